From an optimization exercise on the open Yosys and OpenROAD flow, aimed at small area; shortcuts taken in it are not production practice. Where RTL was checked, it was by simulation tests only, not by an equivalence proof against the original. Runs are listed by start time; runs that overlapped did not see each other's results, and the first one shown may already differ from the original design. Not every run is shown, and edits may drop behaviour that the tests do not exercise. For run 3, only the layout was checked, not whether the RTL still works. The clock cells of runs 10 to 29 come from the design's own scripts or RTL, not from TritonCTS. The flow treats the clock pin as an ideal source. Dropping or thinning the clock tree relies on that and would not hold on a real chip.

==> constraint.sdc <==
create_clock -name core_clock -period 5.0 [get_ports {CLOCK}]
set_input_delay 1.0000 -clock core_clock [delete_from_list [all_inputs] [get_ports {CLOCK}]]
set_output_delay 1.0000 -clock core_clock [all_outputs]
set_load 0.01 [all_outputs]
==> config.mk <==
export PLATFORM = sky130hd
export DESIGN_NAME = cpu
export DESIGN_NICKNAME = cpu
export VERILOG_FILES = /design/flow/design.v
export SDC_FILE = /design/flow/constraint.sdc
export NUM_CORES = 4
export LEC_CHECK = 0
export CAP_MARGIN = 20
export CORE_MARGIN = 2
export CORE_UTILIZATION = 40
export SLEW_MARGIN = 20
==> run.sh <==
#!/bin/bash
# synth_recipe.tcl (not shown) runs the flow's synth.tcl, then flattens the netlist and writes it again
# the make line also repeats each setting of config.mk as NAME=value (left out here)
make -C /OpenROAD-flow-scripts/flow DESIGN_CONFIG=/design/flow/config.mk WORK_HOME=/design/flow/orfs CLKGATE_MAP_FILE= SYNTH_SCRIPT=/design/flow/synth_recipe.tcl finish
==> design.v <==
typedef logic [8-1:0] DEFAULT_TYPE;
typedef logic [9-1:0] EXTEND_DEFAULT_TYPE;
typedef struct packed{
  DEFAULT_TYPE a;
  DEFAULT_TYPE sp;
  DEFAULT_TYPE flag;
} REGISTER_PACK_TYPE;
typedef enum logic [2:0] {
  RESET_STAGE
  , FETCH_OPERATION
  , DECODE
  , FETCH_IMMEDIATE
  , EXECUTE
  , WRITE_REGISTER
  , WRITE_MEMORY
} STAGE_TYPE;
typedef enum logic [1:0] {
  IDL_FETCH_OPERATION
  , BGN_FETCH_OPERATION
  , END_FETCH_OPERATION
} STAGE_FETCH_OPERATION_TYPE;
typedef enum logic [3:0] {
  IDL_FETCH_IMMEDIATE
  , BGN_FETCH_IMMEDIATE
  , END_FETCH_IMMEDIATE
  , WAIT_IMMEDIATE
  , LOAD_IMMEDIATE
  , WAIT_SRC_ADDR
  , LOAD_SRC_ADDR
  , WAIT_SRC
  , LOAD_SRC
  , WAIT_DST_ADDR
  , LOAD_DST_ADDR
  , WAIT_DST
  , LOAD_DST
} STAGE_FETCH_IMMEDIATE_TYPE;
typedef enum logic [4:0] {ADD, CMP, MOV, HLT, JMP, NOP, PUSH, POP, JO, JNO, JC, JNC, JZ, JNZ, JBE, JA, JS, JNS, JP, JNP, JL, JGE, JLE, JG} OPECODE_TYPE;
typedef enum logic [3:0] {
  REG_A
  , REG_SP
  , ADDRESS_REG_A
  , ADDRESS_REG_SP_PUSH
  , ADDRESS_REG_SP_POP
  , ADDRESS_REG_SP
  , ADDRESS_IMM
  , IMM
  , UNUSED
} OPERAND_TYPE;
typedef enum logic [3:0] {MEMORY_STAY, MEMORY_READ, MEMORY_WRITE} MEMORY_FLAG_TYPE;
typedef enum logic [1:0] {
  IDL_WRITE_MEMORY
  , BGN_WRITE_MEMORY
  , END_WRITE_MEMORY
} STAGE_WRITE_MEMORY_TYPE;
typedef struct packed{
  OPECODE_TYPE ope;
  OPERAND_TYPE src;
  OPERAND_TYPE dst;
} INSTRUCTION_PACK_TYPE;
module cpu( 
  input logic CLOCK
  , input logic RESET
  , input  logic [8-1:0] read_bus
  , output logic [3:0]          ctrl_bus
  , output logic [8-1:0] addr_bus
  , output logic [8-1:0] write_bus
  , output logic [8-1:0] OUT
);
  STAGE_TYPE stage;
  STAGE_FETCH_OPERATION_TYPE stage_fetch_operation;
  STAGE_FETCH_IMMEDIATE_TYPE stage_fetch_immediate;
  STAGE_WRITE_MEMORY_TYPE    stage_write_memory;
  DEFAULT_TYPE ip;
  DEFAULT_TYPE ope;
  INSTRUCTION_PACK_TYPE instruction;
  decoder decoder0(.*);
  REGISTER_PACK_TYPE register;
  DEFAULT_TYPE imm;
  DEFAULT_TYPE mem_src, imm_src_addr;
  DEFAULT_TYPE mem_dst, imm_dst_addr;
  DEFAULT_TYPE addr_immediate;
  DEFAULT_TYPE next_ip_immediate;
  DEFAULT_TYPE src;
  decoder_src decoder_src0(.*);
  DEFAULT_TYPE original_dst;
  update_original_dst update_original_dst0(.*);
  DEFAULT_TYPE dst, dst_register_flag;;
  alu alu0(.*);
  update_register_value update_register_value0(.*);
  DEFAULT_TYPE jmp;
  jmp_addr_bus jmp_addr_bus0(.*);
  DEFAULT_TYPE addr_write;
  MEMORY_FLAG_TYPE ctrl_bus_write;
  update_memory_write update_memory_write0(.*,
    .addr(addr_write),
    .ctrl_bus(ctrl_bus_write)
  );
  update_memory_addr_bus update_memory_addr_bus0(.*);
  update_memory_flag update_memory_flag0(.*);
  update_stage update_stage0(.*);
  DEFAULT_TYPE next_ip_operation;
  update_stage_fetch_operation update_stage_fetch_operation0(.*, .next_ip(next_ip_operation));
  update_ip  update_ip0(.*);
  update_stage_fetch_immediate update_stage_fetch_immediate0(.*,
    .next_ip(next_ip_immediate),
    .addr(addr_immediate)
  );
  assign OUT = register.a;
  logic flag_carry, flag_zero, flag_sign, flag_overflow, flag_underflow;
  assign flag_carry     = register.flag[0];
  assign flag_zero      = register.flag[1];
  assign flag_sign      = register.flag[2];
  assign flag_overflow  = register.flag[3];
  assign flag_underflow = register.flag[4];
endmodule 
module decoder( 
  input    logic        CLOCK
  , input  logic        RESET
  , input  STAGE_TYPE   stage
  , input  DEFAULT_TYPE ope
  , output INSTRUCTION_PACK_TYPE instruction
);
  INSTRUCTION_PACK_TYPE next_instruction;
  always_comb begin
    case (stage)
      DECODE: casez (ope)
        8'b00_???_???: next_instruction.ope = MOV;
        8'b01_???_???: next_instruction.ope = ADD;
        8'b10_???_???: next_instruction.ope = CMP;
        8'b11_000_???: next_instruction.ope = PUSH;
        8'b11_001_???: next_instruction.ope = POP;
        8'b11_010_000: next_instruction.ope = JMP;
        8'b11_100_000: next_instruction.ope = JO;
        8'b11_100_001: next_instruction.ope = JNO;
        8'b11_100_010: next_instruction.ope = JC;
        8'b11_100_011: next_instruction.ope = JNC;
        8'b11_100_100: next_instruction.ope = JZ;
        8'b11_100_101: next_instruction.ope = JNZ;
        8'b11_100_110: next_instruction.ope = JBE;
        8'b11_100_111: next_instruction.ope = JA;
        8'b11_101_000: next_instruction.ope = JS;
        8'b11_101_001: next_instruction.ope = JNS;
        8'b11_101_010: next_instruction.ope = JP;
        8'b11_101_011: next_instruction.ope = JNP;
        8'b11_101_100: next_instruction.ope = JL;
        8'b11_101_101: next_instruction.ope = JGE;
        8'b11_101_110: next_instruction.ope = JLE;
        8'b11_101_111: next_instruction.ope = JG;
        8'b11_111_110: next_instruction.ope = NOP;
        8'b11_111_111: next_instruction.ope = HLT;
        default:              next_instruction.ope = HLT;
      endcase
      default:                next_instruction.ope = instruction.ope;
    endcase
  end
  always_comb begin
    case (stage)
      DECODE: casez (ope)
        8'b0?_000_???: next_instruction.dst = REG_A;
        8'b0?_001_???: next_instruction.dst = ADDRESS_REG_A;
        8'b0?_010_???: next_instruction.dst = ADDRESS_IMM;
        8'b0?_011_???: next_instruction.dst = IMM;
        8'b0?_100_???: next_instruction.dst = REG_SP;
        8'b0?_101_???: next_instruction.dst = ADDRESS_REG_SP;
        8'b0?_110_???: next_instruction.dst = ADDRESS_IMM;
        8'b0?_111_???: next_instruction.dst = IMM;
        8'b10_000_???: next_instruction.dst = REG_A;
        8'b10_001_???: next_instruction.dst = ADDRESS_REG_A;
        8'b10_010_???: next_instruction.dst = ADDRESS_IMM;
        8'b10_011_???: next_instruction.dst = IMM;
        8'b10_100_???: next_instruction.dst = REG_SP;
        8'b10_101_???: next_instruction.dst = ADDRESS_REG_SP;
        8'b10_110_???: next_instruction.dst = ADDRESS_IMM;
        8'b10_111_???: next_instruction.dst = IMM;
        8'b11_000_???: next_instruction.dst = ADDRESS_REG_SP;
        8'b11_001_000: next_instruction.dst = REG_A;
        8'b11_001_001: next_instruction.dst = ADDRESS_REG_A;
        8'b11_001_010: next_instruction.dst = ADDRESS_IMM;
        8'b11_001_011: next_instruction.dst = IMM;
        8'b11_001_100: next_instruction.dst = REG_SP;
        8'b11_001_101: next_instruction.dst = ADDRESS_REG_SP;
        8'b11_001_110: next_instruction.dst = ADDRESS_IMM;
        8'b11_001_111: next_instruction.dst = IMM;
        default:              next_instruction.dst = UNUSED;
        endcase
      default:                next_instruction.dst = instruction.dst;
    endcase
  end
  always_comb begin
    case (stage)
      DECODE: casez (ope)
        8'b0?_???_000: next_instruction.src = REG_A;
        8'b0?_???_001: next_instruction.src = ADDRESS_REG_A;
        8'b0?_???_010: next_instruction.src = ADDRESS_IMM;
        8'b0?_???_011: next_instruction.src = IMM;  
        8'b0?_???_100: next_instruction.src = REG_SP;
        8'b0?_???_101: next_instruction.src = ADDRESS_REG_SP;
        8'b0?_???_110: next_instruction.src = ADDRESS_IMM;
        8'b0?_???_111: next_instruction.src = IMM;
        8'b10_???_000: next_instruction.src = REG_A;
        8'b10_???_001: next_instruction.src = ADDRESS_REG_A;
        8'b10_???_010: next_instruction.src = ADDRESS_IMM;
        8'b10_???_011: next_instruction.src = IMM;  
        8'b10_???_100: next_instruction.src = REG_SP;
        8'b10_???_101: next_instruction.src = ADDRESS_REG_SP;
        8'b10_???_110: next_instruction.src = ADDRESS_IMM;
        8'b10_???_111: next_instruction.src = IMM;
        8'b11_000_000: next_instruction.src = REG_A;
        8'b11_000_001: next_instruction.src = ADDRESS_REG_A;
        8'b11_000_010: next_instruction.src = ADDRESS_IMM;
        8'b11_000_011: next_instruction.src = IMM;
        8'b11_000_100: next_instruction.src = REG_SP;
        8'b11_000_101: next_instruction.src = ADDRESS_REG_SP;
        8'b11_000_110: next_instruction.src = ADDRESS_IMM;
        8'b11_000_111: next_instruction.src = IMM;
        8'b11_001_???: next_instruction.src = ADDRESS_REG_SP;
        8'b11_01?_???: next_instruction.src = IMM;
        8'b11_10?_???: next_instruction.src = IMM;
        default:              next_instruction.src = UNUSED;
        endcase
      default:                next_instruction.src = instruction.src;
    endcase
  end
  always_ff @(posedge CLOCK) begin
    if (RESET) begin
      instruction.ope <= NOP;
      instruction.src <= UNUSED;
      instruction.dst <= UNUSED;
    end else begin
      instruction.ope <= next_instruction.ope;
      instruction.src <= next_instruction.src;
      instruction.dst <= next_instruction.dst;
    end
  end
endmodule 
module decoder_src( 
  input INSTRUCTION_PACK_TYPE instruction
  , input REGISTER_PACK_TYPE register
  , input DEFAULT_TYPE imm
  , input DEFAULT_TYPE mem_src
  , output DEFAULT_TYPE src
);
  always_comb begin
    case (instruction.src)
      REG_A:               src = register.a;
      REG_SP:              src = register.sp;
      ADDRESS_REG_A:       src = mem_src;
      ADDRESS_REG_SP:      src = mem_src;
      ADDRESS_IMM:         src = mem_src;
      IMM:                 src = imm;
      default:             src = 8'd0;
    endcase
  end
endmodule 
module update_original_dst( 
  input    logic        CLOCK
  , input  logic        RESET
  , input INSTRUCTION_PACK_TYPE instruction
  , input  REGISTER_PACK_TYPE register
  , input  DEFAULT_TYPE imm
  , input  DEFAULT_TYPE mem_dst
  , output DEFAULT_TYPE original_dst
);
  DEFAULT_TYPE next_original_dst;
  always_comb begin
    case (instruction.dst)
      REG_A:               next_original_dst = register.a;
      REG_SP:              next_original_dst = register.sp;
      ADDRESS_REG_A:       next_original_dst = mem_dst;
      ADDRESS_REG_SP:      next_original_dst = mem_dst;
      ADDRESS_IMM:         next_original_dst = mem_dst;
      default:             next_original_dst = 8'd0;
    endcase
  end
  always_ff @(posedge CLOCK) begin
    if (RESET) original_dst <= 8'b0;
    else original_dst <= next_original_dst;
  end
endmodule 
module alu( 
  input    logic        CLOCK
  , input  logic        RESET
  , input  STAGE_TYPE   stage
  , input  INSTRUCTION_PACK_TYPE instruction
  , input  DEFAULT_TYPE src
  , input  DEFAULT_TYPE original_dst
  , output DEFAULT_TYPE dst
  , output DEFAULT_TYPE dst_register_flag
);
  EXTEND_DEFAULT_TYPE u_ex_src1, u_ex_src2, u_ex_inv2;
  EXTEND_DEFAULT_TYPE s_ex_src1, s_ex_src2, s_ex_inv2;
  assign u_ex_src1 = {1'b0, original_dst};
  assign u_ex_src2 = {1'b0, src};
  assign u_ex_inv2 = {1'b0, 8'(~(src) + 8'b1)};
  assign s_ex_src1 = {original_dst[8-1], original_dst};
  assign s_ex_src2 = {src[8-1], src};
  assign s_ex_inv2 = ~(s_ex_src2) + 9'b1;
  EXTEND_DEFAULT_TYPE u_ex_dst;
  always_comb begin
    case (instruction.ope)
      ADD:     u_ex_dst = u_ex_src1 + u_ex_src2;
      CMP:     u_ex_dst = u_ex_src1 + u_ex_inv2;
      MOV:     u_ex_dst = u_ex_src2;
      PUSH:    u_ex_dst = u_ex_src2;
      POP:     u_ex_dst = u_ex_src2;
      HLT:     u_ex_dst = u_ex_src1;
      default: u_ex_dst = u_ex_src1;
    endcase
  end
  EXTEND_DEFAULT_TYPE s_ex_dst;
  always_comb begin
    case (instruction.ope)
      ADD:     s_ex_dst = s_ex_src1 + s_ex_src2;
      CMP:     s_ex_dst = s_ex_src1 + s_ex_inv2;
      MOV:     s_ex_dst = s_ex_src2;
      PUSH:    s_ex_dst = s_ex_src2;
      POP:     s_ex_dst = s_ex_src2;
      HLT:     s_ex_dst = s_ex_src1;
      default: s_ex_dst = s_ex_src1;
    endcase
  end
  logic carry, zero, sign, overflow, underflow;
  assign carry     = u_ex_dst[9-1];
  assign zero      = ~(|(u_ex_dst[8-1:0]));
  assign sign      = u_ex_dst[8-1];
  assign overflow  = ((s_ex_dst[9-1] == 1'b0) & (s_ex_dst[8-1] == 1'b1)) ? 1'b1 : 1'b0;
  assign underflow = ((s_ex_dst[9-1] == 1'b1) & (s_ex_dst[8-1] == 1'b0)) ? 1'b1 : 1'b0;
  DEFAULT_TYPE flag;
  assign flag = {1'b0, 1'b0, 1'b0, underflow, overflow, sign, zero, carry};
  DEFAULT_TYPE next_dst;
  always_comb begin
    case (stage)
      EXECUTE: case (instruction.ope)
        CMP:     next_dst = dst;
        default: next_dst = u_ex_dst[8-1:0];
      endcase
      default:   next_dst = dst;
    endcase
  end
  DEFAULT_TYPE next_flag;
  always_comb begin
    case (stage)
      EXECUTE: case (instruction.ope)
        ADD:     next_flag = flag;
        CMP:     next_flag = flag;
        default: next_flag = dst_register_flag;
      endcase
      default:   next_flag = dst_register_flag;
    endcase
  end
  always_ff @(posedge CLOCK) begin
    if (RESET) dst <= 8'd0;
    else dst <= next_dst;
    if (RESET) dst_register_flag <= 8'd0;
    else dst_register_flag <= next_flag;
  end
endmodule 
module jmp_addr_bus( 
  input INSTRUCTION_PACK_TYPE instruction
  , input DEFAULT_TYPE imm
  , input REGISTER_PACK_TYPE register
  , output DEFAULT_TYPE jmp
);
  logic cf, zf, sf, of;
  assign cf = register.flag[0];
  assign zf = register.flag[1];
  assign sf = register.flag[2];
  assign of = register.flag[3];
  always_comb begin
    case (instruction.ope)
      JMP:     jmp = imm;
      JO:      jmp = (of == 1'b1)                   ? imm : 8'd0;
      JNO:     jmp = (of == 1'b0)                   ? imm : 8'd0;
      JC:      jmp = (cf == 1'b1)                   ? imm : 8'd0;
      JNC:     jmp = (cf == 1'b0)                   ? imm : 8'd0;
      JZ:      jmp = (zf == 1'b1)                   ? imm : 8'd0;
      JNZ:     jmp = (zf == 1'b0)                   ? imm : 8'd0;
      JBE:     jmp = ((cf == 1'b1) | (zf == 1'b1))  ? imm : 8'd0;
      JA:      jmp = ((cf == 1'b0) & (zf == 1'b0))  ? imm : 8'd0;
      JS:      jmp = (sf == 1'b1)                   ? imm : 8'd0;
      JNS:     jmp = (sf == 1'b0)                   ? imm : 8'd0;
      JP:      jmp = imm;  
      JNP:     jmp = imm;  
      JL:      jmp = (sf != of)                     ? imm : 8'd0;
      JGE:     jmp = (sf == of)                     ? imm : 8'd0;
      JLE:     jmp = ((zf == 1'b1) | (sf != of))    ? imm : 8'd0;
      JG:      jmp = ((zf != 1'b1) & (sf == of))    ? imm : 8'd0;
      default: jmp = 8'd0;
    endcase
  end
endmodule 
module update_stage( 
  input    logic CLOCK
  , input  logic RESET
  , input STAGE_FETCH_OPERATION_TYPE stage_fetch_operation
  , input STAGE_FETCH_IMMEDIATE_TYPE stage_fetch_immediate
  , input STAGE_WRITE_MEMORY_TYPE    stage_write_memory
  , input INSTRUCTION_PACK_TYPE instruction
  , output STAGE_TYPE stage
);
  STAGE_TYPE next_stage;
  always_comb begin
    case (stage)
      RESET_STAGE: next_stage = FETCH_OPERATION;
      FETCH_OPERATION: case (stage_fetch_operation)
        END_FETCH_OPERATION: next_stage = DECODE;
        default:             next_stage = FETCH_OPERATION;
      endcase
      DECODE: next_stage = FETCH_IMMEDIATE;
      FETCH_IMMEDIATE: case (stage_fetch_immediate)
        END_FETCH_IMMEDIATE: next_stage = EXECUTE;
        default:             next_stage = FETCH_IMMEDIATE;
      endcase
      EXECUTE: next_stage = WRITE_REGISTER;
      WRITE_REGISTER: case (instruction.dst)
        ADDRESS_IMM:         next_stage = WRITE_MEMORY;
        ADDRESS_REG_SP:      next_stage = WRITE_MEMORY;
        default:             next_stage = FETCH_OPERATION;
      endcase
      WRITE_MEMORY: case (stage_write_memory)
        END_WRITE_MEMORY:    next_stage = FETCH_OPERATION;
        default:             next_stage = WRITE_MEMORY;
      endcase
      default: next_stage = FETCH_OPERATION;
    endcase
  end
  always_ff @(posedge CLOCK) begin
    if (RESET) stage <= RESET_STAGE;
    else stage <= next_stage;
  end
endmodule 
module update_register_value( 
  input    logic        CLOCK
  , input  logic        RESET
  , input  STAGE_TYPE   stage
  , input  INSTRUCTION_PACK_TYPE instruction
  , input  DEFAULT_TYPE dst
  , output REGISTER_PACK_TYPE register
  , input  DEFAULT_TYPE dst_register_flag
);
  REGISTER_PACK_TYPE next_register;
  always_comb begin
    if ((stage == WRITE_REGISTER) & (instruction.dst == REG_A )) next_register.a  = dst;
    else next_register.a = register.a;
  end
  always_comb begin
    if (stage == WRITE_REGISTER) begin
      if (instruction.dst == REG_SP)    next_register.sp = dst;
      else if (instruction.ope == PUSH) next_register.sp = register.sp-8'd1;
      else if (instruction.ope == POP)  next_register.sp = register.sp+8'd1;
      else next_register.sp = register.sp;
    end else next_register.sp = register.sp;
  end
  always_comb begin
    if (stage == WRITE_REGISTER) next_register.flag = dst_register_flag;
    else next_register.flag = register.flag;
  end
  always_ff @(posedge CLOCK) begin
    if (RESET) register.a <= 8'd0;
    else              register.a <= next_register.a;
    if (RESET) register.sp <= 8'd128;
    else              register.sp <= next_register.sp;
    if (RESET) register.flag <= 8'd128;
    else              register.flag <= next_register.flag;
  end
endmodule 
module update_ip( 
  input    logic        CLOCK
  , input  logic        RESET
  , input  STAGE_TYPE   stage
  , input INSTRUCTION_PACK_TYPE instruction
  , input  DEFAULT_TYPE next_ip_operation
  , input  DEFAULT_TYPE next_ip_immediate
  , input  DEFAULT_TYPE jmp
  , output DEFAULT_TYPE ip
);
  DEFAULT_TYPE next_ip;
  always_comb begin
    if (instruction.ope == HLT) next_ip = ip;
    else case (stage)
      FETCH_OPERATION: next_ip = next_ip_operation;
      FETCH_IMMEDIATE: next_ip = next_ip_immediate;
      EXECUTE:         next_ip = ip + jmp;
      default:         next_ip = ip;
    endcase
  end
  always_ff @(posedge CLOCK) begin
    if (RESET) ip <= 8'b0;
    else ip <= next_ip;
  end
endmodule 
module update_memory_addr_bus( 
  input    STAGE_TYPE   stage
  , input  DEFAULT_TYPE ip
  , input  DEFAULT_TYPE addr_immediate
  , input  DEFAULT_TYPE addr_write
  , output DEFAULT_TYPE addr_bus
);
  always_comb begin
    case (stage)
      FETCH_OPERATION: addr_bus = ip;
      FETCH_IMMEDIATE: addr_bus = addr_immediate;
      WRITE_MEMORY:    addr_bus = addr_write;
      default:         addr_bus = 8'd0;
    endcase
  end
endmodule 
module update_memory_write( 
  input    logic        CLOCK
  , input  logic        RESET
  , input  REGISTER_PACK_TYPE register
  , input  DEFAULT_TYPE imm_dst_addr
  , output DEFAULT_TYPE addr
  , input  STAGE_TYPE   stage
  , input INSTRUCTION_PACK_TYPE instruction
  , input  DEFAULT_TYPE dst
  , output DEFAULT_TYPE write_bus
  , output STAGE_WRITE_MEMORY_TYPE stage_write_memory
  , output MEMORY_FLAG_TYPE ctrl_bus
);
  STAGE_WRITE_MEMORY_TYPE next_stage_write_memory;
  always_comb begin
    case (stage)
      WRITE_MEMORY: begin
        case (stage_write_memory)
          BGN_WRITE_MEMORY: next_stage_write_memory = END_WRITE_MEMORY;
          END_WRITE_MEMORY: next_stage_write_memory = IDL_WRITE_MEMORY;
          IDL_WRITE_MEMORY: next_stage_write_memory = BGN_WRITE_MEMORY;
          default:          next_stage_write_memory = IDL_WRITE_MEMORY;
        endcase
      end
      default: next_stage_write_memory = IDL_WRITE_MEMORY;
    endcase
  end
  always_comb begin
    case (stage)
      WRITE_MEMORY: case(stage_write_memory)
        BGN_WRITE_MEMORY: ctrl_bus = MEMORY_WRITE;
        END_WRITE_MEMORY: ctrl_bus = MEMORY_WRITE;
        IDL_WRITE_MEMORY: ctrl_bus = MEMORY_STAY;
        default:          ctrl_bus = MEMORY_STAY;
      endcase
      default:            ctrl_bus = MEMORY_STAY;
    endcase
  end
  always_comb begin
    case (stage)
      WRITE_MEMORY: case (instruction.dst)
        ADDRESS_REG_A:  addr = register.a;
        ADDRESS_REG_SP: addr = register.sp;
        ADDRESS_IMM:    addr = imm_dst_addr;
        default:        addr = 8'd0;
      endcase
      default:          addr = 8'd0;
    endcase
  end
  DEFAULT_TYPE next_write_bus;
  always_comb begin
    case (stage)
      WRITE_MEMORY: case (instruction.dst)
        REG_A:          next_write_bus = write_bus;
        REG_SP:         next_write_bus = write_bus;
        ADDRESS_REG_A:  next_write_bus = dst;
        ADDRESS_REG_SP: next_write_bus = dst;
        ADDRESS_IMM:    next_write_bus = dst;
        default:        next_write_bus = write_bus;
      endcase
      default:         next_write_bus = write_bus;
    endcase
  end
  always_ff @(posedge CLOCK) begin
    if (RESET) begin
      stage_write_memory <= IDL_WRITE_MEMORY;
      write_bus <= 8'b0;
    end else begin
      stage_write_memory <= next_stage_write_memory;
      write_bus <= next_write_bus;
    end
  end
endmodule 
module update_memory_flag( 
  input    STAGE_TYPE       stage
  , input  MEMORY_FLAG_TYPE ctrl_bus_write
  , output MEMORY_FLAG_TYPE ctrl_bus
);
  always_comb begin
    case (stage)
      FETCH_OPERATION: ctrl_bus = MEMORY_READ;
      FETCH_IMMEDIATE: ctrl_bus = MEMORY_READ;
      WRITE_MEMORY:    ctrl_bus = ctrl_bus_write;
      default:         ctrl_bus = MEMORY_STAY;
    endcase
  end
endmodule 
module update_stage_fetch_operation( 
  input logic CLOCK
  , input logic RESET
  , input STAGE_TYPE stage
  , input  DEFAULT_TYPE read_bus
  , input  DEFAULT_TYPE ip
  , output STAGE_FETCH_OPERATION_TYPE stage_fetch_operation
  , output DEFAULT_TYPE next_ip
  , output DEFAULT_TYPE ope
);
  STAGE_FETCH_OPERATION_TYPE next_stage_fetch_operation;
  always_comb begin
    case (stage)
      FETCH_OPERATION: begin
        case (stage_fetch_operation)
          BGN_FETCH_OPERATION: next_stage_fetch_operation = END_FETCH_OPERATION;
          END_FETCH_OPERATION: next_stage_fetch_operation = IDL_FETCH_OPERATION;
          IDL_FETCH_OPERATION: next_stage_fetch_operation = BGN_FETCH_OPERATION;
          default:             next_stage_fetch_operation = IDL_FETCH_OPERATION;
        endcase
      end
      default: next_stage_fetch_operation = IDL_FETCH_OPERATION;
    endcase
  end
  DEFAULT_TYPE next_ope;
  always_comb begin
    case (stage)
      FETCH_OPERATION: begin
        case (stage_fetch_operation)
          BGN_FETCH_OPERATION: begin
            next_ope = read_bus;
            next_ip  = ip;
          end
          END_FETCH_OPERATION: begin
            next_ope = ope;
            next_ip  = ip + 8'd1;
          end
          default: begin
            next_ope = ope;
            next_ip  = ip;
          end
        endcase
      end
      default: begin
        next_ope = ope;
        next_ip  = ip;
      end
    endcase
  end
  always_ff @(posedge CLOCK) begin
    if (RESET) begin
      stage_fetch_operation <= IDL_FETCH_OPERATION;
      ope <= 8'b11111110;
    end else begin
      stage_fetch_operation <= next_stage_fetch_operation;
      ope <= next_ope;
    end
  end
endmodule 
module update_stage_fetch_immediate( 
  input logic CLOCK
  , input logic RESET
  , input STAGE_TYPE stage
  , input  DEFAULT_TYPE read_bus
  , input  DEFAULT_TYPE ip
  , input  REGISTER_PACK_TYPE register
  , input  INSTRUCTION_PACK_TYPE instruction
  , output STAGE_FETCH_IMMEDIATE_TYPE stage_fetch_immediate
  , output DEFAULT_TYPE next_ip
  , output DEFAULT_TYPE imm
  , output DEFAULT_TYPE mem_src
  , output DEFAULT_TYPE imm_src_addr
  , output DEFAULT_TYPE mem_dst
  , output DEFAULT_TYPE imm_dst_addr
  , output DEFAULT_TYPE addr
);
  STAGE_FETCH_IMMEDIATE_TYPE next_stage_fetch_immediate;
  always_comb begin
    case (stage)
      FETCH_IMMEDIATE: case (stage_fetch_immediate)
        BGN_FETCH_IMMEDIATE: begin
          if (instruction.src == IMM)            next_stage_fetch_immediate = WAIT_IMMEDIATE;
          else if     (instruction.src == ADDRESS_IMM)    next_stage_fetch_immediate = WAIT_SRC_ADDR;
          else if     (instruction.src == ADDRESS_REG_A)  next_stage_fetch_immediate = WAIT_SRC;
          else if     (instruction.src == ADDRESS_REG_SP) next_stage_fetch_immediate = WAIT_SRC;
          else if     (instruction.dst == ADDRESS_IMM)    next_stage_fetch_immediate = WAIT_DST_ADDR;
          else if     (instruction.dst == ADDRESS_REG_A)  next_stage_fetch_immediate = WAIT_DST;
          else if     (instruction.dst == ADDRESS_REG_SP) next_stage_fetch_immediate = WAIT_DST;
          else                                            next_stage_fetch_immediate = END_FETCH_IMMEDIATE;
        end
        LOAD_IMMEDIATE: begin
          if (instruction.dst == ADDRESS_IMM)    next_stage_fetch_immediate = WAIT_DST_ADDR;
          else if     (instruction.dst == ADDRESS_REG_A)  next_stage_fetch_immediate = WAIT_DST;
          else if     (instruction.dst == ADDRESS_REG_SP) next_stage_fetch_immediate = WAIT_DST;
          else                                            next_stage_fetch_immediate = END_FETCH_IMMEDIATE;
        end
        LOAD_SRC_ADDR: next_stage_fetch_immediate = WAIT_SRC;
        LOAD_SRC: begin
          if (instruction.dst == ADDRESS_IMM)    next_stage_fetch_immediate = WAIT_DST_ADDR;
          else if     (instruction.dst == ADDRESS_REG_A)  next_stage_fetch_immediate = WAIT_DST;
          else if     (instruction.dst == ADDRESS_REG_SP) next_stage_fetch_immediate = WAIT_DST;
          else                                            next_stage_fetch_immediate = END_FETCH_IMMEDIATE;
        end
        LOAD_DST_ADDR: next_stage_fetch_immediate = WAIT_DST;
        LOAD_DST: next_stage_fetch_immediate = END_FETCH_IMMEDIATE;
        WAIT_IMMEDIATE: next_stage_fetch_immediate = LOAD_IMMEDIATE;
        WAIT_SRC_ADDR:  next_stage_fetch_immediate = LOAD_SRC_ADDR;
        WAIT_SRC:       next_stage_fetch_immediate = LOAD_SRC;
        WAIT_DST_ADDR:  next_stage_fetch_immediate = LOAD_DST_ADDR;
        WAIT_DST:       next_stage_fetch_immediate = LOAD_DST;
        END_FETCH_IMMEDIATE: next_stage_fetch_immediate = IDL_FETCH_IMMEDIATE;
        IDL_FETCH_IMMEDIATE: next_stage_fetch_immediate = BGN_FETCH_IMMEDIATE;
        default:             next_stage_fetch_immediate = IDL_FETCH_IMMEDIATE;
      endcase
      default: next_stage_fetch_immediate = IDL_FETCH_IMMEDIATE;
    endcase
  end
  DEFAULT_TYPE next_imm;
  DEFAULT_TYPE next_mem_src;
  DEFAULT_TYPE next_mem_dst;
  DEFAULT_TYPE next_imm_src_addr;
  DEFAULT_TYPE next_imm_dst_addr;
  always_comb begin
    case (stage)
      FETCH_IMMEDIATE: case (stage_fetch_immediate)
        LOAD_IMMEDIATE: begin
          next_ip           = ip + 8'd1;
          next_imm          = read_bus;
          next_imm_src_addr = imm_src_addr;
          next_mem_src      = mem_src;
          next_imm_dst_addr = imm_dst_addr;
          next_mem_dst      = mem_dst;
        end
        LOAD_SRC_ADDR: begin
          next_ip           = ip + 8'd1;
          next_imm          = imm;
          next_imm_src_addr = read_bus;
          next_mem_src      = mem_src;
          next_imm_dst_addr = imm_dst_addr;
          next_mem_dst      = mem_dst;
        end
        LOAD_SRC: begin
          next_ip           = ip;
          next_imm          = imm;
          next_imm_src_addr = imm_src_addr;
          next_mem_src      = read_bus;
          next_imm_dst_addr = imm_dst_addr;
          next_mem_dst      = mem_dst;
        end
        LOAD_DST_ADDR: begin
          next_ip           = ip + 8'd1;
          next_imm          = imm;
          next_imm_src_addr = imm_src_addr;
          next_mem_src      = mem_src;
          next_imm_dst_addr = read_bus;
          next_mem_dst      = mem_dst;
        end
        LOAD_DST: begin
          next_ip           = ip;
          next_imm          = imm;
          next_imm_src_addr = imm_src_addr;
          next_mem_src      = mem_src;
          next_imm_dst_addr = imm_dst_addr;
          next_mem_dst      = read_bus;
        end
        default: begin
          next_ip           = ip;
          next_imm          = imm;
          next_imm_src_addr = imm_src_addr;
          next_mem_src      = mem_src;
          next_imm_dst_addr = imm_dst_addr;
          next_mem_dst      = mem_dst;
        end
      endcase
      default: begin
        next_ip           = ip;
        next_imm          = imm;
        next_imm_src_addr = imm_src_addr;
        next_mem_src      = mem_src;
        next_imm_dst_addr = imm_dst_addr;
        next_mem_dst      = mem_dst;
      end
    endcase
  end
  always_comb begin
    case (stage)
      FETCH_IMMEDIATE: begin
        case (stage_fetch_immediate)
          WAIT_IMMEDIATE, LOAD_IMMEDIATE:  addr = ip;
          WAIT_SRC_ADDR,  LOAD_SRC_ADDR:   addr = ip;
          WAIT_DST_ADDR,  LOAD_DST_ADDR:   addr = ip;
          WAIT_SRC, LOAD_SRC: case (instruction.src)
            ADDRESS_REG_A:       addr = register.a;
            ADDRESS_REG_SP:      addr = register.sp;
            ADDRESS_IMM:         addr = imm_src_addr;
            default:             addr = 8'd0;
          endcase
          WAIT_DST, LOAD_DST: case (instruction.dst)
            ADDRESS_REG_A:  addr = register.a;
            ADDRESS_REG_SP: addr = register.sp;
            ADDRESS_IMM:    addr = imm_dst_addr;
            default:        addr = 8'd0;
          endcase
          default:          addr = 8'd0;
        endcase
      end
      default:              addr = 8'd0;
    endcase
  end
  always_ff @(posedge CLOCK) begin
    if (RESET) begin
      stage_fetch_immediate <= IDL_FETCH_IMMEDIATE;
      imm          <= 8'd0;
      imm_src_addr <= 8'd0;
      mem_src      <= 8'd0;
      imm_dst_addr <= 8'd0;
      mem_dst      <= 8'd0;
    end else begin
      stage_fetch_immediate <= next_stage_fetch_immediate;
      imm          <= next_imm;
      imm_src_addr <= next_imm_src_addr;
      mem_src      <= next_mem_src;
      imm_dst_addr <= next_imm_dst_addr;
      mem_dst      <= next_mem_dst;
    end
  end
endmodule 
==> impl_metrics.toml, run 1 <==
[die]
core-area_um2 = 19500
io-pin-count = 38
dieWidth_um = 146
row_count = 51
die-area_um2 = 21200
start_util_pct = 41.0
die_h_um = 146

[worst_hold_path]
hp-start = "alu0.dst_register_flag[3]$_SDFFE_PP0P_"
hold_path_class = "reg2reg"
min_to = "update_register_value0.register[3]$_SDFFE_PP0P_"
hold_depth = 2

[grt]
gr-usage-all-layers_pct = 22.9
overflow = 0
grt_first_pass_wirelength_mm = 38.1
grt_antenna_before_repair = 0
grt_pass1_vias = 6679
grt_max_degree = 78

[clocking]
clockBufferDepth = 2
clock_latency_ns = 0.43
cts-root-buf = "clkbuf_16"
clk_pin_slew_worst_paths_ns = 0.06
htreeDepth = 4
post-cts-setup-buffers = 0
cts_buffers = 17
cts_sinks = 128
cts-resized-gates = 0
cts_tree = "yes"
cts_hold_buffers = 0

[sta]
whs_ns = 0.456
rsz0062_at_grt = "no"
maxSlewHeadroom_pct = 27.4
fin_crit_sh_pct = 81.1
worstMarginPinSlew_ns = 1.08
slew_violations = 0
fmax_ghz = 0.247
setup_violations = 0
period_needed_ns = 4.05
setup_tns_ns = 0
finalHoldViolations = 0
clock_skew_ns = 0.00475

[setup_path]
worstPathMaxFanout = 18
reg2regPathDepth = 14
critPathKind = "reg2out"
crit_family = "buffers and inverters"
reg2reg_slack_ns = 1.00
crit_path_end_kind = "output pin"
timing.rr.end = "update_ip0.ip[7]$_SDFFE_PP0P_"
arrival_ns = 3.05
max_stage_delay_ns = 0.68
cp_num_cells = 7
r2r-start = "decoder0.instruction[8]$_SDFFE_PP1P_"
cp-startpoint = "decoder0.instruction[4]$_SDFFE_PP0P_"
cp.required_ns = 4.00
cp_num_buf_inv = 2
startpoint_type = "flip-flop"
crit_slowest_cell = "dfxtp_1"
crit_chain = "nand3b_1 > a21oi_1 > buf_4 > and3_1 > a22oi_1 > o22ai_1 > clkdlybuf4s50_1"

[synth]
syn_area_um2 = 8010
synthCells = 1010
ys_types = 66
ys_seq_area_share_pct = 32.0
ys_seq_elements = 128
ys_top_cells_by_count = "nor2_1, dfxtp_1, nand2_1, a21oi_1, mux2i_1"
synth_area_leaders = "dfxtp_1, mux2i_1, nor2_1"
synth_warnings = 13
synth_edf_count = 0
ys.flop_type = "dfxtp_1"
postSynthAreaPerCell_um2 = 7.93
yosys.area.top_type = "dfxtp_1"
synth.most_common_cell = "nor2_1"
synth_top_area_share_pct = 32.0
async_reset_ff_share_pct = 0

[place]
io_buffers = 35
dpl.hpwl_mm = 17.7
globalplace.congestion = 0.949
placed_cells = 1254

[routing]
vias = 7334
viasPerCell = 5.70
totalWireLength_mm = 24.2
firstDrtPassIters = 8
ant_nets = 0
drc = 0
dr.first_iter.drc_count = 559
post_drt_wl_per_cell_um = 18.8

[cells_and_area]
area_growth_pct = 13.3
layout.cells.non_filler = 1286
fin_nets = 1062
final_util_pct = 46.5
drive_above_1_share_pct = 6.76
num_antenna_cells = 0

[outcome]
outcome = "finished clean"

[job]
drv_cap = 0
-- through the flow --
step | area [um^2] | setup WS, ns
5_1_grt | 9070 | 0.650
3_5_place_dp | 8470 | 1.07
4_1_cts | 9070 | 0.964
6_report | 9070 | 0.946
3_3_place_gp | 8470 | 1.13
2_1_floorplan | 8010 | 1.62
-- per-layer routing --
metal  global-route usage (%)  wire length (um)  vias to the layer above
li1                         -                 -                     3583
met1                     31.1             11300                     3500
met2                     37.0             11100                      216
met3                     3.86              1240                       35
met4                     7.45               529                        0
met5                        0                 0                        -
-- logic make-up (layout without fill, tap and decap cells) --
kind of cell	after synthesis	in the layout	share of synthesized area, %
simple gates	369	369	21.7
xor+xnor	20	20	2.19
fa+ha+maj	44	44	7.16
buf+inv	113	123	6.03
mux	81	81	10.3
flops	128	128	32.0
other cells	1	2	0.0468
compound gates	254	254	20.5
-- worst reg2reg max path: stages, from the launching register on --
cell,delay [ns]
dfxtp_1,0.56
inv_1,0.20
a2111oi_0,0.40
a31oi_1,0.11
a311o_1,0.44
a21oi_1,0.33
and2_1,0.23
ha_1,0.29
a21oi_1,0.16
nor2b_1,0.08
nor4_1,0.38
nor2_1,0.11
a41oi_1,0.21
o21ai_1,0.09
mux2_1,0.30
-- area by class of cell --
type	instances	area, um^2
Clock buffer	19	443
Clock inverter	13	163
Fill cell	2026	10500
Inverter	43	161
Multi-Input combinational cell	770	4970
Sequential cell	128	2560
Tap cell	265	332
Timing Repair Buffer	48	445
-- flip-flops by register name, summed over array words and instances (netlist names) --
signal and cells:
update_register_value0.register 20, decoder0.instruction 13, alu0.dst 8, update_ip0.ip 8, update_memory_write0.write_bus 8, update_original_dst0.original_dst 8
update_stage_fetch_immediate0.imm 8, update_stage_fetch_immediate0.imm_dst_addr 8, update_stage_fetch_immediate0.imm_src_addr 8, update_stage_fetch_immediate0.mem_dst 8, update_stage_fetch_immediate0.mem_src 8, update_stage_fetch_operation0.ope 8
alu0.dst_register_flag 4, update_stage_fetch_immediate0.stage_fetch_immediate 4, update_stage0.stage 3, update_memory_write0.stage_write_memory 2, update_stage_fetch_operation0.stage_fetch_operation 2
-- layout by cell type (no fill, tap or decap), types with 4 or more instances in the layout --
| master | count |
|---|---|
| clkdlybuf4s50_1 | 34 |
| dfxtp_1 | 128 |
| or3_1 | 5 |
| a2111oi_0 | 6 |
| and3_1 | 9 |
| a22oi_1 | 24 |
| clkbuf_16 | 17 |
| a22o_1 | 6 |
| nand2_1 | 82 |
| nand3_1 | 26 |
| nor3b_1 | 8 |
| a21boi_0 | 4 |
| nor4_1 | 7 |
| o22ai_1 | 11 |
| o21a_1 | 7 |
| and2_1 | 6 |
| xor2_1 | 5 |
| nor3_1 | 17 |
| nor2b_1 | 16 |
| inv_1 | 42 |
| buf_4 | 14 |
| mux2_2 | 11 |
| a31oi_1 | 12 |
| nand2b_1 | 16 |
| nor2_1 | 146 |
| a211oi_1 | 16 |
| a21oi_1 | 71 |
| a221o_1 | 6 |
| ha_1 | 41 |
| mux2i_1 | 69 |
| o21ai_0 | 49 |
| a21o_1 | 5 |
| a311oi_1 | 6 |
| o211ai_1 | 9 |
| xnor2_1 | 15 |
| nand4_1 | 5 |
| nand3b_1 | 7 |
-- worst max-delay path by stage --
stage	to
5_1_grt	update_ip0.ip[6]$_SDFFE_PP0P_
2_1_floorplan	alu0.dst_register_flag[1]$_SDFFE_PP0P_
3_3_place_gp	alu0.dst_register_flag[1]$_SDFFE_PP0P_
4_1_cts	addr_bus[7]
3_5_place_dp	update_ip0.ip[7]$_SDFFE_PP0P_
6_report	addr_bus[7]
Power of run 1 is not shown: the default activity estimate is doubtful for this run.
==> inputs of run 2 (changes only) <==
==> design.v (replaced) <==
module cpu (
  input  logic       CLOCK,
  input  logic       RESET,
  input  logic [7:0] read_bus,
  output logic [3:0] ctrl_bus,
  output logic [7:0] addr_bus,
  output logic [7:0] write_bus,
  output logic [7:0] OUT
);
  localparam logic [3:0] F0     = 4'd0;   
  localparam logic [3:0] F1     = 4'd1;   
  localparam logic [3:0] DEC    = 4'd2;   
  localparam logic [3:0] J1     = 4'd3;   
  localparam logic [3:0] S_I    = 4'd4;   
  localparam logic [3:0] S_D    = 4'd5;   
  localparam logic [3:0] INC    = 4'd6;   
  localparam logic [3:0] DST0   = 4'd7;   
  localparam logic [3:0] X_I    = 4'd8;   
  localparam logic [3:0] X_D    = 4'd9;   
  localparam logic [3:0] WB0    = 4'd10;  
  localparam logic [3:0] WB1    = 4'd11;  
  localparam logic [3:0] WB_I   = 4'd12;  
  localparam logic [3:0] WB_INC = 4'd13;  
  logic [3:0] st, st_n;
  logic [7:0] opc, t, l, a, sp, ip;
  logic       fc, fz, fs, fo;
  logic is_add, is_cmp, is_arith, is_push, is_pop, is_stk, is_jmp, is_jcc, is_hlt;
  assign is_add   = (opc[7:6] == 2'b01);
  assign is_cmp   = (opc[7:6] == 2'b10);
  assign is_arith = is_add | is_cmp;
  assign is_push  = (opc[7:3] == 5'b11000);
  assign is_pop   = (opc[7:3] == 5'b11001);
  assign is_stk   = is_push | is_pop;
  assign is_jmp   = (opc == 8'b11010000);
  assign is_jcc   = (opc[7:4] == 4'b1110);
  assign is_hlt   = (opc[7:6] == 2'b11) & ~is_stk & ~is_jmp & ~is_jcc & (opc != 8'b11111110);
  logic [2:0] sm, dm;
  assign sm = is_pop ? 3'b101 : (is_jmp | is_jcc) ? 3'b011 : opc[2:0];
  assign dm = is_push ? 3'b101 : is_pop ? opc[2:0] : opc[5:3];
  logic cb, taken;
  always_comb begin
    case (opc[3:1])
      3'b000:  cb = fo;
      3'b001:  cb = fc;
      3'b010:  cb = fz;
      3'b011:  cb = fc | fz;
      3'b100:  cb = fs;
      3'b101:  cb = ~opc[0];
      3'b110:  cb = fs ^ fo;
      default: cb = fz | (fs ^ fo);
    endcase
    taken = is_jmp | (cb ^ opc[0]);
  end
  logic xa, xsp, xip, xd, yt, yd, inv, cin;
  logic [7:0] x, y, r;
  logic [8:0] c;
  assign x = ({8{xa}} & a) | ({8{xsp}} & sp) | ({8{xip}} & ip) | ({8{xd}} & read_bus);
  assign y = (({8{yt}} & t) | ({8{yd}} & read_bus)) ^ {8{inv}};
  always_comb begin
    c[0] = cin;
    for (int i = 0; i < 8; i++) begin
      r[i]   = x[i] ^ y[i] ^ c[i];
      c[i+1] = (x[i] & y[i]) | (x[i] & c[i]) | (y[i] & c[i]);
    end
  end
  logic ld_opc, ld_ip, ld_t, ld_l, clr_l, ld_f, ld_a, ld_sp_r, ld_sp_l, we;
  always_comb begin
    xa = 1'b0; xsp = 1'b0; xip = 1'b0; xd = 1'b0;
    yt = 1'b0; yd = 1'b0; inv = 1'b0; cin = 1'b0;
    ld_opc = 1'b0; ld_ip = 1'b0; ld_t = 1'b0; ld_l = 1'b0; clr_l = 1'b0;
    ld_f = 1'b0; ld_a = 1'b0; ld_sp_r = 1'b0; ld_sp_l = 1'b0; we = 1'b0;
    st_n = F0;
    case (st)
      F0: begin
        xip = 1'b1;
        st_n = F1;
      end
      F1: begin
        xip = 1'b1; cin = ~is_hlt; ld_ip = 1'b1; ld_opc = 1'b1;
        st_n = DEC;
      end
      DEC: begin
        if (is_jmp | is_jcc) begin
          clr_l = 1'b1; xip = 1'b1;
          st_n = J1;
        end else if (~is_arith & (opc[7:6] != 2'b00) & ~is_stk) begin
          clr_l = 1'b1;   
          st_n = F0;
        end else begin
          case (sm[1:0])
            2'b00: begin
              xa = ~sm[2]; xsp = sm[2]; ld_t = 1'b1; ld_l = ~is_arith;
              st_n = is_arith ? DST0 : is_stk ? WB0 : WB1;
            end
            2'b01: begin
              xa = ~sm[2]; xsp = sm[2];
              st_n = S_D;
            end
            2'b10: begin
              xip = 1'b1;
              st_n = S_I;
            end
            default: begin
              xip = 1'b1;
              st_n = S_D;
            end
          endcase
        end
      end
      J1: begin
        xip = 1'b1; yd = taken; cin = 1'b1; ld_ip = 1'b1;
        st_n = F0;
      end
      S_I: begin
        xd = 1'b1;
        st_n = S_D;
      end
      S_D: begin
        xd = 1'b1; ld_t = 1'b1; ld_l = ~is_arith;
        st_n = sm[1] ? INC : is_arith ? DST0 : is_stk ? WB0 : WB1;
      end
      INC: begin
        xip = 1'b1; cin = 1'b1; ld_ip = 1'b1;
        st_n = is_arith ? DST0 : is_stk ? WB0 : WB1;
      end
      DST0: begin
        case (dm[1:0])
          2'b00: begin
            xa = ~dm[2]; xsp = dm[2]; yt = 1'b1; inv = is_cmp; cin = is_cmp;
            ld_f = 1'b1; ld_l = ~is_cmp;
            st_n = WB1;
          end
          2'b01: begin
            xa = ~dm[2]; xsp = dm[2];
            st_n = X_D;
          end
          2'b10: begin
            xip = 1'b1;
            st_n = X_I;
          end
          default: begin
            yt = 1'b1; inv = is_cmp; cin = is_cmp;
            ld_f = 1'b1; ld_l = ~is_cmp;
            st_n = F0;
          end
        endcase
      end
      X_I: begin
        xd = 1'b1;
        st_n = X_D;
      end
      X_D: begin
        xd = 1'b1; yt = 1'b1; inv = is_cmp; cin = is_cmp;
        ld_f = 1'b1; ld_l = ~is_cmp;
        st_n = WB1;
      end
      WB0: begin
        xsp = 1'b1; inv = is_push; cin = is_pop; ld_sp_r = 1'b1;
        st_n = WB1;
      end
      WB1: begin
        case (dm[1:0])
          2'b00: begin
            ld_a = ~dm[2]; ld_sp_l = dm[2];
            st_n = F0;
          end
          2'b01: begin
            xsp = 1'b1; we = dm[2];
            st_n = F0;
          end
          2'b10: begin
            xip = 1'b1;
            st_n = WB_I;
          end
          default: st_n = F0;
        endcase
      end
      WB_I: begin
        xd = 1'b1; we = 1'b1;
        st_n = WB_INC;
      end
      WB_INC: begin
        xip = 1'b1; cin = 1'b1; ld_ip = 1'b1;
        st_n = F0;
      end
      default: st_n = F0;
    endcase
  end
  logic nc, nz, ns, no;
  assign nc = c[8] & (is_add | (|t));
  assign nz = ~|r;
  assign ns = r[7];
  assign no = ~x[7] & ~y[7] & r[7];
  always_ff @(posedge CLOCK) begin
    if (RESET) begin
      st <= F0;
      ip <= 8'd0;
      a  <= 8'd0;
      sp <= 8'h80;
      l  <= 8'd0;
      fc <= 1'b0; fz <= 1'b0; fs <= 1'b0; fo <= 1'b0;
      opc[7] <= 1'b0;
    end else begin
      st <= st_n;
      if (ld_ip) ip <= r;
      if (ld_a) a <= l;
      if (ld_sp_r) sp <= r;
      else if (ld_sp_l) sp <= l;
      if (clr_l) l <= 8'd0;
      else if (ld_l) l <= r;
      if (ld_f) begin
        fc <= nc; fz <= nz; fs <= ns; fo <= no;
      end
      if (ld_opc) opc[7] <= read_bus[7];
    end
  end
  always_ff @(posedge CLOCK) begin
    if (ld_opc) opc[6:0] <= read_bus[6:0];
    if (ld_t) t <= r;
  end
  assign addr_bus  = r;
  assign write_bus = l;
  assign ctrl_bus  = {2'b00, we, 1'b0};
  assign OUT       = a;
endmodule
==> run 2 against run 1 <==
- the layout now fails its checks (negative setup slack)
- first-iteration DRC count down 59%
- cell count fell by 50%
- sequential cell count decreased by 72
- non-clock buffer count rose by 84
==> impl_metrics.toml, run 2 <==
[sta]
fmax_ghz = 0.152
layout_setup_ws_ns = -1.56
fin_crit_sh_pct = 131
finalHoldViolations = 0
slew_violations = 0
maxSlewHeadroom_pct = 58.6
setup_violations = 18
worstMarginPinSlew_ns = 0.614
clock_skew_ns = 0.0102
period_needed_ns = 6.56
rsz0062_at_grt = "yes"

[setup_path]
cp.required_ns = 4.00
crit_slowest_cell = "fa_2"
startpoint_type = "flip-flop"
critPathKind = "reg2out"
worst_path_most_repeated_cell = "fa_2"
crit_path_end_kind = "output pin"
arrival_ns = 5.56
max_stage_delay_ns = 0.60
crit_chain = "and4bb_4 > nor2_1 > or2_4 > ha_4 > and4bb_2 > nor2_4 > nor2_4 > a22o_1 > a221oi_2 > a211o_1 > fa_2 > fa_2 > inv_2 > fa_2 > fa_2 > fa_2 > fa_2 > fa_2 > fa_2 > buf_6"
worstPathMaxFanout = 6

[routing]
ant_nets = 0
totalWireLength_mm = 11.2
vias = 3559
viasPerCell = 5.53
post_drt_wl_per_cell_um = 17.4
drc = 0
dr.first_iter.drc_count = 230
firstDrtPassIters = 5

[grt]
grt_max_degree = 31
grt_first_pass_wirelength_mm = 18.0
grt_pass1_vias = 3453
overflow = 0
gr-usage-all-layers_pct = 22.9
grt_antenna_before_repair = 0

[cells_and_area]
area.sequential_um2 = 1270
fillCellCount = 850
num_antenna_cells = 0
layout_commonest_cell = "buf_4"
fin_nets = 559
area_growth_pct = 35.6
multi_input_area_um2 = 2310
final_cell_mix = "buf_4, nor2_1, dfxtp_1"
drive_above_1_share_pct = 30.8

[synth]
synth_top_area_share_pct = 22.2
synth.most_common_cell = "nor2_1"
ys_seq_area_share_pct = 34.4
ys_top_cells_by_count = "nor2_1, dfxtp_1, nand2_1, mux2i_1, inv_1"
postSynthAreaPerCell_um2 = 8.78
ys_seq_elements = 56
syn_area_um2 = 3690
synthCells = 421
yosys.area.top_type = "dfxtp_1"
synth_area_leaders = "dfxtp_1, edfxtp_1, mux2i_1"
ys_types = 69
async_reset_ff_share_pct = 0
ys.flop_type = "dfxtp_1"
synth_warnings = 1
synth_edf_count = 15

[die]
die-area_um2 = 10000
io-pin-count = 38
row_count = 35
dieWidth_um = 100
start_util_pct = 40.6
core-area_um2 = 9110
die_h_um = 100

[clocking]
cts_hold_buffers = 0
cts_buffers = 5
cts_tree = "yes"
htreeDepth = 2
clk_pin_slew_worst_paths_ns = 0.10
cts-root-buf = "clkbuf_8"
clockBufferDepth = 2
clock_latency_ns = 0.31
cts_sinks = 56

[place]
globalplace.congestion = 0.914
dpl.hpwl_mm = 8.69
place_ws_ns = -1.64
io_buffers = 34

[outcome]
outcome = "complete, but fails checks"
so_faults = "negative setup slack"

[worst_hold_path]
hold_path_class = "reg2reg"

[job]
drv_cap = 0
[run 2: logic make-up after synthesis]
| kind of cell | after synthesis | share of synthesized area [%] |
|---|---|---|
| muxes | 28 | 7.62 |
| and+or+nand+nor | 145 | 19.9 |
| DFF | 56 | 34.4 |
| adders and majority gates | 17 | 7.38 |
| xor gates and xnor gates | 1 | 0.237 |
| other | 1 | 0.101 |
| AOI/OAI and AO/OA | 118 | 23.4 |
| buffers and inverters | 55 | 6.94 |
[run 2: layout make-up]
cell class / count / area share, %
Multi-Input combinational cell: 312 / 46.2
Sequential cell: 56 / 25.4
Timing Repair Buffer: 132 / 22.1
Tap cell: 111 / 2.77
Inverter: 25 / 1.87
Clock buffer: 6 / 1.45
Clock inverter: 2 / 0.275
[run 2: critical path: cells and delay by family, from the launching register on]
kind                     cells  cell delay [ns]
buffers and inverters        2             0.16
AO/OA/AOI/OAI                3             0.59
flip-flops                   1             0.41
AND/OR/NAND/NOR              6             1.11
adder cells (fa/ha/maj)      9             2.98
[run 2: final timing paths]
check	start	endpoint	slack (ns)	depth (start not counted)
max	opc[4]$_DFFE_PP_	addr_bus[7]	-1.56	20
min	fc$_SDFFE_PP0P_	fc$_SDFFE_PP0P_	0.48	2
max reg2reg	opc[4]$_DFFE_PP_	sp[7]$_SDFFE_PP1P_	-1.02	24
min reg2reg	fc$_SDFFE_PP0P_	fc$_SDFFE_PP0P_	0.48	2
[run 2: metrics by stage]
stage               util, %  instance area (um^2)  hold slack [ns]  instances  TNS [ns]
floorplan                 -                  3770            0.436        423     -6.17
global placement       52.1                  4740            0.457        628     -9.59
detailed placement     52.1                  4740            0.456        628    -10.41
CTS                    53.3                  4860            0.474        638    -11.36
global route           55.0                  5010            0.500        644    -14.20
finish                 55.0                  5010            0.484        644    -10.58
[run 2: per-layer routing]
| metal | vias up | wire length [um] | GRT usage [%] |
|---|---|---|---|
| li1 | 1748 | - | - |
| met2 | 121 | 5070 | 36.0 |
| met5 | - | 0 | 0 |
| met4 | 0 | 156 | 4.00 |
| met1 | 1671 | 5340 | 33.5 |
| met3 | 19 | 608 | 4.25 |
[run 2: timing repair]
action | 4_1_cts | 5_1_grt
pin swaps | 7 | 5
setup buffers | 2 | 6
resized for setup | 18 | 46
endpoints found under the setup margin | 20 | 27
Power of run 2 is not shown: the default activity estimate is doubtful for this run.
==> inputs of run 3 (changes only) <==
--- a/design.v
+++ b/design.v
@@ -12,4 +12,5 @@
   localparam logic [3:0] DEC    = 4'd2;   
   localparam logic [3:0] J1     = 4'd3;   
+  localparam logic [3:0] J2     = 4'd14;  
   localparam logic [3:0] S_I    = 4'd4;   
   localparam logic [3:0] S_D    = 4'd5;   
@@ -52,9 +53,9 @@
     taken = is_jmp | (cb ^ opc[0]);
   end
-  logic xa, xsp, xip, xd, yt, yd, inv, cin;
+  logic xa, xsp, xip, xd, yt, inv, cin;
   logic [7:0] x, y, r;
   logic [8:0] c;
   assign x = ({8{xa}} & a) | ({8{xsp}} & sp) | ({8{xip}} & ip) | ({8{xd}} & read_bus);
-  assign y = (({8{yt}} & t) | ({8{yd}} & read_bus)) ^ {8{inv}};
+  assign y = ({8{yt}} & t) ^ {8{inv}};
   always_comb begin
     c[0] = cin;
@@ -67,5 +68,5 @@
   always_comb begin
     xa = 1'b0; xsp = 1'b0; xip = 1'b0; xd = 1'b0;
-    yt = 1'b0; yd = 1'b0; inv = 1'b0; cin = 1'b0;
+    yt = 1'b0; inv = 1'b0; cin = 1'b0;
     ld_opc = 1'b0; ld_ip = 1'b0; ld_t = 1'b0; ld_l = 1'b0; clr_l = 1'b0;
     ld_f = 1'b0; ld_a = 1'b0; ld_sp_r = 1'b0; ld_sp_l = 1'b0; we = 1'b0;
@@ -109,5 +110,9 @@
       end
       J1: begin
-        xip = 1'b1; yd = taken; cin = 1'b1; ld_ip = 1'b1;
+        xd = 1'b1; ld_t = 1'b1;
+        st_n = J2;
+      end
+      J2: begin
+        xip = 1'b1; yt = taken; cin = 1'b1; ld_ip = 1'b1;
         st_n = F0;
       end
@@ -219,5 +224,5 @@
     if (ld_t) t <= r;
   end
-  assign addr_bus  = r;
+  assign addr_bus  = x;
   assign write_bus = l;
   assign ctrl_bus  = {2'b00, we, 1'b0};
--- a/config.mk
+++ b/config.mk
@@ -6,4 +6,5 @@
 export NUM_CORES = 4
 export LEC_CHECK = 0
+export ABC_AREA = 1
 export CAP_MARGIN = 20
 export CORE_MARGIN = 2
==> run 3 against run 2 <==
- still fails the layout checks on negative setup slack
- via count shrank 0.22%
- sequential share of layout area grew 1.4 points
- clock-buffer cell count shrank 1
- register-to-register slack gained 0.55 ns
- core utilization shrank 0.99 points
- die area shrank 0.85%
- design area shrank 5.1%
- clock skew is essentially flat
- area after synthesis shrank 0.88%
==> impl_metrics.toml, run 3 <==
[clocking]
clock_latency_ns = 0.31
clk_pin_slew_worst_paths_ns = 0.10
cts_tree = "yes"
cts-root-buf = "clkbuf_8"
clockBufferDepth = 2
cts_buffers = 5
htreeDepth = 2
cts_sinks = 56

[synth]
postSynthAreaPerCell_um2 = 7.38
synth_top_area_share_pct = 22.4
synthCells = 496
async_reset_ff_share_pct = 0
ys_top_cells_by_count = "nand2_1, inv_1, nor2_1, dfxtp_1, nand3_1"
ys_seq_area_share_pct = 34.7
synth.most_common_cell = "nand2_1"
synth_warnings = 1
synth_edf_count = 15
yosys.area.top_type = "dfxtp_1"
synth_area_leaders = "dfxtp_1, nand2_1, edfxtp_1"
ys_types = 44
ys_seq_elements = 56
syn_area_um2 = 3660
ys.flop_type = "dfxtp_1"

[sta]
finalHoldViolations = 0
setup_violations = 10
slew_violations = 0
setup_tns_ns = -2.73
maxSlewHeadroom_pct = 47.6
fmax_ghz = 0.183
rsz0062_at_grt = "yes"
clock_skew_ns = 0.0101
layout_setup_ws_ns = -0.466
worstMarginPinSlew_ns = 0.783
period_needed_ns = 5.47
fin_crit_sh_pct = 109
whs_ns = 0.482

[die]
core-area_um2 = 8810
row_count = 34
io-pin-count = 38
die-area_um2 = 9940
dieWidth_um = 99.7
die_h_um = 99.7
start_util_pct = 41.6

[setup_path]
worstPathMaxFanout = 4
critPathKind = "reg2reg"
startpoint_type = "flip-flop"
crit_slowest_cell = "fa_2"
arrival_ns = 5.64
crit_path_end_kind = "flip-flop"
worst_path_most_repeated_cell = "fa_2"
max_stage_delay_ns = 0.45
cp.required_ns = 5.18

[cells_and_area]
final_cell_area_um2 = 4760
area.sequential_um2 = 1270
drive_above_1_share_pct = 23.5
layout.cells.non_filler = 703
area_growth_pct = 29.9
num_antenna_cells = 0
layout_commonest_cell = "nand2_1"
fillCellCount = 863
multi_input_area_um2 = 2140
final_cell_mix = "nand2_1, buf_4, inv_1"
fin_nets = 621

[place]
dpl.hpwl_mm = 8.60
io_buffers = 34
placed_cells = 686
globalplace.congestion = 0.879
place_area_um2 = 4560

[outcome]
outcome = "complete, but fails checks"
so_faults = "negative setup slack"

[routing]
ant_nets = 0
totalWireLength_mm = 10.7
firstDrtPassIters = 4
vias = 3551
dr.first_iter.drc_count = 232
viasPerCell = 5.05
post_drt_wl_per_cell_um = 15.2
drc = 0

[grt]
grt_pass1_vias = 3410
gr-usage-all-layers_pct = 22.4
overflow = 0
grt_antenna_before_repair = 0
grt_first_pass_wirelength_mm = 17.4
grt_max_degree = 20

[job]
drv_cap = 0

[worst_hold_path]
hold_path_class = "reg2reg"
run 3: cell types whose count changed after synthesis, moves of 8 or more:
cell	delta
nand4_1	+11
a221oi_1	-10
nand3_1	+32
nand3b_1	+8
nor2_1	-9
nand2_1	+89
inv_2	+9
inv_1	+25
a21oi_1	+13
mux2i_1	-27
run 3: path summary, 6_finish.rpt:
| path | start | to | slack (ns) | cells after the start |
|---|---|---|---|---|
| max | opc[4]$_DFFE_PP_ | sp[7]$_SDFFE_PP1P_ | -0.47 | 25 |
| min | ip[7]$_SDFFE_PP0P_ | ip[7]$_SDFFE_PP0P_ | 0.48 | 2 |
| max reg2reg | opc[4]$_DFFE_PP_ | sp[7]$_SDFFE_PP1P_ | -0.47 | 25 |
| min reg2reg | ip[7]$_SDFFE_PP0P_ | ip[7]$_SDFFE_PP0P_ | 0.48 | 2 |
run 3: final cells by class:
type                    count  area share [%]
well taps                 108            2.84
clock buffers               5            1.45
flip-flops and latches     56            26.7
repair buffers            105            18.4
inverters                  62            5.05
clock inverters             3           0.421
multi-input cells         364            45.1
run 3: cells by family (layout without fill, tap and decap cells):
group | Yosys count | after routing | share of synthesized area [%]
compound gates | 93 | 93 | 16.1
fa+ha+maj | 17 | 17 | 7.45
buf+inv | 78 | 175 | 9.19
flops | 56 | 56 | 34.7
other cells | 1 | 3 | 0.102
simple gates | 251 | 251 | 32.5
run 3: critical path: cells and delay by family (launching register included):
| kind | cells | cell delay [ns] |
|---|---|---|
| adders and majority gates | 9 | 3.17 |
| buffers and inverters | 7 | 0.68 |
| AOI/OAI and AO/OA | 4 | 0.55 |
| and+or+nand+nor | 5 | 0.51 |
| DFF | 1 | 0.41 |
run 3: what timing repair did:
item | 4_1_cts | 5_1_grt
setup buffers | 5 | 4
pin swaps | 7 | 5
endpoints found under the setup margin | 11 | 12
hold buffers | 0 | 0
gates cloned | 0 | 0
resized for setup | 5 | 8
run 3: per-layer routing:
| metal | vias to the layer above | wire, um | GRT usage (%) |
|---|---|---|---|
| li1 | 1837 | - | - |
| met1 | 1624 | 5270 | 32.7 |
| met2 | 76 | 4660 | 34.5 |
| met3 | 14 | 518 | 3.58 |
| met4 | 0 | 214 | 6.01 |
| met5 | - | 0 | 0 |
run 3: through the flow:
stage	setup slack [ns]	utilization (%)
after floorplan	-0.597	-
after global placement	-0.357	51.8
after detailed placement	-0.478	51.8
after CTS	-0.422	53.4
after global routing	-0.732	54.0
final	-0.466	54.0
Power of run 3 is not shown: the default activity estimate is doubtful for this run.
==> inputs of run 4 (changes only) <==
--- a/design.v
+++ b/design.v
@@ -58,9 +58,15 @@
   assign x = ({8{xa}} & a) | ({8{xsp}} & sp) | ({8{xip}} & ip) | ({8{xd}} & read_bus);
   assign y = ({8{yt}} & t) ^ {8{inv}};
+  logic [7:0] p, g;
+  assign p = x ^ y;
+  assign g = x & y;
   always_comb begin
     c[0] = cin;
     for (int i = 0; i < 8; i++) begin
-      r[i]   = x[i] ^ y[i] ^ c[i];
-      c[i+1] = (x[i] & y[i]) | (x[i] & c[i]) | (y[i] & c[i]);
+      if (i == 4)
+        c[4] = g[3] | (p[3] & g[2]) | (p[3] & p[2] & g[1]) | (p[3] & p[2] & p[1] & g[0])
+             | (p[3] & p[2] & p[1] & p[0] & cin);
+      r[i]   = p[i] ^ c[i];
+      if (i != 3) c[i+1] = g[i] | (p[i] & c[i]);
     end
   end
@@ -129,13 +135,13 @@
         st_n = is_arith ? DST0 : is_stk ? WB0 : WB1;
       end
-      DST0: begin
-        case (dm[1:0])
+      DST0: begin   
+        case (opc[4:3])
           2'b00: begin
-            xa = ~dm[2]; xsp = dm[2]; yt = 1'b1; inv = is_cmp; cin = is_cmp;
-            ld_f = 1'b1; ld_l = ~is_cmp;
+            xa = ~opc[5]; xsp = opc[5]; yt = 1'b1; inv = opc[7]; cin = opc[7];
+            ld_f = 1'b1; ld_l = ~opc[7];
             st_n = WB1;
           end
           2'b01: begin
-            xa = ~dm[2]; xsp = dm[2];
+            xa = ~opc[5]; xsp = opc[5];
             st_n = X_D;
           end
@@ -145,6 +151,6 @@
           end
           default: begin
-            yt = 1'b1; inv = is_cmp; cin = is_cmp;
-            ld_f = 1'b1; ld_l = ~is_cmp;
+            yt = 1'b1; inv = opc[7]; cin = opc[7];
+            ld_f = 1'b1; ld_l = ~opc[7];
             st_n = F0;
           end
@@ -156,10 +162,10 @@
       end
       X_D: begin
-        xd = 1'b1; yt = 1'b1; inv = is_cmp; cin = is_cmp;
-        ld_f = 1'b1; ld_l = ~is_cmp;
+        xd = 1'b1; yt = 1'b1; inv = opc[7]; cin = opc[7];
+        ld_f = 1'b1; ld_l = ~opc[7];
         st_n = WB1;
       end
       WB0: begin
-        xsp = 1'b1; inv = is_push; cin = is_pop; ld_sp_r = 1'b1;
+        xsp = 1'b1; inv = ~opc[3]; cin = opc[3]; ld_sp_r = 1'b1;   
         st_n = WB1;
       end
@@ -193,5 +199,5 @@
   end
   logic nc, nz, ns, no;
-  assign nc = c[8] & (is_add | (|t));
+  assign nc = c[8] & (~opc[7] | (|t));
   assign nz = ~|r;
   assign ns = r[7];
==> run 4 against run 3 <==
- now clean on timing, DRC and antenna
- non-clock buffer count shrank 14
- via count rose by 5.1%
- clock skew grew 0.0024 ns
- critical path depth increased by 2
- area after synthesis down 2.4%
- sequential cell count unchanged
- critical path type unchanged
- critical endpoint unchanged
- highest routed layer unchanged
==> impl_metrics.toml, run 4 <==
[synth]
postSynthAreaPerCell_um2 = 7.05
ys_seq_elements = 56
synth.most_common_cell = "nand2_1"
synthCells = 507
ys_top_cells_by_count = "nand2_1, inv_1, nor2_1, nand3_1, a21oi_1"
ys.flop_type = "dfxtp_1"
yosys.area.top_type = "dfxtp_1"
synth_warnings = 1
synth_area_leaders = "dfxtp_1, edfxtp_1, nand2_1"
async_reset_ff_share_pct = 0
synth_top_area_share_pct = 23.0
synth_edf_count = 15
ys_seq_area_share_pct = 35.6
ys_types = 37
syn_area_um2 = 3570

[clocking]
clock_latency_ns = 0.33
cts_buffers = 5
cts_sinks = 56
clockBufferDepth = 2
cts_tree = "yes"
htreeDepth = 2
clk_pin_slew_worst_paths_ns = 0.12
cts-root-buf = "clkbuf_8"

[routing]
post_drt_wl_per_cell_um = 16.4
ant_nets = 0
firstDrtPassIters = 5
vias = 3733
dr.first_iter.drc_count = 233
drc = 0
viasPerCell = 5.32
totalWireLength_mm = 11.5

[cells_and_area]
area_growth_pct = 33.5
drive_above_1_share_pct = 24.4
final_cell_mix = "nand2_1, buf_4, inv_1"
num_antenna_cells = 0
fin_nets = 621
layout_commonest_cell = "nand2_1"
final_util_pct = 55.0
fillCellCount = 846

[place]
io_buffers = 34
dpl.hpwl_mm = 8.67
place_ws_ns = -0.0648
globalplace.congestion = 0.926

[setup_path]
startpoint_type = "flip-flop"
critPathKind = "reg2reg"
crit_path_end_kind = "flip-flop"
cp.required_ns = 5.19
arrival_ns = 5.06
worstPathMaxFanout = 5

[sta]
worstMarginPinSlew_ns = 0.748
fin_crit_sh_pct = 97.5
setup_violations = 0
layout_setup_ws_ns = 0.125
slew_violations = 0
clock_skew_ns = 0.0125
fmax_ghz = 0.205
maxSlewHeadroom_pct = 50.0
finalHoldViolations = 0
period_needed_ns = 4.88
rsz0062_at_grt = "yes"

[grt]
gr-usage-all-layers_pct = 22.6
grt_antenna_before_repair = 0
grt_pass1_vias = 3398
grt_max_degree = 28
overflow = 0
grt_first_pass_wirelength_mm = 17.2

[die]
dieWidth_um = 98.5
die_h_um = 98.5
core-area_um2 = 8680
row_count = 34
die-area_um2 = 9710
start_util_pct = 41.2
io-pin-count = 38

[job]
drv_cap = 0

[worst_hold_path]
hold_path_class = "reg2reg"

[outcome]
outcome = "finished clean"
## run 4: cell count changes after synthesis, sizes merged, moves of 3 or more
cell,previous run,this run
nand2,129,116
nor3,3,8
nand3b,8,0
inv,60,69
a21oi,40,44
o21ai,30,43
nand3,43,46
nor2,47,59
a31oi,9,2
a21boi,8,0
## run 4: metrics by stage
stage	cells	area (um^2)	hold WS, ns	setup TNS, ns
finish	702	4770	0.491	0
global route	702	4770	0.531	-0.0956
CTS	683	4370	0.500	0
detailed placement	675	4260	0.471	-0.0957
global placement	675	4260	0.459	0
floorplan	509	3580	0.442	0
## run 4: routing by layer
metal	wire length, um	GRT usage [%]	vias up
li1	-	-	1844
met1	5110	30.2	1726
met2	5540	37.9	134
met3	535	2.62	29
met4	324	8.01	0
met5	0	0	-
## run 4: layout make-up
cell class	count	area [um^2]	share of cell area, %
clock inverters	3	28.8	0.603
well taps	108	135	2.83
multi-input cells	370	2230	46.8
flip-flops and latches	56	1270	26.6
inverters	69	259	5.43
clock buffers	5	68.8	1.44
repair buffers	91	776	16.3
## run 4: logic make-up (layout without fill, tap and decap cells)
kind of cell	count (synthesis)	count (layout)	share of synthesized area (%)
simple gates	250	251	31.8
compound gates	97	97	14.8
buf+inv	84	168	9.63
flops	56	56	35.6
fa+ha+maj	18	18	7.77
other cells	1	3	0.105
xor+xnor	1	1	0.245
## run 4: critical path, stage by stage (launching register included)
cell and delay [ns]:
edfxtp_1 0.50, inv_2 0.10, ha_1 0.18, nand2_2 0.08, a21oi_2 0.22, nor2_4 0.08, nor2_4 0.10, buf_4 0.13
nand3_2 0.10, nand2_4 0.13, a21oi_2 0.07, nand3_2 0.11, ha_4 0.20, nand2_1 0.06, inv_1 0.06, nand2_1 0.08
inv_1 0.06, a221oi_2 0.25, nand2_1 0.12, fa_2 0.38, fa_2 0.37, fa_2 0.38, fa_1 0.49, buf_4 0.17
inv_1 0.08, nand2_1 0.06, o211ai_1 0.09, nand3_1 0.09
## run 4: final timing paths
kind                            from                  to  slack (ns)  depth (start not counted)
setup reg to reg    opc[3]$_DFFE_PP_  sp[7]$_SDFFE_PP1P_        0.12                         27
hold / removal    sp[7]$_SDFFE_PP1P_  sp[7]$_SDFFE_PP1P_        0.49                          2
hold reg to reg   sp[7]$_SDFFE_PP1P_  sp[7]$_SDFFE_PP1P_        0.49                          2
setup / recovery    opc[3]$_DFFE_PP_  sp[7]$_SDFFE_PP1P_        0.12                         27
## run 4: timing repair
action                                  CTS  global route
gates cloned                              0             1
pin swaps                                 0            32
hold buffers                              0             0
endpoints found under the hold margin     0             0
setup buffers                             0            18
endpoints found under the setup margin    3             8
resized for setup                         3            58
Power of run 4 is not shown: the default activity estimate is doubtful for this run.
==> inputs of run 5 (changes only) <==
==> design.v (replaced) <==
module cpu (
  input  logic       CLOCK,
  input  logic       RESET,
  input  logic [7:0] read_bus,
  output logic [3:0] ctrl_bus,
  output logic [7:0] addr_bus,
  output logic [7:0] write_bus,
  output logic [7:0] OUT
);
  localparam logic [3:0] FA   = 4'd0;    
  localparam logic [3:0] FB   = 4'd1;    
  localparam logic [3:0] SA   = 4'd2;    
  localparam logic [3:0] SB   = 4'd3;    
  localparam logic [3:0] SC   = 4'd4;    
  localparam logic [3:0] JC   = 4'd5;    
  localparam logic [3:0] DA   = 4'd6;    
  localparam logic [3:0] DB   = 4'd7;    
  localparam logic [3:0] CM   = 4'd8;    
  localparam logic [3:0] WB   = 4'd9;    
  localparam logic [3:0] WR   = 4'd10;   
  localparam logic [3:0] PU   = 4'd11;   
  localparam logic [3:0] PO   = 4'd12;   
  localparam logic [3:0] CL   = 4'd13;   
  localparam logic [3:0] IN   = 4'd14;   
  logic [3:0] st, st_n;
  logic [2:0] ph;
  logic [7:0] a, l, ip, sp, t, opc, mar;
  logic       fc, fz, fs, fo, cy;
  logic is_mov, is_cmp, is_arith, is_push, is_pop, is_jmp, is_jcc, is_jump, is_hlt, is_nop;
  assign is_mov   = (opc[7:6] == 2'b00);
  assign is_cmp   = (opc[7:6] == 2'b10);
  assign is_arith = (opc[7:6] == 2'b01) | is_cmp;
  assign is_push  = (opc[7:3] == 5'b11000);
  assign is_pop   = (opc[7:3] == 5'b11001);
  assign is_jmp   = (opc == 8'b11010000);
  assign is_jcc   = (opc[7:4] == 4'b1110);
  assign is_jump  = is_jmp | is_jcc;
  assign is_nop   = (opc == 8'b11111110);
  assign is_hlt   = (opc[7:6] == 2'b11) & ~is_push & ~is_pop & ~is_jump & ~is_nop;
  logic [2:0] sm, dm;
  assign sm = is_pop ? 3'b101 : is_jump ? 3'b011 : opc[2:0];
  assign dm = is_push ? 3'b101 : is_pop ? opc[2:0] : opc[5:3];
  logic cb, taken;
  always_comb begin
    case (opc[3:1])
      3'b000:  cb = fo;
      3'b001:  cb = fc;
      3'b010:  cb = fz;
      3'b011:  cb = fc | fz;
      3'b100:  cb = fs;
      3'b101:  cb = ~opc[0];
      3'b110:  cb = fs ^ fo;
      default: cb = fz | (fs ^ fo);
    endcase
    taken = is_jmp | (cb ^ opc[0]);
  end
  logic a_bit, d_bit;
  assign a_bit = a[ph];
  assign d_bit = read_bus[ph];
  logic xa, xsp, xip, xd, xl, yt, yd, y1, neg, cin;
  logic ld_ip, ld_sp, ld_t, ld_l, clr_l, ld_f, ld_a, ld_opc, sh_mar, ld_mar, we;
  logic ph0, ph7, init;
  assign ph0 = (ph == 3'd0);
  assign ph7 = (ph == 3'd7);
  always_comb begin
    xa = 1'b0; xsp = 1'b0; xip = 1'b0; xd = 1'b0; xl = 1'b0;
    yt = 1'b0; yd = 1'b0; y1 = 1'b0; neg = 1'b0; cin = 1'b0;
    ld_ip = 1'b0; ld_sp = 1'b0; ld_t = 1'b0; ld_l = 1'b0; clr_l = 1'b0; ld_f = 1'b0;
    ld_a = 1'b0; ld_opc = 1'b0; sh_mar = 1'b0; ld_mar = 1'b0; we = 1'b0;
    init = 1'b0;
    st_n = FA;
    case (st)
      FA: begin
        xip = 1'b1; cin = 1'b1; ld_ip = ~is_hlt; sh_mar = 1'b1;
        st_n = FB;
      end
      FB: begin
        ld_opc = (ph == 3'd1);
        if (is_jump | is_pop) st_n = SA;
        else if (is_hlt | is_nop) st_n = CL;
        else if (opc[1:0] == 2'b00) st_n = SC;
        else st_n = SA;
      end
      SA: begin
        xip = sm[1]; xsp = ~sm[1] & sm[2]; xa = ~sm[1] & ~sm[2];
        cin = sm[1]; ld_ip = sm[1]; sh_mar = 1'b1; clr_l = is_jump;
        st_n = SB;
      end
      SB: begin
        ld_mar = (ph == 3'd1) & (sm[1:0] == 2'b10);
        st_n = is_jump ? JC : SC;
      end
      JC: begin
        xip = 1'b1; yd = taken; ld_ip = 1'b1;
        st_n = FA;
      end
      SC: begin
        if (sm[1:0] == 2'b00) begin
          xsp = sm[2]; xa = ~sm[2];
        end else xd = 1'b1;
        ld_t = 1'b1; ld_l = ~is_cmp;
        if (is_arith) st_n = (dm[1:0] == 2'b00 || dm[1:0] == 2'b11) ? CM : DA;
        else if (is_push) st_n = PU;
        else if (is_pop) st_n = PO;
        else st_n = (dm[1:0] == 2'b10) ? DA : WB;
      end
      DA: begin
        xip = dm[1]; xsp = ~dm[1] & dm[2]; xa = ~dm[1] & ~dm[2];
        cin = dm[1]; ld_ip = dm[1]; sh_mar = 1'b1;
        st_n = DB;
      end
      DB: begin
        ld_mar = (ph == 3'd1) & (dm[1:0] == 2'b10);
        st_n = is_arith ? CM : WR;
      end
      CM: begin
        case (dm[1:0])
          2'b00: begin xsp = dm[2]; xa = ~dm[2]; end
          2'b11: ;
          default: xd = 1'b1;
        endcase
        yt = 1'b1; neg = is_cmp; ld_l = ~is_cmp; ld_f = 1'b1;
        st_n = WB;
      end
      WB: begin
        case (dm[1:0])
          2'b00: begin
            ld_a = ~dm[2] & ph0;
            xl = 1'b1; ld_sp = dm[2];
            st_n = FA;
          end
          2'b01: begin
            xsp = 1'b1; sh_mar = dm[2];
            st_n = dm[2] ? WR : FA;
          end
          2'b10: st_n = WR;
          default: st_n = FA;
        endcase
      end
      WR: begin
        we = ph0;
        st_n = FA;
      end
      PU: begin
        xsp = 1'b1; y1 = 1'b1; ld_sp = 1'b1; sh_mar = 1'b1;
        st_n = WR;
      end
      PO: begin
        xsp = 1'b1; cin = 1'b1; ld_sp = 1'b1; sh_mar = 1'b1;
        st_n = (dm[1:0] == 2'b10) ? DA : WB;
      end
      CL: begin
        clr_l = 1'b1;
        st_n = FA;
      end
      IN: begin
        clr_l = 1'b1; init = 1'b1;
        st_n = FA;
      end
      default: st_n = FA;
    endcase
  end
  logic xb, yb, seen, b, ci, sum, co;
  assign xb   = (xa & a_bit) | (xsp & sp[0]) | (xip & ip[0]) | (xd & d_bit) | (xl & l[0]);
  assign yb   = (yt & t[0]) | (yd & d_bit) | y1;
  assign seen = ~ph0 & fo;
  assign b    = yb ^ (neg & seen);
  assign ci   = ph0 ? cin : cy;
  assign sum  = xb ^ b ^ ci;
  assign co   = (xb & b) | (xb & ci) | (b & ci);
  always_ff @(posedge CLOCK) begin
    if (RESET) begin
      st <= IN;
      ph <= 3'd0;
      a  <= 8'd0;
      fc <= 1'b0; fz <= 1'b0; fs <= 1'b0; fo <= 1'b0;
      opc[7] <= 1'b0;
    end else begin
      ph <= ph + 3'd1;
      if (ph7) st <= st_n;
      if (ld_a) a <= l;
      if (ld_f) begin
        fz <= (ph0 | fz) & ~sum;
        fo <= ph7 ? (~xb & ~(yb ^ neg) & sum) : (seen | yb);
        if (ph7) begin
          fs <= sum;
          fc <= co;
        end
      end
      if (ld_opc) opc[7] <= read_bus[7];
    end
  end
  always_ff @(posedge CLOCK) begin
    cy <= co;
    l  <= {clr_l ? 1'b0 : ld_l ? sum : l[0], l[7:1]};
    ip <= {init | (ld_ip ? sum : ip[0]), ip[7:1]};
    sp <= {init ? ph7 : ld_sp ? sum : sp[0], sp[7:1]};
    t  <= {ld_t ? sum : t[0], t[7:1]};
    if (ld_opc) opc[6:0] <= read_bus[6:0];
    if (ld_mar) mar <= read_bus;
    else if (sh_mar) mar <= {sum, mar[7:1]};
  end
  assign addr_bus  = mar;
  assign write_bus = l;
  assign ctrl_bus  = {2'b00, we, 1'b0};
  assign OUT       = a;
endmodule
==> run 5 against run 4 <==
- still clean
- synthesized cell count down 20%
- core utilization decreased by 5.2 points
- clock-buffer cell count rose by 7
- design area is 19% lower
- maximum frequency rose by 46%
- critical endpoint is now l[7]$_SDFF_PP0_
==> impl_metrics.toml, run 5 <==
[outcome]
outcome = "finished clean"

[synth]
ys_types = 44
ys.flop_type = "dfxtp_1"
synth_top_area_share_pct = 32.5
synth_edf_count = 15
postSynthAreaPerCell_um2 = 7.99
synth.most_common_cell = "nand2_1"
synthCells = 408
ys_seq_area_share_pct = 46.3
yosys.area.top_type = "dfxtp_1"
synth_warnings = 1
ys_seq_elements = 68
ys_top_cells_by_count = "nand2_1, nor2_1, dfxtp_1, inv_1, o21ai_0"
syn_area_um2 = 3260
async_reset_ff_share_pct = 0
synth_area_leaders = "dfxtp_1, edfxtp_1, nand2_1"

[setup_path]
timing.rr.end = "l[7]$_SDFF_PP0_"
worstPathMaxFanout = 5
cp.required_ns = 5.29
crit_path_end_kind = "flip-flop"
critPathKind = "in2reg"
r2r-start = "opc[4]$_DFFE_PP_"
arrival_ns = 3.63
reg2reg_slack_ns = 1.86
reg2regPathDepth = 17
startpoint_type = "input port"

[job]
drv_cap = 0

[cells_and_area]
area_growth_pct = 19.1
fin_nets = 468
multi_input_area_um2 = 1490
num_antenna_cells = 0
layout_commonest_cell = "nand2_1"
fillCellCount = 786
area.sequential_um2 = 1510
final_cell_mix = "nand2_1, nor2_1, dfxtp_1"
drive_above_1_share_pct = 11.9
final_cell_area_um2 = 3880

[die]
row_count = 32
dieWidth_um = 94.3
start_util_pct = 41.8
core-area_um2 = 7810
io-pin-count = 38
die_h_um = 94.3
die-area_um2 = 8890

[sta]
period_needed_ns = 3.35
fmax_ghz = 0.299
setup_violations = 0
finalHoldViolations = 0
rsz0062_at_grt = "no"
worstMarginPinSlew_ns = 0.515
clock_skew_ns = 0.00857
setup_tns_ns = 0
maxSlewHeadroom_pct = 65.6
fin_crit_sh_pct = 66.9
slew_violations = 0

[grt]
met2_usage_pct = 30.4
grtUsageMet3_pct = 5.14
gr-usage-all-layers_pct = 19.8
grt_pass1_vias = 2799
busiest_layer = "met2"
grt_first_pass_wirelength_mm = 13.5
overflow = 0
grt_antenna_before_repair = 0
grt_max_degree = 15
met1_usage_pct = 27.0

[clocking]
cts_hold_buffers = 0
cts_tree = "yes"
htreeDepth = 3
clock_latency_ns = 0.34
cts_buffers = 9
clockBufferDepth = 2
cts-root-buf = "clkbuf_8"
cts-resized-gates = 0
cts_sinks = 68
clk_pin_slew_worst_paths_ns = 0.08
post-cts-setup-buffers = 0

[routing]
totalWireLength_mm = 8.07
dr.first_iter.drc_count = 186
firstDrtPassIters = 5
drc = 0
ant_nets = 0
vias = 2787
viasPerCell = 5.02
post_drt_wl_per_cell_um = 14.5

[place]
place_area_um2 = 3690
io_buffers = 34
dpl.hpwl_mm = 6.19
globalplace.congestion = 0.892

[worst_hold_path]
hold_depth = 0
hold_path_class = "reg2reg"
min_to = "ip[2]$_DFF_P_"
hp-start = "ip[3]$_DFF_P_"
==> run 5: cell types whose count changed after synthesis, sizes merged, moves of 6 or more <==
cell and change:
fa -6, nand3 -21, inv -11, a21oi -25
nand4 -9, o21ai -9, nand2 -29, dfxtp +12
==> run 5: cells by family after synthesis <==
kind of cell / after synthesis / synth area share [%]
buf+inv: 66 / 8.32
flops: 68 / 46.3
compound gates: 70 / 12.7
fa+ha+maj: 10 / 4.07
mux: 5 / 2.07
simple gates: 188 / 26.4
other cells: 1 / 0.115
==> run 5: worst max-delay path by stage <==
stage                startpoint              end  slack, ns  cells after the start
global placement    read_bus[5]  fz$_SDFFE_PP0P_       1.45                     15
detailed placement  read_bus[1]  l[7]$_SDFF_PP0_       1.32                     16
global route        read_bus[5]  l[7]$_SDFF_PP0_       1.37                     16
floorplan           read_bus[5]  fz$_SDFFE_PP0P_       2.10                     14
finish              read_bus[1]  l[7]$_SDFF_PP0_       1.65                     16
CTS                 read_bus[1]  l[7]$_SDFF_PP0_       1.67                     16
==> run 5: per-layer routing <==
metal  part of all wire (%)  wire (um)  up-vias
li1                       -          -     1403
met1                     48       3870     1294
met2                     45       3620       75
met3                    5.3        428       15
met4                    1.7        140        0
met5                      0          0        -
==> run 5: final cells by class <==
cell class / instances / share of cell area [%]
clock inverters: 4 / 0.805
inverters: 59 / 5.70
multi-input cells: 276 / 38.3
clock buffers: 12 / 4.28
repair buffers: 34 / 8.76
well taps: 102 / 3.29
flip-flops and latches: 68 / 38.9
==> run 5: worst max-delay path, cell delays in order <==
cell             delay (ns)
clkdlybuf4s50_1        0.49
inv_1                  0.05
a21oi_1                0.10
o21ai_0                0.09
o21ai_0                0.10
nand2_1                0.09
a21oi_1                0.13
nand2_1                0.10
nand3_1                0.08
nand2_1                0.07
o21ai_0                0.16
inv_1                  0.08
fa_1                   0.59
inv_1                  0.12
o21ai_0                0.21
o311a_1                0.18
==> run 5: through the flow <==
step | util [%] | hold slack (ns) | worst slack [ns] | instances
4_1_cts | 49.8 | 0.325 | 1.67 | 555
6_report | 49.8 | 0.326 | 1.65 | 555
5_1_grt | 49.8 | 0.328 | 1.37 | 555
3_5_place_dp | 47.2 | 0.313 | 1.32 | 539
2_1_floorplan | - | 0.310 | 2.10 | 410
3_3_place_gp | 47.2 | 0.311 | 1.45 | 539
Power of run 5 is not shown: the default activity estimate is doubtful for this run.
==> inputs of run 6 (changes only) <==
--- a/config.mk
+++ b/config.mk
@@ -10,3 +10,6 @@
 export CORE_MARGIN = 2
 export CORE_UTILIZATION = 40
+export CTS_BUF_LIST = sky130_fd_sc_hd__clkbuf_16
+export CTS_CLUSTER_DIAMETER = 500
+export CTS_CLUSTER_SIZE = 70
 export SLEW_MARGIN = 20
==> run 6 against run 5 <==
- via count is 1.1% higher
- die area stayed put
- area after synthesis stayed put
- sequential share of layout area is 0.89 points lower
- maximum frequency is 0.51% lower
- first-iteration DRC count is 1.1% higher
- sequential cell count stayed put
- critical path depth stayed put
- synthesized cell count stayed put
- register-to-register slack hardly changed
- core utilization is 1.2 points higher
- critical path type unchanged
- largest cell class unchanged
==> impl_metrics.toml, run 6 <==
[clocking]
clockBufferDepth = 2
clk_pin_slew_worst_paths_ns = 0.06
cts_hold_buffers = 0
htreeDepth = 3
post-cts-setup-buffers = 0
cts_buffers = 9
cts-resized-gates = 0
cts-root-buf = "clkbuf_16"
cts_tree = "yes"
clock_latency_ns = 0.33
cts_sinks = 68

[setup_path]
r2r-start = "opc[5]$_DFFE_PP_"
crit_path_end_kind = "flip-flop"
worstPathMaxFanout = 5
critPathKind = "in2reg"
cp.required_ns = 5.27
reg2regPathDepth = 17
reg2reg_slack_ns = 1.85
startpoint_type = "input port"
arrival_ns = 3.64
timing.rr.end = "l[7]$_SDFF_PP0_"

[cells_and_area]
fin_nets = 468
drive_above_1_share_pct = 11.7
layout_commonest_cell = "nand2_1"
final_cell_mix = "nand2_1, nor2_1, dfxtp_1"
num_antenna_cells = 0
area_growth_pct = 21.9

[grt]
grt_max_degree = 15
grt_pass1_vias = 2807
gr-usage-all-layers_pct = 19.9
grt_antenna_before_repair = 0
grt_first_pass_wirelength_mm = 13.6
overflow = 0

[sta]
clock_skew_ns = 0.00725
fin_crit_sh_pct = 67.3
setup_violations = 0
finalHoldViolations = 0
rsz0062_at_grt = "no"
fmax_ghz = 0.297
setup_tns_ns = 0
maxSlewHeadroom_pct = 66.1
period_needed_ns = 3.36
worstMarginPinSlew_ns = 0.506
slew_violations = 0

[synth]
synth_top_area_share_pct = 32.5
synth_warnings = 1
async_reset_ff_share_pct = 0
ys.flop_type = "dfxtp_1"
ys_seq_area_share_pct = 46.3
postSynthAreaPerCell_um2 = 7.99
synth_area_leaders = "dfxtp_1, edfxtp_1, nand2_1"
yosys.area.top_type = "dfxtp_1"
synth_edf_count = 15
syn_area_um2 = 3260
synth.most_common_cell = "nand2_1"
ys_seq_elements = 68
ys_types = 44
synthCells = 408
ys_top_cells_by_count = "nand2_1, nor2_1, dfxtp_1, inv_1, o21ai_0"

[die]
core-area_um2 = 7810
start_util_pct = 41.8
die_h_um = 94.3
row_count = 32
io-pin-count = 38
die-area_um2 = 8890
dieWidth_um = 94.3

[routing]
vias = 2819
firstDrtPassIters = 4
drc = 0
viasPerCell = 5.08
ant_nets = 0
post_drt_wl_per_cell_um = 14.6
totalWireLength_mm = 8.08
dr.first_iter.drc_count = 188

[worst_hold_path]
min_to = "t[2]$_DFF_P_"
hold_path_class = "reg2reg"
hold_depth = 0
hp-start = "t[3]$_DFF_P_"

[place]
globalplace.congestion = 0.892
io_buffers = 34
dpl.hpwl_mm = 6.19

[outcome]
outcome = "finished clean"

[job]
drv_cap = 0
## run 6: critical path, cell delays in order
cell	delay (ns)
clkdlybuf4s50_1	0.49
inv_1	0.05
a21oi_1	0.10
o21ai_0	0.09
o21ai_0	0.10
nand2_1	0.09
a21oi_1	0.13
nand2_1	0.10
nand3_1	0.08
nand2_1	0.07
o21ai_0	0.16
inv_1	0.08
fa_1	0.59
inv_1	0.12
o21ai_0	0.21
o311a_1	0.18
## run 6: cells by family after synthesis
family,synth area share [%]
AO/OA/AOI/OAI,12.7
multiplexers,2.07
flip-flops,46.3
adder cells (fa/ha/maj),4.07
other,0.115
buffers and inverters,8.32
AND/OR/NAND/NOR,26.4
## run 6: worst max path at each step
| stage | from | to | slack (ns) |
|---|---|---|---|
| floorplan | read_bus[5] | fz$_SDFFE_PP0P_ | 2.10 |
| global placement | read_bus[5] | fz$_SDFFE_PP0P_ | 1.45 |
| detailed placement | read_bus[1] | l[7]$_SDFF_PP0_ | 1.32 |
| CTS | read_bus[1] | l[7]$_SDFF_PP0_ | 1.65 |
| global route | read_bus[5] | l[7]$_SDFF_PP0_ | 1.35 |
| finish | read_bus[1] | l[7]$_SDFF_PP0_ | 1.64 |
## run 6: final cells by class
class | count | area, um^2
multi-input cells | 276 | 1490
flip-flops and latches | 68 | 1510
clock inverters | 6 | 38.8
well taps | 102 | 128
repair buffers | 34 | 340
inverters | 59 | 221
fillers | 774 | 3830
clock buffers | 10 | 250
## run 6: metal layers
layer | GRT usage [%] | vias up | part of all wire, %
li1 | - | 1405 | -
met1 | 27.1 | 1315 | 48
met2 | 30.4 | 82 | 45
met3 | 4.65 | 17 | 5.5
met4 | 8.33 | 0 | 2.1
met5 | 0 | - | 0
## run 6: stage by stage
stage / instances / hold slack [ns] / setup WS [ns] / cell area (um^2) / utilization (%)
2_1_floorplan: 410 / 0.310 / 2.10 / 3270 / -
3_3_place_gp: 539 / 0.311 / 1.45 / 3690 / 47.2
3_5_place_dp: 539 / 0.313 / 1.32 / 3690 / 47.2
4_1_cts: 555 / 0.322 / 1.65 / 3980 / 50.9
5_1_grt: 555 / 0.325 / 1.35 / 3980 / 50.9
6_report: 555 / 0.323 / 1.64 / 3980 / 50.9
Power of run 6 is not shown: the default activity estimate is doubtful for this run.
==> inputs of run 7 (changes only) <==
--- a/config.mk
+++ b/config.mk
@@ -10,6 +10,6 @@
 export CORE_MARGIN = 2
 export CORE_UTILIZATION = 40
-export CTS_BUF_LIST = sky130_fd_sc_hd__clkbuf_16
+export CTS_BUF_LIST = sky130_fd_sc_hd__clkbuf_8
 export CTS_CLUSTER_DIAMETER = 500
-export CTS_CLUSTER_SIZE = 70
+export CTS_CLUSTER_SIZE = 40
 export SLEW_MARGIN = 20
==> run 7 against run 6 <==
- still clean
- wire length rose by 0.20%
- cell count did not move
- non-clock buffer count did not move
- synthesized cell count did not move
- die area is the same
- critical endpoint unchanged
==> impl_metrics.toml, run 7 <==
[die]
die-area_um2 = 8890
row_count = 32
start_util_pct = 41.8
dieWidth_um = 94.3
core-area_um2 = 7810
die_h_um = 94.3
io-pin-count = 38

[setup_path]
arrival_ns = 3.63
worst_path_most_repeated_cell = "o21ai_0"
reg2regPathDepth = 17
reg2reg_slack_ns = 1.85
max_stage_delay_ns = 0.59
crit_chain = "clkdlybuf4s50_1 > inv_1 > a21oi_1 > o21ai_0 > o21ai_0 > nand2_1 > a21oi_1 > nand2_1 > nand3_1 > nand2_1 > o21ai_0 > inv_1 > fa_1 > inv_1 > o21ai_0 > o311a_1"
worstPathMaxFanout = 5
cp.required_ns = 5.29
crit_slowest_cell = "fa_1"
crit_family = "compound AO/OA/AOI/OAI gates"
crit_path_end_kind = "flip-flop"
r2r-start = "opc[5]$_DFFE_PP_"
critPathKind = "in2reg"
timing.rr.end = "l[7]$_SDFF_PP0_"
cp_num_buf_inv = 4
startpoint_type = "input port"

[clocking]
clock_latency_ns = 0.34
clk_pin_slew_worst_paths_ns = 0.08
cts_tree = "yes"
htreeDepth = 3
cts_buffers = 9
cts_hold_buffers = 0
cts_sinks = 68
post-cts-setup-buffers = 0
cts-root-buf = "clkbuf_8"
cts-resized-gates = 0
clockBufferDepth = 2

[outcome]
outcome = "finished clean"

[synth]
ys.flop_type = "dfxtp_1"
ys_seq_elements = 68
synth_edf_count = 15
postSynthAreaPerCell_um2 = 7.99
ys_top_cells_by_count = "nand2_1, nor2_1, dfxtp_1, inv_1, o21ai_0"
synth_top_area_share_pct = 32.5
async_reset_ff_share_pct = 0
syn_area_um2 = 3260
synth.most_common_cell = "nand2_1"
synth_area_leaders = "dfxtp_1, edfxtp_1, nand2_1"
ys_seq_area_share_pct = 46.3
ys_types = 44
synthCells = 408
synth_warnings = 1
yosys.area.top_type = "dfxtp_1"

[cells_and_area]
num_antenna_cells = 0
final_cell_mix = "nand2_1, nor2_1, dfxtp_1"
drive_above_1_share_pct = 11.9
final_util_pct = 49.8
fin_nets = 468
area_growth_pct = 19.3
fillCellCount = 783
layout_commonest_cell = "nand2_1"

[routing]
totalWireLength_mm = 8.10
post_drt_wl_per_cell_um = 14.6
dr.first_iter.drc_count = 186
drc = 0
viasPerCell = 5.06
firstDrtPassIters = 5
ant_nets = 0
vias = 2806

[place]
io_buffers = 34
globalplace.congestion = 0.892
dpl.hpwl_mm = 6.19

[grt]
grt_pass1_vias = 2799
grt_antenna_before_repair = 0
gr-usage-all-layers_pct = 19.8
grt_first_pass_wirelength_mm = 13.5
overflow = 0
grt_max_degree = 15

[sta]
fmax_ghz = 0.299
rsz0062_at_grt = "no"
period_needed_ns = 3.34
setup_violations = 0
whs_ns = 0.326
clock_skew_ns = 0.00759
setup_tns_ns = 0
slew_violations = 0
worstMarginPinSlew_ns = 0.504
fin_crit_sh_pct = 66.9
finalHoldViolations = 0
maxSlewHeadroom_pct = 66.3

[job]
drv_cap = 0

[worst_hold_path]
hold_depth = 0
hold_path_class = "reg2reg"
min_to = "ip[2]$_DFF_P_"
hp-start = "ip[3]$_DFF_P_"
## run 7: changes by cell type in the layout (fill, tap and decap cells not counted)
cell	previous run	this run
bufinv_16	0	1
clkbuf_16	10	0
clkbuf_8	0	10
clkinv_1	2	1
## run 7: worst max path at each step
| stage | start | end | slack [ns] | cells past startpoint |
|---|---|---|---|---|
| CTS | read_bus[1] | l[7]$_SDFF_PP0_ | 1.67 | 16 |
| global route | read_bus[5] | l[7]$_SDFF_PP0_ | 1.37 | 16 |
| finish | read_bus[1] | l[7]$_SDFF_PP0_ | 1.66 | 16 |
| detailed placement | read_bus[1] | l[7]$_SDFF_PP0_ | 1.32 | 16 |
| floorplan | read_bus[5] | fz$_SDFFE_PP0P_ | 2.10 | 14 |
| global placement | read_bus[5] | fz$_SDFFE_PP0P_ | 1.45 | 15 |
## run 7: through the flow
step,setup WS [ns],cell area [um^2],instances
finish,1.66,3890,555
global route,1.37,3890,555
CTS,1.67,3890,555
detailed placement,1.32,3690,539
global placement,1.45,3690,539
floorplan,2.10,3270,410
## run 7: final cells by class
cell class	instances	area, um^2	area share [%]
Clock inverter	6	65.1	1.67
Sequential cell	68	1510	38.9
Clock buffer	10	138	3.54
Multi-Input combinational cell	276	1490	38.2
Timing Repair Buffer	34	340	8.75
Inverter	59	221	5.69
Tap cell	102	128	3.28
## run 7: layer usage
metal / wire, um / vias to the layer above / track usage (%)
li1: - / 1405 / -
met1: 3890 / 1307 / 27.0
met2: 3650 / 79 / 30.4
met3: 420 / 15 / 5.14
met4: 140 / 0 / 6.88
met5: 0 / - / 0
## run 7: cells by family after synthesis
family	count (synthesis)	share of synthesized area [%]
AO/OA/AOI/OAI	70	12.7
adder cells (fa/ha/maj)	10	4.07
AND/OR/NAND/NOR	188	26.4
buffers and inverters	66	8.32
multiplexers	5	2.07
flip-flops	68	46.3
other	1	0.115
Power of run 7 is not shown: the default activity estimate is doubtful for this run.
==> inputs of run 8 (changes only) <==
==> flow/run.sh (new file) <==
#!/bin/bash
set -e
export BUFFER_PORTS_ARGS="-buffer_cell sky130_fd_sc_hd__buf_1"
export CTS_ARGS="-buf_list sky130_fd_sc_hd__clkbuf_8 -root_buf sky130_fd_sc_hd__clkbuf_8 -dont_use_dummy_load -repair_clock_nets"
bash standard.sh > standard.log 2>&1
==> standard.sh (new file) <==
#!/bin/bash
# synth_recipe.tcl (not shown) runs the flow's synth.tcl, then flattens the netlist and writes it again
# the make line also repeats each setting of config.mk as NAME=value (left out here)
make -C /OpenROAD-flow-scripts/flow DESIGN_CONFIG=/design/flow/config.mk WORK_HOME=/design/flow/orfs CLKGATE_MAP_FILE= SYNTH_SCRIPT=/design/flow/synth_recipe.tcl "${@:-finish}"
--- a/config.mk
+++ b/config.mk
@@ -10,6 +10,3 @@
 export CORE_MARGIN = 2
 export CORE_UTILIZATION = 40
-export CTS_BUF_LIST = sky130_fd_sc_hd__clkbuf_8
-export CTS_CLUSTER_DIAMETER = 500
-export CTS_CLUSTER_SIZE = 40
 export SLEW_MARGIN = 20
removed: run.sh
==> run 8 against run 7 <==
- first-iteration DRC count is 0.54% higher
- die area unchanged
- critical path depth is 1 higher
==> impl_metrics.toml, run 8 <==
[outcome]
outcome = "finished clean"

[setup_path]
timing.rr.end = "l[7]$_SDFF_PP0_"
startpoint_type = "flip-flop"
arrival_ns = 3.48
worstPathMaxFanout = 6
critPathCapture = "l[7]$_SDFF_PP0_"
r2r-start = "opc[5]$_DFFE_PP_"
crit_path_end_kind = "flip-flop"
critPathKind = "reg2reg"
cp.required_ns = 5.26
cp-startpoint = "opc[5]$_DFFE_PP_"
reg2regPathDepth = 17
reg2reg_slack_ns = 1.78

[routing]
ant_nets = 0
drt-met1-wl_mm = 3.75
firstDrtPassIters = 5
drc = 0
wl_met3_um = 390
dr.first_iter.drc_count = 187
top_layer_used = "met4"
vias = 2762
viasPerCell = 5.04
routed-wl-met2_mm = 3.48
post_drt_wl_per_cell_um = 14.1
totalWireLength_mm = 7.75

[synth]
ys.flop_type = "dfxtp_1"
postSynthAreaPerCell_um2 = 7.99
synth_area_leaders = "dfxtp_1, edfxtp_1, nand2_1"
ys_seq_elements = 68
ys_top_cells_by_count = "nand2_1, nor2_1, dfxtp_1, inv_1, o21ai_0"
syn_area_um2 = 3260
synth_top_area_share_pct = 32.5
ys_types = 44
yosys.area.top_type = "dfxtp_1"
synthCells = 408
synth.most_common_cell = "nand2_1"
synth_warnings = 1
ys_seq_area_share_pct = 46.3
async_reset_ff_share_pct = 0
synth_edf_count = 15

[cells_and_area]
fillCellCount = 822
num_antenna_cells = 0
area_growth_pct = 10.3
fin_nets = 468
final_cell_mix = "nand2_1, nor2_1, dfxtp_1"
drive_above_1_share_pct = 10.8
layout_commonest_cell = "nand2_1"

[grt]
grt_pass1_vias = 2600
gr-usage-all-layers_pct = 18.7
grt_antenna_before_repair = 0
grt_max_degree = 15
grt_first_pass_wirelength_mm = 12.6
overflow = 0

[sta]
fin_crit_sh_pct = 64.3
worstMarginPinSlew_ns = 0.662
clock_skew_ns = 0.0170
rsz0062_at_grt = "no"
maxSlewHeadroom_pct = 55.8
fmax_ghz = 0.311
slew_violations = 0
period_needed_ns = 3.22
setup_violations = 0
setup_tns_ns = 0
finalHoldViolations = 0

[die]
die_h_um = 94.3
start_util_pct = 41.8
io-pin-count = 38
dieWidth_um = 94.3
row_count = 32
core-area_um2 = 7810
die-area_um2 = 8890

[clocking]
htreeDepth = 3
clock_latency_ns = 0.34
cts_tree = "yes"
clockBufferDepth = 2
post-cts-setup-buffers = 0
cts_buffers = 9
cts-root-buf = "clkbuf_8"
clk_pin_slew_worst_paths_ns = 0.08
cts-resized-gates = 0
cts_hold_buffers = 0
cts_sinks = 68

[place]
globalplace.congestion = 0.935
io_buffers = 34
dpl.hpwl_mm = 5.98

[job]
drv_cap = 0

[worst_hold_path]
hold_path_class = "reg2reg"
-- run 8: cell counts after synthesis --
Identical to the previous run, type by type.
-- run 8: final cells by class --
type,count,area (um^2),share of cell area [%]
clock buffers,9,124,3.44
inverters,59,221,6.15
multi-input cells,276,1490,41.3
flip-flops and latches,68,1510,42.0
well taps,102,128,3.55
repair buffers,34,128,3.55
-- run 8: worst max-delay path, cell delays in order (launching register included) --
cell	delay, ns
edfxtp_1	0.42
inv_1	0.15
nand2_1	0.08
nor2_2	0.20
nor2_1	0.07
a21oi_1	0.23
inv_1	0.08
ha_1	0.20
inv_1	0.08
o21ai_1	0.07
a21oi_1	0.13
nand2_1	0.08
nand2_1	0.10
nand3_1	0.12
fa_1	0.63
inv_1	0.12
o21ai_0	0.20
o311a_1	0.19
-- run 8: logic make-up after synthesis --
logic type,share of synthesized area [%]
compound gates,12.7
fa+ha+maj,4.07
buf+inv,8.32
flops,46.3
mux,2.07
other cells,0.115
simple gates,26.4
-- run 8: stage by stage --
step                      std cells  area [um^2]  hold WS (ns)  util, %  setup slack, ns
after floorplan                 410         3270         0.310        -             2.10
after global placement          539         3470         0.311     44.5             1.84
after detailed placement        539         3470         0.312     44.5             1.75
after CTS                       548         3600         0.313     46.1             1.80
after global routing            548         3600         0.317     46.1             1.40
final                           548         3600         0.314     46.1             1.78
-- run 8: how the worst min path moves through the flow --
| stage | startpoint | endpoint | slack [ns] | cells past startpoint |
|---|---|---|---|---|
| finish | ip[7]$_DFF_P_ | ip[6]$_DFF_P_ | 0.31 | 0 |
| global route | ip[7]$_DFF_P_ | ip[6]$_DFF_P_ | 0.32 | 0 |
| CTS | ip[7]$_DFF_P_ | ip[6]$_DFF_P_ | 0.31 | 0 |
| detailed placement | sp[4]$_DFF_P_ | sp[3]$_DFF_P_ | 0.31 | 0 |
| global placement | t[3]$_DFF_P_ | t[2]$_DFF_P_ | 0.31 | 0 |
| floorplan | ip[1]$_DFF_P_ | ip[0]$_DFF_P_ | 0.31 | 0 |
-- run 8: layer usage --
metal	up-vias	GRT usage (%)
li1	1395	-
met1	1273	25.3
met2	85	28.2
met3	9	4.90
met4	0	7.97
met5	-	0
Power of run 8 is not shown: the default activity estimate is doubtful for this run.
==> inputs of run 9 (changes only) <==
==> flow/run.sh (replaced) <==
#!/bin/bash
set -e
export BUFFER_PORTS_ARGS="-buffer_cell sky130_fd_sc_hd__buf_1"
export CTS_ARGS="-sink_clustering_enable -sink_clustering_size 80 -sink_clustering_max_diameter 1000 -buf_list sky130_fd_sc_hd__clkbuf_16 -dont_use_dummy_load -repair_clock_nets"
bash standard.sh > standard.log 2>&1
==> run 9 against run 8 <==
- still clean on timing, DRC and antenna
- sequential cell count did not move
- clock skew decreased by 0.0051 ns
- sequential share of layout area decreased by 1.2 points
- global-route usage is 0.085 points higher
- core utilization grew 1.3 points
- die area unchanged
- highest routed layer unchanged
==> impl_metrics.toml, run 9 <==
[outcome]
outcome = "finished clean"

[grt]
grt_max_degree = 15
grt_first_pass_wirelength_mm = 12.7
gr-usage-all-layers_pct = 18.8
overflow = 0
grt_pass1_vias = 2612
grt_antenna_before_repair = 0

[routing]
dr.first_iter.drc_count = 184
viasPerCell = 5.02
ant_nets = 0
drc = 0
vias = 2749
firstDrtPassIters = 4
totalWireLength_mm = 7.78
post_drt_wl_per_cell_um = 14.2

[worst_hold_path]
hold_path_class = "reg2reg"

[sta]
worstMarginPinSlew_ns = 0.631
clock_skew_ns = 0.0119
period_needed_ns = 3.21
slew_violations = 0
setup_tns_ns = 0
fmax_ghz = 0.311
setup_violations = 0
maxSlewHeadroom_pct = 58.0
fin_crit_sh_pct = 64.2
finalHoldViolations = 0
rsz0062_at_grt = "no"
layout_setup_ws_ns = 1.79

[place]
dpl.hpwl_mm = 5.98
io_buffers = 34
place_ws_ns = 1.75
globalplace.congestion = 0.935

[cells_and_area]
layout_commonest_cell = "nand2_1"
num_antenna_cells = 0
area.sequential_um2 = 1510
fin_nets = 468
final_cell_mix = "nand2_1, nor2_1, dfxtp_1"
drive_above_1_share_pct = 10.8
fillCellCount = 807
multi_input_area_um2 = 1490
area_growth_pct = 13.4

[synth]
ys_types = 44
ys_seq_area_share_pct = 46.3
yosys.area.top_type = "dfxtp_1"
ys.flop_type = "dfxtp_1"
synthCells = 408
synth.most_common_cell = "nand2_1"
synth_area_leaders = "dfxtp_1, edfxtp_1, nand2_1"
async_reset_ff_share_pct = 0
synth_warnings = 1
synth_top_area_share_pct = 32.5
ys_top_cells_by_count = "nand2_1, nor2_1, dfxtp_1, inv_1, o21ai_0"
syn_area_um2 = 3260
synth_edf_count = 15
postSynthAreaPerCell_um2 = 7.99
ys_seq_elements = 68

[setup_path]
startpoint_type = "flip-flop"
critPathKind = "reg2reg"
cp.required_ns = 5.25
arrival_ns = 3.46
worstPathMaxFanout = 6
crit_path_end_kind = "flip-flop"

[clocking]
clockBufferDepth = 2
cts_buffers = 9
clk_pin_slew_worst_paths_ns = 0.06
htreeDepth = 3
post-cts-setup-buffers = 0
cts_sinks = 68
clock_latency_ns = 0.32
cts-resized-gates = 0
cts-root-buf = "clkbuf_16"
cts_tree = "yes"
cts_hold_buffers = 0

[die]
io-pin-count = 38
row_count = 32
start_util_pct = 41.8
die-area_um2 = 8890
core-area_um2 = 7810
die_h_um = 94.3
dieWidth_um = 94.3

[job]
drv_cap = 0
[run 9: cell counts after synthesis]
Identical to the previous run, type by type.
[run 9: layout make-up]
class	count	area share, %
Clock buffer	9	6.09
Inverter	59	5.99
Multi-Input combinational cell	276	40.2
Sequential cell	68	40.9
Tap cell	102	3.45
Timing Repair Buffer	34	3.45
[run 9: per-layer routing]
layer	track usage (%)	wire length, um
met1	25.4	3700
met2	28.3	3550
met3	4.33	486
met4	8.82	53
met5	0	0
[run 9: cell families (layout without fill, tap and decap cells)]
kind of cell | count (synthesis) | count (layout) | share of synthesized area (%)
compound gates | 70 | 70 | 12.7
fa+ha+maj | 10 | 10 | 4.07
buf+inv | 66 | 102 | 8.32
flops | 68 | 68 | 46.3
mux | 5 | 5 | 2.07
other cells | 1 | 3 | 0.115
simple gates | 188 | 188 | 26.4
[run 9: worst max-delay path, stage by stage (launching register included)]
cell and delay [ns]:
edfxtp_1 0.42, inv_1 0.15, nand2_1 0.08, nor2_2 0.20, nor2_1 0.07, a21oi_1 0.23
inv_1 0.08, ha_1 0.20, inv_1 0.08, o21ai_1 0.07, a21oi_1 0.14, nand2_1 0.09
nand2_1 0.10, nand3_1 0.13, fa_1 0.63, inv_1 0.12, o21ai_0 0.19, o311a_1 0.19
[run 9: stage by stage]
step	instance area (um^2)	cells	hold slack, ns	utilization, %
floorplan	3270	410	0.310	-
global placement	3470	539	0.311	44.5
detailed placement	3470	539	0.312	44.5
CTS	3700	548	0.319	47.4
global route	3700	548	0.322	47.4
finish	3700	548	0.318	47.4
[run 9: worst paths after layout]
path                     from               to  slack (ns)  cells after the start
max          opc[5]$_DFFE_PP_  l[7]$_SDFF_PP0_        1.79                     17
min             ip[7]$_DFF_P_    ip[6]$_DFF_P_        0.32                      0
max reg2reg  opc[5]$_DFFE_PP_  l[7]$_SDFF_PP0_        1.79                     17
min reg2reg     ip[7]$_DFF_P_    ip[6]$_DFF_P_        0.32                      0
Power of run 9 is not shown: the default activity estimate is doubtful for this run.
==> inputs of run 10 (changes only) <==
==> flow/run.sh (replaced) <==
#!/bin/bash
# Standard layout, with buf_1 port buffers and four clock buffers in place of the clock tree.
set -e
export BUFFER_PORTS_ARGS="-buffer_cell sky130_fd_sc_hd__buf_1"
export PRE_CTS_TCL="$(pwd)/flow/clock_buffers.tcl"
export CTS_ONE_BUF=sky130_fd_sc_hd__clkbuf_8
export CTS_NBUF=4
bash standard.sh > standard.log 2>&1
==> flow/clock_buffers.tcl (new file) <==
# Replaces clock_tree_synthesis: the clock port drives CTS_NBUF clock buffers,
# each placed at the centre of a group of nearby flip-flops and driving their
# clock pins.
rename clock_tree_synthesis __orig_clock_tree_synthesis
proc cluster_centre { its } {
  set sx 0
  set sy 0
  foreach it $its {
    set bb [[$it getInst] getBBox]
    set sx [expr {$sx + ([$bb xMin] + [$bb xMax]) / 2}]
    set sy [expr {$sy + ([$bb yMin] + [$bb yMax]) / 2}]
  }
  set n [llength $its]
  return [list [expr {$sx / $n}] [expr {$sy / $n}]]
}
proc sort_by { its axis } {
  set keyed {}
  foreach it $its {
    set bb [[$it getInst] getBBox]
    if { $axis == "x" } {
      lappend keyed [list [expr {[$bb xMin] + [$bb xMax]}] $it]
    } else {
      lappend keyed [list [expr {[$bb yMin] + [$bb yMax]}] $it]
    }
  }
  set out {}
  foreach k [lsort -integer -index 0 $keyed] { lappend out [lindex $k 1] }
  return $out
}
proc split_half { its axis } {
  set s [sort_by $its $axis]
  set h [expr {[llength $s] / 2}]
  return [list [lrange $s 0 [expr {$h - 1}]] [lrange $s $h end]]
}
proc clock_tree_synthesis { args } {
  set db [ord::get_db]
  set block [ord::get_db_block]
  set master [$db findMaster $::env(CTS_ONE_BUF)]
  set nbuf $::env(CTS_NBUF)
  set clk [$block findNet CLOCK]
  set sinks [$clk getITerms]
  puts "manual clock buffering: [llength $sinks] clock sinks, $nbuf x $::env(CTS_ONE_BUF)"
  set groups [list $sinks]
  if { $nbuf >= 2 } { set groups [split_half $sinks x] }
  if { $nbuf >= 4 } {
    set g {}
    foreach h $groups { foreach q [split_half $h y] { lappend g $q } }
    set groups $g
  }
  set i 0
  foreach grp $groups {
    set inst [odb::dbInst_create $block $master clkbuf_leaf_$i]
    set net [odb::dbNet_create $block clknet_leaf_$i]
    $net setSigType CLOCK
    foreach it $grp {
      $it disconnect
      $it connect $net
    }
    [$inst findITerm A] connect $clk
    [$inst findITerm X] connect $net
    lassign [cluster_centre $grp] x y
    $inst setLocation $x $y
    $inst setPlacementStatus PLACED
    puts "  clkbuf_leaf_$i: [llength $grp] sinks at $x $y"
    incr i
  }
  set_propagated_clock [all_clocks]
}
==> run 10 against run 9 <==
- global-route usage decreased by 1.4 points
- sequential cell count unchanged
- design area shrank 4.6%
- synthesized cell count unchanged
- via count fell by 0.98%
- first-iteration DRC count decreased by 9.2%
- area after synthesis is the same
- die area unchanged
- wire length is 1.4% lower
- clock skew increased by 0.0092 ns
- critical endpoint unchanged
- highest routed layer unchanged
==> impl_metrics.toml, run 10 <==
[routing]
ant_nets = 0
viasPerCell = 5.01
totalWireLength_mm = 7.67
dr.first_iter.drc_count = 167
drc = 0
post_drt_wl_per_cell_um = 14.1
vias = 2722
firstDrtPassIters = 4

[synth]
ys_seq_area_share_pct = 46.3
ys_top_cells_by_count = "nand2_1, nor2_1, dfxtp_1, inv_1, o21ai_0"
ys_types = 44
ys_seq_elements = 68
yosys.area.top_type = "dfxtp_1"
synth_edf_count = 15
syn_area_um2 = 3260
synth_area_leaders = "dfxtp_1, edfxtp_1, nand2_1"
synth.most_common_cell = "nand2_1"
synth_top_area_share_pct = 32.5
ys.flop_type = "dfxtp_1"
synthCells = 408
async_reset_ff_share_pct = 0
postSynthAreaPerCell_um2 = 7.99
synth_warnings = 1

[setup_path]
worstPathMaxFanout = 6
crit_family = "adder cells"
max_stage_delay_ns = 0.62
crit_slowest_cell = "fa_1"
critPathKind = "reg2reg"
arrival_ns = 3.34
cp.required_ns = 5.10
startpoint_type = "flip-flop"
reg2regPathDepth = 17
worst_path_most_repeated_cell = "inv_1"
r2r-start = "opc[5]$_DFFE_PP_"
cp_num_buf_inv = 4
timing.rr.end = "l[7]$_SDFF_PP0_"
crit_chain = "inv_1 > nand2_1 > nor2_2 > nor2_1 > a21oi_1 > inv_1 > ha_1 > inv_1 > o21ai_1 > a21oi_1 > nand2_1 > nand2_1 > nand3_1 > fa_1 > inv_1 > o21ai_0 > o311a_1"
crit_path_end_kind = "flip-flop"
reg2reg_slack_ns = 1.76

[die]
io-pin-count = 38
dieWidth_um = 94.3
core-area_um2 = 7810
row_count = 32
die_h_um = 94.3
die-area_um2 = 8890
start_util_pct = 41.8

[sta]
worstMarginPinSlew_ns = 0.635
fin_crit_sh_pct = 64.8
finalHoldViolations = 0
rsz0062_at_grt = "no"
layout_setup_ws_ns = 1.76
setup_violations = 0
slew_violations = 0
setup_tns_ns = 0
fmax_ghz = 0.308
maxSlewHeadroom_pct = 57.7
clock_skew_ns = 0.0211
period_needed_ns = 3.24

[clocking]
cts-resized-gates = 0
post-cts-setup-buffers = 0
cts_hold_buffers = 0
clk_pin_slew_worst_paths_ns = 0.12
clock_latency_ns = 0.17

[cells_and_area]
num_antenna_cells = 0
fin_nets = 463
final_util_pct = 45.2
drive_above_1_share_pct = 9.75
layout_commonest_cell = "nand2_1"
area.sequential_um2 = 1510
layout.cells.non_filler = 543
area_growth_pct = 8.21
multi_input_area_um2 = 1490
final_cell_mix = "nand2_1, nor2_1, dfxtp_1"
fillCellCount = 825

[job]
drv_cap = 0

[grt]
gr-usage-all-layers_pct = 17.4
grt_first_pass_wirelength_mm = 12.4
grtUsageMet3_pct = 1.44
busiest_layer = "met2"
overflow = 0
grt_antenna_before_repair = 0
met2_usage_pct = 28.7
met1_usage_pct = 24.9
grt_pass1_vias = 2573
grt_max_degree = 18

[place]
place_ws_ns = 1.75
dpl.hpwl_mm = 5.98
io_buffers = 34
placed_cells = 539
globalplace.congestion = 0.935

[worst_hold_path]
min_to = "t[1]$_DFF_P_"
hold_path_class = "reg2reg"
hold_depth = 0
hp-start = "t[2]$_DFF_P_"

[outcome]
outcome = "finished clean"
-- run 10: cell counts after synthesis --
Identical to the previous run, type by type.
-- run 10: logic make-up after synthesis --
family          count (synthesis)  synth area share, %
other cells                     1                0.115
compound gates                 70                 12.7
fa+ha+maj                      10                 4.07
mux                             5                 2.07
buf+inv                        66                 8.32
simple gates                  188                 26.4
flops                          68                 46.3
-- run 10: routing by layer --
layer,part of all wire (%),vias up
met5,0,-
met2,46,69
met1,48,1260
li1,-,1383
met4,1.3,0
met3,5.0,10
-- run 10: worst max-delay path by stage --
| stage | end | cells past startpoint | slack (ns) | startpoint |
|---|---|---|---|---|
| after floorplan | fz$_SDFFE_PP0P_ | 14 | 2.10 | read_bus[5] |
| after global placement | fz$_SDFFE_PP0P_ | 15 | 1.84 | read_bus[1] |
| after detailed placement | l[7]$_SDFF_PP0_ | 16 | 1.75 | read_bus[1] |
| after CTS | l[7]$_SDFF_PP0_ | 17 | 1.78 | opc[5]$_DFFE_PP_ |
| after global routing | l[7]$_SDFF_PP0_ | 17 | 1.38 | opc[5]$_DFFE_PP_ |
| final | l[7]$_SDFF_PP0_ | 17 | 1.76 | opc[5]$_DFFE_PP_ |
-- run 10: layout make-up --
| cell class | instances | share of cell area, % |
|---|---|---|
| buffer | 4 | 1.56 |
| inverter | 59 | 6.27 |
| multi-input combinational | 276 | 42.1 |
| sequential | 68 | 42.8 |
| tap | 102 | 3.62 |
| timing repair buffer | 34 | 3.62 |
-- run 10: per-stage QoR --
stage	hold WS [ns]	instance area, um^2
finish	0.312	3530
global placement	0.311	3470
floorplan	0.310	3270
global route	0.320	3530
CTS	0.309	3530
detailed placement	0.312	3470
Power of run 10 is not shown: the default activity estimate is doubtful for this run.
==> inputs of run 11 (changes only) <==
--- a/config.mk
+++ b/config.mk
@@ -9,4 +9,4 @@
 export CAP_MARGIN = 20
 export CORE_MARGIN = 2
-export CORE_UTILIZATION = 40
+export CORE_UTILIZATION = 65
 export SLEW_MARGIN = 20
==> run 11 against run 10 <==
- die area fell by 37%
- first-iteration DRC count rose by 62%
- clock skew fell by 0.0019 ns
- area after synthesis did not move
- design area fell by 1.2%
- register-to-register slack improved by 0.09 ns
- cell count fell by 6.4%
- worst hold slack barely moved
- global-route usage rose by 10 points
- core utilization rose by 28 points
- critical path type unchanged
- largest cell class unchanged
==> impl_metrics.toml, run 11 <==
[job]
drv_cap = 0

[routing]
dr.first_iter.drc_count = 271
firstDrtPassIters = 5
post_drt_wl_per_cell_um = 14.5
ant_nets = 0
vias = 2765
viasPerCell = 5.44
totalWireLength_mm = 7.35
drc = 0

[die]
io-pin-count = 38
row_count = 25
die_h_um = 74.8
start_util_pct = 68.2
core-area_um2 = 4790
dieWidth_um = 74.8
die-area_um2 = 5600

[grt]
gr-usage-all-layers_pct = 27.8
grt_antenna_before_repair = 0
grt_max_degree = 18
grt_first_pass_wirelength_mm = 12.1
overflow = 0
grt_pass1_vias = 2619

[setup_path]
worstPathMaxFanout = 6
crit_slowest_cell = "fa_1"
startpoint_type = "flip-flop"
max_stage_delay_ns = 0.63
crit_chain = "inv_1 > nand2_1 > nor2_2 > nor2_1 > a21oi_1 > inv_1 > ha_1 > inv_1 > o21ai_1 > a21oi_1 > nand2_1 > nand2_1 > nand3_1 > fa_1 > inv_1 > o21ai_0 > o311a_1"
cp.required_ns = 5.12
crit_path_end_kind = "flip-flop"
critPathKind = "reg2reg"
crit_family = "adder cells"
arrival_ns = 3.27
cp_num_buf_inv = 4
worst_path_most_repeated_cell = "inv_1"

[synth]
ys_seq_elements = 68
synthCells = 408
synth_warnings = 1
yosys.area.top_type = "dfxtp_1"
synth_area_leaders = "dfxtp_1, edfxtp_1, nand2_1"
synth.most_common_cell = "nand2_1"
postSynthAreaPerCell_um2 = 7.99
ys_types = 44
ys.flop_type = "dfxtp_1"
ys_top_cells_by_count = "nand2_1, nor2_1, dfxtp_1, inv_1, o21ai_0"
synth_edf_count = 15
async_reset_ff_share_pct = 0
ys_seq_area_share_pct = 46.3
synth_top_area_share_pct = 32.5
syn_area_um2 = 3260

[cells_and_area]
num_antenna_cells = 0
final_cell_mix = "nand2_1, nor2_1, dfxtp_1"
drive_above_1_share_pct = 9.75
layout_commonest_cell = "nand2_1"
fin_nets = 463
fillCellCount = 399
area_growth_pct = 6.87

[clocking]
post-cts-setup-buffers = 0
clk_pin_slew_worst_paths_ns = 0.11
cts-resized-gates = 0
clock_latency_ns = 0.17
cts_hold_buffers = 0

[sta]
worstMarginPinSlew_ns = 0.542
slew_violations = 0
maxSlewHeadroom_pct = 63.9
rsz0062_at_grt = "no"
fmax_ghz = 0.318
setup_violations = 0
clock_skew_ns = 0.0192
finalHoldViolations = 0
setup_tns_ns = 0
fin_crit_sh_pct = 63.0
period_needed_ns = 3.15

[place]
dpl.hpwl_mm = 5.80
io_buffers = 34
globalplace.congestion = 0.977

[outcome]
outcome = "finished clean"

[worst_hold_path]
hold_path_class = "reg2reg"
==> run 11: cell counts in the layout (fill, tap and decap cells not counted) <==
Identical to the previous run, type by type.
==> run 11: cell type report <==
type / count / area (um^2) / share of cell area (%)
sequential: 68 / 1510 / 43.4
multi-input combinational: 276 / 1490 / 42.6
inverter: 59 / 221 / 6.35
timing repair buffer: 34 / 128 / 3.66
tap: 67 / 83.8 / 2.40
buffer: 4 / 55.1 / 1.58
==> run 11: worst paths after layout <==
path / startpoint / to / slack [ns] / cells past startpoint
worst min-delay path: sp[1]$_DFF_P_ / sp[0]$_DFF_P_ / 0.31 / 0
worst max register to register: opc[5]$_DFFE_PP_ / l[7]$_SDFF_PP0_ / 1.85 / 17
worst min register to register: sp[1]$_DFF_P_ / sp[0]$_DFF_P_ / 0.31 / 0
worst max-delay path: opc[5]$_DFFE_PP_ / l[7]$_SDFF_PP0_ / 1.85 / 17
==> run 11: metal layers <==
| layer | up-vias | GRT usage [%] | part of all wire (%) |
|---|---|---|---|
| li1 | 1392 | - | - |
| met1 | 1278 | 39.6 | 47 |
| met2 | 81 | 46.1 | 46 |
| met3 | 14 | 2.81 | 5.3 |
| met4 | 0 | 6.55 | 2.3 |
| met5 | - | 0 | 0 |
==> run 11: kinds of logic (layout without fill, tap and decap cells) <==
kind of cell,after synthesis,in the layout,share of synthesized area (%)
compound gates,70,70,12.7
fa+ha+maj,10,10,4.07
buf+inv,66,97,8.32
flops,68,68,46.3
mux,5,5,2.07
other cells,1,3,0.115
simple gates,188,188,26.4
==> run 11: metrics by stage <==
step	setup WS, ns	util [%]	hold slack (ns)	instance area (um^2)	std cells
after floorplan	2.10	-	0.310	3270	410
after global placement	1.87	71.7	0.310	3430	504
after detailed placement	1.77	71.7	0.312	3430	504
after CTS	1.90	72.8	0.308	3490	508
after global routing	1.49	72.8	0.323	3490	508
final	1.85	72.8	0.312	3490	508
Power of run 11 is not shown: the default activity estimate is doubtful for this run.
==> inputs of run 12 (changes only) <==
--- a/config.mk
+++ b/config.mk
@@ -9,4 +9,4 @@
 export CAP_MARGIN = 20
 export CORE_MARGIN = 2
-export CORE_UTILIZATION = 65
+export CORE_UTILIZATION = 80
 export SLEW_MARGIN = 20
==> run 12 against run 11 <==
- still clean
- design area down 0.61%
- global-route usage up 8.2 points
- first-iteration DRC count is 48% higher
- register-to-register slack worse by 0.10 ns
- die area shrank 18%
- worst setup slack worse by 0.19 ns
- area after synthesis is the same
- synthesized cell count unchanged
- cell count down 3.3%
- maximum frequency fell by 5.8%
==> impl_metrics.toml, run 12 <==
[sta]
period_needed_ns = 3.34
slew_violations = 0
setup_tns_ns = 0
rsz0062_at_grt = "no"
fin_crit_sh_pct = 66.8
finalHoldViolations = 0
setup_violations = 0
clock_skew_ns = 0.0153
fmax_ghz = 0.299
maxSlewHeadroom_pct = 58.4
worstMarginPinSlew_ns = 0.624

[routing]
post_drt_wl_per_cell_um = 16.7
ant_nets = 0
dr.first_iter.drc_count = 401
drc = 0
totalWireLength_mm = 8.19
vias = 3001
firstDrtPassIters = 6
viasPerCell = 6.11

[clocking]
clk_pin_slew_worst_paths_ns = 0.11
post-cts-setup-buffers = 0
cts-resized-gates = 0
clock_latency_ns = 0.16
cts_hold_buffers = 0

[setup_path]
worst_path_most_repeated_cell = "o21ai_0"
crit_slowest_cell = "fa_1"
reg2regPathDepth = 17
worstPathMaxFanout = 5
crit_path_end_kind = "flip-flop"
arrival_ns = 3.44
startpoint_type = "input port"
critPathKind = "in2reg"
crit_chain = "buf_1 > inv_1 > a21oi_1 > o21ai_0 > o21ai_0 > nand2_1 > a21oi_1 > nand2_1 > nand3_1 > nand2_1 > o21ai_0 > inv_1 > fa_1 > inv_1 > o21ai_0 > o311a_1"
max_stage_delay_ns = 0.57
cp.required_ns = 5.10

[cells_and_area]
layout.cells.non_filler = 491
fillCellCount = 216
num_antenna_cells = 0
fin_nets = 463
multi_input_area_um2 = 1490
area.sequential_um2 = 1510
area_growth_pct = 6.21
final_util_pct = 87.2
layout_commonest_cell = "nand2_1"
final_cell_mix = "nand2_1, nor2_1, dfxtp_1"
drive_above_1_share_pct = 9.75

[die]
dieWidth_um = 67.9
die-area_um2 = 4600
core-area_um2 = 3970
die_h_um = 67.9
io-pin-count = 38
start_util_pct = 82.1
row_count = 23

[synth]
ys_types = 44
ys_top_cells_by_count = "nand2_1, nor2_1, dfxtp_1, inv_1, o21ai_0"
synth_warnings = 1
yosys.area.top_type = "dfxtp_1"
synth_area_leaders = "dfxtp_1, edfxtp_1, nand2_1"
async_reset_ff_share_pct = 0
synth_top_area_share_pct = 32.5
ys_seq_area_share_pct = 46.3
ys_seq_elements = 68
ys.flop_type = "dfxtp_1"
postSynthAreaPerCell_um2 = 7.99
synthCells = 408
synth.most_common_cell = "nand2_1"
synth_edf_count = 15
syn_area_um2 = 3260

[place]
io_buffers = 34
globalplace.congestion = 0.989
placed_cells = 487
dpl.hpwl_mm = 6.25

[grt]
grt_antenna_before_repair = 0
overflow = 0
grt_max_degree = 18
gr-usage-all-layers_pct = 36.0
grt_first_pass_wirelength_mm = 12.5
grt_pass1_vias = 2731

[worst_hold_path]
hold_depth = 0
hold_path_class = "reg2reg"

[outcome]
outcome = "finished clean"

[job]
drv_cap = 0
-- run 12: cell counts after synthesis --
Identical to the previous run, type by type.
-- run 12: path summary, 6_finish.rpt --
kind | startpoint | end | slack (ns)
setup / recovery | read_bus[1] | l[7]$_SDFF_PP0_ | 1.66
hold reg to reg | ip[3]$_DFF_P_ | ip[2]$_DFF_P_ | 0.32
setup reg to reg | opc[5]$_DFFE_PP_ | l[7]$_SDFF_PP0_ | 1.75
hold / removal | ip[3]$_DFF_P_ | ip[2]$_DFF_P_ | 0.32
-- run 12: per-stage QoR --
stage | cell area [um^2] | setup slack, ns | hold slack (ns)
2_1_floorplan | 3270 | 2.10 | 0.310
3_3_place_gp | 3410 | 1.86 | 0.312
3_5_place_dp | 3410 | 1.59 | 0.313
4_1_cts | 3460 | 1.75 | 0.327
5_1_grt | 3460 | 1.49 | 0.339
6_report | 3460 | 1.66 | 0.323
-- run 12: kinds of logic after synthesis --
| family | Yosys count | synth area share (%) |
|---|---|---|
| AOI/OAI and AO/OA | 70 | 12.7 |
| adders and majority gates | 10 | 4.07 |
| buffers and inverters | 66 | 8.32 |
| DFF | 68 | 46.3 |
| muxes | 5 | 2.07 |
| other | 1 | 0.115 |
| and+or+nand+nor | 188 | 26.4 |
-- run 12: cell type report --
cell class | instances | area share [%]
tap | 50 | 1.81
buffer | 4 | 1.59
timing repair buffer | 34 | 3.68
multi-input combinational | 276 | 42.9
inverter | 59 | 6.39
sequential | 68 | 43.6
-- run 12: per-layer routing --
layer	global-route usage (%)	up-vias	routed length (um)
met5	0	-	0
met4	11.8	0	345
met3	5.26	48	763
met2	64.5	211	3890
met1	44.7	1352	3190
li1	-	1390	-
-- run 12: worst max-delay path: cells and delay by family --
kind,cells,cell delay (ns)
and+or+nand+nor,4,0.44
buffers and inverters,4,0.39
adders and majority gates,1,0.57
AOI/OAI and AO/OA,7,1.03
Power of run 12 is not shown: the default activity estimate is doubtful for this run.
==> inputs of run 13 (changes only) <==
==> flow/run.sh (replaced) <==
#!/bin/bash
# The standard layout (standard.sh) with these changes:
#  - synthesis maps logic with the ABC script flow/abc_area.script (ABC_AREA is 1);
#    everything else in synthesis is the standard one, so the registers are the same;
#  - ports are buffered with sky130_fd_sc_hd__buf_1;
#  - in place of the clock tree, the clock port drives four clkbuf_8, each placed at the
#    centre of a quarter of the flip-flops and driving their clock pins (flow/clock_buffers.tcl).
# make's output goes to standard.log; each step's log is in orfs/logs/.
set -euo pipefail
rm -rf scripts_local
cp -r "$FLOW_HOME/scripts" scripts_local
cp flow/abc_area.script scripts_local/abc_area.script
export SCRIPTS_DIR="$(pwd)/scripts_local"
export BUFFER_PORTS_ARGS="-buffer_cell sky130_fd_sc_hd__buf_1"
export PRE_CTS_TCL="$(pwd)/flow/clock_buffers.tcl"
export CTS_ONE_BUF=sky130_fd_sc_hd__clkbuf_8
export CTS_NBUF=4
bash standard.sh > standard.log 2>&1
==> flow/abc_area.script (new file) <==
strash
&get -n
&deepsyn -T 20
&st
&dch
&nf -R 1000
&put
--- a/config.mk
+++ b/config.mk
@@ -9,4 +9,4 @@
 export CAP_MARGIN = 20
 export CORE_MARGIN = 2
-export CORE_UTILIZATION = 80
+export CORE_UTILIZATION = 70
 export SLEW_MARGIN = 20
==> run 13 against run 12 <==
- sequential cell count stayed put
- highest routed layer unchanged
- clock skew down 0.0032 ns
- largest cell class unchanged
- worst hold slack improved by 0.011 ns
- sequential share of layout area up 4.9 points
- core utilization fell by 8.8 points
- synthesized cell count is 29% lower
- global-route usage decreased by 8.4 points
- worst setup slack got worse by 0.49 ns
- via count shrank 20%
- die area is 0.53% higher
- cell count down 23%
- maximum frequency down 13%
==> impl_metrics.toml, run 13 <==
[outcome]
outcome = "finished clean"

[clocking]
post-cts-setup-buffers = 0
clock_latency_ns = 0.16
clk_pin_slew_worst_paths_ns = 0.10
cts-resized-gates = 0
cts_hold_buffers = 0

[routing]
totalWireLength_mm = 6.24
post_drt_wl_per_cell_um = 16.6
vias = 2393
dr.first_iter.drc_count = 334
firstDrtPassIters = 6
viasPerCell = 6.35
drc = 0
ant_nets = 0

[sta]
worstMarginPinSlew_ns = 0.721
fin_crit_sh_pct = 76.6
setup_tns_ns = 0
period_needed_ns = 3.83
finalHoldViolations = 0
slew_violations = 0
rsz0062_at_grt = "no"
whs_ns = 0.334
layout_setup_ws_ns = 1.17
clock_skew_ns = 0.0120
fmax_ghz = 0.261
setup_violations = 0
maxSlewHeadroom_pct = 51.9

[synth]
synth_top_area_share_pct = 37.0
synth_compound_area_share_pct = 16.0
yosys.area.top_type = "dfxtp_1"
synth_warnings = 1
ys_types = 42
ys.flop_type = "dfxtp_1"
postSynthAreaPerCell_um2 = 9.97
syn_area_um2 = 2870
synth_edf_count = 15
ys_seq_area_share_pct = 52.7
synth.mux.area_fraction_pct = 4.62
ys_seq_elements = 68
yosys.area_share.simple_pct = 19.7
async_reset_ff_share_pct = 0
synth_top_family_by_area = "simple AND/OR/NAND/NOR gates"
synthCells = 288
synthXorXnorAreaFrac_pct = 0.305
synth-adder-area-share_pct = 4.62
synth_area_leaders = "dfxtp_1, edfxtp_1, ha_1"
synth.most_common_cell = "dfxtp_1"
ys_top_cells_by_count = "dfxtp_1, nand2_1, nor2_1, a21oi_1, nor3_1"

[grt]
overflow = 0
grt_pass1_vias = 2136
gr-usage-all-layers_pct = 27.6
grt_max_degree = 18
grt_antenna_before_repair = 0
grt_first_pass_wirelength_mm = 9.89

[setup_path]
worstPathMaxFanout = 7
arrival_ns = 3.93
crit_path_end_kind = "flip-flop"
critPathKind = "reg2reg"
cp.required_ns = 5.10
startpoint_type = "flip-flop"

[cells_and_area]
area_growth_pct = 8.54
fin_nets = 349
layout_commonest_cell = "dfxtp_1"
num_antenna_cells = 0
final_cell_mix = "dfxtp_1, buf_1, nand2_1"
drive_above_1_share_pct = 2.14
final_util_pct = 78.4

[die]
core-area_um2 = 3970
row_count = 23
die-area_um2 = 4630
start_util_pct = 72.3
io-pin-count = 38
die_h_um = 68.0
dieWidth_um = 68.0

[place]
io_buffers = 34
globalplace.congestion = 0.968
place_ws_ns = 1.29
dpl.hpwl_mm = 4.57

[job]
drv_cap = 0

[worst_hold_path]
hold_path_class = "reg2reg"
==> run 13: worst max-delay path: stages (launching register included) <==
cell	delay (ns)
edfxtp_1	0.46
nor3_1	0.61
and2_0	0.28
a21o_1	0.19
clkinv_1	0.09
ha_1	0.24
nand2_1	0.07
nand2_1	0.05
nand2_1	0.08
o311ai_0	0.12
a31oi_1	0.18
o211ai_1	0.17
fa_1	0.72
nand2b_1	0.13
nor3_1	0.21
nor2_1	0.07
a21oi_1	0.10
==> run 13: cell families after synthesis <==
| logic type | after synthesis |
|---|---|
| AND/OR/NAND/NOR | 115 |
| AO/OA/AOI/OAI | 70 |
| flip-flops | 68 |
| multiplexers | 12 |
| buffers and inverters | 11 |
| adder cells (fa/ha/maj) | 10 |
| other | 1 |
| XOR/XNOR | 1 |
==> run 13: per-layer routing <==
| metal | vias to the layer above | part of all wire [%] | track usage [%] |
|---|---|---|---|
| met2 | 132 | 46 | 46.4 |
| met1 | 1112 | 44 | 38.0 |
| met3 | 20 | 7.4 | 3.13 |
| met4 | 0 | 2.4 | 7.25 |
| met5 | - | 0 | 0 |
| li1 | 1129 | - | - |
==> run 13: worst paths after layout <==
check / start / to / slack (ns) / depth (start not counted)
min: t[6]$_DFF_P_ / t[5]$_DFF_P_ / 0.33 / 0
min reg2reg: t[6]$_DFF_P_ / t[5]$_DFF_P_ / 0.33 / 0
max reg2reg: opc[5]$_DFFE_PP_ / fo$_SDFFE_PP0P_ / 1.17 / 16
max: opc[5]$_DFFE_PP_ / fo$_SDFFE_PP0P_ / 1.17 / 16
==> run 13: metrics by stage <==
step | instances | cell area [um^2]
CTS | 377 | 3120
global route | 377 | 3120
detailed placement | 373 | 3060
finish | 377 | 3120
global placement | 373 | 3060
floorplan | 290 | 2880
==> run 13: cell type report <==
type | instances | area, um^2
buffer | 4 | 55.1
fill | 297 | 856
inverter | 7 | 26.3
multi-input combinational | 211 | 1310
sequential | 68 | 1510
tap | 50 | 62.6
timing repair buffer | 37 | 150
Power of run 13 is not shown: the default activity estimate is doubtful for this run.
==> inputs of run 14 (changes only) <==
==> design.v (replaced) <==
module cpu (
  input  logic       CLOCK,
  input  logic       RESET,
  input  logic [7:0] read_bus,
  output logic [3:0] ctrl_bus,
  output logic [7:0] addr_bus,
  output logic [7:0] write_bus,
  output logic [7:0] OUT
);
  localparam logic [4:0] FA = 5'b00000;   
  localparam logic [4:0] FB = 5'b00001;   
  localparam logic [4:0] SA = 5'b00011;   
  localparam logic [4:0] SB = 5'b00111;   
  localparam logic [4:0] SC = 5'b01111;   
  localparam logic [4:0] DA = 5'b11111;   
  localparam logic [4:0] DB = 5'b11110;   
  localparam logic [4:0] CM = 5'b11100;   
  localparam logic [4:0] WB = 5'b11000;   
  localparam logic [4:0] WR = 5'b10000;   
  logic [4:0] st;
  logic       init_slot;    
  logic [2:0] ph;
  logic [7:0] a, l, ip, sp, t, opc, mar;
  logic       fc, fz, fs, fo, cy;
  logic is_cmp, is_arith, is_push, is_pop, is_jmp, is_jcc, is_jump, is_data, is_nop, is_hlt;
  assign is_cmp   = (opc[7:6] == 2'b10);
  assign is_arith = (opc[7:6] == 2'b01) | is_cmp;
  assign is_push  = (opc[7:3] == 5'b11000);
  assign is_pop   = (opc[7:3] == 5'b11001);
  assign is_jmp   = (opc == 8'b11010000);
  assign is_jcc   = (opc[7:4] == 4'b1110);
  assign is_jump  = is_jmp | is_jcc;
  assign is_data  = ~(opc[7] & opc[6]) | is_push | is_pop;    
  assign is_nop   = (opc == 8'b11111110);
  assign is_hlt   = ~is_data & ~is_jump & ~is_nop;
  logic [2:0] sm, dm;
  assign sm = is_pop ? 3'b101 : is_jump ? 3'b011 : opc[2:0];
  assign dm = is_push ? 3'b101 : is_pop ? opc[2:0] : opc[5:3];
  logic s_mem, d_mem;    
  assign s_mem = (is_data | is_jump) & (sm[1:0] != 2'b00);
  assign d_mem = is_data & (dm[1:0] == 2'b01 || dm[1:0] == 2'b10);
  logic cb, taken;
  always_comb begin
    case (opc[3:1])
      3'b000:  cb = fo;
      3'b001:  cb = fc;
      3'b010:  cb = fz;
      3'b011:  cb = fc | fz;
      3'b100:  cb = fs;
      3'b101:  cb = ~opc[0];
      3'b110:  cb = fs ^ fo;
      default: cb = fz | (fs ^ fo);
    endcase
    taken = is_jmp | (cb ^ opc[0]);
  end
  logic a_bit, d_bit;
  assign a_bit = a[ph];
  assign d_bit = read_bus[ph];
  logic xa, xsp, xip, xd, xl, yt, yd, y1, neg, cin;
  logic ld_ip, ld_sp, ld_t, ld_l, clr_l, ld_f, ld_a, ld_opc, sh_mar, ld_mar, we, init;
  logic ph0, ph1, ph7;
  assign ph0 = (ph == 3'd0);
  assign ph1 = (ph == 3'd1);
  assign ph7 = (ph == 3'd7);
  logic s_fa, s_fb, s_sa, s_sb, s_sc, s_da, s_db, s_cm, s_wb, s_wr;
  assign s_fa = ~st[4] & ~st[0];
  assign s_fb =  st[0] & ~st[1];
  assign s_sa =  st[1] & ~st[2];
  assign s_sb =  st[2] & ~st[3];
  assign s_sc =  st[3] & ~st[4];
  assign s_da =  st[4] &  st[0];
  assign s_db = ~st[0] &  st[1];
  assign s_cm = ~st[1] &  st[2];
  assign s_wb = ~st[2] &  st[3];
  assign s_wr = ~st[3] &  st[4];
  assign xip    = s_fa | (s_sa & sm[1]) | (s_sc & is_jump) | (s_da & dm[1]);
  assign xa     = (s_sa & ~sm[1] & ~sm[2]) | (s_sc & (sm == 3'b000)) | (s_da & ~dm[1] & ~dm[2])
                | (s_cm & (dm == 3'b000));
  assign xsp    = s_sb | (s_sa & ~sm[1] & sm[2]) | (s_sc & (sm == 3'b100)) | (s_da & ~dm[1] & dm[2])
                | (s_cm & (dm == 3'b100));
  assign xd     = (s_sc & ~is_jump & (sm[1:0] != 2'b00)) | (s_cm & (dm[1] ^ dm[0]));
  assign xl     = s_wb;
  assign yt     = s_cm;
  assign yd     = s_sc & is_jump & taken;
  assign y1     = s_da & is_push;
  assign neg    = s_cm & is_cmp;
  assign cin    = s_fa | (s_sa & sm[1]) | s_sb | (s_da & dm[1]);
  assign ld_ip  = (s_fa & ~is_hlt) | (s_sa & sm[1] & s_mem) | (s_sc & is_jump) | (s_da & dm[1] & d_mem);
  assign ld_sp  = (s_sb & is_pop) | (s_da & is_push) | (s_wb & is_data & (dm == 3'b100));
  assign ld_t   = s_sc;
  assign ld_l   = (s_sc & is_data & ~is_cmp) | (s_cm & is_arith & ~is_cmp);
  assign clr_l  = (s_sa & ~is_data) | init_slot;
  assign init   = init_slot;
  assign ld_f   = s_cm & is_arith;
  assign ld_a   = s_wb & is_data & (dm == 3'b000) & ph0;
  assign ld_opc = s_fb & ph1;
  assign sh_mar = s_fa | s_sa | s_da;
  assign ld_mar = ph1 & ((s_sb & s_mem & (sm[1:0] == 2'b10)) | (s_db & d_mem & (dm[1:0] == 2'b10)));
  assign we     = s_wr & ~init_slot & ph0 & is_data & ((dm == 3'b101) | (dm[1:0] == 2'b10));
  logic xb, yb, seen, b, ci, sum, co;
  assign xb   = (xa & a_bit) | (xsp & sp[0]) | (xip & ip[0]) | (xd & d_bit) | (xl & l[0]);
  assign yb   = (yt & t[0]) | (yd & d_bit) | y1;
  assign seen = ~ph0 & fo;
  assign b    = yb ^ (neg & seen);
  assign ci   = ph0 ? cin : cy;
  assign sum  = xb ^ b ^ ci;
  assign co   = (xb & b) | (xb & ci) | (b & ci);
  always_ff @(posedge CLOCK) begin
    if (RESET) begin
      st <= WR;
      init_slot <= 1'b1;
      ph <= 3'd0;
      a  <= 8'd0;
      fc <= 1'b0; fz <= 1'b0; fs <= 1'b0; fo <= 1'b0;
      opc[7] <= 1'b0;
    end else begin
      ph <= ph + 3'd1;
      if (ph7) begin
        st <= {st[3:0], ~st[4]};
        init_slot <= 1'b0;
      end
      if (ld_a) a <= l;
      if (ld_f) begin
        fz <= (ph0 | fz) & ~sum;
        fo <= ph7 ? (~xb & ~(yb ^ neg) & sum) : (seen | yb);
        if (ph7) begin
          fs <= sum;
          fc <= co;
        end
      end
      if (ld_opc) opc[7] <= read_bus[7];
    end
  end
  always_ff @(posedge CLOCK) begin
    cy <= co;
    l  <= {clr_l ? 1'b0 : ld_l ? sum : l[0], l[7:1]};
    ip <= {init | (ld_ip ? sum : ip[0]), ip[7:1]};
    sp <= {init ? ph7 : ld_sp ? sum : sp[0], sp[7:1]};
    t  <= {ld_t ? sum : t[0], t[7:1]};
    if (ld_opc) opc[6:0] <= read_bus[6:0];
    if (ld_mar) mar <= read_bus;
    else if (sh_mar) mar <= {sum, mar[7:1]};
  end
  assign addr_bus  = mar;
  assign write_bus = l;
  assign ctrl_bus  = {2'b00, we, 1'b0};
  assign OUT       = a;
endmodule
==> run 14 against run 13 <==
- still clean
- core utilization up 1.8 points
- first-iteration DRC count down 16%
- wire length up 6.7%
- critical path depth down 5
- die area down 3.8%
- synthesized cell count down 5.9%
- area after synthesis down 4.1%
- via count down 6.0%
- sequential share of layout area up 3.5 points
- global-route usage up 3.4 points
- cell count down 5.6%
- sequential cell count up 2
- critical endpoint is now mar[7]$_DFFE_PP_
==> impl_metrics.toml, run 14 <==
[grt]
gr-usage-all-layers_pct = 31.0
grt_pass1_vias = 2101
overflow = 0
grt_antenna_before_repair = 0
grt_first_pass_wirelength_mm = 10.3
grt_max_degree = 19

[setup_path]
crit_slowest_cell = "nor4_1"
worst_path_most_repeated_cell = "a21oi_1"
crit_path_end_kind = "flip-flop"
reg2regPathDepth = 11
arrival_ns = 3.92
critPathKind = "reg2reg"
crit_chain = "clkinv_1 > nor4_1 > a21oi_1 > ha_1 > nand2_1 > a21oi_1 > a221oi_1 > nand3_1 > fa_1 > clkinv_1 > a21oi_1"
timing.rr.end = "mar[7]$_DFFE_PP_"
max_stage_delay_ns = 0.82
cp.required_ns = 5.00
reg2reg_slack_ns = 1.08
startpoint_type = "flip-flop"
worstPathMaxFanout = 6
r2r-start = "opc[3]$_DFFE_PP_"

[routing]
vias = 2249
ant_nets = 0
dr.first_iter.drc_count = 280
drc = 0
viasPerCell = 6.32
totalWireLength_mm = 6.66
firstDrtPassIters = 5
post_drt_wl_per_cell_um = 18.7

[place]
globalplace.congestion = 0.913
place_ws_ns = 1.22
io_buffers = 34
dpl.hpwl_mm = 5.15
place_area_um2 = 2930

[die]
start_util_pct = 74.1
die_h_um = 66.7
io-pin-count = 38
dieWidth_um = 66.7
core-area_um2 = 3720
die-area_um2 = 4450
row_count = 22

[cells_and_area]
num_antenna_cells = 0
multi_input_area_um2 = 1150
drive_above_1_share_pct = 1.62
fin_nets = 330
final_util_pct = 80.2
layout_commonest_cell = "dfxtp_1"
area_growth_pct = 8.27
fillCellCount = 221
final_cell_area_um2 = 2980
area.sequential_um2 = 1550
final_cell_mix = "dfxtp_1, buf_1, nor2_1"

[clocking]
clk_pin_slew_worst_paths_ns = 0.10
post-cts-setup-buffers = 0
clock_latency_ns = 0.16
cts_hold_buffers = 0
cts-resized-gates = 0

[synth]
synth_top_area_share_pct = 40.0
ys_top_cells_by_count = "dfxtp_1, nor2_1, a21oi_1, nand2_1"
synthCells = 271
syn_area_um2 = 2750
synth_warnings = 1
yosys.area.top_type = "dfxtp_1"
synth_edf_count = 15
synth.most_common_cell = "dfxtp_1"
postSynthAreaPerCell_um2 = 10.2
async_reset_ff_share_pct = 0
ys.flop_type = "dfxtp_1"
ys_types = 36
ys_seq_area_share_pct = 56.3
synth_area_leaders = "dfxtp_1, edfxtp_1, a21oi_1"
ys_seq_elements = 70

[sta]
rsz0062_at_grt = "no"
fmax_ghz = 0.255
setup_tns_ns = 0
maxSlewHeadroom_pct = 38.7
setup_violations = 0
clock_skew_ns = 0.00907
layout_setup_ws_ns = 1.08
worstMarginPinSlew_ns = 0.911
period_needed_ns = 3.92
fin_crit_sh_pct = 78.3
slew_violations = 0
finalHoldViolations = 0

[worst_hold_path]
min_to = "sp[4]$_DFF_P_"
hold_depth = 0
hold_path_class = "reg2reg"
hp-start = "sp[5]$_DFF_P_"

[outcome]
outcome = "finished clean"

[job]
drv_cap = 0
run 14: cell families (layout without fill, tap and decap cells):
family / count (synthesis) / in the layout / synth area share (%)
buf+inv: 13 / 48 / 2.32
other cells: 1 / 3 / 0.136
simple gates: 101 / 101 / 17.8
fa+ha+maj: 10 / 10 / 4.82
flops: 70 / 70 / 56.3
compound gates: 67 / 67 / 15.1
xor+xnor: 2 / 2 / 0.636
mux: 7 / 7 / 2.86
run 14: layout make-up:
cell class	instances	share of cell area, %
well taps	48	2.01
flip-flops and latches	70	52.0
inverters	9	1.13
multi-input cells	190	38.4
repair buffers	35	4.53
plain buffers	4	1.85
run 14: worst max-delay path, delay by kind of cell, from the launching register on:
| kind | cells | cell delay [ns] |
|---|---|---|
| flops | 1 | 0.46 |
| simple gates | 3 | 1.07 |
| buf+inv | 2 | 0.37 |
| fa+ha+maj | 2 | 1.07 |
| compound gates | 4 | 0.79 |
run 14: layer usage:
layer  part of all wire, %  global-route usage (%)
met5                     0                       0
met4                   2.2                    5.87
met3                   8.1                    3.38
met2                    52                    57.1
met1                    38                    39.4
run 14: how the worst max path moves through the flow:
stage	startpoint	end	slack, ns
2_1_floorplan	opc[3]$_DFFE_PP_	fo$_SDFFE_PP0P_	1.77
3_3_place_gp	opc[3]$_DFFE_PP_	mar[7]$_DFFE_PP_	1.49
3_5_place_dp	opc[3]$_DFFE_PP_	mar[7]$_DFFE_PP_	1.22
4_1_cts	opc[3]$_DFFE_PP_	fo$_SDFFE_PP0P_	1.22
5_1_grt	opc[3]$_DFFE_PP_	mar[7]$_DFFE_PP_	0.81
6_report	opc[3]$_DFFE_PP_	mar[7]$_DFFE_PP_	1.08
run 14: stage by stage:
stage	hold WS, ns	instances
3_5_place_dp	0.313	352
6_report	0.337	356
5_1_grt	0.343	356
3_3_place_gp	0.310	352
4_1_cts	0.338	356
2_1_floorplan	0.310	273
Power of run 14 is not shown: the default activity estimate is doubtful for this run.
==> inputs of run 15 (changes only) <==
--- a/flow/run.sh
+++ b/flow/run.sh
@@ -14,5 +14,5 @@
 export BUFFER_PORTS_ARGS="-buffer_cell sky130_fd_sc_hd__buf_1"
 export PRE_CTS_TCL="$(pwd)/flow/clock_buffers.tcl"
-export CTS_ONE_BUF=sky130_fd_sc_hd__clkbuf_8
-export CTS_NBUF=4
+export CTS_ONE_BUF=sky130_fd_sc_hd__clkbuf_16
+export CTS_NBUF=2
 bash standard.sh > standard.log 2>&1
==> run 15 against run 14 <==
- synthesized cell count unchanged
- worst setup slack got worse by 0.057 ns
- core utilization decreased by 0.13 points
- clock skew is 0.0020 ns higher
- area after synthesis unchanged
==> impl_metrics.toml, run 15 <==
[synth]
ys_top_cells_by_count = "dfxtp_1, nor2_1, a21oi_1, nand2_1"
synth_area_leaders = "dfxtp_1, edfxtp_1, a21oi_1"
ys.flop_type = "dfxtp_1"
ys_seq_area_share_pct = 56.3
async_reset_ff_share_pct = 0
ys_seq_elements = 70
postSynthAreaPerCell_um2 = 10.2
synthCells = 271
synth_edf_count = 15
synth_warnings = 1
yosys.area.top_type = "dfxtp_1"
synth.most_common_cell = "dfxtp_1"
synth_top_area_share_pct = 40.0
ys_types = 36
syn_area_um2 = 2750

[sta]
worstMarginPinSlew_ns = 0.905
period_needed_ns = 3.97
setup_tns_ns = 0
whs_ns = 0.341
slew_violations = 0
clock_skew_ns = 0.0110
fin_crit_sh_pct = 79.4
maxSlewHeadroom_pct = 39.1
setup_violations = 0
fmax_ghz = 0.252
rsz0062_at_grt = "no"
finalHoldViolations = 0

[setup_path]
crit_path_end_kind = "flip-flop"
critPathKind = "reg2reg"
reg2regPathDepth = 11
worstPathMaxFanout = 6
crit_slowest_cell = "nor4_1"
cp.required_ns = 5.02
startpoint_type = "flip-flop"
cp_num_buf_inv = 2
crit_family = "adder cells"
max_stage_delay_ns = 0.82
crit_chain = "clkinv_1 > nor4_1 > a21oi_1 > ha_1 > nand2_1 > a21oi_1 > a221oi_1 > nand3_1 > fa_1 > clkinv_1 > a21oi_1"
reg2reg_slack_ns = 1.03
arrival_ns = 3.99
r2r-start = "opc[3]$_DFFE_PP_"
worst_path_most_repeated_cell = "a21oi_1"
timing.rr.end = "mar[7]$_DFFE_PP_"

[routing]
totalWireLength_mm = 6.67
firstDrtPassIters = 5
post_drt_wl_per_cell_um = 18.8
ant_nets = 0
dr.first_iter.drc_count = 238
drc = 0
viasPerCell = 6.46
vias = 2286

[clocking]
clk_pin_slew_worst_paths_ns = 0.12
cts-resized-gates = 0
cts_hold_buffers = 0
clock_latency_ns = 0.18
post-cts-setup-buffers = 0

[cells_and_area]
final_cell_mix = "dfxtp_1, buf_1, nor2_1"
area_growth_pct = 8.09
num_antenna_cells = 0
fin_nets = 328
layout_commonest_cell = "dfxtp_1"
drive_above_1_share_pct = 0.980

[place]
globalplace.congestion = 0.913
dpl.hpwl_mm = 5.15
io_buffers = 34

[die]
core-area_um2 = 3720
die-area_um2 = 4450
die_h_um = 66.7
dieWidth_um = 66.7
io-pin-count = 38
start_util_pct = 74.1
row_count = 22

[grt]
overflow = 0
grt_pass1_vias = 2150
grt_max_degree = 36
grt_first_pass_wirelength_mm = 10.3
gr-usage-all-layers_pct = 31.0
grt_antenna_before_repair = 0

[worst_hold_path]
hold_path_class = "reg2reg"
hp-start = "ip[4]$_DFF_P_"
hold_depth = 0
min_to = "ip[3]$_DFF_P_"

[job]
drv_cap = 0

[outcome]
outcome = "finished clean"
-- run 15: cell count changes in the layout (fill, tap and decap cells not counted), sizes merged --
cell / change
clkbuf: -2
-- run 15: area by class of cell --
cell class                 instances  area (um^2)
sequential                        70         1550
timing repair buffer              35          135
multi-input combinational        190         1150
buffer                             2         50.0
inverter                           9         33.8
tap                               48         60.1
fill                             216          739
-- run 15: cells by family (layout without fill, tap and decap cells) --
kind of cell / after synthesis / in the layout / synth area share, %
simple gates: 101 / 101 / 17.8
flops: 70 / 70 / 56.3
compound gates: 67 / 67 / 15.1
buf+inv: 13 / 46 / 2.32
fa+ha+maj: 10 / 10 / 4.82
mux: 7 / 7 / 2.86
xor+xnor: 2 / 2 / 0.636
other cells: 1 / 3 / 0.136
-- run 15: worst max-delay path by stage --
stage / cells after the start / start / end
5_1_grt: 11 / opc[3]$_DFFE_PP_ / mar[7]$_DFFE_PP_
6_report: 11 / opc[3]$_DFFE_PP_ / mar[7]$_DFFE_PP_
3_3_place_gp: 11 / opc[3]$_DFFE_PP_ / mar[7]$_DFFE_PP_
3_5_place_dp: 11 / opc[3]$_DFFE_PP_ / mar[7]$_DFFE_PP_
4_1_cts: 11 / opc[3]$_DFFE_PP_ / mar[7]$_DFFE_PP_
2_1_floorplan: 13 / opc[3]$_DFFE_PP_ / fo$_SDFFE_PP0P_
-- run 15: routing by layer --
metal / vias to the layer above / GRT usage [%] / routed length [um]
li1: 1041 / - / -
met1: 1076 / 38.5 / 2550
met2: 147 / 56.4 / 3370
met3: 22 / 3.38 / 526
met4: 0 / 9.44 / 223
met5: - / 0 / 0
-- run 15: worst register-to-register path, stage by stage, from the launching register on --
cell	delay, ns
edfxtp_1	0.47
clkinv_1	0.19
nor4_1	0.82
a21oi_1	0.33
ha_1	0.39
nand2_1	0.07
a21oi_1	0.07
a221oi_1	0.24
nand3_1	0.19
fa_1	0.69
clkinv_1	0.19
a21oi_1	0.17
-- run 15: through the flow --
stage	instance area [um^2]	setup slack (ns)	std cells	utilization (%)
floorplan	2760	1.77	273	-
global placement	2930	1.49	352	78.8
detailed placement	2930	1.22	352	78.8
CTS	2980	1.19	354	80.1
global route	2980	0.821	354	80.1
finish	2980	1.03	354	80.1
Power of run 15 is not shown: the default activity estimate is doubtful for this run.
==> inputs of run 16 (changes only) <==
==> design.v (replaced) <==
module cpu (
  input  logic       CLOCK,
  input  logic       RESET,
  input  logic [7:0] read_bus,
  output logic [3:0] ctrl_bus,
  output logic [7:0] addr_bus,
  output logic [7:0] write_bus,
  output logic [7:0] OUT
);
  logic [3:0] st;
  logic       init_slot;
  logic [3:0] ph;    
  logic [7:0] a, l, ip, sp, t, opc, mar;
  logic       fc, fz, fs, fo, cy;
  logic is_cmp, is_arith, is_push, is_pop, is_jmp, is_jcc, is_jump, is_data, is_nop, is_hlt, is_nh;
  assign is_cmp   = (opc[7:6] == 2'b10);
  assign is_arith = (opc[7:6] == 2'b01) | is_cmp;
  assign is_push  = (opc[7:3] == 5'b11000);
  assign is_pop   = (opc[7:3] == 5'b11001);
  assign is_jmp   = (opc == 8'b11010000);
  assign is_jcc   = (opc[7:4] == 4'b1110);
  assign is_jump  = is_jmp | is_jcc;
  assign is_data  = ~(opc[7] & opc[6]) | is_push | is_pop;    
  assign is_nop   = (opc == 8'b11111110);
  assign is_nh    = ~is_data & ~is_jump;                       
  assign is_hlt   = is_nh & ~is_nop;
  logic [2:0] sm, dm;
  assign sm = is_pop ? 3'b101 : is_jump ? 3'b011 : opc[2:0];
  assign dm = is_push ? 3'b101 : is_pop ? opc[2:0] : opc[5:3];
  logic cb, taken;
  always_comb begin
    case (opc[3:1])
      3'b000:  cb = fo;
      3'b001:  cb = fc;
      3'b010:  cb = fz;
      3'b011:  cb = fc | fz;
      3'b100:  cb = fs;
      3'b101:  cb = ~opc[0];
      3'b110:  cb = fs ^ fo;
      default: cb = fz | (fs ^ fo);
    endcase
    taken = is_jmp | (cb ^ opc[0]);
  end
  logic a_bit, d_bit;
  logic [7:0] phs;   
  assign phs = {~ph[2] & ph[3], ~ph[1] & ph[2], ~ph[0] & ph[1], ph[3] & ph[0],
                ph[2] & ~ph[3], ph[1] & ~ph[2], ph[0] & ~ph[1], ~ph[3] & ~ph[0]};
  assign a_bit = |(a & phs);
  assign d_bit = |(read_bus & phs);
  logic xa, xsp, xip, xd, yt, yd, y1, neg, cin;
  logic ld_ip, ld_sp, ld_spl, ld_t, ld_l, clr_l, ld_f, ld_a, ld_opc, sh_mar, ld_mar, we, init;
  logic ph0, ph1, ph7;
  assign ph0 = phs[0];
  assign ph1 = phs[1];
  assign ph7 = phs[7];
  logic s_fa, s_fb, s_sa, s_sb, s_sc, s_da, s_db, s_cm;
  assign s_fa = ~st[3] & ~st[0];
  assign s_fb =  st[0] & ~st[1];
  assign s_sa =  st[1] & ~st[2];
  assign s_sb =  st[2] & ~st[3];
  assign s_sc =  st[3] &  st[0];
  assign s_da = ~st[0] &  st[1];
  assign s_db = ~st[1] &  st[2];
  assign s_cm = ~st[2] &  st[3];
  assign xip    = s_fa | (s_sa & sm[1]) | (s_sc & is_jump) | (s_da & dm[1]);
  assign xa     = (s_sa & ~sm[1] & ~sm[2]) | (s_sc & (sm == 3'b000)) | (s_da & ~dm[1] & ~dm[2])
                | (s_cm & (dm == 3'b000));
  assign xsp    = s_sb | (s_sa & ~sm[1] & sm[2]) | (s_sc & (sm == 3'b100)) | (s_da & ~dm[1] & dm[2])
                | (s_cm & (dm == 3'b100));
  assign xd     = (s_sc & ~is_jump & (sm[1:0] != 2'b00)) | (s_cm & (dm[1] ^ dm[0]));
  assign yt     = s_cm;
  assign yd     = s_sc & is_jump & taken;
  assign y1     = s_da & is_push;
  assign neg    = s_cm & is_cmp;
  assign cin    = s_fa | (s_sa & sm[1]) | s_sb | (s_da & dm[1]);
  assign ld_ip  = (s_fa & ~is_hlt) | (s_sa & sm[1] & ~is_nh) | (s_sc & is_jump)
                | (s_da & dm[1] & ~dm[0] & is_data);
  assign ld_sp  = (s_sb & is_pop) | (s_da & is_push);
  assign ld_spl = s_fa & is_data & (dm == 3'b100);
  assign ld_t   = s_sc;
  assign ld_l   = (s_sc & is_data & ~is_cmp) | (s_cm & is_arith & ~is_cmp);
  assign clr_l  = (s_sa & ~is_data) | init_slot;
  assign init   = init_slot;
  assign ld_f   = s_cm & is_arith;
  assign ld_a   = s_fa & is_data & (dm == 3'b000) & ph0;
  assign ld_opc = s_fb & ph1;
  assign sh_mar = s_fa | s_sa | s_da;
  assign ld_mar = ph1 & ((s_sb & (sm[1:0] == 2'b10)) | (s_db & (dm[1:0] == 2'b10)));
  assign we     = s_fa & ph0 & is_data & ((dm == 3'b101) | (dm[1:0] == 2'b10));
  logic xb, yb, seen, b, ci, sum, co;
  assign xb   = (xa & a_bit) | (xsp & sp[0]) | (xip & ip[0]) | (xd & d_bit);
  assign yb   = (yt & t[0]) | (yd & d_bit) | y1;
  assign seen = ~ph0 & fo;
  assign b    = yb ^ (neg & seen);
  assign ci   = ph0 ? cin : cy;
  assign sum  = xb ^ b ^ ci;
  assign co   = (xb & b) | (xb & ci) | (b & ci);
  always_ff @(posedge CLOCK) begin
    if (RESET) begin
      st <= 4'b1000;
      init_slot <= 1'b1;
      ph <= 4'd0;
      a  <= 8'd0;
      fc <= 1'b0; fz <= 1'b0; fs <= 1'b0; fo <= 1'b0;
      opc[7:6] <= 2'b00;
      opc[4:3] <= 2'b11;
    end else begin
      ph <= {ph[2:0], ~ph[3]};
      if (ph7) begin
        st <= {st[2:0], ~st[3]};
        init_slot <= 1'b0;
      end
      if (ld_a) a <= l;
      if (ld_f) begin
        fz <= (ph0 | fz) & ~sum;
        fo <= ph7 ? (~xb & ~(yb ^ neg) & sum) : (seen | yb);
        if (ph7) begin
          fs <= sum;
          fc <= co;
        end
      end
      if (ld_opc) begin
        opc[7:6] <= read_bus[7:6];
        opc[4:3] <= read_bus[4:3];
      end
    end
  end
  always_ff @(posedge CLOCK) begin
    cy <= co;
    l  <= {clr_l ? 1'b0 : ld_l ? sum : l[0], l[7:1]};
    ip <= {init | (ld_ip ? sum : ip[0]), ip[7:1]};
    sp <= {init ? ph7 : ld_sp ? sum : ld_spl ? l[0] : sp[0], sp[7:1]};
    t  <= {ld_t ? sum : t[0], t[7:1]};
    if (ld_opc) begin
      opc[5]   <= read_bus[5];
      opc[2:0] <= read_bus[2:0];
    end
    if (ld_mar) mar <= read_bus;
    else if (sh_mar) mar <= {sum, mar[7:1]};
  end
  assign addr_bus  = mar;
  assign write_bus = l;
  assign ctrl_bus  = {2'b00, we, 1'b0};
  assign OUT       = a;
endmodule
--- a/flow/run.sh
+++ b/flow/run.sh
@@ -14,5 +14,5 @@
 export BUFFER_PORTS_ARGS="-buffer_cell sky130_fd_sc_hd__buf_1"
 export PRE_CTS_TCL="$(pwd)/flow/clock_buffers.tcl"
-export CTS_ONE_BUF=sky130_fd_sc_hd__clkbuf_16
-export CTS_NBUF=2
+export CTS_ONE_BUF=sky130_fd_sc_hd__clkbuf_8
+export CTS_NBUF=4
 bash standard.sh > standard.log 2>&1
==> run 16 against run 15 <==
- global-route usage decreased by 2.0 points
- synthesized cell count decreased by 3.3%
- register-to-register slack improved by 0.30 ns
- first-iteration DRC count increased by 38%
- sequential cell count unchanged
- maximum frequency increased by 8.2%
==> impl_metrics.toml, run 16 <==
[place]
place_ws_ns = 1.28
place_area_um2 = 2860
io_buffers = 34
dpl.hpwl_mm = 4.41
globalplace.congestion = 1.01

[outcome]
outcome = "finished clean"

[job]
drv_cap = 0

[sta]
fmax_ghz = 0.272
period_needed_ns = 3.67
fin_crit_sh_pct = 73.4
worstMarginPinSlew_ns = 0.908
layout_setup_ws_ns = 1.33
setup_violations = 0
rsz0062_at_grt = "no"
maxSlewHeadroom_pct = 39.0
finalHoldViolations = 0
slew_violations = 0
setup_tns_ns = 0
clock_skew_ns = 0.00874

[cells_and_area]
final_util_pct = 79.1
area_growth_pct = 8.46
num_antenna_cells = 0
fillCellCount = 254
layout_commonest_cell = "dfxtp_1"
final_cell_area_um2 = 2920
fin_nets = 317
final_cell_mix = "dfxtp_1, buf_1, nor2_1"
area.sequential_um2 = 1520
multi_input_area_um2 = 1080
drive_above_1_share_pct = 1.67

[routing]
viasPerCell = 6.25
drc = 0
dr.first_iter.drc_count = 328
ant_nets = 0
vias = 2169
firstDrtPassIters = 5
post_drt_wl_per_cell_um = 17.3
totalWireLength_mm = 6.01

[setup_path]
startpoint_type = "flip-flop"
arrival_ns = 3.74
critPathKind = "reg2reg"
cp.required_ns = 5.07
crit_path_end_kind = "flip-flop"
worstPathMaxFanout = 9

[synth]
ys.flop_type = "dfxtp_1"
async_reset_ff_share_pct = 0
syn_area_um2 = 2690
yosys.area.top_type = "dfxtp_1"
synth_edf_count = 12
synth_warnings = 1
ys_types = 44
postSynthAreaPerCell_um2 = 10.3
synth_area_leaders = "dfxtp_1, edfxtp_1, nor2_1"
synth.most_common_cell = "dfxtp_1"
ys_seq_elements = 70
ys_top_cells_by_count = "dfxtp_1, nor2_1, nand2_1, clkinv_1, a21oi_1"
synth_top_area_share_pct = 43.1
synthCells = 262
ys_seq_area_share_pct = 56.5

[clocking]
clk_pin_slew_worst_paths_ns = 0.10
clock_latency_ns = 0.16
cts_hold_buffers = 0
cts-resized-gates = 0
post-cts-setup-buffers = 0

[die]
row_count = 22
start_util_pct = 73.0
die-area_um2 = 4360
io-pin-count = 38
core-area_um2 = 3690
dieWidth_um = 66.0
die_h_um = 66.0

[grt]
gr-usage-all-layers_pct = 29.0
grt_first_pass_wirelength_mm = 9.80
grt_antenna_before_repair = 0
overflow = 0
grt_max_degree = 19
grt_pass1_vias = 2017

[worst_hold_path]
hold_path_class = "reg2reg"
run 16: cell types whose count changed after synthesis, moves of 4 or more:
cell / before / now
ha_1: 9 / 5
clkinv_1: 9 / 17
nor2_1: 31 / 26
a21oi_1: 25 / 16
nor2b_1: 15 / 10
nand3_1: 10 / 4
nor3_1: 14 / 8
run 16: area by class of cell:
| type | count | area share [%] |
|---|---|---|
| flip-flops and latches | 70 | 52.1 |
| inverters | 17 | 2.19 |
| repair buffers | 35 | 4.63 |
| well taps | 48 | 2.06 |
| multi-input cells | 173 | 37.1 |
| plain buffers | 4 | 1.89 |
run 16: cell families (layout without fill, tap and decap cells):
logic type                 after synthesis  count (layout)  synth area share, %
AOI/OAI and AO/OA                       70              70                 18.0
muxes                                    8               8                 3.21
and+or+nand+nor                         84              84                 14.9
DFF                                     70              70                 56.5
adders and majority gates                6               6                 3.07
buffers and inverters                   21              56                 3.49
xor gates and xnor gates                 2               2                0.651
other                                    1               3                0.139
run 16: worst paths after layout:
check                      startpoint              end  slack [ns]  cells after the start
setup / recovery  opc[6]$_SDFFE_PP0P_  fo$_SDFFE_PP0P_        1.33                     13
hold / removal          sp[1]$_DFF_P_    sp[0]$_DFF_P_        0.33                      0
setup reg to reg  opc[6]$_SDFFE_PP0P_  fo$_SDFFE_PP0P_        1.33                     13
hold reg to reg         sp[1]$_DFF_P_    sp[0]$_DFF_P_        0.33                      0
run 16: critical path, stage by stage, from the launching register on:
cell and delay, ns:
dfxtp_1 0.36, clkinv_1 0.12, nor4_1 0.30, buf_4 0.20, and2_0 0.24, a21oi_1 0.18, ha_1 0.30, a2bb2oi_1 0.18
o211ai_1 0.12, a22oi_1 0.19, o221ai_1 0.23, fa_1 0.76, nand4_1 0.13, a311oi_1 0.27
run 16: per-stage QoR:
step | hold slack [ns] | std cells
detailed placement | 0.314 | 343
global route | 0.343 | 347
floorplan | 0.310 | 264
finish | 0.333 | 347
CTS | 0.335 | 347
global placement | 0.310 | 343
run 16: metal layers:
metal	vias up	wire, um	GRT usage [%]	share of wire, %
met5	-	0	0	0
li1	1021	-	-	-
met1	1019	2570	40.8	43
met4	0	124	5.10	2.1
met3	15	479	2.90	8.0
met2	114	2830	49.5	47
Power of run 16 is not shown: the default activity estimate is doubtful for this run.
==> inputs of run 17 (changes only) <==
==> flow/abc_area.script (replaced) <==
strash
&get -n
&deepsyn -T 20
&st
&dch
&nf -R 1000
&put
strash
&get -n
&deepsyn -T 20
&st
&dch
&nf -R 1000
&put
==> run 17 against run 16 <==
- still clean on timing, DRC and antenna
- design area down 0.21%
- worst setup slack worse by 0.24 ns
- maximum frequency down 6.0%
- cell count up 2.0%
- synthesized cell count up 2.7%
- core utilization up 0.42 points
- sequential share of layout area up 0.11 points
- largest cell class unchanged
- die area down 0.21%
==> impl_metrics.toml, run 17 <==
[synth]
ys_types = 43
synth_area_leaders = "dfxtp_1, edfxtp_1, nor2_1"
async_reset_ff_share_pct = 0
postSynthAreaPerCell_um2 = 9.98
synth.most_common_cell = "dfxtp_1"
ys_top_cells_by_count = "dfxtp_1, nor2_1, nand2_1, clkinv_1, a21oi_1"
yosys.area.top_type = "dfxtp_1"
synth_warnings = 1
synthCells = 269
synth_edf_count = 12
ys_seq_elements = 70
synth_top_area_share_pct = 43.2
ys_seq_area_share_pct = 56.7
syn_area_um2 = 2690
ys.flop_type = "dfxtp_1"

[sta]
setup_tns_ns = 0
maxSlewHeadroom_pct = 41.1
worstMarginPinSlew_ns = 0.883
period_needed_ns = 3.91
setup_violations = 0
slew_violations = 0
fin_crit_sh_pct = 78.1
clock_skew_ns = 0.0118
finalHoldViolations = 0
fmax_ghz = 0.256
rsz0062_at_grt = "no"

[routing]
viasPerCell = 6.13
dr.first_iter.drc_count = 173
totalWireLength_mm = 6.02
post_drt_wl_per_cell_um = 17.0
ant_nets = 0
vias = 2170
drc = 0
firstDrtPassIters = 4

[grt]
grt_pass1_vias = 2022
gr-usage-all-layers_pct = 28.3
grt_max_degree = 21
grt_antenna_before_repair = 0
overflow = 0
grt_first_pass_wirelength_mm = 9.73

[clocking]
clk_pin_slew_worst_paths_ns = 0.11
cts-resized-gates = 0
post-cts-setup-buffers = 0
cts_hold_buffers = 0
clock_latency_ns = 0.16

[cells_and_area]
fillCellCount = 251
area_growth_pct = 8.48
fin_nets = 324
num_antenna_cells = 0
final_cell_mix = "dfxtp_1, buf_1, nor2_1"
drive_above_1_share_pct = 1.63
layout_commonest_cell = "dfxtp_1"

[die]
die-area_um2 = 4350
row_count = 22
core-area_um2 = 3660
dieWidth_um = 65.9
io-pin-count = 38
start_util_pct = 73.3
die_h_um = 65.9

[place]
globalplace.congestion = 0.938
dpl.hpwl_mm = 4.47
io_buffers = 34

[worst_hold_path]
hold_path_class = "reg2reg"

[setup_path]
startpoint_type = "flip-flop"
critPathKind = "reg2reg"
cp.required_ns = 5.09
crit_path_end_kind = "flip-flop"
arrival_ns = 3.99
worstPathMaxFanout = 5

[job]
drv_cap = 0

[outcome]
outcome = "finished clean"
## run 17: cell types whose count changed after synthesis, moves of 3 or more
cell / before / now
nand2_1: 19 / 23
nor2_1: 26 / 31
nand2b_1: 6 / 3
mux2i_1: 3 / 0
o21ai_0: 10 / 14
a22oi_1: 1 / 5
nand4_1: 3 / 0
## run 17: final cells by class
cell class                 count  area [um^2]  share of cell area [%]
multi-input combinational    179         1070                    36.9
buffer                         4         55.1                    1.89
timing repair buffer          35          135                    4.64
inverter                      18         67.6                    2.32
sequential                    70         1520                    52.2
tap                           48         60.1                    2.06
## run 17: critical path: stages, from the launching register on
cell and delay (ns):
edfxtp_1 0.47, nor2_1 0.14, nand3_1 0.15, o21ai_0 0.42, clkinv_1 0.18, ha_1 0.25, a22oi_1 0.26, o32a_1 0.22
o22ai_1 0.10, a221o_1 0.33, fa_1 0.69, o21ai_0 0.15, o311a_1 0.30, nor3_1 0.16
## run 17: worst paths after layout
path	from	endpoint	slack (ns)	depth (start not counted)
setup / recovery	opc[5]$_DFFE_PP_	fo$_SDFFE_PP0P_	1.09	13
hold / removal	sp[1]$_DFF_P_	sp[0]$_DFF_P_	0.33	0
setup reg to reg	opc[5]$_DFFE_PP_	fo$_SDFFE_PP0P_	1.09	13
hold reg to reg	sp[1]$_DFF_P_	sp[0]$_DFF_P_	0.33	0
## run 17: cell families (layout without fill, tap and decap cells)
logic type,count (synthesis),count (layout),synth area share [%]
adders and majority gates,6,6,3.08
other,1,3,0.140
and+or+nand+nor,91,91,15.8
DFF,70,70,56.7
xor gates and xnor gates,3,3,0.979
muxes,3,3,1.26
AOI/OAI and AO/OA,73,73,18.5
buffers and inverters,22,57,3.63
## run 17: per-stage QoR
step | instance area (um^2) | hold WS (ns) | util (%) | worst slack, ns | cells
6_report | 2910 | 0.334 | 79.6 | 1.09 | 354
5_1_grt | 2910 | 0.340 | 79.6 | 0.898 | 354
4_1_cts | 2910 | 0.336 | 79.6 | 1.18 | 354
3_5_place_dp | 2860 | 0.314 | 78.1 | 1.07 | 350
3_3_place_gp | 2860 | 0.311 | 78.1 | 1.24 | 350
2_1_floorplan | 2690 | 0.310 | - | 1.49 | 271
## run 17: layer usage
layer / wire length [um] / GRT usage [%] / up-vias
met5: 0 / 0 / -
met4: 127 / 6.89 / 0
met2: 2870 / 47.7 / 99
li1: - / - / 1035
met3: 423 / 3.24 / 16
met1: 2600 / 39.2 / 1020
Power of run 17 is not shown: the default activity estimate is doubtful for this run.
==> inputs of run 18 (changes only) <==
--- a/design.v
+++ b/design.v
@@ -63,17 +63,21 @@
   assign s_db = ~st[1] &  st[2];
   assign s_cm = ~st[2] &  st[3];
-  assign xip    = s_fa | (s_sa & sm[1]) | (s_sc & is_jump) | (s_da & dm[1]);
-  assign xa     = (s_sa & ~sm[1] & ~sm[2]) | (s_sc & (sm == 3'b000)) | (s_da & ~dm[1] & ~dm[2])
-                | (s_cm & (dm == 3'b000));
-  assign xsp    = s_sb | (s_sa & ~sm[1] & sm[2]) | (s_sc & (sm == 3'b100)) | (s_da & ~dm[1] & dm[2])
-                | (s_cm & (dm == 3'b100));
-  assign xd     = (s_sc & ~is_jump & (sm[1:0] != 2'b00)) | (s_cm & (dm[1] ^ dm[0]));
+  logic dst_ph, adr_sl, val_sl;
+  logic [2:0] m;
+  assign dst_ph = s_da | s_db | s_cm;
+  assign m      = dst_ph ? dm : sm;
+  assign adr_sl = s_sa | s_da;
+  assign val_sl = s_sc | s_cm;
+  assign xip    = s_fa | (adr_sl & m[1]) | (s_sc & is_jump);
+  assign xa     = (adr_sl & ~m[1] & ~m[2]) | (val_sl & (m == 3'b000));
+  assign xsp    = s_sb | (adr_sl & ~m[1] & m[2]) | (val_sl & (m == 3'b100));
+  assign xd     = (s_sc & ~is_jump & (m[1:0] != 2'b00)) | (s_cm & (m[1] ^ m[0]));
   assign yt     = s_cm;
   assign yd     = s_sc & is_jump & taken;
   assign y1     = s_da & is_push;
   assign neg    = s_cm & is_cmp;
-  assign cin    = s_fa | (s_sa & sm[1]) | s_sb | (s_da & dm[1]);
-  assign ld_ip  = (s_fa & ~is_hlt) | (s_sa & sm[1] & ~is_nh) | (s_sc & is_jump)
-                | (s_da & dm[1] & ~dm[0] & is_data);
+  assign cin    = s_fa | (adr_sl & m[1]) | s_sb;
+  assign ld_ip  = (s_fa & ~is_hlt) | (s_sa & m[1] & ~is_nh) | (s_sc & is_jump)
+                | (s_da & m[1] & ~m[0] & is_data);
   assign ld_sp  = (s_sb & is_pop) | (s_da & is_push);
   assign ld_spl = s_fa & is_data & (dm == 3'b100);
@@ -86,5 +90,5 @@
   assign ld_opc = s_fb & ph1;
   assign sh_mar = s_fa | s_sa | s_da;
-  assign ld_mar = ph1 & ((s_sb & (sm[1:0] == 2'b10)) | (s_db & (dm[1:0] == 2'b10)));
+  assign ld_mar = ph1 & (s_sb | s_db) & (m[1:0] == 2'b10);
   assign we     = s_fa & ph0 & is_data & ((dm == 3'b101) | (dm[1:0] == 2'b10));
   logic xb, yb, seen, b, ci, sum, co;
==> run 18 against run 17 <==
- sequential share of layout area down 0.22 points
- sequential cell count did not move
- critical path depth shrank 3
- maximum frequency grew 4.0%
- cell count down 0.28%
- worst setup slack gained 0.15 ns
- global-route usage is 1.4 points lower
- design area grew 0.43%
- first-iteration DRC count up 20%
- die area grew 0.70%
- worst hold slack got worse by 0.012 ns
==> impl_metrics.toml, run 18 <==
[outcome]
outcome = "finished clean"

[sta]
clock_skew_ns = 0.0106
maxSlewHeadroom_pct = 42.8
finalHoldViolations = 0
worstMarginPinSlew_ns = 0.851
setup_violations = 0
setup_tns_ns = 0
period_needed_ns = 3.76
rsz0062_at_grt = "no"
fmax_ghz = 0.266
slew_violations = 0
fin_crit_sh_pct = 75.1

[routing]
ant_nets = 0
dr.first_iter.drc_count = 207
routed-wl-met2_mm = 2.66
top_layer_used = "met4"
post_drt_wl_per_cell_um = 16.3
vias = 2106
wl_met3_um = 475
firstDrtPassIters = 5
viasPerCell = 5.97
drc = 0
drt-met1-wl_mm = 2.54
totalWireLength_mm = 5.76

[synth]
ys_top_cells_by_count = "dfxtp_1, nand2_1, nor2_1"
ys_types = 44
yosys.area.top_type = "dfxtp_1"
syn_area_um2 = 2710
synth_warnings = 1
postSynthAreaPerCell_um2 = 10.1
synth.most_common_cell = "dfxtp_1"
ys_seq_area_share_pct = 56.2
async_reset_ff_share_pct = 0
synth_edf_count = 12
synth_area_leaders = "dfxtp_1, edfxtp_1, a22o_1"
ys.flop_type = "dfxtp_1"
ys_seq_elements = 70
synth_top_area_share_pct = 42.9
synthCells = 269

[clocking]
post-cts-setup-buffers = 0
cts_hold_buffers = 0
cts-resized-gates = 0
clock_latency_ns = 0.16
clk_pin_slew_worst_paths_ns = 0.10

[cells_and_area]
area_growth_pct = 8.14
fin_nets = 322
num_antenna_cells = 0
final_cell_mix = "dfxtp_1, buf_1, nand2_1"
layout.cells.non_filler = 353
layout_commonest_cell = "dfxtp_1"
final_util_pct = 79.3
drive_above_1_share_pct = 1.31
final_cell_area_um2 = 2930

[setup_path]
cp_num_buf_inv = 1
timing.rr.end = "mar[7]$_DFFE_PP_"
critPathKind = "reg2reg"
reg2regPathDepth = 10
cp.required_ns = 4.92
crit_slowest_cell = "or4_1"
crit_chain = "clkinv_1 > or4_1 > o21ai_0 > o32ai_1 > ha_1 > o32a_1 > o221ai_1 > a21o_1 > fa_1 > mux2_1"
crit_family = "compound AO/OA/AOI/OAI gates"
worstPathMaxFanout = 7
cp_num_cells = 10
crit_path_end_kind = "flip-flop"
startpoint_type = "flip-flop"
cp-startpoint = "opc[7]$_SDFFE_PP0P_"
max_stage_delay_ns = 0.60
arrival_ns = 3.68
critPathCapture = "mar[7]$_DFFE_PP_"
r2r-start = "opc[7]$_SDFFE_PP0P_"
reg2reg_slack_ns = 1.24

[worst_hold_path]
hold_path_class = "reg2reg"
hold_depth = 0

[die]
dieWidth_um = 66.2
row_count = 22
io-pin-count = 38
die_h_um = 66.2
core-area_um2 = 3690
die-area_um2 = 4380
start_util_pct = 73.3

[place]
place_area_um2 = 2870
dpl.hpwl_mm = 4.36
globalplace.congestion = 0.954
io_buffers = 34
placed_cells = 349

[job]
drv_cap = 0

[grt]
grt_first_pass_wirelength_mm = 9.15
grt_pass1_vias = 1890
grt_antenna_before_repair = 0
gr-usage-all-layers_pct = 26.9
overflow = 0
grt_max_degree = 19
[run 18: cell types whose count changed in the layout (fill, tap and decap cells not counted), moves of 3 or more]
cell,before,now
nor2_1,31,25
nand2b_1,3,11
a211oi_1,4,1
nand2_1,23,28
a21oi_1,15,12
a31oi_1,2,6
a22oi_1,5,2
clkinv_1,18,13
xnor2_1,3,0
[run 18: layout make-up]
cell class / instances / area [um^2]
flip-flops and latches: 70 / 1520
multi-input cells: 184 / 1110
fillers: 251 / 763
repair buffers: 34 / 128
well taps: 48 / 60.1
plain buffers: 4 / 55.1
inverters: 13 / 48.8
[run 18: worst min path at each step]
stage | start | end | slack [ns]
after global routing | ip[2]$_DFF_P_ | ip[1]$_DFF_P_ | 0.34
after detailed placement | sp[6]$_DFF_P_ | sp[5]$_DFF_P_ | 0.31
after global placement | ip[2]$_DFF_P_ | ip[1]$_DFF_P_ | 0.31
final | ip[2]$_DFF_P_ | ip[1]$_DFF_P_ | 0.32
after CTS | ip[2]$_DFF_P_ | ip[1]$_DFF_P_ | 0.33
after floorplan | ip[1]$_DFF_P_ | ip[0]$_DFF_P_ | 0.31
[run 18: kinds of logic (layout without fill, tap and decap cells)]
kind of cell    count (synthesis)  in the layout  share of synthesized area [%]
mux                             7              7                           2.82
simple gates                  100            100                           17.8
other cells                     1              3                          0.139
flops                          70             70                           56.2
compound gates                 68             68                           17.2
xor+xnor                        1              1                          0.324
fa+ha+maj                       5              5                           2.59
buf+inv                        17             51                           2.91
[run 18: layer usage]
| layer | GRT usage (%) | up-vias |
|---|---|---|
| met1 | 39.7 | 977 |
| met2 | 44.1 | 82 |
| met5 | 0 | - |
| met4 | 3.83 | 0 |
| met3 | 2.73 | 9 |
| li1 | - | 1038 |
[run 18: worst reg2reg max path: stages (launching register included)]
cell and delay (ns):
dfxtp_1 0.42, clkinv_1 0.14, or4_1 0.60, o21ai_0 0.42, o32ai_1 0.21, ha_1 0.24
o32a_1 0.34, o221ai_1 0.17, a21o_1 0.15, fa_1 0.51, mux2_1 0.33
[run 18: per-stage QoR]
stage               hold slack [ns]  setup WS (ns)
detailed placement            0.313           1.31
floorplan                     0.310           1.65
global route                  0.336          0.935
finish                        0.322           1.24
CTS                           0.327           1.28
global placement              0.310           1.35
Power of run 18 is not shown: the default activity estimate is doubtful for this run.
==> inputs of run 19 (changes only) <==
==> flow/abc_area.script (replaced) <==
strash
&get -n
&deepsyn -J 300 -T 200
&st
&dch
&nf -R 1000
&put
strash
&get -n
&deepsyn -J 300 -T 200
&st
&dch
&nf -R 1000
&put
==> run 19 against run 18 <==
- still clean on timing, DRC and antenna
- core utilization stayed put
- worst hold slack unchanged
- die area stayed put
- design area unchanged
- clock skew unchanged
==> impl_metrics.toml, run 19 <==
[routing]
dr.first_iter.drc_count = 207
ant_nets = 0
viasPerCell = 5.97
post_drt_wl_per_cell_um = 16.3
vias = 2106
drc = 0
firstDrtPassIters = 5
totalWireLength_mm = 5.76

[cells_and_area]
multi_input_area_um2 = 1110
final_cell_mix = "dfxtp_1, buf_1, nand2_1"
area.sequential_um2 = 1520
num_antenna_cells = 0
fillCellCount = 251
layout_commonest_cell = "dfxtp_1"
area_growth_pct = 8.14
final_cell_area_um2 = 2930
drive_above_1_share_pct = 1.31
layout.cells.non_filler = 353
fin_nets = 322

[setup_path]
arrival_ns = 3.68
r2r-start = "opc[7]$_SDFFE_PP0P_"
cp.required_ns = 4.92
crit_slowest_cell = "or4_1"
crit_chain = "clkinv_1 > or4_1 > o21ai_0 > o32ai_1 > ha_1 > o32a_1 > o221ai_1 > a21o_1 > fa_1 > mux2_1"
timing.rr.end = "mar[7]$_DFFE_PP_"
critPathKind = "reg2reg"
reg2reg_slack_ns = 1.24
cp_num_buf_inv = 1
reg2regPathDepth = 10
startpoint_type = "flip-flop"
crit_path_end_kind = "flip-flop"
max_stage_delay_ns = 0.60
worstPathMaxFanout = 7
crit_family = "compound AO/OA/AOI/OAI gates"

[synth]
synth_top_area_share_pct = 42.9
syn_area_um2 = 2710
ys_seq_area_share_pct = 56.2
synth.most_common_cell = "dfxtp_1"
postSynthAreaPerCell_um2 = 10.1
synth_warnings = 1
ys.flop_type = "dfxtp_1"
synthCells = 269
yosys.area.top_type = "dfxtp_1"
async_reset_ff_share_pct = 0
ys_types = 44
ys_seq_elements = 70
ys_top_cells_by_count = "dfxtp_1, nand2_1, nor2_1"
synth_edf_count = 12
synth_area_leaders = "dfxtp_1, edfxtp_1, a22o_1"

[worst_hold_path]
hp-start = "ip[2]$_DFF_P_"
hold_path_class = "reg2reg"
min_to = "ip[1]$_DFF_P_"
hold_depth = 0

[grt]
grtUsageMet3_pct = 2.73
gr-usage-all-layers_pct = 26.9
grt_max_degree = 19
met1_usage_pct = 39.7
grt_antenna_before_repair = 0
met2_usage_pct = 44.1
grt_pass1_vias = 1890
overflow = 0
grt_first_pass_wirelength_mm = 9.15
busiest_layer = "met2"

[sta]
maxSlewHeadroom_pct = 42.8
slew_violations = 0
setup_violations = 0
worstMarginPinSlew_ns = 0.851
fmax_ghz = 0.266
clock_skew_ns = 0.0106
finalHoldViolations = 0
period_needed_ns = 3.76
rsz0062_at_grt = "no"
fin_crit_sh_pct = 75.1
setup_tns_ns = 0

[clocking]
clk_pin_slew_worst_paths_ns = 0.10
clock_latency_ns = 0.16
cts_hold_buffers = 0
post-cts-setup-buffers = 0
cts-resized-gates = 0

[place]
dpl.hpwl_mm = 4.36
globalplace.congestion = 0.954
place_area_um2 = 2870
io_buffers = 34
placed_cells = 349

[die]
dieWidth_um = 66.2
io-pin-count = 38
die_h_um = 66.2
core-area_um2 = 3690
die-area_um2 = 4380
row_count = 22
start_util_pct = 73.3

[outcome]
outcome = "finished clean"

[job]
drv_cap = 0
## run 19: cell counts after synthesis
No cell type changed its count.
## run 19: metal layers
metal  up-vias  wire length, um
met5         -                0
met4         0               87
met3         9              475
met2        82             2660
met1       977             2540
li1       1038                -
## run 19: worst max path at each step
stage	startpoint	endpoint	slack [ns]	cells after the start
finish	opc[7]$_SDFFE_PP0P_	mar[7]$_DFFE_PP_	1.24	10
global route	opc[7]$_SDFFE_PP0P_	sp[7]$_DFF_P_	0.94	14
global placement	read_bus[5]	mar[7]$_DFFE_PP_	1.35	11
floorplan	read_bus[5]	mar[7]$_DFFE_PP_	1.65	10
CTS	opc[7]$_SDFFE_PP0P_	sp[7]$_DFF_P_	1.28	13
detailed placement	opc[7]$_SDFFE_PP0P_	mar[7]$_DFFE_PP_	1.31	10
## run 19: final cells by class
| cell class | count | share of cell area, % |
|---|---|---|
| multi-input combinational | 184 | 38.0 |
| sequential | 70 | 52.0 |
| inverter | 13 | 1.67 |
| buffer | 4 | 1.88 |
| timing repair buffer | 34 | 4.36 |
| tap | 48 | 2.05 |
## run 19: metrics by stage
| step | hold WS, ns | utilization, % | worst slack (ns) |
|---|---|---|---|
| floorplan | 0.310 | - | 1.65 |
| global placement | 0.310 | 77.8 | 1.35 |
| detailed placement | 0.313 | 77.8 | 1.31 |
| CTS | 0.327 | 79.3 | 1.28 |
| global route | 0.336 | 79.3 | 0.935 |
| finish | 0.322 | 79.3 | 1.24 |
## run 19: cells by family after synthesis
kind of cell	Yosys count	synth area share, %
simple gates	100	17.8
flops	70	56.2
compound gates	68	17.2
buf+inv	17	2.91
mux	7	2.82
fa+ha+maj	5	2.59
other cells	1	0.139
xor+xnor	1	0.324
Power of run 19 is not shown: the default activity estimate is doubtful for this run.
==> inputs of run 20 (changes only) <==
==> flow/run.sh (replaced) <==
#!/bin/bash
# The standard layout (standard.sh) with these changes:
#  - synthesis maps logic with the ABC script flow/abc_area.script (ABC_AREA is 1). Synthesis
#    runs once for each ABC random seed in SEEDS and the smallest netlist is kept; everything
#    else in synthesis is the standard one, so the registers are the same in every run;
#  - ports are buffered with sky130_fd_sc_hd__buf_1;
#  - in place of the clock tree, the clock port drives four clkbuf_8, each placed at the
#    centre of a quarter of the flip-flops and driving their clock pins (flow/clock_buffers.tcl).
# Logs: make's output in synth_seed*.log and standard.log; each seed's Yosys log in
# yosys_seed*.log; each step's log in orfs/logs/.
set -euo pipefail
W=$(pwd)
R=$W/orfs/results/sky130hd/cpu/base
REP=$W/orfs/reports/sky130hd/cpu/base
LOGD=$W/orfs/logs/sky130hd/cpu/base
SEEDS="0 1 2 3 4 5 6 7"
for S in $SEEDS; do
  rm -rf scripts_s$S
  cp -r "$FLOW_HOME/scripts" scripts_s$S
  sed "s/@SEED@/$S/g" flow/abc_area.script > scripts_s$S/abc_area.script
done
export BUFFER_PORTS_ARGS="-buffer_cell sky130_fd_sc_hd__buf_1"
export PRE_CTS_TCL="$W/flow/clock_buffers.tcl"
export CTS_ONE_BUF=sky130_fd_sc_hd__clkbuf_8
export CTS_NBUF=4

best_area=""
first=1
for S in $SEEDS; do
  if [ $first = 1 ]; then
    SCRIPTS_DIR=$W/scripts_s$S bash standard.sh synth > synth_seed$S.log 2>&1
    first=0
  else
    SCRIPTS_DIR=$W/scripts_s$S bash standard.sh do-yosys > synth_seed$S.log 2>&1
  fi
  cp $LOGD/1_2_yosys.log yosys_seed$S.log
  area=$(sed -n "s/.*Chip area for module '\\\\cpu': \([0-9.]*\).*/\1/p" $REP/synth_stat.txt | head -1)
  echo "seed $S: area $area" | tee -a synth_seeds.txt
  if [ -z "$best_area" ] || awk -v a="$area" -v b="$best_area" 'BEGIN { exit !(a < b) }'; then
    best_area=$area
    cp $R/1_2_yosys.v best_1_2_yosys.v
    cp $REP/synth_stat.txt best_synth_stat.txt
    echo "seed $S is the best so far" | tee -a synth_seeds.txt
  fi
done
cp best_1_2_yosys.v $R/1_2_yosys.v
cp best_synth_stat.txt $REP/synth_stat.txt
touch $R/1_2_yosys.v
SCRIPTS_DIR=$W/scripts_s0 bash standard.sh > standard.log 2>&1
==> flow/abc_area.script (replaced) <==
strash
&get -n
&deepsyn -J 300 -T 200 -S @SEED@
&st
&dch
&nf -R 1000
&put
strash
&get -n
&deepsyn -J 300 -T 200 -S @SEED@
&st
&dch
&nf -R 1000
&put
==> run 20 against run 19 <==
- first-iteration DRC count up 11%
- worst setup slack worse by 0.083 ns
- cell count down 2.0%
- wire length up 11%
- critical endpoint is now l[7]$_SDFF_PP0_
==> impl_metrics.toml, run 20 <==
[routing]
post_drt_wl_per_cell_um = 18.5
totalWireLength_mm = 6.41
viasPerCell = 6.37
ant_nets = 0
dr.first_iter.drc_count = 229
drc = 0
vias = 2204
firstDrtPassIters = 5

[die]
io-pin-count = 38
die_h_um = 65.6
core-area_um2 = 3660
row_count = 22
die-area_um2 = 4310
dieWidth_um = 65.6
start_util_pct = 72.6

[setup_path]
crit_path_end_kind = "flip-flop"
critPathKind = "reg2reg"
crit_family = "compound AO/OA/AOI/OAI gates"
reg2reg_slack_ns = 1.16
cp.required_ns = 5.04
worst_path_most_repeated_cell = "clkinv_1"
crit_chain = "nor2b_1 > nor3_1 > o21ai_0 > o22ai_1 > clkinv_1 > ha_1 > a22o_1 > a221o_1 > fa_1 > clkinv_1 > a211oi_1"
arrival_ns = 3.88
max_stage_delay_ns = 0.66
cp_num_buf_inv = 2
startpoint_type = "flip-flop"
crit_slowest_cell = "fa_1"
worstPathMaxFanout = 8

[cells_and_area]
layout_commonest_cell = "dfxtp_1"
fin_nets = 315
final_cell_mix = "dfxtp_1, buf_1, nor2_1"
num_antenna_cells = 0
area_growth_pct = 8.28
drive_above_1_share_pct = 1.34
fillCellCount = 245

[synth]
ys_seq_elements = 70
synth_area_leaders = "dfxtp_1, edfxtp_1, nor2_1"
async_reset_ff_share_pct = 0
synth_edf_count = 12
ys_types = 39
syn_area_um2 = 2660
synthCells = 262
ys.flop_type = "dfxtp_1"
yosys.area.top_type = "dfxtp_1"
synth.most_common_cell = "dfxtp_1"
postSynthAreaPerCell_um2 = 10.1
ys_top_cells_by_count = "dfxtp_1, nor2_1, nand2_1, a21oi_1, o21ai_0"
synth_top_area_share_pct = 43.7
ys_seq_area_share_pct = 57.2
synth_warnings = 1

[place]
dpl.hpwl_mm = 4.83
io_buffers = 34
place_ws_ns = 1.21
globalplace.congestion = 0.946

[grt]
grt_antenna_before_repair = 0
grt_first_pass_wirelength_mm = 10.4
grt_pass1_vias = 2112
overflow = 0
grt_max_degree = 20
gr-usage-all-layers_pct = 31.5

[sta]
worstMarginPinSlew_ns = 1.04
rsz0062_at_grt = "no"
layout_setup_ws_ns = 1.16
fin_crit_sh_pct = 76.8
slew_violations = 0
setup_tns_ns = 0
period_needed_ns = 3.84
clock_skew_ns = 0.0103
fmax_ghz = 0.260
finalHoldViolations = 0
setup_violations = 0
maxSlewHeadroom_pct = 30.4

[clocking]
cts_hold_buffers = 0
cts-resized-gates = 0
post-cts-setup-buffers = 0
clock_latency_ns = 0.16
clk_pin_slew_worst_paths_ns = 0.10

[worst_hold_path]
hold_path_class = "reg2reg"

[outcome]
outcome = "finished clean"

[job]
drv_cap = 0
[run 20: cell types whose count changed after synthesis, sizes merged, moves of 3 or more]
cell | before | now
nor2 | 25 | 28
a21oi | 12 | 15
nand2b | 11 | 5
nand2 | 28 | 23
nand3 | 6 | 3
[run 20: layer usage]
layer | vias up | part of all wire, % | global-route usage (%)
met2 | 113 | 49 | 54.0
met3 | 25 | 5.9 | 3.60
met4 | 0 | 3.6 | 13.0
met1 | 1049 | 41 | 40.2
met5 | - | 0 | 0
li1 | 1017 | - | -
[run 20: per-stage QoR]
stage | utilization [%] | std cells | hold WS, ns | area, um^2
after floorplan | - | 264 | 0.310 | 2670
after global placement | 77.1 | 342 | 0.310 | 2820
after detailed placement | 77.1 | 342 | 0.312 | 2820
after CTS | 78.6 | 346 | 0.338 | 2880
after global routing | 78.6 | 346 | 0.343 | 2880
final | 78.6 | 346 | 0.336 | 2880
[run 20: cells by family after synthesis]
group | count (synthesis) | share of synthesized area [%]
other | 1 | 0.141
AND/OR/NAND/NOR | 87 | 15.1
buffers and inverters | 17 | 2.96
AO/OA/AOI/OAI | 75 | 19.1
adder cells (fa/ha/maj) | 5 | 2.64
XOR/XNOR | 1 | 0.329
flip-flops | 70 | 57.2
multiplexers | 6 | 2.49
[run 20: final timing paths]
check,startpoint,end,cells past startpoint
worst max-delay path,st[0]$_SDFFE_PP0P_,l[7]$_SDFF_PP0_,11
worst min register to register,sp[2]$_DFF_P_,sp[1]$_DFF_P_,0
worst min-delay path,sp[2]$_DFF_P_,sp[1]$_DFF_P_,0
worst max register to register,st[0]$_SDFFE_PP0P_,l[7]$_SDFF_PP0_,11
[run 20: final cells by class]
type | instances | area (um^2) | share of cell area, %
Buffer | 4 | 55.1 | 1.91
Inverter | 13 | 48.8 | 1.69
Timing Repair Buffer | 34 | 128 | 4.43
Sequential cell | 70 | 1520 | 52.8
Tap cell | 48 | 60.1 | 2.09
Multi-Input combinational cell | 177 | 1070 | 37.0
Power of run 20 is not shown: the default activity estimate is doubtful for this run.
==> inputs of run 21 (changes only) <==
--- a/design.v
+++ b/design.v
@@ -65,5 +65,5 @@
   logic dst_ph, adr_sl, val_sl;
   logic [2:0] m;
-  assign dst_ph = s_da | s_db | s_cm;
+  assign dst_ph = s_fa | s_da | s_db | s_cm;    
   assign m      = dst_ph ? dm : sm;
   assign adr_sl = s_sa | s_da;
@@ -81,5 +81,5 @@
                 | (s_da & m[1] & ~m[0] & is_data);
   assign ld_sp  = (s_sb & is_pop) | (s_da & is_push);
-  assign ld_spl = s_fa & is_data & (dm == 3'b100);
+  assign ld_spl = s_fa & is_data & (m == 3'b100);
   assign ld_t   = s_sc;
   assign ld_l   = (s_sc & is_data & ~is_cmp) | (s_cm & is_arith & ~is_cmp);
@@ -87,9 +87,9 @@
   assign init   = init_slot;
   assign ld_f   = s_cm & is_arith;
-  assign ld_a   = s_fa & is_data & (dm == 3'b000) & ph0;
+  assign ld_a   = s_fa & is_data & (m == 3'b000) & ph0;
   assign ld_opc = s_fb & ph1;
   assign sh_mar = s_fa | s_sa | s_da;
   assign ld_mar = ph1 & (s_sb | s_db) & (m[1:0] == 2'b10);
-  assign we     = s_fa & ph0 & is_data & ((dm == 3'b101) | (dm[1:0] == 2'b10));
+  assign we     = s_fa & ph0 & is_data & ((m == 3'b101) | (m[1:0] == 2'b10));
   logic xb, yb, seen, b, ci, sum, co;
   assign xb   = (xa & a_bit) | (xsp & sp[0]) | (xip & ip[0]) | (xd & d_bit);
==> run 21 against run 20 <==
- die area is 0.44% lower
- critical endpoint is now fo$_SDFFE_PP0P_
- register-to-register slack got worse by 0.12 ns
- largest cell class unchanged
- still clean on timing, DRC and antenna
- synthesized cell count shrank 3.4%
- clock skew rose by 0.0065 ns
- sequential cell count unchanged
- wire length shrank 5.4%
- via count shrank 1.4%
- design area decreased by 0.17%
- highest routed layer unchanged
==> impl_metrics.toml, run 21 <==
[outcome]
outcome = "finished clean"

[die]
row_count = 22
die_h_um = 65.5
core-area_um2 = 3660
start_util_pct = 72.3
die-area_um2 = 4290
dieWidth_um = 65.5
io-pin-count = 38

[sta]
fmax_ghz = 0.253
maxSlewHeadroom_pct = 49.6
clock_skew_ns = 0.0168
setup_violations = 0
fin_crit_sh_pct = 79.1
period_needed_ns = 3.96
finalHoldViolations = 0
worstMarginPinSlew_ns = 0.756
slew_violations = 0
setup_tns_ns = 0
rsz0062_at_grt = "no"

[clocking]
cts-resized-gates = 0
clock_latency_ns = 0.17
clk_pin_slew_worst_paths_ns = 0.11
post-cts-setup-buffers = 0
cts_hold_buffers = 0

[routing]
post_drt_wl_per_cell_um = 17.9
ant_nets = 0
vias = 2174
viasPerCell = 6.43
totalWireLength_mm = 6.06
drc = 0
dr.first_iter.drc_count = 200
firstDrtPassIters = 5

[setup_path]
crit_path_end_kind = "flip-flop"
arrival_ns = 4.00
startpoint_type = "flip-flop"
worstPathMaxFanout = 7
cp.required_ns = 5.04
critPathKind = "reg2reg"

[cells_and_area]
final_cell_mix = "dfxtp_1, buf_1, nor2_1"
drive_above_1_share_pct = 1.72
num_antenna_cells = 0
layout_commonest_cell = "dfxtp_1"
fin_nets = 308
area_growth_pct = 8.61

[place]
dpl.hpwl_mm = 4.47
io_buffers = 34
globalplace.congestion = 0.969

[synth]
yosys.area.top_type = "dfxtp_1"
synth.most_common_cell = "dfxtp_1"
synth_edf_count = 12
syn_area_um2 = 2650
synth_top_area_share_pct = 43.9
postSynthAreaPerCell_um2 = 10.5
ys_top_cells_by_count = "dfxtp_1, nor2_1, nand2_1, clkinv_1"
ys_seq_elements = 70
synth_area_leaders = "dfxtp_1, edfxtp_1, a22o_1"
async_reset_ff_share_pct = 0
ys.flop_type = "dfxtp_1"
ys_seq_area_share_pct = 57.5
ys_types = 39
synth_warnings = 1
synthCells = 253

[grt]
grt_max_degree = 19
busiest_layer = "met2"
gr-usage-all-layers_pct = 29.1
met1_usage_pct = 38.6
grtUsageMet3_pct = 2.23
grt_antenna_before_repair = 0
grt_pass1_vias = 2011
overflow = 0
grt_first_pass_wirelength_mm = 9.69
met2_usage_pct = 50.1

[job]
drv_cap = 0

[worst_hold_path]
hold_path_class = "reg2reg"
-- run 21: path summary, 6_finish.rpt --
| check | start | to | cells after the start | slack, ns |
|---|---|---|---|---|
| worst min-delay path | sp[1]$_DFF_P_ | sp[0]$_DFF_P_ | 0 | 0.32 |
| worst min register to register | sp[1]$_DFF_P_ | sp[0]$_DFF_P_ | 0 | 0.32 |
| worst max-delay path | opc[5]$_DFFE_PP_ | fo$_SDFFE_PP0P_ | 12 | 1.04 |
| worst max register to register | opc[5]$_DFFE_PP_ | fo$_SDFFE_PP0P_ | 12 | 1.04 |
-- run 21: stage by stage --
stage | hold slack, ns | instances | utilization (%) | setup slack, ns | cell area (um^2)
global placement | 0.311 | 334 | 77.0 | 1.34 | 2820
CTS | 0.321 | 338 | 78.5 | 1.13 | 2870
finish | 0.317 | 338 | 78.5 | 1.04 | 2870
floorplan | 0.310 | 255 | - | 1.70 | 2650
detailed placement | 0.314 | 334 | 77.0 | 1.16 | 2820
global route | 0.334 | 338 | 78.5 | 0.600 | 2870
-- run 21: kinds of logic (layout without fill, tap and decap cells) --
kind of cell,count (synthesis),count (layout),share of synthesized area (%)
and+or+nand+nor,82,82,14.9
DFF,70,70,57.5
AOI/OAI and AO/OA,62,62,16.8
buffers and inverters,22,57,3.69
adders and majority gates,6,6,3.12
muxes,6,6,2.51
xor gates and xnor gates,4,4,1.32
other,1,3,0.142
-- run 21: layout make-up --
| cell class | instances | area, um^2 |
|---|---|---|
| Buffer | 4 | 55.1 |
| Fill cell | 232 | 787 |
| Inverter | 18 | 67.6 |
| Multi-Input combinational cell | 163 | 1030 |
| Sequential cell | 70 | 1520 |
| Tap cell | 48 | 60.1 |
| Timing Repair Buffer | 35 | 135 |
-- run 21: worst max-delay path: stages, from the launching register on --
cell and delay [ns]:
edfxtp_1 0.47, nor3_1 0.42, nand2_1 0.15, xnor2_1 0.30, nand3_1 0.17, o32ai_1 0.30, ha_1 0.30, o32ai_1 0.11
a32oi_1 0.16, o221ai_1 0.20, fa_1 0.73, nor2_1 0.10, a2111oi_0 0.43
-- run 21: layer usage --
metal  part of all wire, %  up-vias
met5                     0        -
met4                   4.4        0
met3                   9.2       29
met2                    48      157
met1                    39      998
li1                      -      990
Power of run 21 is not shown: the default activity estimate is doubtful for this run.
==> inputs of run 22 (changes only) <==
--- a/flow/run.sh
+++ b/flow/run.sh
@@ -1,4 +1,6 @@
 #!/bin/bash
 # The standard layout (standard.sh) with these changes:
+#  - synthesis skips the extraction of full and half adders (ADDER_MAP_FILE is empty), so that
+#    ABC maps all of the logic;
 #  - synthesis maps logic with the ABC script flow/abc_area.script (ABC_AREA is 1). Synthesis
 #    runs once for each ABC random seed in SEEDS and the smallest netlist is kept; everything
@@ -20,4 +22,5 @@
   sed "s/@SEED@/$S/g" flow/abc_area.script > scripts_s$S/abc_area.script
 done
+export ADDER_MAP_FILE=
 export BUFFER_PORTS_ARGS="-buffer_cell sky130_fd_sc_hd__buf_1"
 export PRE_CTS_TCL="$W/flow/clock_buffers.tcl"
==> run 22 against run 21 <==
- still clean
- design area decreased by 2.4%
- maximum frequency about the same
- worst setup slack got worse by 0.0017 ns
- sequential share of layout area increased by 1.3 points
==> impl_metrics.toml, run 22 <==
[sta]
setup_tns_ns = 0
layout_setup_ws_ns = 1.04
fmax_ghz = 0.253
worstMarginPinSlew_ns = 0.724
fin_crit_sh_pct = 79.2
setup_violations = 0
clock_skew_ns = 0.0107
maxSlewHeadroom_pct = 51.7
rsz0062_at_grt = "no"
period_needed_ns = 3.96
whs_ns = 0.323
finalHoldViolations = 0
slew_violations = 0

[setup_path]
cp-startpoint = "opc[3]$_SDFFE_PP1P_"
r2r-start = "opc[3]$_SDFFE_PP1P_"
startpoint_type = "flip-flop"
crit_path_end_kind = "output pin"
cp.required_ns = 4.00
worstPathMaxFanout = 9
reg2reg_slack_ns = 1.29
arrival_ns = 2.96
timing.rr.end = "sp[7]$_DFF_P_"
critPathKind = "reg2out"
reg2regPathDepth = 13

[synth]
synth_top_area_share_pct = 45.1
yosys.area.top_type = "dfxtp_1"
ys_top_cells_by_count = "dfxtp_1, nor2_1, nand2_1, a21oi_1, o21ai_0"
synth_area_leaders = "dfxtp_1, edfxtp_1, a22o_1"
ys.flop_type = "dfxtp_1"
postSynthAreaPerCell_um2 = 10.1
syn_area_um2 = 2580
ys_types = 40
synth.most_common_cell = "dfxtp_1"
synth_warnings = 1
ys_seq_elements = 70
async_reset_ff_share_pct = 0
ys_seq_area_share_pct = 59.1
synthCells = 255
synth_edf_count = 12

[routing]
dr.first_iter.drc_count = 181
ant_nets = 0
viasPerCell = 6.24
totalWireLength_mm = 5.73
drc = 0
firstDrtPassIters = 5
post_drt_wl_per_cell_um = 16.9
vias = 2121

[cells_and_area]
layout.cells.non_filler = 340
final_cell_mix = "dfxtp_1, buf_1, nor2_1"
area_growth_pct = 8.84
drive_above_1_share_pct = 1.71
fin_nets = 304
layout_commonest_cell = "dfxtp_1"
multi_input_area_um2 = 980
area.sequential_um2 = 1520
num_antenna_cells = 0
fillCellCount = 258

[worst_hold_path]
min_to = "t[0]$_DFF_P_"
hold_path_class = "reg2reg"
hold_depth = 0
hp-start = "t[1]$_DFF_P_"

[clocking]
clk_pin_slew_worst_paths_ns = 0.10
clock_latency_ns = 0.16
cts-resized-gates = 0
post-cts-setup-buffers = 0
cts_hold_buffers = 0

[die]
start_util_pct = 71.4
dieWidth_um = 64.7
core-area_um2 = 3610
io-pin-count = 38
die_h_um = 64.7
row_count = 22
die-area_um2 = 4180

[place]
dpl.hpwl_mm = 4.22
place_ws_ns = 1.14
placed_cells = 336
io_buffers = 34
globalplace.congestion = 0.915

[grt]
gr-usage-all-layers_pct = 28.4
grt_max_degree = 19
grt_antenna_before_repair = 0
grt_pass1_vias = 1997
grt_first_pass_wirelength_mm = 9.37
overflow = 0

[job]
drv_cap = 0

[outcome]
outcome = "finished clean"
## run 22: cell types whose count changed in the layout (fill, tap and decap cells not counted), moves of 3 or more
cell      previous run  this run
a21oi_1              7        17
o21ai_0              8        16
ha_1                 5         0
nor2_1              23        28
clkinv_1            18        14
nor3_1               8         4
a22oi_1              8         5
a32oi_1              5         2
mux2_1               5         2
nand4_1              2         5
## run 22: worst max path at each step
stage / to / cells past startpoint
global route: ctrl_bus[1] / 9
floorplan: fo$_SDFFE_PP0P_ / 11
global placement: fo$_SDFFE_PP0P_ / 12
CTS: ctrl_bus[1] / 9
finish: ctrl_bus[1] / 9
detailed placement: fo$_SDFFE_PP0P_ / 12
## run 22: critical path, stage by stage (launching register included)
cell and delay [ns]:
dfxtp_1 0.53, nand2b_1 0.16, nand3b_1 0.10, o31ai_1 0.26
and2_0 0.27, nor2_1 0.07, o21ai_0 0.54, nor2_1 0.17
a2111oi_0 0.51, buf_1 0.20
## run 22: layout make-up
type                    count  share of cell area, %
well taps                  48                   2.14
multi-input cells         169                   34.9
plain buffers               4                   1.96
repair buffers             35                   4.82
inverters                  14                   1.87
flip-flops and latches     70                   54.3
## run 22: logic make-up (layout without fill, tap and decap cells)
logic type,count (synthesis),count (layout),synth area share [%]
other cells,1,3,0.146
buf+inv,18,53,3.21
flops,70,70,59.1
mux,2,2,0.874
xor+xnor,5,5,1.70
compound gates,75,75,19.5
simple gates,84,84,15.5
## run 22: metal layers
| metal | GRT usage [%] | vias up | part of all wire, % | routed length [um] |
|---|---|---|---|---|
| li1 | - | 992 | - | - |
| met1 | 37.9 | 1007 | 42 | 2390 |
| met2 | 49.5 | 109 | 49 | 2800 |
| met5 | 0 | - | 0 | 0 |
| met3 | 2.95 | 13 | 7.2 | 412 |
| met4 | 7.98 | 0 | 2.2 | 126 |
## run 22: metrics by stage
step           area (um^2)  util (%)
2_1_floorplan         2580         -
3_3_place_gp          2750      76.2
3_5_place_dp          2750      76.2
4_1_cts               2800      77.8
5_1_grt               2800      77.8
6_report              2800      77.8
Power of run 22 is not shown: the default activity estimate is doubtful for this run.
==> inputs of run 23 (changes only) <==
--- a/flow/run.sh
+++ b/flow/run.sh
@@ -16,5 +16,5 @@
 REP=$W/orfs/reports/sky130hd/cpu/base
 LOGD=$W/orfs/logs/sky130hd/cpu/base
-SEEDS="0 1 2 3 4 5 6 7"
+SEEDS="3"
 for S in $SEEDS; do
   rm -rf scripts_s$S
@@ -25,5 +25,5 @@
 export BUFFER_PORTS_ARGS="-buffer_cell sky130_fd_sc_hd__buf_1"
 export PRE_CTS_TCL="$W/flow/clock_buffers.tcl"
-export CTS_ONE_BUF=sky130_fd_sc_hd__clkbuf_8
+export CTS_ONE_BUF=sky130_fd_sc_hd__buf_6
 export CTS_NBUF=4
 
@@ -50,3 +50,3 @@
 cp best_synth_stat.txt $REP/synth_stat.txt
 touch $R/1_2_yosys.v
-SCRIPTS_DIR=$W/scripts_s0 bash standard.sh > standard.log 2>&1
+SCRIPTS_DIR=$W/scripts_s${SEEDS%% *} bash standard.sh > standard.log 2>&1
==> run 23 against run 22 <==
- worst hold slack improved by 0.0012 ns
- still clean on timing, DRC and antenna
- worst setup slack improved by 0.049 ns
- wire length decreased by 2.6%
- critical path depth unchanged
- sequential cell count unchanged
- global-route usage decreased by 0.67 points
- clock skew increased by 0.00054 ns
- maximum frequency increased by 1.3%
- via count decreased by 2.1%
- register-to-register slack improved by 0.04 ns
==> impl_metrics.toml, run 23 <==
[sta]
setup_violations = 0
period_needed_ns = 3.91
worstMarginPinSlew_ns = 0.683
clock_skew_ns = 0.0112
slew_violations = 0
finalHoldViolations = 0
rsz0062_at_grt = "no"
fin_crit_sh_pct = 78.2
setup_tns_ns = 0
fmax_ghz = 0.256
maxSlewHeadroom_pct = 53.9

[cells_and_area]
num_antenna_cells = 0
drive_above_1_share_pct = 1.71
final_cell_area_um2 = 2790
area_growth_pct = 8.45
layout_commonest_cell = "dfxtp_1"
layout.cells.non_filler = 340
final_cell_mix = "dfxtp_1, buf_1, nor2_1"
fin_nets = 304

[setup_path]
worst_path_most_repeated_cell = "nor2_1"
reg2reg_slack_ns = 1.33
arrival_ns = 2.91
critPathKind = "reg2out"
startpoint_type = "flip-flop"
cp_num_cells = 9
max_stage_delay_ns = 0.53
crit_family = "compound AO/OA/AOI/OAI gates"
worstPathMaxFanout = 9
crit_slowest_cell = "dfxtp_1"
cp_num_buf_inv = 1
crit_chain = "nand2b_1 > nand3b_1 > o31ai_1 > and2_0 > nor2_1 > o21ai_0 > nor2_1 > a2111oi_0 > buf_1"
reg2regPathDepth = 13
r2r-start = "opc[3]$_SDFFE_PP1P_"
cp.required_ns = 4.00
timing.rr.end = "sp[7]$_DFF_P_"
crit_path_end_kind = "output pin"

[job]
drv_cap = 0

[clocking]
clock_latency_ns = 0.14
cts-resized-gates = 0
clk_pin_slew_worst_paths_ns = 0.11
cts_hold_buffers = 0
post-cts-setup-buffers = 0

[die]
core-area_um2 = 3610
row_count = 22
die_h_um = 64.7
start_util_pct = 71.4
io-pin-count = 38
die-area_um2 = 4180
dieWidth_um = 64.7

[place]
place_area_um2 = 2750
io_buffers = 34
placed_cells = 336
dpl.hpwl_mm = 4.22
globalplace.congestion = 0.915

[synth]
ys_top_cells_by_count = "dfxtp_1, nor2_1, nand2_1, a21oi_1, o21ai_0"
synth.most_common_cell = "dfxtp_1"
yosys.area.top_type = "dfxtp_1"
ys.flop_type = "dfxtp_1"
synth_top_area_share_pct = 45.1
synth_edf_count = 12
synth_warnings = 1
synth_area_leaders = "dfxtp_1, edfxtp_1, a22o_1"
ys_seq_elements = 70
ys_types = 40
syn_area_um2 = 2580
postSynthAreaPerCell_um2 = 10.1
async_reset_ff_share_pct = 0
ys_seq_area_share_pct = 59.1
synthCells = 255

[outcome]
outcome = "finished clean"

[routing]
routed-wl-met2_mm = 2.68
firstDrtPassIters = 5
wl_met3_um = 391
drc = 0
dr.first_iter.drc_count = 230
drt-met1-wl_mm = 2.37
viasPerCell = 6.11
ant_nets = 0
post_drt_wl_per_cell_um = 16.4
vias = 2076
totalWireLength_mm = 5.58
top_layer_used = "met4"

[grt]
overflow = 0
gr-usage-all-layers_pct = 27.7
grt_max_degree = 19
grt_pass1_vias = 1957
grt_first_pass_wirelength_mm = 9.18
grt_antenna_before_repair = 0

[worst_hold_path]
min_to = "t[0]$_DFF_P_"
hold_path_class = "reg2reg"
hold_depth = 0
hp-start = "t[1]$_DFF_P_"
-- run 23: cell counts after synthesis --
Identical to the previous run, type by type.
-- run 23: cells by family after synthesis --
group                     Yosys count  share of synthesized area (%)
DFF                                70                           59.1
muxes                               2                          0.874
AOI/OAI and AO/OA                  75                           19.5
xor gates and xnor gates            5                           1.70
other                               1                          0.146
buffers and inverters              18                           3.21
and+or+nand+nor                    84                           15.5
-- run 23: final cells by class --
type,instances,area (um^2)
fillers,259,812
multi-input cells,169,980
repair buffers,35,135
inverters,14,52.6
plain buffers,4,45.0
flip-flops and latches,70,1520
well taps,48,60.1
-- run 23: stage by stage --
step,utilization (%),worst slack (ns),hold WS (ns)
floorplan,-,1.63,0.310
global placement,76.2,1.29,0.311
detailed placement,76.2,1.14,0.314
CTS,77.5,1.08,0.330
global route,77.5,0.827,0.338
finish,77.5,1.09,0.324
-- run 23: worst max-delay path by stage --
stage | from | endpoint | slack (ns)
floorplan | read_bus[3] | fo$_SDFFE_PP0P_ | 1.63
global route | opc[3]$_SDFFE_PP1P_ | ctrl_bus[1] | 0.83
finish | opc[3]$_SDFFE_PP1P_ | ctrl_bus[1] | 1.09
CTS | opc[3]$_SDFFE_PP1P_ | ctrl_bus[1] | 1.08
global placement | read_bus[3] | fo$_SDFFE_PP0P_ | 1.29
detailed placement | read_bus[3] | fo$_SDFFE_PP0P_ | 1.14
-- run 23: metal layers --
layer  vias up  track usage (%)
met4         0             7.45
met3        14             2.95
met5         -                0
met1       977             37.5
li1        991                -
met2        94             47.9
-- run 23: worst register-to-register path, cell delays in order (launching register included) --
cell and delay (ns):
dfxtp_1 0.53, nand2b_1 0.16, nand3b_1 0.09, o31ai_1 0.25, and2_0 0.27, nand3_1 0.12, o311ai_0 0.64, xnor2_1 0.15
o21ai_0 0.32, xor2_1 0.19, xnor2_1 0.45, nor2b_1 0.10, nor3_1 0.21, a21oi_1 0.07
Power of run 23 is not shown: the default activity estimate is doubtful for this run.
==> inputs of run 24 (changes only) <==
--- a/flow/run.sh
+++ b/flow/run.sh
@@ -25,5 +25,5 @@
 export BUFFER_PORTS_ARGS="-buffer_cell sky130_fd_sc_hd__buf_1"
 export PRE_CTS_TCL="$W/flow/clock_buffers.tcl"
-export CTS_ONE_BUF=sky130_fd_sc_hd__buf_6
+export CTS_ONE_BUF=sky130_fd_sc_hd__buf_8
 export CTS_NBUF=4
 
==> run 24 against run 23 <==
- area after synthesis unchanged
- highest routed layer unchanged
- maximum frequency decreased by 0.13%
- clock skew decreased by 0.00063 ns
- still clean on timing, DRC and antenna
- die area unchanged
- critical path depth unchanged
- cell count unchanged
- largest cell class unchanged
- worst setup slack got worse by 0.0052 ns
==> impl_metrics.toml, run 24 <==
[synth]
postSynthAreaPerCell_um2 = 10.1
ys_types = 40
synth.mux.area_fraction_pct = 0.874
synth_top_area_share_pct = 45.1
ys_seq_area_share_pct = 59.1
synth_edf_count = 12
synthCells = 255
synth-adder-area-share_pct = 0
synth_compound_area_share_pct = 19.5
async_reset_ff_share_pct = 0
ys_top_cells_by_count = "dfxtp_1, nor2_1, nand2_1, a21oi_1, o21ai_0"
yosys.area.top_type = "dfxtp_1"
yosys.area_share.simple_pct = 15.5
syn_area_um2 = 2580
synth_warnings = 1
ys.flop_type = "dfxtp_1"
ys_seq_elements = 70
synth.most_common_cell = "dfxtp_1"
synth_area_leaders = "dfxtp_1, edfxtp_1, a22o_1"
synth_top_family_by_area = "compound AO/OA/AOI/OAI gates"
synthXorXnorAreaFrac_pct = 1.70

[setup_path]
worstPathMaxFanout = 9
worst_path_most_repeated_cell = "nor2_1"
max_stage_delay_ns = 0.55
crit_path_end_kind = "output pin"
cp.required_ns = 4.00
crit_chain = "nand2b_1 > nand3b_1 > o31ai_1 > and2_0 > nor2_1 > o21ai_0 > nor2_1 > a2111oi_0 > buf_1"
critPathKind = "reg2out"
cp_num_buf_inv = 1
arrival_ns = 2.91
startpoint_type = "flip-flop"
crit_slowest_cell = "o21ai_0"
crit_family = "compound AO/OA/AOI/OAI gates"

[clocking]
clock_latency_ns = 0.12
cts_hold_buffers = 0
cts-resized-gates = 0
post-cts-setup-buffers = 0
clk_pin_slew_worst_paths_ns = 0.09

[routing]
dr.first_iter.drc_count = 182
vias = 2072
firstDrtPassIters = 5
totalWireLength_mm = 5.64
viasPerCell = 6.09
drc = 0
ant_nets = 0
post_drt_wl_per_cell_um = 16.6

[die]
die_h_um = 64.7
core-area_um2 = 3610
dieWidth_um = 64.7
io-pin-count = 38
die-area_um2 = 4180
start_util_pct = 71.4
row_count = 22

[worst_hold_path]
hold_path_class = "reg2reg"

[sta]
slew_violations = 0
maxSlewHeadroom_pct = 52.9
fin_crit_sh_pct = 78.3
worstMarginPinSlew_ns = 0.707
period_needed_ns = 3.91
setup_tns_ns = 0
clock_skew_ns = 0.0106
rsz0062_at_grt = "no"
finalHoldViolations = 0
setup_violations = 0
fmax_ghz = 0.255

[grt]
grt_max_degree = 19
gr-usage-all-layers_pct = 27.7
grt_first_pass_wirelength_mm = 9.16
grt_antenna_before_repair = 0
overflow = 0
grt_pass1_vias = 1947

[cells_and_area]
drive_above_1_share_pct = 1.71
layout_commonest_cell = "dfxtp_1"
fin_nets = 304
num_antenna_cells = 0
final_cell_mix = "dfxtp_1, buf_1, nor2_1"
area_growth_pct = 9.03

[place]
globalplace.congestion = 0.915
io_buffers = 34
dpl.hpwl_mm = 4.22

[job]
drv_cap = 0

[outcome]
outcome = "finished clean"
[run 24: worst paths after layout]
check,depth (start not counted),slack (ns),end,from
worst max register to register,13,1.32,sp[7]$_DFF_P_,opc[3]$_SDFFE_PP1P_
worst min register to register,0,0.32,t[0]$_DFF_P_,t[1]$_DFF_P_
worst max-delay path,9,1.09,ctrl_bus[1],opc[3]$_SDFFE_PP1P_
worst min-delay path,0,0.32,t[0]$_DFF_P_,t[1]$_DFF_P_
[run 24: cell families (layout without fill, tap and decap cells)]
group | after synthesis | in the layout
mux | 2 | 2
simple gates | 84 | 84
xor+xnor | 5 | 5
flops | 70 | 70
buf+inv | 18 | 53
other cells | 1 | 3
compound gates | 75 | 75
[run 24: area by class of cell]
type	instances	area, um^2
plain buffers	4	60.1
fillers	258	797
inverters	14	52.6
multi-input cells	169	980
flip-flops and latches	70	1520
well taps	48	60.1
repair buffers	35	135
[run 24: stage by stage]
| stage | instance area, um^2 | worst slack, ns | utilization (%) | instances | hold WS [ns] |
|---|---|---|---|---|---|
| final | 2810 | 1.09 | 77.9 | 340 | 0.325 |
| after global routing | 2810 | 0.850 | 77.9 | 340 | 0.336 |
| after CTS | 2810 | 1.10 | 77.9 | 340 | 0.328 |
| after detailed placement | 2750 | 1.14 | 76.2 | 336 | 0.314 |
| after global placement | 2750 | 1.29 | 76.2 | 336 | 0.311 |
| after floorplan | 2580 | 1.63 | - | 257 | 0.310 |
[run 24: per-layer routing]
metal  share of wire (%)  track usage (%)
met5                   0                0
met4                 2.5             7.98
met3                 6.4             1.91
met2                  49             48.4
met1                  42             37.2
Power of run 24 is not shown: the default activity estimate is doubtful for this run.
==> inputs of run 25 (changes only) <==
--- a/flow/run.sh
+++ b/flow/run.sh
@@ -25,6 +25,7 @@
 export BUFFER_PORTS_ARGS="-buffer_cell sky130_fd_sc_hd__buf_1"
 export PRE_CTS_TCL="$W/flow/clock_buffers.tcl"
-export CTS_ONE_BUF=sky130_fd_sc_hd__buf_8
+export CTS_ONE_BUF=sky130_fd_sc_hd__buf_6
 export CTS_NBUF=4
+export SKIP_REPAIR_TIE_FANOUT=1
 
 best_area=""
==> run 25 against run 24 <==
- still clean on timing, DRC and antenna
- via count rose by 0.43%
- register-to-register slack got worse by 0.06 ns
- die area did not move
- design area fell by 0.80%
- largest cell class unchanged
- highest routed layer unchanged
==> impl_metrics.toml, run 25 <==
[synth]
async_reset_ff_share_pct = 0
synth_top_family_by_area = "compound AO/OA/AOI/OAI gates"
synth.most_common_cell = "dfxtp_1"
synthXorXnorAreaFrac_pct = 1.70
synth_compound_area_share_pct = 19.5
synth_top_area_share_pct = 45.1
synth_edf_count = 12
ys_seq_area_share_pct = 59.1
synth_warnings = 1
synth-adder-area-share_pct = 0
ys_types = 40
synthCells = 255
ys_top_cells_by_count = "dfxtp_1, nor2_1, nand2_1, a21oi_1, o21ai_0"
ys.flop_type = "dfxtp_1"
postSynthAreaPerCell_um2 = 10.1
yosys.area.top_type = "dfxtp_1"
yosys.area_share.simple_pct = 15.5
syn_area_um2 = 2580
synth_area_leaders = "dfxtp_1, edfxtp_1, a22o_1"
synth.mux.area_fraction_pct = 0.874
ys_seq_elements = 70

[place]
globalplace.congestion = 0.917
dpl.hpwl_mm = 4.46
io_buffers = 34

[setup_path]
arrival_ns = 2.90
startpoint_type = "flip-flop"
crit_path_end_kind = "output pin"
worstPathMaxFanout = 9
cp.required_ns = 4.00
critPathKind = "reg2out"

[grt]
grt_max_degree = 19
met1_usage_pct = 38.0
grtUsageMet3_pct = 2.26
met2_usage_pct = 52.1
grt_pass1_vias = 1968
gr-usage-all-layers_pct = 29.2
busiest_layer = "met2"
grt_antenna_before_repair = 0
grt_first_pass_wirelength_mm = 9.49
overflow = 0

[clocking]
cts_hold_buffers = 0
clock_latency_ns = 0.14
clk_pin_slew_worst_paths_ns = 0.11
cts-resized-gates = 0
post-cts-setup-buffers = 0

[routing]
drc = 0
dr.first_iter.drc_count = 264
vias = 2081
totalWireLength_mm = 5.84
firstDrtPassIters = 5
post_drt_wl_per_cell_um = 17.3
ant_nets = 0
viasPerCell = 6.16

[cells_and_area]
num_antenna_cells = 0
fin_nets = 302
final_cell_mix = "dfxtp_1, buf_1, nor2_1"
area_growth_pct = 8.16
drive_above_1_share_pct = 1.72
layout_commonest_cell = "dfxtp_1"

[sta]
period_needed_ns = 3.90
fin_crit_sh_pct = 77.9
setup_tns_ns = 0
rsz0062_at_grt = "no"
setup_violations = 0
worstMarginPinSlew_ns = 0.702
maxSlewHeadroom_pct = 53.2
fmax_ghz = 0.257
finalHoldViolations = 0
slew_violations = 0
clock_skew_ns = 0.00738

[die]
core-area_um2 = 3610
dieWidth_um = 64.7
die_h_um = 64.7
die-area_um2 = 4180
io-pin-count = 38
row_count = 22
start_util_pct = 71.4

[job]
drv_cap = 0

[worst_hold_path]
hold_path_class = "reg2reg"

[outcome]
outcome = "finished clean"
-- run 25: cell counts after synthesis --
No cell type changed its count.
-- run 25: cell families after synthesis --
family / after synthesis
compound gates: 75
mux: 2
xor+xnor: 5
simple gates: 84
buf+inv: 18
flops: 70
other cells: 1
-- run 25: final cells by class --
cell class,count,area [um^2]
Multi-Input combinational cell,167,972
Buffer,4,45.0
Sequential cell,70,1520
Inverter,14,52.6
Tap cell,48,60.1
Fill cell,258,820
Timing Repair Buffer,35,135
-- run 25: final timing paths --
check | startpoint | end | slack, ns | cells after the start
setup / recovery | opc[3]$_SDFFE_PP1P_ | ctrl_bus[1] | 1.10 | 9
hold / removal | t[1]$_DFF_P_ | t[0]$_DFF_P_ | 0.33 | 0
setup reg to reg | opc[3]$_SDFFE_PP1P_ | fo$_SDFFE_PP0P_ | 1.26 | 12
hold reg to reg | t[1]$_DFF_P_ | t[0]$_DFF_P_ | 0.33 | 0
-- run 25: per-layer routing --
metal | vias to the layer above | part of all wire (%)
met5 | - | 0
met4 | 0 | 3.5
met3 | 22 | 7.3
met2 | 124 | 49
met1 | 943 | 40
li1 | 992 | -
-- run 25: critical path, stage by stage, from the launching register on --
cell       delay (ns)
dfxtp_1          0.53
nand2b_1         0.15
nand3b_1         0.10
o31ai_1          0.28
and2_0           0.28
nor2_1           0.06
o21ai_0          0.51
nor2_1           0.18
a2111oi_0        0.47
buf_1            0.20
-- run 25: per-stage QoR --
| stage | hold WS (ns) | instances | setup slack (ns) | cell area [um^2] | util, % |
|---|---|---|---|---|---|
| after global routing | 0.335 | 338 | 0.855 | 2790 | 77.3 |
| after floorplan | 0.310 | 255 | 1.63 | 2580 | - |
| final | 0.329 | 338 | 1.10 | 2790 | 77.3 |
| after CTS | 0.330 | 338 | 1.14 | 2790 | 77.3 |
| after global placement | 0.310 | 334 | 1.30 | 2740 | 76.0 |
| after detailed placement | 0.314 | 334 | 1.10 | 2740 | 76.0 |
Power of run 25 is not shown: the default activity estimate is doubtful for this run.
==> inputs of run 26 (changes only) <==
--- a/flow/run.sh
+++ b/flow/run.sh
@@ -7,6 +7,8 @@
 #    else in synthesis is the standard one, so the registers are the same in every run;
 #  - ports are buffered with sky130_fd_sc_hd__buf_1;
-#  - in place of the clock tree, the clock port drives four clkbuf_8, each placed at the
-#    centre of a quarter of the flip-flops and driving their clock pins (flow/clock_buffers.tcl).
+#  - in place of the clock tree, the clock port drives four buf_6, each placed at the
+#    centre of a quarter of the flip-flops and driving their clock pins (flow/clock_buffers.tcl);
+#  - the floorplan keeps synthesis's single tie cell for the constant outputs
+#    (SKIP_REPAIR_TIE_FANOUT is 1) instead of one tie cell for each.
 # Logs: make's output in synth_seed*.log and standard.log; each seed's Yosys log in
 # yosys_seed*.log; each step's log in orfs/logs/.
@@ -16,5 +18,5 @@
 REP=$W/orfs/reports/sky130hd/cpu/base
 LOGD=$W/orfs/logs/sky130hd/cpu/base
-SEEDS="3"
+SEEDS="0 1 2 3 4 5 6 7"
 for S in $SEEDS; do
   rm -rf scripts_s$S
==> run 26 against run 25 <==
- area after synthesis is the same
- core utilization did not move
- worst setup slack stayed put
- via count stayed put
- still clean
==> impl_metrics.toml, run 26 <==
[outcome]
outcome = "finished clean"

[die]
io-pin-count = 38
start_util_pct = 71.4
row_count = 22
dieWidth_um = 64.7
die_h_um = 64.7
core-area_um2 = 3610
die-area_um2 = 4180

[synth]
synth_area_leaders = "dfxtp_1, edfxtp_1, a22o_1"
synthCells = 255
synth-adder-area-share_pct = 0
synth_top_family_by_area = "compound AO/OA/AOI/OAI gates"
synth_warnings = 1
ys_seq_elements = 70
synth_compound_area_share_pct = 19.5
synth.mux.area_fraction_pct = 0.874
postSynthAreaPerCell_um2 = 10.1
ys.flop_type = "dfxtp_1"
yosys.area.top_type = "dfxtp_1"
syn_area_um2 = 2580
synth_top_area_share_pct = 45.1
ys_seq_area_share_pct = 59.1
synth_edf_count = 12
yosys.area_share.simple_pct = 15.5
ys_top_cells_by_count = "dfxtp_1, nor2_1, nand2_1, a21oi_1, o21ai_0"
synth.most_common_cell = "dfxtp_1"
async_reset_ff_share_pct = 0
synthXorXnorAreaFrac_pct = 1.70
ys_types = 40

[job]
drv_cap = 0

[place]
io_buffers = 34
dpl.hpwl_mm = 4.46
globalplace.congestion = 0.917

[clocking]
cts_hold_buffers = 0
cts-resized-gates = 0
clk_pin_slew_worst_paths_ns = 0.11
post-cts-setup-buffers = 0
clock_latency_ns = 0.14

[sta]
setup_violations = 0
clock_skew_ns = 0.00738
maxSlewHeadroom_pct = 53.2
worstMarginPinSlew_ns = 0.702
whs_ns = 0.329
finalHoldViolations = 0
fmax_ghz = 0.257
setup_tns_ns = 0
rsz0062_at_grt = "no"
slew_violations = 0
period_needed_ns = 3.90
fin_crit_sh_pct = 77.9

[setup_path]
reg2reg_slack_ns = 1.26
arrival_ns = 2.90
crit_path_end_kind = "output pin"
worst_path_most_repeated_cell = "nor2_1"
cp.required_ns = 4.00
crit_chain = "nand2b_1 > nand3b_1 > o31ai_1 > and2_0 > nor2_1 > o21ai_0 > nor2_1 > a2111oi_0 > buf_1"
worstPathMaxFanout = 9
startpoint_type = "flip-flop"
critPathKind = "reg2out"
max_stage_delay_ns = 0.53
crit_slowest_cell = "dfxtp_1"

[routing]
post_drt_wl_per_cell_um = 17.3
totalWireLength_mm = 5.84
viasPerCell = 6.16
dr.first_iter.drc_count = 264
vias = 2081
drc = 0
ant_nets = 0
firstDrtPassIters = 5

[grt]
grt_antenna_before_repair = 0
gr-usage-all-layers_pct = 29.2
grt_max_degree = 19
overflow = 0
grt_first_pass_wirelength_mm = 9.49
grt_pass1_vias = 1968

[cells_and_area]
num_antenna_cells = 0
fin_nets = 302
final_cell_mix = "dfxtp_1, buf_1, nor2_1"
drive_above_1_share_pct = 1.72
layout_commonest_cell = "dfxtp_1"
area_growth_pct = 8.16

[worst_hold_path]
hold_path_class = "reg2reg"
## run 26: cell counts after synthesis
No cell type changed its count.
## run 26: cell families (layout without fill, tap and decap cells)
family,Yosys count,after routing
and+or+nand+nor,84,84
AOI/OAI and AO/OA,75,75
DFF,70,70
buffers and inverters,18,53
xor gates and xnor gates,5,5
muxes,2,2
other,1,1
## run 26: routing by layer
| metal | routed length, um | GRT usage, % | vias up |
|---|---|---|---|
| li1 | - | - | 992 |
| met1 | 2340 | 38.0 | 943 |
| met2 | 2870 | 52.1 | 124 |
| met3 | 427 | 2.26 | 22 |
| met4 | 204 | 8.78 | 0 |
| met5 | 0 | 0 | - |
## run 26: layout make-up
| class | count | area [um^2] |
|---|---|---|
| Fill cell | 258 | 820 |
| Tap cell | 48 | 60.1 |
| Multi-Input combinational cell | 167 | 972 |
| Timing Repair Buffer | 35 | 135 |
| Inverter | 14 | 52.6 |
| Buffer | 4 | 45.0 |
| Sequential cell | 70 | 1520 |
## run 26: worst paths after layout
kind	cells past startpoint	endpoint	from
setup / recovery	9	ctrl_bus[1]	opc[3]$_SDFFE_PP1P_
setup reg to reg	12	fo$_SDFFE_PP0P_	opc[3]$_SDFFE_PP1P_
hold / removal	0	t[0]$_DFF_P_	t[1]$_DFF_P_
hold reg to reg	0	t[0]$_DFF_P_	t[1]$_DFF_P_
## run 26: stage by stage
step                util (%)  area (um^2)  setup WS, ns  instances
CTS                     77.3         2790          1.14        338
global route            77.3         2790         0.855        338
global placement        76.0         2740          1.30        334
detailed placement      76.0         2740          1.10        334
finish                  77.3         2790          1.10        338
floorplan                  -         2580          1.63        255
## run 26: worst max-delay path, delay by kind of cell (launching register included)
kind | cells | cell delay, ns
buffers and inverters | 1 | 0.20
AO/OA/AOI/OAI | 3 | 1.26
AND/OR/NAND/NOR | 5 | 0.77
flip-flops | 1 | 0.53
Power of run 26 is not shown: the default activity estimate is doubtful for this run.
==> inputs of run 27 (changes only) <==
--- a/flow/run.sh
+++ b/flow/run.sh
@@ -18,5 +18,5 @@
 REP=$W/orfs/reports/sky130hd/cpu/base
 LOGD=$W/orfs/logs/sky130hd/cpu/base
-SEEDS="0 1 2 3 4 5 6 7"
+SEEDS="3"
 for S in $SEEDS; do
   rm -rf scripts_s$S
--- a/config.mk
+++ b/config.mk
@@ -7,6 +7,6 @@
 export LEC_CHECK = 0
 export ABC_AREA = 1
-export CAP_MARGIN = 20
+export CAP_MARGIN = 0
 export CORE_MARGIN = 2
 export CORE_UTILIZATION = 70
-export SLEW_MARGIN = 20
+export SLEW_MARGIN = 0
==> run 27 against run 26 <==
- still clean on timing, DRC and antenna
- worst hold slack is the same
- sequential cell count is the same
- die area is the same
- register-to-register slack is essentially flat
- worst setup slack is the same
- global-route usage is the same
- sequential share of layout area is the same
- via count is the same
- largest cell class unchanged
==> impl_metrics.toml, run 27 <==
[cells_and_area]
multi_input_area_um2 = 972
fillCellCount = 258
area_growth_pct = 8.16
layout_commonest_cell = "dfxtp_1"
drive_above_1_share_pct = 1.72
fin_nets = 302
area.sequential_um2 = 1520
num_antenna_cells = 0
final_cell_mix = "dfxtp_1, buf_1, nor2_1"

[grt]
grt_first_pass_wirelength_mm = 9.49
grt_antenna_before_repair = 0
grt_max_degree = 19
grt_pass1_vias = 1968
gr-usage-all-layers_pct = 29.2
overflow = 0

[setup_path]
critPathKind = "reg2out"
worst_path_most_repeated_cell = "nor2_1"
arrival_ns = 2.90
reg2reg_slack_ns = 1.26
crit_chain = "nand2b_1 > nand3b_1 > o31ai_1 > and2_0 > nor2_1 > o21ai_0 > nor2_1 > a2111oi_0 > buf_1"
worstPathMaxFanout = 9
crit_slowest_cell = "dfxtp_1"
crit_path_end_kind = "output pin"
startpoint_type = "flip-flop"
max_stage_delay_ns = 0.53
crit_family = "compound AO/OA/AOI/OAI gates"
cp_num_buf_inv = 1
cp.required_ns = 4.00

[die]
dieWidth_um = 64.7
io-pin-count = 38
die-area_um2 = 4180
start_util_pct = 71.4
row_count = 22
core-area_um2 = 3610
die_h_um = 64.7

[sta]
slew_violations = 0
fin_crit_sh_pct = 77.9
period_needed_ns = 3.90
rsz0062_at_grt = "no"
fmax_ghz = 0.257
setup_violations = 0
finalHoldViolations = 0
maxSlewHeadroom_pct = 53.2
setup_tns_ns = 0
clock_skew_ns = 0.00738
worstMarginPinSlew_ns = 0.702

[routing]
vias = 2081
drc = 0
ant_nets = 0
viasPerCell = 6.16
totalWireLength_mm = 5.84
firstDrtPassIters = 5
post_drt_wl_per_cell_um = 17.3
dr.first_iter.drc_count = 264

[worst_hold_path]
hold_path_class = "reg2reg"

[synth]
synth_warnings = 1
synth_top_area_share_pct = 45.1
synth-adder-area-share_pct = 0
synth_area_leaders = "dfxtp_1, edfxtp_1, a22o_1"
synthXorXnorAreaFrac_pct = 1.70
ys.flop_type = "dfxtp_1"
synth_compound_area_share_pct = 19.5
async_reset_ff_share_pct = 0
synthCells = 255
yosys.area_share.simple_pct = 15.5
synth_top_family_by_area = "compound AO/OA/AOI/OAI gates"
syn_area_um2 = 2580
synth.most_common_cell = "dfxtp_1"
ys_types = 40
postSynthAreaPerCell_um2 = 10.1
ys_seq_area_share_pct = 59.1
yosys.area.top_type = "dfxtp_1"
synth_edf_count = 12
ys_top_cells_by_count = "dfxtp_1, nor2_1, nand2_1, a21oi_1, o21ai_0"
synth.mux.area_fraction_pct = 0.874
ys_seq_elements = 70

[place]
dpl.hpwl_mm = 4.46
io_buffers = 34
globalplace.congestion = 0.917

[job]
drv_cap = 0

[clocking]
clk_pin_slew_worst_paths_ns = 0.11
post-cts-setup-buffers = 0
clock_latency_ns = 0.14
cts-resized-gates = 0
cts_hold_buffers = 0

[outcome]
outcome = "finished clean"
run 27: cell counts after synthesis:
Identical to the previous run, type by type.
run 27: path summary, 6_finish.rpt:
kind / start / to / cells after the start
max: opc[3]$_SDFFE_PP1P_ / ctrl_bus[1] / 9
min: t[1]$_DFF_P_ / t[0]$_DFF_P_ / 0
max reg2reg: opc[3]$_SDFFE_PP1P_ / fo$_SDFFE_PP0P_ / 12
min reg2reg: t[1]$_DFF_P_ / t[0]$_DFF_P_ / 0
run 27: area by class of cell:
type	count	share of cell area, %
repair buffers	35	4.85
inverters	14	1.89
flip-flops and latches	70	54.6
plain buffers	4	1.62
multi-input cells	167	34.9
well taps	48	2.16
run 27: metal layers:
metal	track usage (%)	vias up	share of wire, %
li1	-	992	-
met3	2.26	22	7.3
met1	38.0	943	40
met2	52.1	124	49
met5	0	-	0
met4	8.78	0	3.5
run 27: kinds of logic after synthesis:
| family | Yosys count |
|---|---|
| and+or+nand+nor | 84 |
| DFF | 70 |
| other | 1 |
| muxes | 2 |
| xor gates and xnor gates | 5 |
| buffers and inverters | 18 |
| AOI/OAI and AO/OA | 75 |
run 27: worst reg2reg max path: stages, from the launching register on:
cell	delay, ns
dfxtp_1	0.53
nand2b_1	0.15
nand3b_1	0.10
o31ai_1	0.29
and2_0	0.28
nand3_1	0.12
o311ai_0	0.60
xnor2_1	0.18
o21ai_0	0.32
xor2_1	0.19
xnor2_1	0.44
nor3_1	0.14
a32o_1	0.29
run 27: per-stage QoR:
stage / area, um^2 / setup slack (ns) / hold slack (ns) / util (%) / instances
finish: 2790 / 1.10 / 0.329 / 77.3 / 338
floorplan: 2580 / 1.63 / 0.310 / - / 255
global route: 2790 / 0.855 / 0.335 / 77.3 / 338
detailed placement: 2740 / 1.10 / 0.314 / 76.0 / 334
CTS: 2790 / 1.14 / 0.330 / 77.3 / 338
global placement: 2740 / 1.30 / 0.310 / 76.0 / 334
Power of run 27 is not shown: the default activity estimate is doubtful for this run.
==> inputs of run 28 (changes only) <==
--- a/flow/run.sh
+++ b/flow/run.sh
@@ -25,4 +25,5 @@
 done
 export ADDER_MAP_FILE=
+export SYNTH_INSBUF=0
 export BUFFER_PORTS_ARGS="-buffer_cell sky130_fd_sc_hd__buf_1"
 export PRE_CTS_TCL="$W/flow/clock_buffers.tcl"
--- a/config.mk
+++ b/config.mk
@@ -7,6 +7,7 @@
 export LEC_CHECK = 0
 export ABC_AREA = 1
-export CAP_MARGIN = 0
+export CAP_MARGIN = 20
 export CORE_MARGIN = 2
 export CORE_UTILIZATION = 70
-export SLEW_MARGIN = 0
+export GPL_TIMING_DRIVEN = 0
+export SLEW_MARGIN = 20
==> run 28 against run 27 <==
- maximum frequency down 3.1%
- still clean on timing, DRC and antenna
- register-to-register slack worse by 0.23 ns
- synthesized cell count shrank 1.6%
- first-iteration DRC count down 13%
- area after synthesis shrank 1.2%
- clock skew grew 0.0064 ns
- cell count decreased by 0.89%
- global-route usage down 0.68 points
- wire length decreased by 1.7%
- critical endpoint is now fo$_SDFFE_PP0P_
- die area down 1.1%
- sequential cell count stayed put
==> impl_metrics.toml, run 28 <==
[outcome]
outcome = "finished clean"

[grt]
grt_max_degree = 19
overflow = 0
grt_pass1_vias = 1984
grt_antenna_before_repair = 0
gr-usage-all-layers_pct = 28.5
grt_first_pass_wirelength_mm = 9.37

[die]
row_count = 21
start_util_pct = 74.5
die_h_um = 64.3
io-pin-count = 38
die-area_um2 = 4140
core-area_um2 = 3420
dieWidth_um = 64.3

[cells_and_area]
fillCellCount = 222
layout_commonest_cell = "dfxtp_1"
area.sequential_um2 = 1520
fin_nets = 301
final_cell_mix = "dfxtp_1, buf_1, nor2_1"
area_growth_pct = 9.04
num_antenna_cells = 0
multi_input_area_um2 = 972
drive_above_1_share_pct = 1.38

[setup_path]
reg2regPathDepth = 12
cp_num_cells = 12
cp-startpoint = "read_bus[3]"
crit_family = "compound AO/OA/AOI/OAI gates"
worst_path_most_repeated_cell = "xnor2_1"
r2r-start = "opc[3]$_SDFFE_PP1P_"
startpoint_type = "input port"
crit_path_end_kind = "flip-flop"
worstPathMaxFanout = 7
max_stage_delay_ns = 0.64
crit_chain = "buf_1 > clkinv_1 > o22ai_1 > a22oi_1 > and3_1 > o311ai_0 > xnor2_1 > o21ai_0 > xor2_1 > xnor2_1 > nor3_1 > a32o_1"
arrival_ns = 4.06
cp.required_ns = 5.04
cp_num_buf_inv = 2
crit_slowest_cell = "o311ai_0"
timing.rr.end = "fo$_SDFFE_PP0P_"
critPathKind = "in2reg"
reg2reg_slack_ns = 1.03

[routing]
drc = 0
vias = 2062
totalWireLength_mm = 5.74
viasPerCell = 6.16
post_drt_wl_per_cell_um = 17.1
firstDrtPassIters = 4
ant_nets = 0
dr.first_iter.drc_count = 230

[sta]
period_needed_ns = 4.02
slew_violations = 0
fmax_ghz = 0.249
clock_skew_ns = 0.0138
setup_violations = 0
fin_crit_sh_pct = 80.4
rsz0062_at_grt = "no"
worstMarginPinSlew_ns = 0.940
maxSlewHeadroom_pct = 37.1
setup_tns_ns = 0
finalHoldViolations = 0

[worst_hold_path]
hold_path_class = "reg2reg"
hp-start = "t[3]$_DFF_P_"
hold_depth = 0
min_to = "t[2]$_DFF_P_"

[synth]
async_reset_ff_share_pct = 0
synth_top_area_share_pct = 45.6
ys_types = 39
ys.flop_type = "dfxtp_1"
synth-adder-area-share_pct = 0
synth_edf_count = 12
synthCells = 251
yosys.area.top_type = "dfxtp_1"
synth_top_family_by_area = "compound AO/OA/AOI/OAI gates"
synth.most_common_cell = "dfxtp_1"
postSynthAreaPerCell_um2 = 10.1
yosys.area_share.simple_pct = 15.7
ys_top_cells_by_count = "dfxtp_1, nor2_1, nand2_1, a21oi_1, o21ai_0"
synth_area_leaders = "dfxtp_1, edfxtp_1, a22o_1"
ys_seq_elements = 70
ys_seq_area_share_pct = 59.8
synth_compound_area_share_pct = 19.8
synth_warnings = 1
synth.mux.area_fraction_pct = 0.885
syn_area_um2 = 2550
synthXorXnorAreaFrac_pct = 1.72

[clocking]
clk_pin_slew_worst_paths_ns = 0.11
cts-resized-gates = 0
cts_hold_buffers = 0
clock_latency_ns = 0.14
post-cts-setup-buffers = 0

[job]
drv_cap = 0

[place]
io_buffers = 34
dpl.hpwl_mm = 4.25
globalplace.congestion = 0.949
## run 28: cell types whose count changed in the layout (fill, tap and decap cells not counted)
cell,delta
buf_4,-1
## run 28: layout make-up
type | count | area share (%)
Tap cell | 46 | 2.07
Timing Repair Buffer | 34 | 4.60
Buffer | 4 | 1.62
Inverter | 14 | 1.89
Sequential cell | 70 | 54.8
Multi-Input combinational cell | 167 | 35.0
## run 28: routing by layer
| layer | share of wire, % | vias up | global-route usage [%] |
|---|---|---|---|
| met3 | 7.2 | 12 | 1.94 |
| met5 | 0 | - | 0 |
| met4 | 2.0 | 0 | 4.52 |
| li1 | - | 988 | - |
| met2 | 49 | 90 | 50.1 |
| met1 | 42 | 972 | 39.6 |
## run 28: through the flow
stage                     utilization [%]  instances  instance area [um^2]  hold slack, ns  worst slack, ns
after CTS                            81.3        335                  2780           0.337             1.02
after floorplan                         -        251                  2550           0.310             1.63
after global placement               80.0        331                  2730           0.311            0.960
after detailed placement             80.0        331                  2730           0.313            0.890
after global routing                 81.3        335                  2780           0.343            0.664
final                                81.3        335                  2780           0.337            0.981
## run 28: logic make-up (layout without fill, tap and decap cells)
logic type / after synthesis / after routing
other cells: 1 / 1
compound gates: 75 / 75
xor+xnor: 5 / 5
flops: 70 / 70
mux: 2 / 2
buf+inv: 14 / 52
simple gates: 84 / 84
## run 28: worst max-delay path by stage
stage	endpoint	slack, ns
CTS	fo$_SDFFE_PP0P_	1.02
global route	fo$_SDFFE_PP0P_	0.66
detailed placement	fo$_SDFFE_PP0P_	0.89
global placement	fo$_SDFFE_PP0P_	0.96
floorplan	fo$_SDFFE_PP0P_	1.63
finish	fo$_SDFFE_PP0P_	0.98
Power of run 28 is not shown: the default activity estimate is doubtful for this run.
==> inputs of run 29 (changes only) <==
--- a/flow/run.sh
+++ b/flow/run.sh
@@ -2,5 +2,5 @@
 # The standard layout (standard.sh) with these changes:
 #  - synthesis skips the extraction of full and half adders (ADDER_MAP_FILE is empty), so that
-#    ABC maps all of the logic;
+#    ABC maps all of the logic, and inserts no buffers between nets and ports (SYNTH_INSBUF is 0);
 #  - synthesis maps logic with the ABC script flow/abc_area.script (ABC_AREA is 1). Synthesis
 #    runs once for each ABC random seed in SEEDS and the smallest netlist is kept; everything
@@ -10,7 +10,5 @@
 #    centre of a quarter of the flip-flops and driving their clock pins (flow/clock_buffers.tcl);
 #  - the floorplan keeps synthesis's single tie cell for the constant outputs
-#    (SKIP_REPAIR_TIE_FANOUT is 1) instead of one tie cell for each.
-# Logs: make's output in synth_seed*.log and standard.log; each seed's Yosys log in
-# yosys_seed*.log; each step's log in orfs/logs/.
+#    (SKIP_REPAIR_TIE_FANOUT is 1) instead of one tie cell for each;
 set -euo pipefail
 W=$(pwd)
@@ -18,5 +16,5 @@
 REP=$W/orfs/reports/sky130hd/cpu/base
 LOGD=$W/orfs/logs/sky130hd/cpu/base
-SEEDS="3"
+SEEDS="0 1 2 3 4 5 6 7"
 for S in $SEEDS; do
   rm -rf scripts_s$S
==> run 29 against run 28 <==
- core utilization unchanged
- global-route usage is the same
- highest routed layer unchanged
- critical path depth did not move
- still clean
- sequential cell count is the same
- die area is the same
- clock skew stayed put
- first-iteration DRC count did not move
==> impl_metrics.toml, run 29 <==
[routing]
totalWireLength_mm = 5.74
firstDrtPassIters = 4
vias = 2062
ant_nets = 0
viasPerCell = 6.16
post_drt_wl_per_cell_um = 17.1
dr.first_iter.drc_count = 230
drc = 0

[sta]
layout_setup_ws_ns = 0.981
maxSlewHeadroom_pct = 37.1
finalHoldViolations = 0
clock_skew_ns = 0.0138
setup_violations = 0
rsz0062_at_grt = "no"
fin_crit_sh_pct = 80.4
worstMarginPinSlew_ns = 0.940
setup_tns_ns = 0
whs_ns = 0.337
slew_violations = 0
fmax_ghz = 0.249
period_needed_ns = 4.02

[clocking]
clk_pin_slew_worst_paths_ns = 0.11
cts_hold_buffers = 0
clock_latency_ns = 0.14
cts-resized-gates = 0
post-cts-setup-buffers = 0

[cells_and_area]
multi_input_area_um2 = 972
area_growth_pct = 9.04
fin_nets = 301
layout_commonest_cell = "dfxtp_1"
drive_above_1_share_pct = 1.38
final_cell_mix = "dfxtp_1, buf_1, nor2_1"
area.sequential_um2 = 1520
num_antenna_cells = 0
fillCellCount = 222

[synth]
synth_edf_count = 12
syn_area_um2 = 2550
yosys.area.top_type = "dfxtp_1"
ys_top_cells_by_count = "dfxtp_1, nor2_1, nand2_1, a21oi_1, o21ai_0"
synth_area_leaders = "dfxtp_1, edfxtp_1, a22o_1"
ys_seq_elements = 70
async_reset_ff_share_pct = 0
synth_warnings = 1
synth.most_common_cell = "dfxtp_1"
synthCells = 251
ys_types = 39
ys_seq_area_share_pct = 59.8
synth_top_area_share_pct = 45.6
ys.flop_type = "dfxtp_1"
postSynthAreaPerCell_um2 = 10.1

[grt]
grt_max_degree = 19
overflow = 0
grt_pass1_vias = 1984
grt_first_pass_wirelength_mm = 9.37
grt_antenna_before_repair = 0
gr-usage-all-layers_pct = 28.5

[job]
drv_cap = 0

[die]
io-pin-count = 38
die_h_um = 64.3
die-area_um2 = 4140
row_count = 21
core-area_um2 = 3420
dieWidth_um = 64.3
start_util_pct = 74.5

[setup_path]
crit_path_end_kind = "flip-flop"
worstPathMaxFanout = 7
arrival_ns = 4.06
startpoint_type = "input port"
cp.required_ns = 5.04
critPathKind = "in2reg"

[place]
io_buffers = 34
dpl.hpwl_mm = 4.25
globalplace.congestion = 0.949
place_ws_ns = 0.890

[worst_hold_path]
hold_path_class = "reg2reg"

[outcome]
outcome = "finished clean"
## run 29: cell counts in the layout (fill, tap and decap cells not counted)
Identical to the previous run, type by type.
## run 29: worst max-delay path, cell delays in order
cell,delay [ns]
buf_1,0.07
clkinv_1,0.11
o22ai_1,0.19
a22oi_1,0.10
and3_1,0.21
o311ai_0,0.64
xnor2_1,0.19
o21ai_0,0.29
xor2_1,0.17
xnor2_1,0.59
nor3_1,0.18
a32o_1,0.30
## run 29: path summary, 6_finish.rpt
check,startpoint,end,slack [ns],cells past startpoint
worst max-delay path,read_bus[3],fo$_SDFFE_PP0P_,0.98,12
worst min-delay path,t[3]$_DFF_P_,t[2]$_DFF_P_,0.34,0
worst max register to register,opc[3]$_SDFFE_PP1P_,fo$_SDFFE_PP0P_,1.03,12
worst min register to register,t[3]$_DFF_P_,t[2]$_DFF_P_,0.34,0
## run 29: final cells by class
class                      count  area share [%]
sequential                    70            54.8
multi-input combinational    167            35.0
timing repair buffer          34            4.60
tap                           46            2.07
inverter                      14            1.89
buffer                         4            1.62
## run 29: kinds of logic after synthesis
| logic type | synth area share, % |
|---|---|
| buffers and inverters | 2.06 |
| multiplexers | 0.884 |
| AO/OA/AOI/OAI | 19.8 |
| flip-flops | 59.8 |
| AND/OR/NAND/NOR | 15.7 |
| other | 0.147 |
| XOR/XNOR | 1.72 |
## run 29: layer usage
| metal | vias to the layer above | routed length (um) | GRT usage (%) |
|---|---|---|---|
| met2 | 90 | 2820 | 50.1 |
| met3 | 12 | 412 | 1.94 |
| met1 | 972 | 2390 | 39.6 |
| met4 | 0 | 113 | 4.52 |
| li1 | 988 | - | - |
| met5 | - | 0 | 0 |
## run 29: stage by stage
step           std cells  area [um^2]  util (%)
2_1_floorplan        251         2550         -
3_3_place_gp         331         2730      80.0
3_5_place_dp         331         2730      80.0
4_1_cts              335         2780      81.3
5_1_grt              335         2780      81.3
6_report             335         2780      81.3
Power of run 29 is not shown: the default activity estimate is doubtful for this run.

-- what the ideal ports hide --
How much do the figures lean on ideal ports? The routed layouts below were timed once more, with nothing changed but the port constraints. Step 1 assumes that a clkbuf_16 drives the clock port and a buf_2 every other input. Step 2, shift: input delay + t, output delay - t, t = (earliest + latest rising clock arrival at the registers) / 2. This alone moves slack from input paths to output paths. a / b / c = no drivers / after step 1 / after step 2; a / b = the first two.
run | shift t [ns] | setup slack, ns | latest minus earliest clock arrival (ns)
run 1 | 0.475 | 0.946 / 0.900 / 1.000 | 0.006 / 0.006
run 2 | 0.334 | -1.559 / -1.587 / -1.253 | 0.010 / 0.010
run 3 | 0.341 | -0.466 / -0.466 / -0.466 | 0.011 / 0.011
run 4 | 0.357 | 0.125 / 0.125 / -0.030 | 0.012 / 0.012
run 5 | 0.362 | 1.653 / 1.659 / 1.297 | 0.009 / 0.008
run 6 | 0.355 | 1.636 / 1.644 / 1.289 | 0.007 / 0.007
run 7 | 0.363 | 1.656 / 1.662 / 1.299 | 0.007 / 0.008
run 8 | 0.357 | 1.785 / 1.785 / 1.656 | 0.022 / 0.022
run 9 | 0.350 | 1.788 / 1.788 / 1.686 | 0.014 / 0.013
run 10 | 0.222 | 1.758 / 1.758 / 1.681 | 0.021 / 0.021
run 11 | 0.217 | 1.852 / 1.852 / 1.721 | 0.019 / 0.020
run 12 | 0.209 | 1.659 / 1.666 / 1.457 | 0.016 / 0.016
run 13 | 0.207 | 1.171 / 1.171 / 1.171 | 0.012 / 0.012
run 14 | 0.215 | 1.085 / 1.085 / 1.085 | 0.009 / 0.009
run 15 | 0.224 | 1.028 / 1.028 / 1.028 | 0.011 / 0.011
run 16 | 0.211 | 1.329 / 1.329 / 1.236 | 0.009 / 0.009
run 17 | 0.214 | 1.094 / 1.094 / 1.011 | 0.013 / 0.013
run 18 | 0.211 | 1.243 / 1.243 / 1.243 | 0.010 / 0.011
run 19 | 0.211 | 1.243 / 1.243 / 1.243 | 0.010 / 0.011
run 20 | 0.211 | 1.160 / 1.160 / 1.107 | 0.011 / 0.011
run 21 | 0.214 | 1.044 / 1.044 / 1.044 | 0.017 / 0.017
run 22 | 0.209 | 1.042 / 0.988 / 1.098 | 0.011 / 0.011
run 23 | 0.189 | 1.091 / 1.034 / 1.128 | 0.012 / 0.012
run 24 | 0.189 | 1.086 / 1.016 / 1.108 | 0.010 / 0.011
run 25 | 0.194 | 1.103 / 1.042 / 1.066 | 0.007 / 0.007
run 26 | 0.194 | 1.103 / 1.042 / 1.066 | 0.007 / 0.007
run 27 | 0.194 | 1.103 / 1.042 / 1.066 | 0.007 / 0.007
run 28 | 0.190 | 0.981 / 0.954 / 0.826 | 0.014 / 0.014
run 29 | 0.190 | 0.981 / 0.954 / 0.826 | 0.014 / 0.014
Met with ideal ports but missed after step 2: setup timing in run 4. The setup slack of run 7, which loses most, moves by +0.006 ns with the drivers and by -0.357 ns with both steps.
